This is an optimization exercise on Yosys and OpenROAD, whose aim is small area, not a production implementation.
Only simulation tests tie the RTL to the original design; equivalence was not proved.
Runs are listed by start time; runs that overlapped did not see each other's results, and the first one shown may already differ from the original design.
Some runs may be left out. An edit can pass the tests and still lose a function that they never use.
Power figures rest on the tool's default switching activity, not on a simulated workload.

## flow/config.mk

```make
export PLATFORM = sky130hd
export DESIGN_NAME = fp16_approx_systolic_array
export DESIGN_NICKNAME = fp16_approx_systolic_array
export VERILOG_FILES = /design/flow/design.v
export SDC_FILE = /design/flow/constraint.sdc
export NUM_CORES = 8
export LEC_CHECK = 0
export CAP_MARGIN = 20
export CORE_MARGIN = 2
export CORE_UTILIZATION = 40
export SLEW_MARGIN = 20
```

## flow/constraint.sdc

```tcl
create_clock -name core_clock -period 12.0 [get_ports {clk}]
set_input_delay 2.4000 -clock core_clock [delete_from_list [all_inputs] [get_ports {clk}]]
set_output_delay 2.4000 -clock core_clock [all_outputs]
set_load 0.01 [all_outputs]
```

## flow/design.v

```verilog
module fp16_approximate_multiplier #(
    parameter APPROX_BITS = 6   
)(
    input wire [15:0] a,       
    input wire [15:0] b,       
    output wire [15:0] result  
);
    wire sign_a = a[15];
    wire sign_b = b[15];
    wire [4:0] exp_a = a[14:10];
    wire [4:0] exp_b = b[14:10];
    wire [9:0] mant_a = a[9:0];
    wire [9:0] mant_b = b[9:0];
    wire sign_result;
    reg [4:0] exp_result;
    reg [9:0] mant_result;
    assign sign_result = sign_a ^ sign_b;
    wire [5:0] exp_sum = exp_a + exp_b;
    wire [5:0] exp_unbiased = exp_sum - 6'd15;
    wire [10:0] mant_a_full = (exp_a == 0) ? {1'b0, mant_a} : {1'b1, mant_a};
    wire [10:0] mant_b_full = (exp_b == 0) ? {1'b0, mant_b} : {1'b1, mant_b};
    wire [APPROX_BITS-1:0] mant_a_approx = mant_a_full[10:10-APPROX_BITS+1];
    wire [APPROX_BITS-1:0] mant_b_approx = mant_b_full[10:10-APPROX_BITS+1];
    wire [2*APPROX_BITS-1:0] mant_mult_approx = mant_a_approx * mant_b_approx;
    wire normalize = mant_mult_approx[2*APPROX_BITS-1];
    always @(*) begin
        if (exp_a == 0 || exp_b == 0) begin
            exp_result = 5'b00000;
            mant_result = 10'b0;
        end else if (exp_a == 5'b11111 || exp_b == 5'b11111) begin
            exp_result = 5'b11111;
            mant_result = 10'b0;
        end else begin
            if (normalize) begin
                exp_result = exp_unbiased[4:0] + 1;
                mant_result = {mant_mult_approx[2*APPROX_BITS-2:2*APPROX_BITS-2-5], 4'b0};
            end else begin
                exp_result = exp_unbiased[4:0];
                mant_result = {mant_mult_approx[2*APPROX_BITS-3:2*APPROX_BITS-3-5], 4'b0};
            end
            if (exp_unbiased[5] == 1'b1) begin   
                exp_result = 5'b00000;
                mant_result = 10'b0;
            end else if (exp_result >= 5'b11111) begin   
                exp_result = 5'b11111;
                mant_result = 10'b0;
            end
        end
    end
    assign result = {sign_result, exp_result, mant_result};
endmodule
module fp16_approximate_adder #(
    parameter APPROX_ALIGN = 4   
)(
    input wire [15:0] a,
    input wire [15:0] b,
    output wire [15:0] result
);
    wire sign_a = a[15];
    wire sign_b = b[15];
    wire [4:0] exp_a = a[14:10];
    wire [4:0] exp_b = b[14:10];
    wire [9:0] mant_a = a[9:0];
    wire [9:0] mant_b = b[9:0];
    wire a_larger = (exp_a > exp_b) || ((exp_a == exp_b) && (mant_a >= mant_b));
    wire [4:0] exp_large = a_larger ? exp_a : exp_b;
    wire [4:0] exp_small = a_larger ? exp_b : exp_a;
    wire [9:0] mant_large = a_larger ? mant_a : mant_b;
    wire [9:0] mant_small = a_larger ? mant_b : mant_a;
    wire sign_large = a_larger ? sign_a : sign_b;
    wire sign_small = a_larger ? sign_b : sign_a;
    wire [10:0] mant_large_full = (exp_large == 0) ? {1'b0, mant_large} : {1'b1, mant_large};
    wire [10:0] mant_small_full = (exp_small == 0) ? {1'b0, mant_small} : {1'b1, mant_small};
    wire [4:0] exp_diff = exp_large - exp_small;
    wire [4:0] shift_amount = (exp_diff > APPROX_ALIGN) ? APPROX_ALIGN : exp_diff;
    wire [10:0] mant_small_aligned = mant_small_full >> shift_amount;
    reg [11:0] mant_sum;
    reg sign_result;
    always @(*) begin
        if (sign_large == sign_small) begin
            mant_sum = mant_large_full + mant_small_aligned;
            sign_result = sign_large;
        end else begin
            mant_sum = mant_large_full - mant_small_aligned;
            sign_result = sign_large;
        end
    end
    reg [4:0] exp_result;
    reg [9:0] mant_result;
    always @(*) begin
        if (mant_sum[11]) begin
            exp_result = exp_large + 1;
            mant_result = mant_sum[10:1];
        end else if (mant_sum[10]) begin
            exp_result = exp_large;
            mant_result = mant_sum[9:0];
        end else begin
            exp_result = exp_large - 1;
            mant_result = mant_sum[8:0] << 1;
        end
        if (exp_large == 0) begin
            exp_result = 5'b00000;
            mant_result = 10'b0;
        end else if (exp_result >= 5'b11111) begin
            exp_result = 5'b11111;
            mant_result = 10'b0;
        end
    end
    assign result = {sign_result, exp_result, mant_result};
endmodule
module fp16_approx_mac_unit #(
    parameter APPROX_MULT_BITS = 6,   
    parameter APPROX_ALIGN = 4         
)(
    input wire clk,
    input wire rst_n,
    input wire enable,
    input wire acc_clear,
    input wire [15:0] a_in,       
    input wire [15:0] w_in,       
    input wire [15:0] acc_in,     
    output reg [15:0] a_out,      
    output reg [15:0] w_out,      
    output reg [15:0] acc_out     
);
    wire [15:0] mult_result;
    reg [15:0] mult_result_reg;   
    wire [15:0] add_result;
    reg [15:0] accumulator;
    fp16_approximate_multiplier #(
        .APPROX_BITS(APPROX_MULT_BITS)
    ) mult (
        .a(a_in),
        .b(w_in),
        .result(mult_result)
    );
    fp16_approximate_adder #(
        .APPROX_ALIGN(APPROX_ALIGN)
    ) adder (
        .a(accumulator),
        .b(mult_result_reg),
        .result(add_result)
    );
    always @(posedge clk or negedge rst_n) begin
        if (!rst_n) begin
            mult_result_reg <= 16'h0000;   
            accumulator <= 16'h0000;   
            a_out <= 16'h0000;
            w_out <= 16'h0000;
            acc_out <= 16'h0000;
        end else if (enable) begin
            mult_result_reg <= mult_result;
            a_out <= a_in;
            w_out <= w_in;
            if (acc_clear) begin
                accumulator <= mult_result_reg;
            end else begin
                accumulator <= add_result;
            end
            acc_out <= accumulator;
        end
    end
endmodule
module fp16_approx_systolic_array #(
    parameter SIZE = 8,               
    parameter APPROX_MULT_BITS = 6,   
    parameter APPROX_ALIGN = 4        
)(
    input wire clk,
    input wire rst_n,
    input wire enable,
    input wire acc_clear,
    input wire [15:0] a_in_0, a_in_1, a_in_2, a_in_3,
    input wire [15:0] a_in_4, a_in_5, a_in_6, a_in_7,
    input wire [15:0] w_in_0, w_in_1, w_in_2, w_in_3,
    input wire [15:0] w_in_4, w_in_5, w_in_6, w_in_7,
    output wire [15:0] acc_out_00, acc_out_01, acc_out_02, acc_out_03, acc_out_04, acc_out_05, acc_out_06, acc_out_07,
    output wire [15:0] acc_out_10, acc_out_11, acc_out_12, acc_out_13, acc_out_14, acc_out_15, acc_out_16, acc_out_17,
    output wire [15:0] acc_out_20, acc_out_21, acc_out_22, acc_out_23, acc_out_24, acc_out_25, acc_out_26, acc_out_27,
    output wire [15:0] acc_out_30, acc_out_31, acc_out_32, acc_out_33, acc_out_34, acc_out_35, acc_out_36, acc_out_37,
    output wire [15:0] acc_out_40, acc_out_41, acc_out_42, acc_out_43, acc_out_44, acc_out_45, acc_out_46, acc_out_47,
    output wire [15:0] acc_out_50, acc_out_51, acc_out_52, acc_out_53, acc_out_54, acc_out_55, acc_out_56, acc_out_57,
    output wire [15:0] acc_out_60, acc_out_61, acc_out_62, acc_out_63, acc_out_64, acc_out_65, acc_out_66, acc_out_67,
    output wire [15:0] acc_out_70, acc_out_71, acc_out_72, acc_out_73, acc_out_74, acc_out_75, acc_out_76, acc_out_77
);
    wire [15:0] a_wire [0:SIZE-1][0:SIZE];
    wire [15:0] w_wire [0:SIZE][0:SIZE-1];
    wire [15:0] acc_wire [0:SIZE-1][0:SIZE-1];
    assign a_wire[0][0] = a_in_0;
    assign a_wire[1][0] = a_in_1;
    assign a_wire[2][0] = a_in_2;
    assign a_wire[3][0] = a_in_3;
    assign a_wire[4][0] = a_in_4;
    assign a_wire[5][0] = a_in_5;
    assign a_wire[6][0] = a_in_6;
    assign a_wire[7][0] = a_in_7;
    assign w_wire[0][0] = w_in_0;
    assign w_wire[0][1] = w_in_1;
    assign w_wire[0][2] = w_in_2;
    assign w_wire[0][3] = w_in_3;
    assign w_wire[0][4] = w_in_4;
    assign w_wire[0][5] = w_in_5;
    assign w_wire[0][6] = w_in_6;
    assign w_wire[0][7] = w_in_7;
    assign acc_out_00 = acc_wire[0][0];
    assign acc_out_01 = acc_wire[0][1];
    assign acc_out_02 = acc_wire[0][2];
    assign acc_out_03 = acc_wire[0][3];
    assign acc_out_04 = acc_wire[0][4];
    assign acc_out_05 = acc_wire[0][5];
    assign acc_out_06 = acc_wire[0][6];
    assign acc_out_07 = acc_wire[0][7];
    assign acc_out_10 = acc_wire[1][0];
    assign acc_out_11 = acc_wire[1][1];
    assign acc_out_12 = acc_wire[1][2];
    assign acc_out_13 = acc_wire[1][3];
    assign acc_out_14 = acc_wire[1][4];
    assign acc_out_15 = acc_wire[1][5];
    assign acc_out_16 = acc_wire[1][6];
    assign acc_out_17 = acc_wire[1][7];
    assign acc_out_20 = acc_wire[2][0];
    assign acc_out_21 = acc_wire[2][1];
    assign acc_out_22 = acc_wire[2][2];
    assign acc_out_23 = acc_wire[2][3];
    assign acc_out_24 = acc_wire[2][4];
    assign acc_out_25 = acc_wire[2][5];
    assign acc_out_26 = acc_wire[2][6];
    assign acc_out_27 = acc_wire[2][7];
    assign acc_out_30 = acc_wire[3][0];
    assign acc_out_31 = acc_wire[3][1];
    assign acc_out_32 = acc_wire[3][2];
    assign acc_out_33 = acc_wire[3][3];
    assign acc_out_34 = acc_wire[3][4];
    assign acc_out_35 = acc_wire[3][5];
    assign acc_out_36 = acc_wire[3][6];
    assign acc_out_37 = acc_wire[3][7];
    assign acc_out_40 = acc_wire[4][0];
    assign acc_out_41 = acc_wire[4][1];
    assign acc_out_42 = acc_wire[4][2];
    assign acc_out_43 = acc_wire[4][3];
    assign acc_out_44 = acc_wire[4][4];
    assign acc_out_45 = acc_wire[4][5];
    assign acc_out_46 = acc_wire[4][6];
    assign acc_out_47 = acc_wire[4][7];
    assign acc_out_50 = acc_wire[5][0];
    assign acc_out_51 = acc_wire[5][1];
    assign acc_out_52 = acc_wire[5][2];
    assign acc_out_53 = acc_wire[5][3];
    assign acc_out_54 = acc_wire[5][4];
    assign acc_out_55 = acc_wire[5][5];
    assign acc_out_56 = acc_wire[5][6];
    assign acc_out_57 = acc_wire[5][7];
    assign acc_out_60 = acc_wire[6][0];
    assign acc_out_61 = acc_wire[6][1];
    assign acc_out_62 = acc_wire[6][2];
    assign acc_out_63 = acc_wire[6][3];
    assign acc_out_64 = acc_wire[6][4];
    assign acc_out_65 = acc_wire[6][5];
    assign acc_out_66 = acc_wire[6][6];
    assign acc_out_67 = acc_wire[6][7];
    assign acc_out_70 = acc_wire[7][0];
    assign acc_out_71 = acc_wire[7][1];
    assign acc_out_72 = acc_wire[7][2];
    assign acc_out_73 = acc_wire[7][3];
    assign acc_out_74 = acc_wire[7][4];
    assign acc_out_75 = acc_wire[7][5];
    assign acc_out_76 = acc_wire[7][6];
    assign acc_out_77 = acc_wire[7][7];
    genvar row, col;
    generate
        for (row = 0; row < SIZE; row = row + 1) begin : gen_row
            for (col = 0; col < SIZE; col = col + 1) begin : gen_col
                fp16_approx_mac_unit #(
                    .APPROX_MULT_BITS(APPROX_MULT_BITS),
                    .APPROX_ALIGN(APPROX_ALIGN)
                ) pe (
                    .clk(clk),
                    .rst_n(rst_n),
                    .enable(enable),
                    .acc_clear(acc_clear),
                    .a_in(a_wire[row][col]),
                    .w_in(w_wire[row][col]),
                    .acc_in(16'h0000),
                    .a_out(a_wire[row][col+1]),
                    .w_out(w_wire[row+1][col]),
                    .acc_out(acc_wire[row][col])
                );
            end
        end
    endgenerate
endmodule
```

## flow/run.sh

```bash
#!/bin/bash
# synth_recipe.tcl (not shown) runs the flow's synth.tcl, then flattens the netlist and writes it again
# the make line also repeats each setting of config.mk as NAME=value (left out here)
make -C /OpenROAD-flow-scripts/flow DESIGN_CONFIG=/design/flow/config.mk WORK_HOME=/design/flow/orfs CLKGATE_MAP_FILE= SYNTH_SCRIPT=/design/flow/synth_recipe.tcl finish
```

==> results of run 1 <==
-- per-stage QoR --
stage               utilization [%]  cells  worst slack (ns)
floorplan                         -  44400              3.28
global placement               42.8  57300              1.25
CTS                            44.8  58300              1.29
detailed placement             42.8  57300              1.39
finish                         44.9  58500              1.04
global route                   44.9  58400             0.391
-- worst paths after layout --
check,start,end,slack (ns),cells after the start
max,gen_row[7].gen_col[2].pe.accumulator[10],gen_row[7].gen_col[2].pe.accumulator[4],1.04,35
min,gen_row[5].gen_col[0].pe.mult_result_reg[9],gen_row[5].gen_col[0].pe.accumulator[9],0.50,2
max reg2reg,gen_row[7].gen_col[2].pe.accumulator[10],gen_row[7].gen_col[2].pe.accumulator[4],1.04,35
min reg2reg,gen_row[5].gen_col[0].pe.mult_result_reg[9],gen_row[5].gen_col[0].pe.accumulator[9],0.50,2
max in group asynchronous,rst_n,gen_row[1].gen_col[4].pe.acc_out[12],7.85,4
min in group asynchronous,rst_n,gen_row[7].gen_col[2].pe.accumulator[8],1.28,1
-- Yosys cell counts, types with 955 or more instances --
library cell / count
a21oi_1: 3499
and2_1: 955
clkbuf_1: 1423
dfrtp_1: 4048
fa_1: 1216
ha_1: 3392
inv_1: 3882
mux2_2: 2508
mux2i_1: 1798
nand2_1: 3869
nor2_1: 3097
nor3_1: 999
o21ai_0: 2044
xnor2_1: 1517
-- cells by family (layout without fill, tap and decap cells) --
kind of cell | after synthesis | in the layout | synth area share [%]
xor gates and xnor gates | 2459 | 2459 | 5.61
muxes | 4527 | 4527 | 13.1
DFF | 4048 | 4048 | 25.9
buffers and inverters | 5679 | 6634 | 5.54
adders and majority gates | 4608 | 4608 | 17.1
and+or+nand+nor | 12500 | 12500 | 15.5
AOI/OAI and AO/OA | 10600 | 10600 | 17.2
other | 0 | 162 | 0
-- layer usage --
layer	wire [um]	vias up	track usage [%]
met3	108000	2382	5.80
met1	608000	169000	37.0
met5	615	-	0
li1	-	159000	-
met2	626000	11100	43.3
met4	95200	100	16.6
-- layout make-up --
type | instances | area (um^2)
Antenna cell | 162 | 405
Timing Repair Buffer | 1743 | 16600
Fill cell | 94000 | 535000
Sequential cell | 4048 | 101000
Clock buffer | 718 | 15700
Clock inverter | 258 | 3550
Multi-Input combinational cell | 34700 | 268000
Inverter | 3915 | 14700
Tap cell | 12900 | 16200
-- tightest hold or removal path, delay by kind of cell, from the launching register on --
kind             cells  cell delay, ns
AO/OA/AOI/OAI        1            0.06
AND/OR/NAND/NOR      1            0.07
flip-flops           1            0.34
==> run notes, run 1 <==
number of flip-flops under the largest register name 1024; Die W 992 um; Distinct cells, synth 151; Setup CP Type reg2reg; Avg Inst Size Synth 8.78 um^2; Avg Vias per Cell 5.84; Antenna Nets Post-Route 0; post-synth top area cell dfrtp_1; Pre-antenna DRT Iters 7; GRT Total Usage 28.3%; total grt overflow 0; CTS tree built; WHS 0.496 ns; fin area 437000 um^2; Max stage delay on crit path 0.87 ns; TNS Setup 0 ns; # DRC 0; element type at the critical path start flip-flop; cts hold-fix bufs 0; area growth from synthesis to layout 11.8%; flops & latches, synth 4048; clk_skew 0.0982 ns; post-synthesis sequential area ratio 25.9%; asr flop ratio synth 100%; initial drt markers 29500; most common cell after layout, fill and taps aside dfrtp_1; Detail Placement HPWL 1140000 um; Final min period 10.96 ns; Starting Density 40.2%; Syn Std Cell Area 390000 um^2; crit path capture type flip-flop; Worst-Margin Slew 1.28 ns; clock latency on the worst-skew pair 1.16 ns; Total Wirelength 1440000 um; die area 984000 um^2; CP required 12.88 ns; first-pass GRT wire length 2140000 um; WL/cell 24.6 um; PostCTS Resize Cnt 0; Synth Net Count 49300; DP Area 416000 um^2; # port buffers 1203; Setup Viol. Count Final 0; fin. max-slew vios 0; postcts setup bufs 0; initial antenna violation count 236; CP Max Fanout 38; RSZ-0062 raised after global routing no; clk buf depth 5; worst path bufs/invs 4; ranking of synthesized cells by area dfrtp_1, ha_1, mux2_2; final hold vios 0; TritonCTS Sinks 4048; CP delay by family, top compound AO/OA/AOI/OAI gates; Die H 992 um; vias in the first global route 331000; max_cap viols 0; CTS root buf clkbuf_16; instance count of the mapped netlist 44400; H-tree levels 6; I/O pins 1284; most frequent cells in the layout dfrtp_1, inv_1, nand2_1; Final #Nets 49800; synth warn 4; largest net degree at the start of global routing 164; CORE AREA 972000 um^2; outcome finished clean; share of the synthesized area in the top cell type 25.9%; WP data arrival 11.84 ns; Final period util 91.3%; GP Congestion 0.961; maximum clock frequency 0.0913 GHz; Hold WC Path Type reg2reg; Primary FF master, synth dfrtp_1; Clock transition at path regs 0.05 ns; # rows 362; layout cells sized above 1 10.2%; max_slew headroom 14.2%; Num CTS Buffers 556; Worst path slowest cell nand3_1; EDFF count, synth 0; routed via count 341000
Power of run 1 is left out: the tool's default activity adds up to more than one toggle a clock period on the data nets, which glitch-free logic cannot reach.
==> run 2, diff against run 1 <==
==> flow/design.v (replaced) <==
module fp16_approximate_multiplier (
    input  wire [10:0] a,
    input  wire        a_ok,    
    input  wire [10:0] b,
    input  wire        b_ok,
    output wire [11:0] p
);
    wire [4:0] ea = a[9:5], eb = b[9:5];
    wire [11:0] prod;
    mant_mul mm (.a(a[4:0]), .b(b[4:0]), .s(prod));
    wire norm = prod[11];
    wire [5:0] m = norm ? prod[10:5] : prod[9:4];
    wire [5:0] c;
    wire [4:0] u;
    assign c[0] = norm;
    genvar i;
    generate for (i = 0; i < 5; i = i + 1) begin : g_e
        assign u[i] = ea[i] ^ eb[i] ^ c[i];
        assign c[i+1] = (ea[i] & eb[i]) | (c[i] & (ea[i] ^ eb[i]));
    end endgenerate
    wire u5 = ea[4] ^ c[5];
    wire uf = u5 ^ (norm & (u == 5'd0));
    wire za = !a_ok | (ea == 5'b10000);
    wire zb = !b_ok | (eb == 5'b00001);
    wire ia = a_ok & (ea == 5'b01111);
    wire ib = b_ok & (eb == 5'b00000);
    wire zin = za | zb;
    wire iin = ia | ib;
    wire zero = zin | (!iin & uf);
    wire inf = !zin & (iin | (!uf & (u == 5'd31)));
    assign p[11] = (a[10] & a_ok) ^ (b[10] & b_ok);
    assign p[10:6] = zero ? 5'd0 : inf ? 5'd31 : u;
    assign p[5:0] = (zero | inf) ? 6'd0 : m;
endmodule
module mant_mul (
    input  wire [4:0] a,
    input  wire [4:0] b,
    output wire [11:0] s
);
    wire t1 = (a[0] & b[4]) ^ (a[1] & b[3]);
    wire t2 = (a[0] & b[4]) & (a[1] & b[3]);
    wire t3 = (a[1] & b[4]) ^ (a[2] & b[3]) ^ (a[3] & b[2]);
    wire t4 = ((a[1] & b[4]) & (a[2] & b[3])) | ((a[3] & b[2]) & ((a[1] & b[4]) ^ (a[2] & b[3])));
    wire t5 = (a[4] & b[1]) ^ a[0];
    wire t6 = (a[4] & b[1]) & a[0];
    wire t7 = (a[2] & b[4]) ^ (a[3] & b[3]) ^ (a[4] & b[2]);
    wire t8 = ((a[2] & b[4]) & (a[3] & b[3])) | ((a[4] & b[2]) & ((a[2] & b[4]) ^ (a[3] & b[3])));
    wire t9 = a[1] ^ b[1];
    wire t10 = a[1] & b[1];
    wire t11 = (a[3] & b[4]) ^ (a[4] & b[3]) ^ a[2];
    wire t12 = ((a[3] & b[4]) & (a[4] & b[3])) | (a[2] & ((a[3] & b[4]) ^ (a[4] & b[3])));
    wire t13 = (a[0] & b[3]) ^ (a[1] & b[2]);
    wire t14 = (a[0] & b[3]) & (a[1] & b[2]);
    wire t15 = t1 ^ (a[2] & b[2]) ^ (a[3] & b[1]);
    wire t16 = (t1 & (a[2] & b[2])) | ((a[3] & b[1]) & (t1 ^ (a[2] & b[2])));
    wire t17 = t2 ^ t3 ^ t5;
    wire t18 = (t2 & t3) | (t5 & (t2 ^ t3));
    wire t19 = t4 ^ t6 ^ t7;
    wire t20 = (t4 & t6) | (t7 & (t4 ^ t6));
    wire t21 = t8 ^ t10 ^ t11;
    wire t22 = (t8 & t10) | (t11 & (t8 ^ t10));
    wire t23 = t12 ^ (a[4] & b[4]) ^ a[3];
    wire t24 = (t12 & (a[4] & b[4])) | (a[3] & (t12 ^ (a[4] & b[4])));
    wire t25 = (a[0] & b[2]) ^ (a[1] & b[1]);
    wire t26 = (a[0] & b[2]) & (a[1] & b[1]);
    wire t27 = t13 ^ (a[2] & b[1]) ^ (a[3] & b[0]);
    wire t28 = (t13 & (a[2] & b[1])) | ((a[3] & b[0]) & (t13 ^ (a[2] & b[1])));
    wire t29 = t14 ^ t15 ^ (a[4] & b[0]);
    wire t30 = (t14 & t15) | ((a[4] & b[0]) & (t14 ^ t15));
    wire t31 = t16 ^ t17 ^ b[0];
    wire t32 = (t16 & t17) | (b[0] & (t16 ^ t17));
    wire t33 = t18 ^ t19 ^ t9;
    wire t34 = (t18 & t19) | (t9 & (t18 ^ t19));
    wire t35 = t20 ^ t21 ^ b[2];
    wire t36 = (t20 & t21) | (b[2] & (t20 ^ t21));
    wire t37 = t22 ^ t23 ^ b[3];
    wire t38 = (t22 & t23) | (b[3] & (t22 ^ t23));
    wire t39 = t24 ^ a[4] ^ b[4];
    wire t40 = (t24 & a[4]) | (b[4] & (t24 ^ a[4]));
    wire [12:0] c;
    assign c[0] = 1'b0;
    assign s[0] = (a[0] & b[0]) ^ 1'b0 ^ c[0];
    assign c[1] = ((a[0] & b[0]) & 1'b0) | (c[0] & ((a[0] & b[0]) ^ 1'b0));
    assign s[1] = (a[0] & b[1]) ^ (a[1] & b[0]) ^ c[1];
    assign c[2] = ((a[0] & b[1]) & (a[1] & b[0])) | (c[1] & ((a[0] & b[1]) ^ (a[1] & b[0])));
    assign s[2] = t25 ^ (a[2] & b[0]) ^ c[2];
    assign c[3] = (t25 & (a[2] & b[0])) | (c[2] & (t25 ^ (a[2] & b[0])));
    assign s[3] = t26 ^ t27 ^ c[3];
    assign c[4] = (t26 & t27) | (c[3] & (t26 ^ t27));
    assign s[4] = t28 ^ t29 ^ c[4];
    assign c[5] = (t28 & t29) | (c[4] & (t28 ^ t29));
    assign s[5] = t30 ^ t31 ^ c[5];
    assign c[6] = (t30 & t31) | (c[5] & (t30 ^ t31));
    assign s[6] = t32 ^ t33 ^ c[6];
    assign c[7] = (t32 & t33) | (c[6] & (t32 ^ t33));
    assign s[7] = t34 ^ t35 ^ c[7];
    assign c[8] = (t34 & t35) | (c[7] & (t34 ^ t35));
    assign s[8] = t36 ^ t37 ^ c[8];
    assign c[9] = (t36 & t37) | (c[8] & (t36 ^ t37));
    assign s[9] = t38 ^ t39 ^ c[9];
    assign c[10] = (t38 & t39) | (c[9] & (t38 ^ t39));
    assign s[10] = t40 ^ 1'b1 ^ c[10];
    assign c[11] = (t40 & 1'b1) | (c[10] & (t40 ^ 1'b1));
    assign s[11] = 1'b0 ^ 1'b0 ^ c[11];
    assign c[12] = (1'b0 & 1'b0) | (c[11] & (1'b0 ^ 1'b0));
endmodule
module fp16_approximate_adder (
    input  wire [15:0] x_in,
    input  wire [11:0] y,
    input  wire        clr,     
    input  wire        hold,    
    output wire [15:0] r
);
    wire sy = hold ? x_in[15] : y[11];
    wire [15:0] x = clr ? {sy, 15'd0} : x_in;
    wire sx = x[15];
    wire [4:0] ex = x[14:10], ey = y[10:6];
    wire [9:0] mx = x[9:0];
    wire [5:0] my = y[5:0];
    genvar i;
    wire [6:0] bc;
    assign bc[0] = 1'b0;
    generate for (i = 0; i < 6; i = i + 1) begin : g_bm
        assign bc[i+1] = (!mx[i+4] & my[i]) | (!(mx[i+4] ^ my[i]) & bc[i]);
    end endgenerate
    wire bm = bc[6];
    wire [5:0] tb;
    wire [5:0] t;
    assign tb[0] = 1'b0;
    generate for (i = 0; i < 5; i = i + 1) begin : g_t
        assign t[i] = ex[i] ^ ey[i] ^ tb[i];
        assign tb[i+1] = (!ex[i] & ey[i]) | (!(ex[i] ^ ey[i]) & tb[i]);
    end endgenerate
    assign t[5] = tb[5];
    wire tz = t[4:0] == 5'd0;
    wire x_ge = !t[5] & (!tz | !bm);
    wire sh4 = !((t[5:2] == 4'b0000) | ((t[5:2] == 4'b1111) & (t[1] | t[0])));
    wire sh1 = !sh4 & t[0];
    wire sh2 = !sh4 & (t[1] ^ (t[0] & t[5]));
    wire [4:0] el = x_ge ? ex : ey;
    wire hx = ex != 5'd0, hy = ey != 5'd0;
    wire [10:0] L = x_ge ? {1'b1, mx} : {1'b1, my, 4'd0};
    wire [10:0] S = x_ge ? {hy, my, 4'd0} : {hx, mx};
    wire o0 = !sh4 & !sh1 & !sh2, o1 = sh1 & !sh2, o2 = !sh1 & sh2, o3 = sh1 & sh2, o4 = sh4;
    wire [14:0] Sx = {4'b0, S};
    wire [10:0] S3;
    generate for (i = 0; i < 11; i = i + 1) begin : g_sh
        assign S3[i] = (o0 & Sx[i]) | (o1 & Sx[i+1]) | (o2 & Sx[i+2]) | (o3 & Sx[i+3]) | (o4 & Sx[i+4]);
    end endgenerate
    wire sub = sx ^ sy;
    wire [10:0] B = S3 ^ {11{sub}};
    wire [11:0] cc;
    wire [11:0] sum;
    assign cc[0] = sub;
    generate for (i = 0; i < 11; i = i + 1) begin : g_s
        assign sum[i] = L[i] ^ B[i] ^ cc[i];
        assign cc[i+1] = (L[i] & B[i]) | (cc[i] & (L[i] ^ B[i]));
    end endgenerate
    assign sum[11] = cc[11] & !sub;
    wire up = sum[11], dn = !sum[11] & !sum[10];
    wire kp = !sum[11] & sum[10];
    wire [11:0] sx0 = {sum[10:0], 1'b0};
    wire [9:0] mr;
    generate for (i = 0; i < 10; i = i + 1) begin : g_n
        assign mr[i] = (up & sum[i+1]) | (kp & sum[i]) | (dn & sx0[i]);
    end endgenerate
    wire [5:0] k;
    wire [4:0] er;
    assign k[0] = up | dn;
    generate for (i = 0; i < 5; i = i + 1) begin : g_e
        assign er[i] = el[i] ^ k[i];
        assign k[i+1] = k[i] & (el[i] ^ dn);
    end endgenerate
    wire zero = !clr & !hold & (x_ge ? !hx : !hy);
    wire inf = !zero & (er == 5'd31);
    assign r[15] = x_ge ? sx : sy;
    assign r[14:10] = zero ? 5'd0 : er;
    assign r[9:0] = (zero | inf) ? 10'd0 : mr;
endmodule
module fp16_approx_mac_unit (
    input  wire        clk,
    input  wire        rst_n,
    input  wire        enable,
    input  wire        clr_d,
    input  wire        p_ok,    
    input  wire [10:0] a,       
    input  wire        a_ok,    
    input  wire [10:0] w,
    input  wire        w_ok,
    output reg  [15:0] acc_out
);
    wire [11:0] p;
    reg  [11:0] p_reg;
    fp16_approximate_multiplier mult (.a(a), .a_ok(a_ok), .b(w), .b_ok(w_ok), .p(p));
    always @(posedge clk) begin
        if (enable)
            p_reg <= p;
    end
    wire live = enable & p_ok;
    wire [11:0] y = {p_reg[11], p_reg[10:0] & {11{live}}};
    wire [15:0] s;
    fp16_approximate_adder adder (.x_in(acc_out), .y(y), .clr(clr_d & enable), .hold(!enable), .r(s));
    always @(posedge clk or negedge rst_n) begin
        if (!rst_n)
            acc_out <= 16'h0000;
        else
            acc_out <= s;
    end
endmodule
module fp16_approx_systolic_array #(
    parameter SIZE = 8,
    parameter APPROX_MULT_BITS = 6,
    parameter APPROX_ALIGN = 4
)(
    input wire clk,
    input wire rst_n,
    input wire enable,
    input wire acc_clear,
    input wire [15:0] a_in_0,
    input wire [15:0] a_in_1,
    input wire [15:0] a_in_2,
    input wire [15:0] a_in_3,
    input wire [15:0] a_in_4,
    input wire [15:0] a_in_5,
    input wire [15:0] a_in_6,
    input wire [15:0] a_in_7,
    input wire [15:0] w_in_0,
    input wire [15:0] w_in_1,
    input wire [15:0] w_in_2,
    input wire [15:0] w_in_3,
    input wire [15:0] w_in_4,
    input wire [15:0] w_in_5,
    input wire [15:0] w_in_6,
    input wire [15:0] w_in_7,
    output wire [15:0] acc_out_00,
    output wire [15:0] acc_out_01,
    output wire [15:0] acc_out_02,
    output wire [15:0] acc_out_03,
    output wire [15:0] acc_out_04,
    output wire [15:0] acc_out_05,
    output wire [15:0] acc_out_06,
    output wire [15:0] acc_out_07,
    output wire [15:0] acc_out_10,
    output wire [15:0] acc_out_11,
    output wire [15:0] acc_out_12,
    output wire [15:0] acc_out_13,
    output wire [15:0] acc_out_14,
    output wire [15:0] acc_out_15,
    output wire [15:0] acc_out_16,
    output wire [15:0] acc_out_17,
    output wire [15:0] acc_out_20,
    output wire [15:0] acc_out_21,
    output wire [15:0] acc_out_22,
    output wire [15:0] acc_out_23,
    output wire [15:0] acc_out_24,
    output wire [15:0] acc_out_25,
    output wire [15:0] acc_out_26,
    output wire [15:0] acc_out_27,
    output wire [15:0] acc_out_30,
    output wire [15:0] acc_out_31,
    output wire [15:0] acc_out_32,
    output wire [15:0] acc_out_33,
    output wire [15:0] acc_out_34,
    output wire [15:0] acc_out_35,
    output wire [15:0] acc_out_36,
    output wire [15:0] acc_out_37,
    output wire [15:0] acc_out_40,
    output wire [15:0] acc_out_41,
    output wire [15:0] acc_out_42,
    output wire [15:0] acc_out_43,
    output wire [15:0] acc_out_44,
    output wire [15:0] acc_out_45,
    output wire [15:0] acc_out_46,
    output wire [15:0] acc_out_47,
    output wire [15:0] acc_out_50,
    output wire [15:0] acc_out_51,
    output wire [15:0] acc_out_52,
    output wire [15:0] acc_out_53,
    output wire [15:0] acc_out_54,
    output wire [15:0] acc_out_55,
    output wire [15:0] acc_out_56,
    output wire [15:0] acc_out_57,
    output wire [15:0] acc_out_60,
    output wire [15:0] acc_out_61,
    output wire [15:0] acc_out_62,
    output wire [15:0] acc_out_63,
    output wire [15:0] acc_out_64,
    output wire [15:0] acc_out_65,
    output wire [15:0] acc_out_66,
    output wire [15:0] acc_out_67,
    output wire [15:0] acc_out_70,
    output wire [15:0] acc_out_71,
    output wire [15:0] acc_out_72,
    output wire [15:0] acc_out_73,
    output wire [15:0] acc_out_74,
    output wire [15:0] acc_out_75,
    output wire [15:0] acc_out_76,
    output wire [15:0] acc_out_77
);
    wire [15:0] a_in [0:7];
    wire [15:0] w_in [0:7];
    wire [15:0] acc  [0:7][0:7];
    assign a_in[0] = a_in_0;
    assign w_in[0] = w_in_0;
    assign a_in[1] = a_in_1;
    assign w_in[1] = w_in_1;
    assign a_in[2] = a_in_2;
    assign w_in[2] = w_in_2;
    assign a_in[3] = a_in_3;
    assign w_in[3] = w_in_3;
    assign a_in[4] = a_in_4;
    assign w_in[4] = w_in_4;
    assign a_in[5] = a_in_5;
    assign w_in[5] = w_in_5;
    assign a_in[6] = a_in_6;
    assign w_in[6] = w_in_6;
    assign a_in[7] = a_in_7;
    assign w_in[7] = w_in_7;
    assign acc_out_00 = acc[0][0];
    assign acc_out_01 = acc[0][1];
    assign acc_out_02 = acc[0][2];
    assign acc_out_03 = acc[0][3];
    assign acc_out_04 = acc[0][4];
    assign acc_out_05 = acc[0][5];
    assign acc_out_06 = acc[0][6];
    assign acc_out_07 = acc[0][7];
    assign acc_out_10 = acc[1][0];
    assign acc_out_11 = acc[1][1];
    assign acc_out_12 = acc[1][2];
    assign acc_out_13 = acc[1][3];
    assign acc_out_14 = acc[1][4];
    assign acc_out_15 = acc[1][5];
    assign acc_out_16 = acc[1][6];
    assign acc_out_17 = acc[1][7];
    assign acc_out_20 = acc[2][0];
    assign acc_out_21 = acc[2][1];
    assign acc_out_22 = acc[2][2];
    assign acc_out_23 = acc[2][3];
    assign acc_out_24 = acc[2][4];
    assign acc_out_25 = acc[2][5];
    assign acc_out_26 = acc[2][6];
    assign acc_out_27 = acc[2][7];
    assign acc_out_30 = acc[3][0];
    assign acc_out_31 = acc[3][1];
    assign acc_out_32 = acc[3][2];
    assign acc_out_33 = acc[3][3];
    assign acc_out_34 = acc[3][4];
    assign acc_out_35 = acc[3][5];
    assign acc_out_36 = acc[3][6];
    assign acc_out_37 = acc[3][7];
    assign acc_out_40 = acc[4][0];
    assign acc_out_41 = acc[4][1];
    assign acc_out_42 = acc[4][2];
    assign acc_out_43 = acc[4][3];
    assign acc_out_44 = acc[4][4];
    assign acc_out_45 = acc[4][5];
    assign acc_out_46 = acc[4][6];
    assign acc_out_47 = acc[4][7];
    assign acc_out_50 = acc[5][0];
    assign acc_out_51 = acc[5][1];
    assign acc_out_52 = acc[5][2];
    assign acc_out_53 = acc[5][3];
    assign acc_out_54 = acc[5][4];
    assign acc_out_55 = acc[5][5];
    assign acc_out_56 = acc[5][6];
    assign acc_out_57 = acc[5][7];
    assign acc_out_60 = acc[6][0];
    assign acc_out_61 = acc[6][1];
    assign acc_out_62 = acc[6][2];
    assign acc_out_63 = acc[6][3];
    assign acc_out_64 = acc[6][4];
    assign acc_out_65 = acc[6][5];
    assign acc_out_66 = acc[6][6];
    assign acc_out_67 = acc[6][7];
    assign acc_out_70 = acc[7][0];
    assign acc_out_71 = acc[7][1];
    assign acc_out_72 = acc[7][2];
    assign acc_out_73 = acc[7][3];
    assign acc_out_74 = acc[7][4];
    assign acc_out_75 = acc[7][5];
    assign acc_out_76 = acc[7][6];
    assign acc_out_77 = acc[7][7];
    reg [10:0] a_dl [0:7][1:8];
    reg [10:0] w_dl [0:7][1:8];
    integer i, k;
    always @(posedge clk) begin
        if (enable) begin
            for (i = 0; i < 8; i = i + 1) begin
                a_dl[i][1] <= {a_in[i][15], a_in[i][14:10] ^ 5'b10000, a_in[i][9:5]};
                w_dl[i][1] <= {w_in[i][15], w_in[i][14:10] + 5'd1, w_in[i][9:5]};
                for (k = 2; k <= 8; k = k + 1) begin
                    a_dl[i][k] <= a_dl[i][k-1];
                    w_dl[i][k] <= w_dl[i][k-1];
                end
            end
        end
    end
    reg [8:1] fill;
    reg clr_d;
    always @(posedge clk or negedge rst_n) begin
        if (!rst_n) begin
            fill <= 8'd0;
            clr_d <= 1'b0;
        end else if (enable) begin
            fill <= {fill[7:1], 1'b1};
            clr_d <= acc_clear;
        end
    end
    genvar r, c;
    generate
        for (r = 0; r < 8; r = r + 1) begin : gen_row
            for (c = 0; c < 8; c = c + 1) begin : gen_col
                fp16_approx_mac_unit pe (
                    .clk(clk), .rst_n(rst_n), .enable(enable), .clr_d(clr_d), .p_ok(fill[1]),
                    .a(a_dl[r][c+1]), .a_ok(fill[c+1]),
                    .w(w_dl[c][r+1]), .w_ok(fill[r+1]),
                    .acc_out(acc[r][c])
                );
            end
        end
    endgenerate
endmodule
==> run notes, run 2 <==
outcome finished clean; most used cell, CP fa_1; total grt overflow 0 (unchanged); Detail Placement HPWL 787000 um (-31%); # DRC 0 (unchanged); H-tree levels 5 (-1); post-synthesis sequential area ratio 32.9% (+7.0 points); max_slew headroom 23.7% (+9.5 points); flops & latches, synth 3209 (-21%); Syn Std Cell Area 277000 um^2 (-29%); GRT Total Usage 27.2% (-1.0 points); Antenna Nets Post-Route 0 (unchanged); largest net degree at the start of global routing 140 (-15%); clk buf depth 4 (-1); WHS 0.428 ns (-0.0681 ns); reg2reg setup slack 1.23 ns (+0.19 ns); layout cells sized above 1 13.5% (+3.2 points); Worst path slowest cell or4b_2; share of the synthesized area in the top cell type 23.6% (-2.3 points); CP required 12.93 ns (+0.05 ns); first-pass GRT wire length 1460000 um (-32%); Final min period 11.65 ns (+0.694 ns); Pre-antenna DRT Iters 11 (+4); RSZ-0062 raised after global routing no; Final #Nets 35400 (-29%); Avg Inst Size Synth 9.62 um^2 (+9.6%); GP Congestion 0.955 (-0.60%); TNS Setup 0 ns (unchanged); Avg Vias per Cell 5.60 (-4.0%); Synth Net Count 32500 (-34%); die area 699000 um^2 (-29%); element type at the critical path start primary input; ranking of synthesized cells by area edfxtp_1, fa_1, dfrtp_1; I/O pins 1284 (unchanged); # rows 305 (-16%); number of flip-flops under the largest register name 1024 (unchanged); instance count of the mapped netlist 28800 (-35%); CTS tree built; cts hold-fix bufs 0 (unchanged); CP Max Fanout 12 (-68%); crit path capture type flip-flop; fin area 333000 um^2 (-24%); WL/cell 23.6 um (-4.0%); fin. max-slew vios 0 (unchanged); top cells by count, synth nand2_1, nor2_1, fa_1; max_cap viols 0 (unchanged); Die W 836 um (-16%); Die H 836 um (-16%); post-synth top area cell edfxtp_1; DP Area 319000 um^2 (-23%); WP data arrival 12.58 ns (+0.74 ns); Clock transition at path regs 0.06 ns (about the same); Worst-Margin Slew 1.14 ns (-0.137 ns); CTS root buf clkbuf_16; EDFF count, synth 2176 (+2176); clock latency on the worst-skew pair 1.12 ns (-0.04 ns); maximum clock frequency 0.0858 GHz (-6.0%); clk_skew 0.110 ns (+0.0118 ns); most common cell in the synthesized netlist nand2_1; Setup Viol. Count Final 0 (unchanged); asr flop ratio synth 32.2% (-68 points); Fillers 64400 (-31%); synth warn 6 (+2); Num CTS Buffers 398 (-28%); postcts setup bufs 0 (unchanged); Primary FF master, synth edfxtp_1; Setup CP Type in2reg; TritonCTS Sinks 3209 (-21%); Total Wirelength 975000 um (-32%); initial drt markers 21700 (-26%); vias in the first global route 227000 (-31%); Distinct cells, synth 125 (-17%); # port buffers 1203 (unchanged); initial antenna violation count 75 (-68%); most common cell after layout, fill and taps aside nand2_1; Starting Density 40.1% (about the same); area growth from synthesis to layout 20.1%; most frequent cells in the layout nand2_1, nor2_1, buf_4; final hold vios 0 (unchanged); Final period util 97.1% (+5.8 points); CORE AREA 690000 um^2 (-29%); Max stage delay on crit path 0.67 ns (-0.20 ns); routed via count 231000 (-32%); Hold WC Path Type reg2reg
[run 2: cell types whose count changed after synthesis, moves of 569 or more]
| cell | change |
|---|---|
| dfrtp_1 | -3015 |
| ha_1 | -2424 |
| a21oi_1 | -2409 |
| mux2_2 | -2352 |
| edfxtp_1 | +2176 |
| inv_1 | -1520 |
| fa_1 | +1280 |
| mux2i_1 | -867 |
| o21ai_0 | -824 |
| nor2b_1 | -657 |
| nand2_1 | -640 |
| xnor2_1 | -569 |
[run 2: kinds of logic after synthesis]
kind of cell | share of synthesized area [%]
AND/OR/NAND/NOR | 17.9
XOR/XNOR | 4.57
flip-flops | 32.9
multiplexers | 4.06
buffers and inverters | 5.18
AO/OA/AOI/OAI | 12.9
adder cells (fa/ha/maj) | 22.4
[run 2: metrics by stage]
| step | worst slack [ns] | cells | util [%] |
|---|---|---|---|
| floorplan | -0.0320 | 28800 | - |
| global placement | -0.497 | 40500 | 46.2 |
| detailed placement | -0.692 | 40500 | 46.2 |
| CTS | 0.411 | 41300 | 48.2 |
| global route | 0.0173 | 41300 | 48.2 |
| finish | 0.350 | 41300 | 48.2 |
[run 2: critical path, delay by kind of cell]
| kind | cells | cell delay (ns) |
|---|---|---|
| buffers and inverters | 8 | 1.20 |
| AOI/OAI and AO/OA | 9 | 1.57 |
| and+or+nand+nor | 7 | 1.63 |
| adders and majority gates | 15 | 5.21 |
| muxes | 2 | 0.43 |
[run 2: cell type report]
class	instances	area, um^2	share of cell area [%]
Multi-Input combinational cell	21900	174000	52.4
Sequential cell	3209	91200	27.4
Timing Repair Buffer	3834	32900	9.89
Tap cell	9210	11500	3.47
Clock buffer	466	10500	3.15
Inverter	2366	8880	2.67
Clock inverter	278	3290	0.990
Antenna cell	28	70.1	0.0211
[run 2: per-layer routing]
metal | vias up | wire [um] | global-route usage [%]
met5 | - | 37 | 0
met3 | 1382 | 69500 | 4.45
met2 | 8104 | 440000 | 43.2
li1 | 107000 | - | -
met4 | 6 | 43000 | 9.99
met1 | 115000 | 422000 | 37.7
[run 2: repair_timing]
action,in CTS,in global routing
hold endpoints to repair,0,0
setup endpoints to repair,0,23
resized for setup,0,8
[run 2: path summary, 6_finish.rpt]
kind,from,endpoint,depth (start not counted)
max,enable,gen_row[0].gen_col[5].pe.acc_out[4],41
min,a_dl[41][10],a_dl[42][10],0
max reg2reg,clr_d,gen_row[0].gen_col[5].pe.acc_out[4],39
min reg2reg,a_dl[41][10],a_dl[42][10],0
max in group asynchronous,rst_n,gen_row[3].gen_col[1].pe.acc_out[8],4
min in group asynchronous,rst_n,gen_row[7].gen_col[6].pe.acc_out[7],1
Power of run 2 is not shown: the default activity estimate is doubtful for this run.
==> run 3, diff against run 2 <==
==> flow/flow/run.sh (new file) <==
#!/bin/bash
# Own flow: the standard layout (standard.sh), with one change in synthesis: the final ABC
# technology mapping uses an area-oriented script (flow/area.abc) instead of ORFS's
# abc_speed/abc_area scripts. Everything else (the Yosys passes before it, the registers, and
# every layout step) is the standard flow's.
set -euo pipefail
here=$(pwd)
# synth_recipe.tcl with the abc command's -script argument replaced
{
  cat <<TCL
proc abc {args} {
  set i [lsearch -exact \$args -script]
  if {\$i >= 0} { lset args [expr {\$i + 1}] {$here/flow/area.abc} }
  puts "own flow: abc -script [lindex \$args [expr {\$i + 1}]]"
  yosys abc {*}\$args
}
TCL
  cat synth_recipe.tcl
} > own_synth.tcl
bash standard.sh SYNTH_SCRIPT="$here/own_synth.tcl" synth > synth.log 2>&1
bash standard.sh SYNTH_SCRIPT="$here/own_synth.tcl" finish > layout.log 2>&1
==> flow/flow/area.abc (new file) <==
strash
&get -n
&st
&dch
&nf -a -R 1000
&put
==> flow/standard.sh (new file) <==
#!/bin/bash
# synth_recipe.tcl (not shown) runs the flow's synth.tcl, then flattens the netlist and writes it again
# the make line also repeats each setting of config.mk as NAME=value (left out here)
make -C /OpenROAD-flow-scripts/flow DESIGN_CONFIG=/design/flow/config.mk WORK_HOME=/design/flow/orfs CLKGATE_MAP_FILE= SYNTH_SCRIPT=/design/flow/synth_recipe.tcl "${@:-finish}"
removed: flow/run.sh
==> run notes, run 3 <==
most used cell, CP fa_1; clk buf depth 4 (unchanged); instance count of the mapped netlist 25300 (-12%); CP delay by family, top adder cells; RSZ-0062 raised after global routing no; EDFF count, synth 2176 (unchanged); worst reg2reg path depth 37 (-5.1%); crit path from enable; GR met3 Demand/Resource 3.62% (-0.84 points); area growth from synthesis to layout 21.4%; Clock transition at path regs 0.06 ns (about the same); Setup Viol. Count Final 0 (unchanged); initial antenna violation count 45 (-40%); vias in the first global route 204000 (-10%); max_slew headroom 22.2% (-1.5 points); TNS Setup 0 ns (unchanged); WL/cell 22.2 um (-5.9%); PostCTS Resize Cnt 0 (unchanged); Worst-Margin Slew 1.15 ns (+0.0122 ns); maximum clock frequency 0.0879 GHz (+2.4%); GP Congestion 0.935 (-2.1%); # rows 293 (-3.9%); routed via count 205000 (-11%); critical path depth 41 (unchanged); Pre-antenna DRT Iters 13 (+2); Avg Inst Size Synth 10.1 um^2 (+5.1%); CORE AREA 637000 um^2 (-7.7%); H-tree levels 5 (unchanged); CP required 12.95 ns (+0.02 ns); Final min period 11.37 ns (-0.278 ns); crit path capture gen_row[2].gen_col[3].pe.acc_out[2]; max_cap viols 0 (unchanged); layout cells sized above 1 11.6% (-1.9 points); CTS root buf clkbuf_16; total grt overflow 0 (unchanged); Distinct cells, synth 52 (-58%); Setup CP Type in2reg; share of the synthesized area in the top cell type 25.5% (+1.9 points); final std cells w/o fill 37600 (-9.0%); Starting Density 40.2% (about the same); Num CTS Buffers 393 (-1.3%); Avg Vias per Cell 5.46 (-2.5%); clock latency on the worst-skew pair 1.07 ns (-0.05 ns); Detail Placement HPWL 681000 um (-13%); most frequent cells in the layout nand2_1, nor2_1, clkinv_1; CTS tree built; initial drt markers 16200 (-25%); post-synth top area cell edfxtp_1; Syn Std Cell Area 256000 um^2 (-7.6%); Total Wirelength 835000 um (-14%); ranking of synthesized cells by area edfxtp_1, fa_1, dfrtp_1; die area 646000 um^2 (-7.6%); # port buffers 1203 (unchanged); reg2reg setup slack 1.60 ns (+0.37 ns); outcome finished clean; Max stage delay on crit path 0.49 ns (-0.18 ns); synth warn 6 (unchanged); # DRC 0 (unchanged); Setup WS post-layout 0.628 ns (+0.278 ns); Worst R2R Start fill[1]; busiest grt layer met2; asr flop ratio synth 32.2% (unchanged); cts hold-fix bufs 0 (unchanged); first-pass GRT wire length 1260000 um (-14%); clk_skew 0.0682 ns (-0.0417 ns); fin. max-slew vios 0 (unchanged); crit path capture type flip-flop; Die H 804 um (-3.9%); Final period util 94.8% (-2.3 points); GRT Total Usage 25.4% (-1.8 points); top cells by count, synth nand2_1, fa_1, nor2_1; worst path bufs/invs 7 (-1); TritonCTS Sinks 3209 (unchanged); M1 GR Usage 32.8% (-4.8 points); Hold WC Path Type reg2reg; largest net degree at the start of global routing 133 (-5.0%); flops & latches, synth 3209 (unchanged); CP Max Fanout 33 (+21); Antenna Nets Post-Route 0 (unchanged); Primary FF master, synth edfxtp_1; postcts setup bufs 0 (unchanged); I/O pins 1284 (unchanged); r2r endpoint gen_row[7].gen_col[1].pe.acc_out[0]; most common cell in the synthesized netlist nand2_1; Place WS -0.340 ns (+0.353 ns); WP data arrival 12.33 ns (-0.25 ns); number of flip-flops under the largest register name 1024 (unchanged); most common cell after layout, fill and taps aside nand2_1; Final #Nets 32500 (-8.2%); Worst path slowest cell fa_1; post-synthesis sequential area ratio 35.7% (+2.7 points); Cells after DPL 36800 (-9.1%); Synth Net Count 29000 (-11%); met2 Usage GRT 41.9% (-1.3 points); Die W 804 um (-3.9%); final hold vios 0 (unchanged); element type at the critical path start primary input
-- run 3: per-layer routing --
metal	vias up	wire [um]
met3	1316	48900
met1	102000	345000
met5	-	110
met2	5931	392000
met4	16	49100
li1	96000	-
-- run 3: logic make-up (layout without fill, tap and decap cells) --
group	Yosys count	count (layout)	share of synthesized area, %
and+or+nand+nor	9557	9557	17.5
AOI/OAI and AO/OA	4699	4699	11.7
adders and majority gates	3464	3464	24.3
DFF	3209	3209	35.7
buffers and inverters	2225	6088	3.27
xor gates and xnor gates	1531	1531	5.24
muxes	589	589	2.31
other	0	21	0
-- run 3: worst reg2reg max path: cells and delay by family (launching register included) --
kind	cells	cell delay [ns]
multiplexers	1	0.14
adder cells (fa/ha/maj)	15	5.38
buffers and inverters	4	0.63
AND/OR/NAND/NOR	10	1.84
XOR/XNOR	1	0.09
flip-flops	1	0.73
AO/OA/AOI/OAI	6	1.43
-- run 3: worst min path at each step --
stage                     slack (ns)         start  cells past startpoint      endpoint
after floorplan                 0.43  a_dl[10][10]                      0  a_dl[11][10]
after global placement          0.43  a_dl[61][10]                      0  a_dl[62][10]
after detailed placement        0.43  a_dl[41][10]                      0  a_dl[42][10]
after CTS                       0.41  a_dl[57][10]                      0  a_dl[58][10]
after global routing            0.42  a_dl[57][10]                      0  a_dl[58][10]
final                           0.41  a_dl[57][10]                      0  a_dl[58][10]
-- run 3: layout make-up --
type	count	area, um^2
Clock buffer	493	10600
Multi-Input combinational cell	19800	159000
Clock inverter	244	2810
Tap cell	8407	10500
Antenna cell	21	52.6
Timing Repair Buffer	3126	27500
Inverter	2225	8380
Sequential cell	3209	91200
Fill cell	58500	326000
-- run 3: per-stage QoR --
stage / hold slack (ns) / utilization [%] / area (um^2)
global placement: 0.432 / 46.6 / 297000
global route: 0.421 / 48.7 / 310000
finish: 0.411 / 48.7 / 310000
floorplan: 0.427 / - / 259000
CTS: 0.409 / 48.7 / 310000
detailed placement: 0.434 / 46.6 / 297000
Power of run 3 is not shown: the default activity estimate is doubtful for this run.
==> run 4, diff against run 3 <==
--- a/flow/design.v
+++ b/flow/design.v
@@ -106,13 +106,12 @@
 endmodule
 module fp16_approximate_adder (
-    input  wire [15:0] x_in,
+    input  wire [15:0] x,
     input  wire [11:0] y,
-    input  wire        clr,     
-    input  wire        hold,    
+    input  wire        clr,
+    input  wire        kill,
     output wire [15:0] r
 );
-    wire sy = hold ? x_in[15] : y[11];
-    wire [15:0] x = clr ? {sy, 15'd0} : x_in;
     wire sx = x[15];
+    wire sy = y[11];
     wire [4:0] ex = x[14:10], ey = y[10:6];
     wire [9:0] mx = x[9:0];
@@ -134,5 +133,5 @@
     assign t[5] = tb[5];
     wire tz = t[4:0] == 5'd0;
-    wire x_ge = !t[5] & (!tz | !bm);
+    wire x_ge = kill | (!clr & !t[5] & (!tz | !bm));
     wire sh4 = !((t[5:2] == 4'b0000) | ((t[5:2] == 4'b1111) & (t[1] | t[0])));
     wire sh1 = !sh4 & t[0];
@@ -142,5 +141,7 @@
     wire [10:0] L = x_ge ? {1'b1, mx} : {1'b1, my, 4'd0};
     wire [10:0] S = x_ge ? {hy, my, 4'd0} : {hx, mx};
-    wire o0 = !sh4 & !sh1 & !sh2, o1 = sh1 & !sh2, o2 = !sh1 & sh2, o3 = sh1 & sh2, o4 = sh4;
+    wire nz = !(clr | kill);
+    wire o0 = nz & !sh4 & !sh1 & !sh2, o1 = nz & sh1 & !sh2, o2 = nz & !sh1 & sh2,
+         o3 = nz & sh1 & sh2, o4 = nz & sh4;
     wire [14:0] Sx = {4'b0, S};
     wire [10:0] S3;
@@ -172,5 +173,5 @@
         assign k[i+1] = k[i] & (el[i] ^ dn);
     end endgenerate
-    wire zero = !clr & !hold & (x_ge ? !hx : !hy);
+    wire zero = !clr & (x_ge ? !hx : !hy);
     wire inf = !zero & (er == 5'd31);
     assign r[15] = x_ge ? sx : sy;
@@ -197,12 +198,10 @@
             p_reg <= p;
     end
-    wire live = enable & p_ok;
-    wire [11:0] y = {p_reg[11], p_reg[10:0] & {11{live}}};
     wire [15:0] s;
-    fp16_approximate_adder adder (.x_in(acc_out), .y(y), .clr(clr_d & enable), .hold(!enable), .r(s));
+    fp16_approximate_adder adder (.x(acc_out), .y(p_reg), .clr(clr_d), .kill(!p_ok), .r(s));
     always @(posedge clk or negedge rst_n) begin
         if (!rst_n)
             acc_out <= 16'h0000;
-        else
+        else if (enable)
             acc_out <= s;
     end
==> flow/flow/run.sh (replaced) <==
#!/bin/bash
# Own flow: the standard layout (standard.sh), with two changes in synthesis: Yosys's synth
# runs without its generic ABC pass (-noabc), and the final ABC technology mapping uses an
# area-oriented script (flow/area.abc) instead of ORFS's abc_speed/abc_area scripts. Everything
# else (the Yosys passes, the registers, and every layout step) is the standard flow's.
set -euo pipefail
here=$(pwd)
# synth_recipe.tcl with the abc command's -script argument replaced
{
  cat <<TCL
proc abc {args} {
  set i [lsearch -exact \$args -script]
  if {\$i >= 0} { lset args [expr {\$i + 1}] {$here/flow/area.abc} }
  puts "own flow: abc -script [lindex \$args [expr {\$i + 1}]]"
  yosys abc {*}\$args
}
TCL
  head -n 1 synth_recipe.tcl
  # replaces synth_recipe.tcl's synth (its first line) with one that also skips the generic ABC
  # pass inside synth's fine stage, so that extract_fa sees the adders as written
  echo 'proc synth {args} { yosys synth -nofsm -noshare -noabc {*}$args }'
  tail -n +2 synth_recipe.tcl
} > own_synth.tcl
bash standard.sh SYNTH_SCRIPT="$here/own_synth.tcl" synth > synth.log 2>&1
bash standard.sh SYNTH_SCRIPT="$here/own_synth.tcl" finish > layout.log 2>&1
--- a/flow/config.mk
+++ b/flow/config.mk
@@ -8,4 +8,7 @@
 export CAP_MARGIN = 20
 export CORE_MARGIN = 2
-export CORE_UTILIZATION = 40
+export CORE_UTILIZATION = 60
+export CTS_BUF_LIST = sky130_fd_sc_hd__clkbuf_8
+export GPL_TIMING_DRIVEN = 0
+export PLACE_DENSITY = 0.72
 export SLEW_MARGIN = 20
==> run notes, run 4 <==
Detail Placement HPWL 605000 um (-11%); reg2reg setup slack 0.56 ns (-1.04 ns); fin. max-slew vios 0 (unchanged); GRT Total Usage 36.2% (+11 points); first-pass GRT wire length 1170000 um (-7.3%); asr flop ratio synth 32.2% (unchanged); area of the multi-input gates 156000 um^2 (-2.2%); WL/cell 24.8 um (+12%); flops & latches, synth 3209 (unchanged); maximum clock frequency 0.0874 GHz (-0.59%); Total Wirelength 773000 um (-7.4%); most frequent cells in the layout fa_1, nor2_1, edfxtp_1; Syn Std Cell Area 251000 um^2 (-1.8%); crit path capture type flip-flop; # rows 237 (-19%); M1 GR Usage 43.9% (+11 points); element type at the critical path start flip-flop; CTS root buf clkbuf_8; total grt overflow 0 (unchanged); clk_skew 0.0587 ns (-0.00958 ns); Antenna Nets Post-Route 0 (unchanged); Place WS -0.272 ns (+0.0677 ns); Pre-antenna DRT Iters 7 (-6); post-synthesis sequential area ratio 36.3% (+0.64 points); H-tree levels 6 (+1); Avg Inst Size Synth 10.8 um^2 (+6.8%); area growth from synthesis to layout 13.5%; Final min period 11.44 ns (+0.0679 ns); CP required 13.06 ns (+0.11 ns); Final period util 95.3% (+0.57 points); Hold WC Path Type reg2reg; routed via count 195000 (-4.9%); post-synth top area cell edfxtp_1; Synth Net Count 27000 (-6.8%); most used cell, CP fa_1; number of flip-flops under the largest register name 1024 (unchanged); r2r endpoint gen_row[5].gen_col[1].pe.acc_out[6]; Setup WS post-layout 0.560 ns (-0.0679 ns); Setup CP Type reg2reg; EDFF count, synth 2176 (unchanged); clock latency on the worst-skew pair 1.27 ns (+0.20 ns); Max stage delay on crit path 0.57 ns (+0.08 ns); max_slew headroom 17.4% (-4.8 points); layout cells sized above 1 4.39% (-7.2 points); GP Congestion 0.969 (+3.6%); TritonCTS Sinks 3209 (unchanged); Starting Density 60.3% (+20 points); Worst R2R Start gen_row[5].gen_col[1].pe.acc_out[10]; final hold vios 0 (unchanged); Fillers 31900 (-45%); clk buf depth 4 (unchanged); fin area 285000 um^2 (-8.1%); vias in the first global route 192000 (-5.9%); # DRC 0 (unchanged); synth warn 6 (unchanged); outcome finished clean; Worst-Margin Slew 1.23 ns (+0.0823 ns); GR met3 Demand/Resource 6.60% (+3.0 points); share of the synthesized area in the top cell type 26.0% (+0.46 points); Worst path slowest cell nor2b_2; Clock transition at path regs 0.07 ns (about the same); met2 Usage GRT 56.8% (+15 points); RSZ-0062 raised after global routing no; worst reg2reg path depth 34 (-8.1%); I/O pins 1284 (unchanged); die area 424000 um^2 (-34%); CP Max Fanout 24 (-27%); max_cap viols 0 (unchanged); Avg Vias per Cell 6.26 (+15%); Num CTS Buffers 583 (+48%); most common cell after layout, fill and taps aside fa_1; most common cell in the synthesized netlist fa_1; hold wc startpoint a_dl[29][10]; Die W 651 um (-19%); instance count of the mapped netlist 23200 (-8.0%); Distinct cells, synth 60 (+15%); ranking of synthesized cells by area edfxtp_1, fa_1, dfrtp_1; Hold Path Depth 0 (unchanged); initial drt markers 18200 (+12%); Hold EP a_dl[30][10]; WP data arrival 12.50 ns (+0.17 ns); Setup Viol. Count Final 0 (unchanged); Final #Nets 28900 (-11%); DP Area 273000 um^2 (-8.1%); busiest grt layer met2; initial antenna violation count 52 (+16%); Die H 651 um (-19%); top cells by count, synth fa_1, nor2_1, edfxtp_1; largest net degree at the start of global routing 172 (+29%); CORE AREA 417000 um^2 (-35%); CTS tree built; Reg area 91200 um^2 (about the same); # port buffers 1203 (unchanged); Primary FF master, synth edfxtp_1
run 4: how the worst max path moves through the flow:
stage,from,to,cells after the start
detailed placement,gen_row[6].gen_col[4].pe.acc_out[10],gen_row[6].gen_col[4].pe.acc_out[8],34
floorplan,gen_row[5].gen_col[6].pe.acc_out[10],gen_row[5].gen_col[6].pe.acc_out[1],35
global route,gen_row[5].gen_col[0].pe.acc_out[10],gen_row[5].gen_col[0].pe.acc_out[6],35
CTS,gen_row[2].gen_col[7].pe.acc_out[10],gen_row[2].gen_col[7].pe.acc_out[2],34
global placement,enable,gen_row[5].gen_col[0].pe.acc_out[2],3
finish,gen_row[5].gen_col[1].pe.acc_out[10],gen_row[5].gen_col[1].pe.acc_out[6],34
run 4: kinds of logic after synthesis:
kind of cell | Yosys count | synth area share, %
AO/OA/AOI/OAI | 5296 | 13.3
XOR/XNOR | 1536 | 5.36
adder cells (fa/ha/maj) | 3528 | 25.2
buffers and inverters | 1288 | 1.92
flip-flops | 3209 | 36.3
multiplexers | 795 | 3.22
AND/OR/NAND/NOR | 7591 | 14.6
run 4: cell type report:
type                            count  share of cell area (%)
Multi-Input combinational cell  18700                    54.6
Clock buffer                      641                    3.09
Inverter                         1288                    1.70
Tap cell                         5497                    2.41
Antenna cell                       38                  0.0333
Timing Repair Buffer             1321                    5.08
Clock inverter                    436                    1.06
Sequential cell                  3209                    32.0
run 4: worst max-delay path, delay by kind of cell, from the launching register on:
kind / cells / cell delay, ns
xor+xnor: 2 / 0.34
mux: 1 / 0.40
compound gates: 5 / 1.25
flops: 1 / 0.45
fa+ha+maj: 16 / 6.04
simple gates: 6 / 1.97
buf+inv: 4 / 0.74
run 4: timing repair:
action,in CTS,in global routing
gates resized for setup,5,37
pin swaps,0,3
buffers inserted,0,4
setup endpoints to repair,39,264
hold buffers,0,0
run 4: per-layer routing:
layer,vias to the layer above,part of all wire [%]
met5,-,0.028
met4,34,9.9
met3,2005,7.3
met2,7953,46
met1,96500,37
li1,88700,-
run 4: per-stage QoR:
stage	setup TNS (ns)	std cells	hold WS, ns	util, %
floorplan	0	23200	0.427	-
global placement	-	29900	0.430	64.8
detailed placement	-3.09	30100	0.433	65.5
CTS	0	31100	0.439	68.3
global route	0	31200	0.452	68.4
finish	0	31200	0.441	68.4
Power of run 4 is not shown: the default activity estimate is doubtful for this run.
==> run 5, diff against run 4 <==
--- a/flow/config.mk
+++ b/flow/config.mk
@@ -8,7 +8,4 @@
 export CAP_MARGIN = 20
 export CORE_MARGIN = 2
-export CORE_UTILIZATION = 60
-export CTS_BUF_LIST = sky130_fd_sc_hd__clkbuf_8
-export GPL_TIMING_DRIVEN = 0
-export PLACE_DENSITY = 0.72
+export CORE_UTILIZATION = 40
 export SLEW_MARGIN = 20
==> run notes, run 5 <==
post-synthesis sequential area ratio 36.3% (unchanged); final hold vios 0 (unchanged); first-pass GRT wire length 1260000 um (+7.3%); EDFF count, synth 2176 (unchanged); ranking of synthesized cells by area edfxtp_1, fa_1, dfrtp_1; number of flip-flops under the largest register name 1024 (unchanged); WP data arrival 12.10 ns (-0.40 ns); cts hold-fix bufs 0 (unchanged); Antenna Nets Post-Route 0 (unchanged); Syn Std Cell Area 251000 um^2 (unchanged); Worst path slowest cell o31a_1; vias in the first global route 192000 (+0.023%); clock latency on the worst-skew pair 1.07 ns (-0.20 ns); clk_skew 0.0650 ns (+0.00635 ns); area growth from synthesis to layout 15.6%; clk buf depth 4 (unchanged); Final min period 11.19 ns (-0.246 ns); instance count of the mapped netlist 23200 (unchanged); max_slew headroom 30.3% (+13 points); routed via count 193000 (-0.98%); crit path capture type flip-flop; Total Wirelength 847000 um (+9.6%); CTS root buf clkbuf_16; M1 GR Usage 31.0% (-13 points); # DRC 0 (unchanged); CORE AREA 627000 um^2 (+50%); top cells by count, synth fa_1, nor2_1, edfxtp_1; Detail Placement HPWL 671000 um (+11%); Setup Viol. Count Final 0 (unchanged); RSZ-0062 raised after global routing no; initial drt markers 15700 (-13%); GP Congestion 0.953 (-1.7%); WL/cell 25.0 um (+0.82%); Reg area 91200 um^2 (unchanged); Avg Vias per Cell 5.70 (-8.9%); GR met3 Demand/Resource 4.70% (-1.9 points); Starting Density 40.1% (-20 points); outcome finished clean; Final period util 93.3% (-2.1 points); final std cells w/o fill 33900 (+8.7%); H-tree levels 5 (-1); most common cell after layout, fill and taps aside fa_1; met2 Usage GRT 43.2% (-14 points); busiest grt layer met2; die area 634000 um^2 (+50%); CP required 12.90 ns (-0.16 ns); postcts setup bufs 0 (unchanged); Die H 796 um (+22%); element type at the critical path start flip-flop; Synth Net Count 27000 (unchanged); layout cells sized above 1 3.85% (-0.54 points); GRT Total Usage 26.2% (-10 points); Avg Inst Size Synth 10.8 um^2 (unchanged); share of the synthesized area in the top cell type 26.0% (unchanged); Num CTS Buffers 388 (-33%); Cells after DPL 33100 (+10%); Primary FF master, synth edfxtp_1; most used cell, CP fa_1; largest net degree at the start of global routing 159 (-7.6%); asr flop ratio synth 32.2% (unchanged); total grt overflow 0 (unchanged); Clock transition at path regs 0.06 ns (about the same); initial antenna violation count 82 (+58%); PostCTS Resize Cnt 0 (-5); TNS Setup 0 ns (unchanged); max_cap viols 0 (unchanged); most common cell in the synthesized netlist fa_1; CP Max Fanout 29 (+21%); # port buffers 1203 (unchanged); most frequent cells in the layout fa_1, nor2_1, edfxtp_1; flops & latches, synth 3209 (unchanged); CTS tree built; Worst-Margin Slew 1.05 ns (-0.189 ns); area of the multi-input gates 155000 um^2 (-0.37%); # rows 291 (+23%); Pre-antenna DRT Iters 8 (+1); synth warn 6 (unchanged); fin. max-slew vios 0 (unchanged); post-synth top area cell edfxtp_1; Distinct cells, synth 60 (unchanged); Hold WC Path Type reg2reg; Die W 796 um (+22%); Setup CP Type reg2reg; maximum clock frequency 0.0893 GHz (+2.2%); Fillers 58000 (+82%); I/O pins 1284 (unchanged); TritonCTS Sinks 3209 (unchanged); Max stage delay on crit path 0.84 ns (+0.27 ns); Final #Nets 28900 (+0.021%)
[run 5: cell counts after synthesis]
No cell type changed its count.
[run 5: final cells by class]
cell class | instances | share of cell area (%)
clock inverter | 251 | 1.11
clock buffer | 480 | 3.60
tap | 8350 | 3.60
antenna | 56 | 0.0483
inverter | 1288 | 1.67
sequential | 3209 | 31.4
timing repair buffer | 1522 | 5.07
multi-input combinational | 18700 | 53.5
[run 5: kinds of logic after synthesis]
family                     Yosys count  share of synthesized area [%]
muxes                              795                           3.22
xor gates and xnor gates          1536                           5.36
and+or+nand+nor                   7591                           14.6
buffers and inverters             1288                           1.92
AOI/OAI and AO/OA                 5296                           13.3
adders and majority gates         3528                           25.2
DFF                               3209                           36.3
[run 5: routing by layer]
metal,vias to the layer above,part of all wire [%]
met5,-,0.028
met4,36,8.7
met3,1645,6.3
met2,6591,47
met1,96300,38
li1,88600,-
[run 5: final timing paths]
path                                                 startpoint                             endpoint  slack (ns)  cells after the start
max in group asynchronous                                 rst_n  gen_row[3].gen_col[5].pe.acc_out[5]        8.35                      4
min                                                a_dl[20][10]                         a_dl[21][10]        0.45                      0
max reg2reg                gen_row[2].gen_col[1].pe.acc_out[10]  gen_row[2].gen_col[1].pe.acc_out[8]        0.81                     37
max                        gen_row[2].gen_col[1].pe.acc_out[10]  gen_row[2].gen_col[1].pe.acc_out[8]        0.81                     37
min in group asynchronous                                 rst_n  gen_row[4].gen_col[7].pe.acc_out[9]        1.31                      1
min reg2reg                                        a_dl[20][10]                         a_dl[21][10]        0.45                      0
[run 5: per-stage QoR]
stage / cell area, um^2 / hold WS (ns) / util (%) / setup slack (ns)
floorplan: 251000 / 0.427 / - / 0.00424
global placement: 277000 / 0.431 / 44.1 / 1.03
detailed placement: 277000 / 0.434 / 44.1 / 0.988
CTS: 290000 / 0.448 / 46.3 / 0.918
global route: 290000 / 0.457 / 46.3 / 0.0628
finish: 290000 / 0.449 / 46.3 / 0.806
[run 5: worst max-delay path, delay by kind of cell, from the launching register on]
kind	cells	cell delay (ns)
adders and majority gates	16	6.15
and+or+nand+nor	12	2.61
xor gates and xnor gates	2	0.24
AOI/OAI and AO/OA	5	1.47
buffers and inverters	2	0.22
DFF	1	0.36
Power of run 5 is not shown: the default activity estimate is doubtful for this run.
==> run 6, diff against run 5 <==
--- a/flow/design.v
+++ b/flow/design.v
@@ -161,8 +161,12 @@
     wire up = sum[11], dn = !sum[11] & !sum[10];
     wire kp = !sum[11] & sum[10];
+    wire zero = !clr & (x_ge ? !hx : !hy);
+    wire upm = up & !zero & (el != 5'd30);
+    wire kpm = kp & !zero & (el != 5'd31);
+    wire dnm = dn & !zero & (el != 5'd0);
     wire [11:0] sx0 = {sum[10:0], 1'b0};
     wire [9:0] mr;
     generate for (i = 0; i < 10; i = i + 1) begin : g_n
-        assign mr[i] = (up & sum[i+1]) | (kp & sum[i]) | (dn & sx0[i]);
+        assign mr[i] = (upm & sum[i+1]) | (kpm & sum[i]) | (dnm & sx0[i]);
     end endgenerate
     wire [5:0] k;
@@ -173,9 +177,7 @@
         assign k[i+1] = k[i] & (el[i] ^ dn);
     end endgenerate
-    wire zero = !clr & (x_ge ? !hx : !hy);
-    wire inf = !zero & (er == 5'd31);
     assign r[15] = x_ge ? sx : sy;
     assign r[14:10] = zero ? 5'd0 : er;
-    assign r[9:0] = (zero | inf) ? 10'd0 : mr;
+    assign r[9:0] = mr;
 endmodule
 module fp16_approx_mac_unit (
--- a/flow/flow/run.sh
+++ b/flow/flow/run.sh
@@ -3,5 +3,6 @@
 # runs without its generic ABC pass (-noabc), and the final ABC technology mapping uses an
 # area-oriented script (flow/area.abc) instead of ORFS's abc_speed/abc_area scripts. Everything
-# else (the Yosys passes, the registers, and every layout step) is the standard flow's.
+# else (the Yosys passes, the registers, and every layout step) is the standard flow's, except
+# for the clock tree synthesis options (cts_args below) and the port buffers' cell.
 set -euo pipefail
 here=$(pwd)
@@ -22,4 +23,8 @@
   tail -n +2 synth_recipe.tcl
 } > own_synth.tcl
+# clock tree: larger sink clusters and no dummy loads (fewer clock buffers)
+cts_args="-sink_clustering_enable -repair_clock_nets -dont_use_dummy_load -sink_clustering_size 20 -sink_clustering_max_diameter 100"
 bash standard.sh SYNTH_SCRIPT="$here/own_synth.tcl" synth > synth.log 2>&1
-bash standard.sh SYNTH_SCRIPT="$here/own_synth.tcl" finish > layout.log 2>&1
+# every input and output port still gets its buffer, the smallest one (buf_1)
+bash standard.sh SYNTH_SCRIPT="$here/own_synth.tcl" CTS_ARGS="$cts_args" \
+  BUFFER_PORTS_ARGS="-buffer_cell sky130_fd_sc_hd__buf_1" finish > layout.log 2>&1
--- a/flow/config.mk
+++ b/flow/config.mk
@@ -8,4 +8,6 @@
 export CAP_MARGIN = 20
 export CORE_MARGIN = 2
-export CORE_UTILIZATION = 40
+export CORE_UTILIZATION = 60
+export GPL_TIMING_DRIVEN = 0
+export PLACE_DENSITY = 0.72
 export SLEW_MARGIN = 20
==> run notes, run 6 <==
outcome finished clean; post-synth top area cell edfxtp_1; most common cell in the synthesized netlist fa_1; Starting Density 60.1% (+20 points); Post-Synth XOR/XNOR Area 5.34% (-0.020 points); synth warn 6 (unchanged); Final min period 10.48 ns (-0.716 ns); die area 425000 um^2 (-33%); maximum clock frequency 0.0954 GHz (+6.8%); CP required 12.86 ns (-0.04 ns); initial antenna violation count 38 (-54%); Total Wirelength 727000 um (-14%); PostCTS Resize Cnt 0 (unchanged); WP data arrival 11.34 ns (-0.76 ns); share of the synthesized area in the top cell type 25.9% (-0.097 points); Clock transition at path regs 0.08 ns (+0.02 ns); clock latency on the worst-skew pair 0.98 ns (-0.09 ns); CTS tree built; # port buffers 1203 (unchanged); GRT Total Usage 33.9% (+7.7 points); clk buf depth 4 (unchanged); # rows 238 (-18%); GP Congestion 0.968 (+1.6%); post-synthesis sequential area ratio 36.2% (-0.14 points); cts hold-fix bufs 0 (unchanged); simple logic cell fraction of the synthesized area 15.3% (+0.67 points); EDFF count, synth 2176 (unchanged); CTS root buf clkbuf_16; I/O pins 1284 (unchanged); H-tree levels 4 (-1); vias in the first global route 188000 (-2.5%); routed via count 192000 (-0.57%); most used cell, CP fa_1; final hold vios 0 (unchanged); CP Max Fanout 40 (+38%); reg2reg setup slack 1.52 ns (+0.72 ns); mux share of post-synthesis cell area 4.14% (+0.92 points); Avg Inst Size Synth 10.9 um^2 (+1.3%); asr flop ratio synth 32.2% (unchanged); initial drt markers 19500 (+24%); TritonCTS Sinks 3209 (unchanged); crit path capture type flip-flop; postcts setup bufs 0 (unchanged); ranking of synthesized cells by area edfxtp_1, fa_1, dfrtp_1; layout cells sized above 1 2.88% (-0.97 points); element type at the critical path start flip-flop; top cells by count, synth fa_1, nor2_1, edfxtp_1; Primary FF master, synth edfxtp_1; Max stage delay on crit path 0.90 ns (+0.06 ns); Final period util 87.3% (-6.0 points); hold wc startpoint a_dl[8][10]; worst path bufs/invs 2 (unchanged); CP delay by family, top adder cells; instance count of the mapped netlist 23000 (-0.87%); fin. max-slew vios 0 (unchanged); Setup CP Type reg2reg; max_slew headroom 20.2% (-10 points); largest net degree at the start of global routing 48 (-70%); Die H 652 um (-18%); Worst-Margin Slew 1.20 ns (+0.150 ns); Num CTS Buffers 195 (-50%); # DRC 0 (unchanged); worst reg2reg path depth 30 (-19%); number of flip-flops under the largest register name 1024 (unchanged); max_cap viols 0 (unchanged); Worst path slowest cell nor3_1; CORE AREA 419000 um^2 (-33%); Avg Vias per Cell 6.35 (+11%); Antenna Nets Post-Route 0 (unchanged); main combinational cell family by area after synthesis adder cells; RSZ-0062 raised after global routing no; Setup Viol. Count Final 0 (unchanged); Syn Std Cell Area 252000 um^2 (+0.37%); most frequent cells in the layout fa_1, nor2_1, edfxtp_1; Synth Area in Adders 25.1% (-0.094 points); Worst R2R Start gen_row[3].gen_col[6].pe.acc_out[10]; Die W 652 um (-18%); Compound-Gate Fraction of Synth Area 12.2% (-1.2 points); total grt overflow 0 (unchanged); area growth from synthesis to layout 8.93%; most common cell after layout, fill and taps aside fa_1; Hold Path Depth 0 (unchanged); Pre-antenna DRT Iters 14 (+6); clk_skew 0.0609 ns (-0.00407 ns); Hold EP a_dl[9][10]; Distinct cells, synth 60 (unchanged); TNS Setup 0 ns (unchanged); WL/cell 24.0 um (-3.9%); r2r endpoint gen_row[3].gen_col[6].pe.acc_out[2]; Detail Placement HPWL 580000 um (-14%); Synth Net Count 26800 (-0.75%); first-pass GRT wire length 1120000 um (-11%); flops & latches, synth 3209 (unchanged); Hold WC Path Type reg2reg; crit path from gen_row[3].gen_col[6].pe.acc_out[10]; Final #Nets 28500 (-1.5%)
==> run 6: cell type report <==
cell class / instances / area [um^2]
inverters: 1182 / 4440
repair buffers: 1487 / 9350
clock buffers: 195 / 4880
multi-input cells: 18700 / 158000
fillers: 32900 / 145000
diodes: 29 / 72.6
well taps: 5520 / 6910
flip-flops and latches: 3209 / 91200
==> run 6: logic make-up after synthesis <==
| family | count (synthesis) |
|---|---|
| xor gates and xnor gates | 1536 |
| muxes | 1030 |
| buffers and inverters | 1182 |
| and+or+nand+nor | 7873 |
| AOI/OAI and AO/OA | 4683 |
| adders and majority gates | 3528 |
| DFF | 3209 |
==> run 6: routing by layer <==
layer  track usage [%]  wire length [um]  up-vias
met1              44.1            283000    95800
met5                 0                81        -
met4              21.2             55100       12
met3              5.16             52500     1437
met2              53.8            336000     7436
li1                  -                 -    87400
==> run 6: through the flow <==
| step | setup WS (ns) | hold slack, ns | cell area [um^2] | util (%) | cells |
|---|---|---|---|---|---|
| finish | 1.52 | 0.452 | 275000 | 65.5 | 30300 |
| global route | 0.977 | 0.463 | 275000 | 65.5 | 30300 |
| CTS | 1.69 | 0.452 | 274000 | 65.4 | 30200 |
| detailed placement | 1.70 | 0.433 | 269000 | 64.3 | 30000 |
| global placement | -167.59 | 0.431 | 264000 | 62.9 | 29800 |
| floorplan | 1.23 | 0.427 | 252000 | - | 23000 |
==> run 6: worst max-delay path by stage <==
stage / endpoint / cells past startpoint
floorplan: gen_row[7].gen_col[6].pe.acc_out[1] / 23
global placement: gen_row[3].gen_col[6].pe.acc_out[10] / 3
detailed placement: gen_row[3].gen_col[6].pe.acc_out[8] / 30
CTS: gen_row[5].gen_col[6].pe.acc_out[8] / 29
global route: gen_row[2].gen_col[1].pe.acc_out[2] / 31
finish: gen_row[3].gen_col[6].pe.acc_out[2] / 30
Power of run 6 is not shown: the default activity estimate is doubtful for this run.
==> run 7, diff against run 6 <==
--- a/flow/design.v
+++ b/flow/design.v
@@ -110,4 +110,5 @@
     input  wire        clr,
     input  wire        kill,
+    input  wire        hold,
     output wire [15:0] r
 );
@@ -137,9 +138,10 @@
     wire sh1 = !sh4 & t[0];
     wire sh2 = !sh4 & (t[1] ^ (t[0] & t[5]));
-    wire [4:0] el = x_ge ? ex : ey;
+    wire xl = x_ge | hold;                 
+    wire [4:0] el = xl ? ex : ey;
     wire hx = ex != 5'd0, hy = ey != 5'd0;
-    wire [10:0] L = x_ge ? {1'b1, mx} : {1'b1, my, 4'd0};
+    wire [10:0] L = xl ? {1'b1, mx} : {1'b1, my, 4'd0};
     wire [10:0] S = x_ge ? {hy, my, 4'd0} : {hx, mx};
-    wire nz = !(clr | kill);
+    wire nz = !(clr | kill | hold);
     wire o0 = nz & !sh4 & !sh1 & !sh2, o1 = nz & sh1 & !sh2, o2 = nz & !sh1 & sh2,
          o3 = nz & sh1 & sh2, o4 = nz & sh4;
@@ -149,5 +151,5 @@
         assign S3[i] = (o0 & Sx[i]) | (o1 & Sx[i+1]) | (o2 & Sx[i+2]) | (o3 & Sx[i+3]) | (o4 & Sx[i+4]);
     end endgenerate
-    wire sub = sx ^ sy;
+    wire sub = !hold & (sx ^ sy);
     wire [10:0] B = S3 ^ {11{sub}};
     wire [11:0] cc;
@@ -161,5 +163,5 @@
     wire up = sum[11], dn = !sum[11] & !sum[10];
     wire kp = !sum[11] & sum[10];
-    wire zero = !clr & (x_ge ? !hx : !hy);
+    wire zero = !clr & !hold & (x_ge ? !hx : !hy);
     wire upm = up & !zero & (el != 5'd30);
     wire kpm = kp & !zero & (el != 5'd31);
@@ -177,5 +179,5 @@
         assign k[i+1] = k[i] & (el[i] ^ dn);
     end endgenerate
-    assign r[15] = x_ge ? sx : sy;
+    assign r[15] = xl ? sx : sy;
     assign r[14:10] = zero ? 5'd0 : er;
     assign r[9:0] = mr;
@@ -201,9 +203,10 @@
     end
     wire [15:0] s;
-    fp16_approximate_adder adder (.x(acc_out), .y(p_reg), .clr(clr_d), .kill(!p_ok), .r(s));
+    fp16_approximate_adder adder (.x(acc_out), .y(p_reg), .clr(clr_d & enable), .kill(!p_ok),
+                                  .hold(!enable), .r(s));
     always @(posedge clk or negedge rst_n) begin
         if (!rst_n)
             acc_out <= 16'h0000;
-        else if (enable)
+        else
             acc_out <= s;
     end
--- a/flow/config.mk
+++ b/flow/config.mk
@@ -6,8 +6,8 @@
 export NUM_CORES = 8
 export LEC_CHECK = 0
-export CAP_MARGIN = 20
+export CAP_MARGIN = 10
 export CORE_MARGIN = 2
-export CORE_UTILIZATION = 60
+export CORE_UTILIZATION = 70
 export GPL_TIMING_DRIVEN = 0
-export PLACE_DENSITY = 0.72
-export SLEW_MARGIN = 20
+export PLACE_DENSITY = 0.8
+export SLEW_MARGIN = 10
==> run notes, run 7 <==
outcome finished clean; crit path capture type flip-flop; vias in the first global route 187000 (-0.40%); most common cell in the synthesized netlist fa_1; Clock transition at path regs 0.09 ns (about the same); r2r endpoint gen_row[1].gen_col[0].pe.acc_out[5]; CP Max Fanout 36 (-10%); final std cells w/o fill 28800 (-4.8%); top cells by count, synth fa_1, nor2_1, edfxtp_1; CP required 12.79 ns (-0.07 ns); H-tree levels 4 (unchanged); Fillers 24100 (-27%); Synth Area in Adders 25.5% (+0.33 points); first-pass GRT wire length 1100000 um (-1.3%); Hold WC Path Type reg2reg; Worst path slowest cell nor4_2; initial antenna violation count 47 (+24%); simple logic cell fraction of the synthesized area 15.6% (+0.31 points); asr flop ratio synth 32.2% (unchanged); main combinational cell family by area after synthesis adder cells; # rows 218 (-8.4%); reg2reg setup slack 1.69 ns (+0.17 ns); clk buf depth 4 (unchanged); CTS tree built; flops & latches, synth 3209 (unchanged); Reg area 91200 um^2 (about the same); synth warn 6 (unchanged); Worst-Margin Slew 1.29 ns (+0.0928 ns); TNS Setup 0 ns (unchanged); initial drt markers 23000 (+18%); clock latency on the worst-skew pair 0.97 ns (about the same); fin. max-slew vios 0 (unchanged); Met1 Wirelength 267000 um (-5.7%); EDFF count, synth 2176 (unchanged); number of flip-flops under the largest register name 1024 (unchanged); met3 routed wirelength 70500 um (+34%); Final period util 97.1% (+9.8 points); Starting Density 70.5% (+10 points); cts hold-fix bufs 0 (unchanged); post-synthesis sequential area ratio 36.6% (+0.47 points); area of the multi-input gates 153000 um^2 (-3.2%); max_slew headroom 13.6% (-6.6 points); element type at the critical path start primary input; Post-Synth XOR/XNOR Area 5.09% (-0.24 points); Syn Std Cell Area 249000 um^2 (-1.3%); total grt overflow 0 (unchanged); maximum clock frequency 0.0858 GHz (-10%); most used cell, CP fa_1; WL/cell 25.0 um (+4.2%); Distinct cells, synth 61 (+1.7%); Avg Vias per Cell 6.59 (+3.9%); CORE AREA 353000 um^2 (-16%); share of the synthesized area in the top cell type 26.2% (+0.34 points); largest net degree at the start of global routing 43 (-10%); Final #Nets 27800 (-2.3%); Total Wirelength 721000 um (-0.75%); Antenna Nets Post-Route 0 (unchanged); # DRC 0 (unchanged); # port buffers 1203 (unchanged); Max stage delay on crit path 0.83 ns (-0.07 ns); die area 360000 um^2 (-15%); Setup CP Type in2reg; RSZ-0062 raised after global routing no; Num CTS Buffers 188 (-3.6%); most frequent cells in the layout fa_1, nor2_1, edfxtp_1; Pre-antenna DRT Iters 17 (+3); highest metal used met5; ranking of synthesized cells by area edfxtp_1, fa_1, dfrtp_1; met2 routed WL 324000 um (-3.8%); Die H 600 um (-8.0%); Worst R2R Start gen_row[1].gen_col[0].pe.acc_out[10]; max_cap viols 0 (unchanged); I/O pins 1284 (unchanged); Synth Net Count 26200 (-2.2%); instance count of the mapped netlist 22400 (-2.6%); most common cell after layout, fill and taps aside fa_1; worst reg2reg path depth 31 (+3.3%); Detail Placement HPWL 569000 um (-1.9%); routed via count 190000 (-1.1%); Compound-Gate Fraction of Synth Area 10.7% (-1.4 points); Cells after DPL 28600 (-5.0%); CTS root buf clkbuf_16; area growth from synthesis to layout 8.16%; Final min period 11.66 ns (+1.18 ns); GP Congestion 0.997 (+3.0%); WP data arrival 12.44 ns (+1.10 ns); Primary FF master, synth edfxtp_1; WHS 0.452 ns (+0.000137 ns); Setup Viol. Count Final 0 (unchanged); Avg Inst Size Synth 11.1 um^2 (+1.3%); TritonCTS Sinks 3209 (unchanged); layout cells sized above 1 2.69% (-0.19 points); Die W 600 um (-8.0%); Hold Path Depth 0 (unchanged); hold wc startpoint w_dl[1][10]; final hold vios 0 (unchanged); Layout Utilization 76.2% (+11 points); mux share of post-synthesis cell area 4.00% (-0.13 points); Hold EP w_dl[2][10]; clk_skew 0.0455 ns (-0.0155 ns); post-synth top area cell edfxtp_1; GRT Total Usage 39.8% (+5.9 points)
## run 7: layout make-up
cell class,count,area share [%]
Sequential cell,3209,33.9
Clock buffer,188,1.75
Antenna cell,46,0.0428
Inverter,1627,2.27
Timing Repair Buffer,1419,3.13
Tap cell,4730,2.20
Multi-Input combinational cell,17600,56.7
## run 7: what timing repair did
item,CTS,global route
gates cloned,9,4
pin swaps,2,3
setup buffers,14,13
endpoints found under the setup margin,959,856
resized for setup,189,24
## run 7: metal layers
layer	global-route usage [%]	up-vias
met5	0	-
met4	27.3	18
met3	8.55	1951
met2	60.6	9670
met1	51.6	94500
li1	-	84000
## run 7: worst max-delay path: cells and delay by family
kind | cells | cell delay, ns
AOI/OAI and AO/OA | 4 | 0.56
and+or+nand+nor | 8 | 2.12
buffers and inverters | 12 | 2.32
adders and majority gates | 11 | 4.34
xor gates and xnor gates | 3 | 0.48
## run 7: how the worst max path moves through the flow
stage,start,endpoint,slack [ns],cells past startpoint
3_3_place_gp,enable,gen_row[3].gen_col[5].pe.acc_out[1],-169.53,6
3_5_place_dp,enable,gen_row[1].gen_col[5].pe.acc_out[1],-3.85,37
5_1_grt,enable,gen_row[0].gen_col[5].pe.acc_out[14],0.03,41
2_1_floorplan,enable,gen_row[7].gen_col[6].pe.acc_out[1],0.03,24
6_report,enable,gen_row[3].gen_col[5].pe.acc_out[14],0.34,38
4_1_cts,enable,gen_row[0].gen_col[7].pe.acc_out[14],0.03,44
## run 7: cells by family (layout without fill, tap and decap cells)
kind of cell / after synthesis / count (layout)
flops: 3209 / 3209
xor+xnor: 1447 / 1447
fa+ha+maj: 3528 / 3528
compound gates: 3832 / 3832
buf+inv: 1627 / 3234
other cells: 0 / 46
simple gates: 7824 / 7826
mux: 979 / 979
## run 7: through the flow
step,setup WS (ns),area [um^2]
4_1_cts,0.0333,269000
6_report,0.344,269000
5_1_grt,0.0321,269000
2_1_floorplan,0.0311,249000
3_3_place_gp,-169.53,259000
3_5_place_dp,-3.85,263000
Power of run 7 is not shown: the default activity estimate is doubtful for this run.
==> run 8, diff against run 7 <==
--- a/flow/config.mk
+++ b/flow/config.mk
@@ -6,8 +6,8 @@
 export NUM_CORES = 8
 export LEC_CHECK = 0
-export CAP_MARGIN = 10
+export CAP_MARGIN = 20
 export CORE_MARGIN = 2
-export CORE_UTILIZATION = 70
+export CORE_UTILIZATION = 60
 export GPL_TIMING_DRIVEN = 0
-export PLACE_DENSITY = 0.8
-export SLEW_MARGIN = 10
+export PLACE_DENSITY = 0.72
+export SLEW_MARGIN = 20
==> run notes, run 8 <==
CP Max Fanout 50 (+39%); CTS root buf clkbuf_16; most common cell in the synthesized netlist fa_1; top cells by count, synth fa_1, nor2_1, edfxtp_1; WL/cell 24.5 um (-1.9%); Detail Placement HPWL 580000 um (+2.1%); CTS tree built; Final min period 11.58 ns (-0.0714 ns); Setup CP Type in2reg; vias in the first global route 183000 (-2.1%); element type at the critical path start primary input; Starting Density 60.3% (-10 points); Post-Synth XOR/XNOR Area 5.09% (unchanged); TritonCTS Sinks 3209 (unchanged); reg2reg setup slack 1.80 ns (+0.11 ns); RSZ-0062 raised after global routing no; maximum clock frequency 0.0863 GHz (+0.62%); GP Congestion 0.980 (-1.7%); total grt overflow 0 (unchanged); asr flop ratio synth 32.2% (unchanged); ranking of synthesized cells by area edfxtp_1, fa_1, dfrtp_1; max_slew headroom 24.2% (+11 points); first-pass GRT wire length 1100000 um (-0.19%); simple logic cell fraction of the synthesized area 15.6% (unchanged); CP required 12.83 ns (+0.04 ns); initial drt markers 20200 (-12%); die area 420000 um^2 (+17%); Synth Net Count 26200 (unchanged); main combinational cell family by area after synthesis adder cells; max_cap viols 0 (unchanged); routed via count 187000 (-1.7%); Pre-antenna DRT Iters 17 (unchanged); Met1 Wirelength 281000 um (+5.4%); Die H 648 um (+8.0%); Clock transition at path regs 0.08 ns (about the same); final hold vios 0 (unchanged); Worst-Margin Slew 1.13 ns (-0.158 ns); Place WS -2.96 ns (+0.884 ns); most frequent cells in the layout fa_1, nor2_1, edfxtp_1; largest net degree at the start of global routing 38 (-12%); Pwr Total 0.0754 W; cts hold-fix bufs 0 (unchanged); mux share of post-synthesis cell area 4.00% (unchanged); Pleak 103 nW; clk buf depth 4 (unchanged); GRT Total Usage 34.4% (-5.4 points); share of the synthesized area in the top cell type 26.2% (unchanged); Synth Area in Adders 25.5% (unchanged); met2 routed WL 327000 um (+0.93%); EDFF count, synth 2176 (unchanged); Die W 648 um (+8.0%); # DRC 0 (unchanged); flops & latches, synth 3209 (unchanged); number of flip-flops under the largest register name 1024 (unchanged); Num CTS Buffers 197 (+4.8%); highest metal used met5; outcome finished clean; crit path capture type flip-flop; pwr dens 278 nW/um^2; Avg Vias per Cell 6.31 (-4.3%); instance count of the mapped netlist 22400 (unchanged); met3 routed wirelength 62400 um (-12%); Total Wirelength 726000 um (+0.67%); CORE AREA 413000 um^2 (+17%); clock latency on the worst-skew pair 1.01 ns (+0.04 ns); Max stage delay on crit path 0.43 ns (-0.40 ns); Setup WS post-layout 0.415 ns (+0.0714 ns); # port buffers 1203 (unchanged); post-synth top area cell edfxtp_1; Avg Inst Size Synth 11.1 um^2 (unchanged); layout cells sized above 1 3.26% (+0.58 points); Antenna Nets Post-Route 0 (unchanged); post-synthesis sequential area ratio 36.6% (unchanged); # rows 236 (+8.3%); Syn Std Cell Area 249000 um^2 (unchanged); VDD IR max 0.248 mV; synth warn 6 (unchanged); WP data arrival 12.41 ns (-0.03 ns); Final period util 96.5% (-0.60 points); most common cell after layout, fill and taps aside fa_1; clk_skew 0.0827 ns (+0.0372 ns); fin. max-slew vios 0 (unchanged); Worst path slowest cell mux2_1; Distinct cells, synth 61 (unchanged); initial antenna violation count 50 (+6.4%); most used cell, CP fa_1; Compound-Gate Fraction of Synth Area 10.7% (unchanged); Final #Nets 27900 (+0.13%); Hold WC Path Type reg2reg; H-tree levels 4 (unchanged); area growth from synthesis to layout 9.00%; TNS Setup 0 ns (unchanged); Setup Viol. Count Final 0 (unchanged); Primary FF master, synth edfxtp_1; I/O pins 1284 (unchanged)
## run 8: changes by cell type in the layout (fill, tap and decap cells not counted), moves of 11 or more
cell       before  now
a211oi_1      157  123
a211oi_2       35   68
diode_2        46   24
and2_1         21    5
mux2i_1       843  828
clkbuf_16     192  205
o31a_1         16    3
buf_2          10   22
and2_4          6   17
mux2i_2         4   15
## run 8: worst paths after layout
kind                            depth (start not counted)                                    to                                  from
worst max-delay path                                   39  gen_row[1].gen_col[5].pe.acc_out[14]                                enable
worst min-delay path                                    0                          w_dl[50][10]                          w_dl[49][10]
worst max register to register                         34  gen_row[1].gen_col[0].pe.acc_out[14]  gen_row[1].gen_col[0].pe.acc_out[10]
worst min register to register                          0                          w_dl[50][10]                          w_dl[49][10]
max in group asynchronous                              10   gen_row[1].gen_col[6].pe.acc_out[4]                                 rst_n
min in group asynchronous                               1   gen_row[7].gen_col[3].pe.acc_out[8]                                 rst_n
## run 8: area by class of cell
type	instances	area (um^2)
well taps	5474	6850
clock buffers	197	4930
diodes	24	60.1
multi-input cells	17600	153000
repair buffers	1447	8820
flip-flops and latches	3209	91200
inverters	1627	6110
fillers	32300	142000
## run 8: logic make-up after synthesis
kind of cell	after synthesis
adders and majority gates	3528
AOI/OAI and AO/OA	3832
buffers and inverters	1627
and+or+nand+nor	7824
DFF	3209
xor gates and xnor gates	1447
muxes	979
## run 8: timing repair
item,CTS,global route
pin swaps,3,4
gates cloned,2,9
setup buffers,9,12
setup endpoints to repair,911,892
gates resized for setup,239,42
## run 8: stage by stage
stage          util (%)  instance area, um^2  hold WS, ns  cells
3_3_place_gp       63.0               260000        0.432  29100
4_1_cts            65.5               271000        0.443  29500
5_1_grt            65.7               271000        0.463  29600
6_report           65.7               271000        0.451  29600
3_5_place_dp       64.1               265000        0.436  29300
2_1_floorplan         -               249000        0.427  22400
## run 8: critical path: cells and delay by family
family	cells	cell delay [ns]
fa+ha+maj	11	4.24
buf+inv	15	3.03
simple gates	6	0.78
compound gates	3	0.61
xor+xnor	3	0.52
mux	1	0.43
## run 8: power breakdown
| group | total, W | internal, W | leakage, nW | switching (W) |
|---|---|---|---|---|
| clock | 0.00671 | 0.00291 | 2.43 | 0.00381 |
| sequential | 0.0184 | 0.0152 | 34.3 | 0.00316 |
| combinational | 0.0502 | 0.0204 | 66.7 | 0.0299 |
| total | 0.0754 | 0.0385 | 103 | 0.0368 |
## run 8: metal layers
metal / up-vias / global-route usage, %
met5: - / 0
li1: 84000 / -
met1: 93300 / 44.9
met3: 1488 / 6.82
met2: 8007 / 52.9
met4: 16 / 21.6
==> run 9, diff against run 8 <==
--- a/flow/design.v
+++ b/flow/design.v
@@ -8,5 +8,5 @@
     wire [4:0] ea = a[9:5], eb = b[9:5];
     wire [11:0] prod;
-    mant_mul mm (.a(a[4:0]), .b(b[4:0]), .s(prod));
+    mant_mul mm (.a(~a[4:0]), .b(~b[4:0]), .s(prod));    
     wire norm = prod[11];
     wire [5:0] m = norm ? prod[10:5] : prod[9:4];
@@ -203,6 +203,6 @@
     end
     wire [15:0] s;
-    fp16_approximate_adder adder (.x(acc_out), .y(p_reg), .clr(clr_d & enable), .kill(!p_ok),
-                                  .hold(!enable), .r(s));
+    fp16_approximate_adder adder (.x(acc_out), .y(p_reg), .clr(clr_d), .kill(!p_ok), .hold(!enable),
+                                  .r(s));
     always @(posedge clk or negedge rst_n) begin
         if (!rst_n)
@@ -391,6 +391,6 @@
         if (enable) begin
             for (i = 0; i < 8; i = i + 1) begin
-                a_dl[i][1] <= {a_in[i][15], a_in[i][14:10] ^ 5'b10000, a_in[i][9:5]};
-                w_dl[i][1] <= {w_in[i][15], w_in[i][14:10] + 5'd1, w_in[i][9:5]};
+                a_dl[i][1] <= {a_in[i][15], a_in[i][14:10] ^ 5'b10000, ~a_in[i][9:5]};
+                w_dl[i][1] <= {w_in[i][15], w_in[i][14:10] + 5'd1, ~w_in[i][9:5]};
                 for (k = 2; k <= 8; k = k + 1) begin
                     a_dl[i][k] <= a_dl[i][k-1];
--- a/flow/flow/run.sh
+++ b/flow/flow/run.sh
@@ -4,5 +4,6 @@
 # area-oriented script (flow/area.abc) instead of ORFS's abc_speed/abc_area scripts. Everything
 # else (the Yosys passes, the registers, and every layout step) is the standard flow's, except
-# for the clock tree synthesis options (cts_args below) and the port buffers' cell.
+# for the clock tree synthesis options (cts_args below), the port buffers' cell and no timing
+# repair in the floorplan step.
 set -euo pipefail
 here=$(pwd)
@@ -24,7 +25,9 @@
 } > own_synth.tcl
 # clock tree: larger sink clusters and no dummy loads (fewer clock buffers)
-cts_args="-sink_clustering_enable -repair_clock_nets -dont_use_dummy_load -sink_clustering_size 20 -sink_clustering_max_diameter 100"
+cts_args="-sink_clustering_enable -repair_clock_nets -dont_use_dummy_load -sink_clustering_size 25 -sink_clustering_max_diameter 120"
 bash standard.sh SYNTH_SCRIPT="$here/own_synth.tcl" synth > synth.log 2>&1
 # every input and output port still gets its buffer, the smallest one (buf_1)
-bash standard.sh SYNTH_SCRIPT="$here/own_synth.tcl" CTS_ARGS="$cts_args" \
+# floorplan: no timing repair before placement (REMOVE_ABC_BUFFERS, which only removes synthesis
+# buffers there); the enable net's unbuffered fanout makes that repair upsize cells for nothing
+bash standard.sh SYNTH_SCRIPT="$here/own_synth.tcl" CTS_ARGS="$cts_args" REMOVE_ABC_BUFFERS=1 \
   BUFFER_PORTS_ARGS="-buffer_cell sky130_fd_sc_hd__buf_1" finish > layout.log 2>&1
==> run notes, run 9 <==
Gate power share 64.6% (-2.1 points); clock latency on the worst-skew pair 0.97 ns (-0.04 ns); Fillers 32700 (+1.2%); max_cap viols 0 (unchanged); Num CTS Buffers 158 (-20%); final hold vios 0 (unchanged); CORE AREA 413000 um^2 (about the same); area growth from synthesis to layout 8.11%; instance count of the mapped netlist 23500 (+4.6%); VDD IR max 0.200 mV (-19%); H-tree levels 4 (unchanged); sequential fraction of design power 26.6% (+2.2 points); outcome finished clean; crit path capture type flip-flop; most common cell in the synthesized netlist nor2_1; highest metal used met5; post-synth top area cell edfxtp_1; most used cell, CP fa_1; switching share of power 48.5% (-0.36 points); Reg area 91200 um^2 (about the same); Die H 649 um (about the same); Pwr Total 0.0678 W (-10%); Die W 649 um (about the same); # port buffers 1203 (unchanged); Worst-Margin Slew 1.18 ns (+0.0524 ns); pwr dens 252 nW/um^2 (-9.4%); EDFF count, synth 2176 (unchanged); # DRC 0 (unchanged); WHS 0.450 ns (-0.000588 ns); post-synthesis sequential area ratio 36.6% (-0.073 points); Pre-antenna DRT Iters 15 (-2); routed via count 190000 (+1.5%); Final min period 11.60 ns (+0.0177 ns); flops & latches, synth 3209 (unchanged); Setup Viol. Count Final 0 (unchanged); element type at the critical path start primary input; Clock Power Share 8.8% (about the same); # rows 236 (unchanged); reg2reg setup slack 1.55 ns (-0.25 ns); Met1 Wirelength 279000 um (-0.78%); Hold WC Path Type reg2reg; Layout Utilization 65.2% (-0.45 points); postcts setup bufs 0 (-9); Clock transition at path regs 0.10 ns (+0.02 ns); fin. max-slew vios 0 (unchanged); vias in the first global route 185000 (+0.98%); I/O pins 1284 (unchanged); RSZ-0062 raised after global routing yes; maximum clock frequency 0.0862 GHz (-0.15%); synth warn 6 (unchanged); max_slew headroom 20.6% (-3.6 points); WL/cell 23.5 um (-4.2%); Total Wirelength 718000 um (-1.1%); most common cell after layout, fill and taps aside nor2_1; initial drt markers 19800 (-2.3%); WP data arrival 12.46 ns (+0.05 ns); met2 routed WL 327000 um (about the same); Final #Nets 28800 (+3.5%); Primary FF master, synth edfxtp_1; Setup CP Type in2reg; CP Max Fanout 34 (-32%); met3 routed wirelength 55800 um (-11%); Detail Placement HPWL 579000 um (-0.30%); number of flip-flops under the largest register name 1024 (unchanged); Avg Vias per Cell 6.20 (-1.7%); layout cells sized above 1 2.29% (-0.98 points); total grt overflow 0 (unchanged); Starting Density 60.3% (+0.077 points); Max stage delay on crit path 1.11 ns (+0.68 ns); top cells by count, synth nor2_1, clkinv_1, fa_1; CP required 12.86 ns (+0.03 ns); Distinct cells, synth 64 (+4.9%); most frequent cells in the layout nor2_1, clkinv_1, fa_1; Int Power 0.0349 W (-9.4%); CTS root buf clkbuf_16; GP Congestion 0.965 (-1.5%); PostCTS Resize Cnt 0 (-100%); share of the synthesized area in the top cell type 26.2% (-0.052 points); clk_skew 0.0848 ns (+0.00215 ns); Antenna Nets Post-Route 0 (unchanged); Worst path slowest cell nor2_2; Pleak 103 nW (-0.13%); ranking of synthesized cells by area edfxtp_1, fa_1, dfrtp_1; initial antenna violation count 37 (-26%); sw power 0.0329 W (-11%); cts hold-fix bufs 0 (unchanged); GRT Total Usage 33.9% (-0.44 points); largest net degree at the start of global routing 37 (-2.6%); TritonCTS Sinks 3209 (unchanged); Final period util 96.7% (+0.15 points); CTS tree built; asr flop ratio synth 32.2% (unchanged); Avg Inst Size Synth 10.6 um^2 (-4.2%); die area 421000 um^2 (+0.20%); first-pass GRT wire length 1100000 um (about the same); Syn Std Cell Area 249000 um^2 (+0.20%); clk buf depth 4 (unchanged); area of the multi-input gates 149000 um^2 (-2.7%)
## run 9: cell families (layout without fill, tap and decap cells)
family | count (synthesis) | count (layout) | share of synthesized area (%)
muxes | 1004 | 1004 | 4.09
AOI/OAI and AO/OA | 3851 | 3851 | 10.6
xor gates and xnor gates | 1424 | 1424 | 5.00
other | 0 | 26 | 0
buffers and inverters | 2640 | 4217 | 3.97
and+or+nand+nor | 7825 | 7825 | 14.3
adders and majority gates | 3528 | 3528 | 25.4
DFF | 3209 | 3209 | 36.6
## run 9: final cells by class
class,instances,area share (%)
Timing Repair Buffer,1419,3.12
Antenna cell,26,0.0241
Tap cell,5474,2.54
Clock buffer,158,1.47
Inverter,2640,3.68
Sequential cell,3209,33.8
Multi-Input combinational cell,17600,55.3
## run 9: worst max-delay path: cells and delay by family
family,cells,cell delay (ns)
adders and majority gates,11,4.15
buffers and inverters,12,3.14
and+or+nand+nor,5,2.37
AOI/OAI and AO/OA,1,0.22
## run 9: final timing paths
| check | startpoint | end | depth (start not counted) |
|---|---|---|---|
| setup / recovery | enable | gen_row[5].gen_col[5].pe.acc_out[1] | 29 |
| hold / removal | w_dl[46][10] | w_dl[47][10] | 0 |
| setup reg to reg | gen_row[1].gen_col[3].pe.acc_out[10] | gen_row[1].gen_col[3].pe.acc_out[1] | 30 |
| hold reg to reg | w_dl[46][10] | w_dl[47][10] | 0 |
| max in group asynchronous | rst_n | gen_row[0].gen_col[0].pe.acc_out[12] | 11 |
| min in group asynchronous | rst_n | gen_row[7].gen_col[5].pe.acc_out[4] | 1 |
## run 9: metrics by stage
| step | setup WS, ns | cell area [um^2] | cells | TNS (ns) |
|---|---|---|---|---|
| 2_1_floorplan | -4.70 | 249000 | 23500 | -3607.99 |
| 3_3_place_gp | -189.67 | 261000 | 30200 | - |
| 3_5_place_dp | -0.607 | 265000 | 30400 | -65.50 |
| 4_1_cts | 0.445 | 269000 | 30500 | 0 |
| 5_1_grt | -0.0717 | 270000 | 30500 | -0.411 |
| 6_report | 0.397 | 270000 | 30600 | 0 |
## run 9: metal layers
metal  vias to the layer above  track usage [%]
li1                      85900                -
met1                     94200             44.2
met2                      7930             53.1
met3                      1472             5.67
met4                        20             21.8
met5                         -                0
## run 9: power groups by stage
| stage | Clock, W | Combinational [W] | Sequential (W) |
|---|---|---|---|
| global route | 0.00647 | 0.0487 | 0.0183 |
| detailed placement | 0 | 0.0428 | 0.0182 |
| CTS | 0.00614 | 0.0432 | 0.0180 |
| global placement | 0 | 0.0415 | 0.0196 |
| floorplan | 0 | 0.0311 | 0.0177 |
| finish | 0.00598 | 0.0438 | 0.0180 |
==> run 10, diff against run 9 <==
--- a/flow/design.v
+++ b/flow/design.v
@@ -110,5 +110,4 @@
     input  wire        clr,
     input  wire        kill,
-    input  wire        hold,
     output wire [15:0] r
 );
@@ -138,10 +137,9 @@
     wire sh1 = !sh4 & t[0];
     wire sh2 = !sh4 & (t[1] ^ (t[0] & t[5]));
-    wire xl = x_ge | hold;                 
-    wire [4:0] el = xl ? ex : ey;
+    wire [4:0] el = x_ge ? ex : ey;
     wire hx = ex != 5'd0, hy = ey != 5'd0;
-    wire [10:0] L = xl ? {1'b1, mx} : {1'b1, my, 4'd0};
+    wire [10:0] L = x_ge ? {1'b1, mx} : {1'b1, my, 4'd0};
     wire [10:0] S = x_ge ? {hy, my, 4'd0} : {hx, mx};
-    wire nz = !(clr | kill | hold);
+    wire nz = !(clr | kill);
     wire o0 = nz & !sh4 & !sh1 & !sh2, o1 = nz & sh1 & !sh2, o2 = nz & !sh1 & sh2,
          o3 = nz & sh1 & sh2, o4 = nz & sh4;
@@ -151,5 +149,5 @@
         assign S3[i] = (o0 & Sx[i]) | (o1 & Sx[i+1]) | (o2 & Sx[i+2]) | (o3 & Sx[i+3]) | (o4 & Sx[i+4]);
     end endgenerate
-    wire sub = !hold & (sx ^ sy);
+    wire sub = sx ^ sy;
     wire [10:0] B = S3 ^ {11{sub}};
     wire [11:0] cc;
@@ -163,5 +161,5 @@
     wire up = sum[11], dn = !sum[11] & !sum[10];
     wire kp = !sum[11] & sum[10];
-    wire zero = !clr & !hold & (x_ge ? !hx : !hy);
+    wire zero = !clr & (x_ge ? !hx : !hy);
     wire upm = up & !zero & (el != 5'd30);
     wire kpm = kp & !zero & (el != 5'd31);
@@ -179,5 +177,5 @@
         assign k[i+1] = k[i] & (el[i] ^ dn);
     end endgenerate
-    assign r[15] = xl ? sx : sy;
+    assign r[15] = x_ge ? sx : sy;
     assign r[14:10] = zero ? 5'd0 : er;
     assign r[9:0] = mr;
@@ -203,10 +201,9 @@
     end
     wire [15:0] s;
-    fp16_approximate_adder adder (.x(acc_out), .y(p_reg), .clr(clr_d), .kill(!p_ok), .hold(!enable),
-                                  .r(s));
+    fp16_approximate_adder adder (.x(acc_out), .y(p_reg), .clr(clr_d), .kill(!p_ok), .r(s));
     always @(posedge clk or negedge rst_n) begin
         if (!rst_n)
             acc_out <= 16'h0000;
-        else
+        else if (enable)
             acc_out <= s;
     end
==> run notes, run 10 <==
Worst path slowest cell nor2_1; Final period util 88.7% (-7.9 points); ranking of synthesized cells by area edfxtp_1, fa_1, dfrtp_1; # DRC 0 (unchanged); total grt overflow 0 (unchanged); Clock transition at path regs 0.11 ns (about the same); Layout Utilization 65.3% (+0.12 points); Primary FF master, synth edfxtp_1; PostCTS Resize Cnt 0 (unchanged); GP Congestion 0.970 (+0.54%); Fillers 33200 (+1.6%); CTS tree built; Worst-Margin Slew 1.09 ns (-0.0917 ns); Num CTS Buffers 156 (-1.3%); Total Wirelength 752000 um (+4.7%); first-pass GRT wire length 1150000 um (+4.2%); crit path capture type flip-flop; initial drt markers 20300 (+2.5%); post-synth top area cell edfxtp_1; Setup WS post-layout 1.35 ns (+0.954 ns); # port buffers 1203 (unchanged); Final min period 10.65 ns (-0.954 ns); largest net degree at the start of global routing 50 (+35%); Die H 653 um (+0.68%); final hold vios 0 (unchanged); Antenna Nets Post-Route 0 (unchanged); crit path from gen_row[0].gen_col[2].pe.acc_out[10]; vias in the first global route 191000 (+3.4%); outcome finished clean; GRT Total Usage 35.2% (+1.2 points); TNS Setup 0 ns (unchanged); Setup CP Type reg2reg; flops & latches, synth 3209 (unchanged); clk buf depth 4 (unchanged); instance count of the mapped netlist 24000 (+2.3%); most common cell in the synthesized netlist nor2_1; CORE AREA 420000 um^2 (+1.6%); H-tree levels 4 (unchanged); die area 427000 um^2 (+1.4%); maximum clock frequency 0.0939 GHz (+9.0%); initial antenna violation count 47 (+27%); WHS 0.442 ns (-0.00831 ns); worst reg2reg path depth 29 (-3.3%); # rows 238 (+0.85%); most frequent cells in the layout nor2_1, fa_1, clkinv_1; synth warn 6 (unchanged); asr flop ratio synth 32.2% (unchanged); Detail Placement HPWL 607000 um (+4.8%); I/O pins 1284 (unchanged); WL/cell 24.1 um (+2.3%); Avg Inst Size Synth 10.5 um^2 (-0.95%); Hold WC Path Type reg2reg; Place WS 1.57 ns (+2.18 ns); Distinct cells, synth 59 (-7.8%); cts hold-fix bufs 0 (unchanged); CP required 12.87 ns (about the same); Setup Viol. Count Final 0 (unchanged); most used cell, CP fa_1; area growth from synthesis to layout 8.51%; Worst R2R Start gen_row[0].gen_col[2].pe.acc_out[10]; Max stage delay on crit path 0.73 ns (-0.38 ns); fin. max-slew vios 0 (unchanged); share of the synthesized area in the top cell type 25.8% (-0.35 points); Pre-antenna DRT Iters 14 (-1); Hold Path Depth 0 (unchanged); clock latency on the worst-skew pair 1.00 ns (+0.03 ns); layout cells sized above 1 2.69% (+0.40 points); max_cap viols 0 (unchanged); TritonCTS Sinks 3209 (unchanged); most common cell after layout, fill and taps aside nor2_1; Final #Nets 29500 (+2.3%); Starting Density 60.2% (-0.12 points); top cells by count, synth nor2_1, fa_1, clkinv_1; post-synthesis sequential area ratio 36.1% (-0.50 points); CTS root buf clkbuf_16; CP Max Fanout 38 (+12%); number of flip-flops under the largest register name 1024 (unchanged); Syn Std Cell Area 253000 um^2 (+1.4%); Die W 653 um (+0.68%); postcts setup bufs 0 (unchanged); hold wc startpoint a_dl[46][10]; max_slew headroom 26.9% (+6.3 points); EDFF count, synth 2176 (unchanged); element type at the critical path start flip-flop; clk_skew 0.0922 ns (+0.00732 ns); routed via count 195000 (+3.0%); RSZ-0062 raised after global routing no; WP data arrival 11.52 ns (-0.94 ns); Avg Vias per Cell 6.24 (+0.67%)
run 10: worst paths after layout:
kind	end	slack, ns
max in group asynchronous	gen_row[1].gen_col[1].pe.acc_out[5]	8.15
min	a_dl[47][10]	0.44
max reg2reg	gen_row[0].gen_col[2].pe.acc_out[9]	1.35
min in group asynchronous	gen_row[7].gen_col[5].pe.acc_out[12]	1.32
min reg2reg	a_dl[47][10]	0.44
max	gen_row[0].gen_col[2].pe.acc_out[9]	1.35
run 10: per-layer routing:
metal	GRT usage [%]	share of wire (%)	vias to the layer above
met4	27.9	9.9	22
met3	6.11	7.3	1745
met5	0	0.018	-
li1	-	-	89200
met2	55.0	46	7547
met1	43.3	37	96700
run 10: final cells by class:
type | instances | area (um^2) | area share, %
Inverter | 2195 | 8240 | 3.00
Clock buffer | 156 | 3900 | 1.42
Sequential cell | 3209 | 91200 | 33.2
Tap cell | 5520 | 6910 | 2.52
Multi-Input combinational cell | 18600 | 154000 | 56.3
Antenna cell | 29 | 72.6 | 0.0264
Timing Repair Buffer | 1520 | 9570 | 3.49
run 10: through the flow:
| step | cells | area [um^2] |
|---|---|---|
| detailed placement | 31100 | 270000 |
| global route | 31200 | 274000 |
| finish | 31300 | 274000 |
| CTS | 31200 | 274000 |
| global placement | 30800 | 264000 |
| floorplan | 24000 | 253000 |
run 10: critical path, delay by kind of cell, from the launching register on:
| family | cells | cell delay (ns) |
|---|---|---|
| fa+ha+maj | 16 | 6.15 |
| simple gates | 5 | 1.58 |
| compound gates | 3 | 1.18 |
| mux | 2 | 0.72 |
| flops | 1 | 0.48 |
| buf+inv | 2 | 0.22 |
| xor+xnor | 1 | 0.17 |
run 10: logic make-up after synthesis:
kind of cell	synth area share, %
AOI/OAI and AO/OA	12.0
xor gates and xnor gates	5.29
adders and majority gates	25.1
buffers and inverters	3.26
DFF	36.1
muxes	4.37
and+or+nand+nor	14.0
Power of run 10 is not shown: the default activity estimate is doubtful for this run.
==> run 11, diff against run 10 <==
--- a/flow/design.v
+++ b/flow/design.v
@@ -8,5 +8,5 @@
     wire [4:0] ea = a[9:5], eb = b[9:5];
     wire [11:0] prod;
-    mant_mul mm (.a(~a[4:0]), .b(~b[4:0]), .s(prod));    
+    mant_mul mm (.a(a[4:0]), .b(b[4:0]), .s(prod));
     wire norm = prod[11];
     wire [5:0] m = norm ? prod[10:5] : prod[9:4];
@@ -121,5 +121,5 @@
     assign bc[0] = 1'b0;
     generate for (i = 0; i < 6; i = i + 1) begin : g_bm
-        assign bc[i+1] = (!mx[i+4] & my[i]) | (!(mx[i+4] ^ my[i]) & bc[i]);
+        assign bc[i+1] = (!mx[i+4] & my[i]) | (!mx[i+4] & bc[i]) | (my[i] & bc[i]);
     end endgenerate
     wire bm = bc[6];
@@ -388,6 +388,6 @@
         if (enable) begin
             for (i = 0; i < 8; i = i + 1) begin
-                a_dl[i][1] <= {a_in[i][15], a_in[i][14:10] ^ 5'b10000, ~a_in[i][9:5]};
-                w_dl[i][1] <= {w_in[i][15], w_in[i][14:10] + 5'd1, ~w_in[i][9:5]};
+                a_dl[i][1] <= {a_in[i][15], a_in[i][14:10] ^ 5'b10000, a_in[i][9:5]};
+                w_dl[i][1] <= {w_in[i][15], w_in[i][14:10] + 5'd1, w_in[i][9:5]};
                 for (k = 2; k <= 8; k = k + 1) begin
                     a_dl[i][k] <= a_dl[i][k-1];
--- a/flow/flow/run.sh
+++ b/flow/flow/run.sh
@@ -4,6 +4,5 @@
 # area-oriented script (flow/area.abc) instead of ORFS's abc_speed/abc_area scripts. Everything
 # else (the Yosys passes, the registers, and every layout step) is the standard flow's, except
-# for the clock tree synthesis options (cts_args below), the port buffers' cell and no timing
-# repair in the floorplan step.
+# for the clock tree synthesis options (cts_args below) and the port buffers' cell.
 set -euo pipefail
 here=$(pwd)
@@ -25,9 +24,7 @@
 } > own_synth.tcl
 # clock tree: larger sink clusters and no dummy loads (fewer clock buffers)
-cts_args="-sink_clustering_enable -repair_clock_nets -dont_use_dummy_load -sink_clustering_size 25 -sink_clustering_max_diameter 120"
+cts_args="-sink_clustering_enable -repair_clock_nets -dont_use_dummy_load -sink_clustering_size 20 -sink_clustering_max_diameter 100"
 bash standard.sh SYNTH_SCRIPT="$here/own_synth.tcl" synth > synth.log 2>&1
 # every input and output port still gets its buffer, the smallest one (buf_1)
-# floorplan: no timing repair before placement (REMOVE_ABC_BUFFERS, which only removes synthesis
-# buffers there); the enable net's unbuffered fanout makes that repair upsize cells for nothing
-bash standard.sh SYNTH_SCRIPT="$here/own_synth.tcl" CTS_ARGS="$cts_args" REMOVE_ABC_BUFFERS=1 \
+bash standard.sh SYNTH_SCRIPT="$here/own_synth.tcl" CTS_ARGS="$cts_args" \
   BUFFER_PORTS_ARGS="-buffer_cell sky130_fd_sc_hd__buf_1" finish > layout.log 2>&1
--- a/flow/config.mk
+++ b/flow/config.mk
@@ -6,8 +6,8 @@
 export NUM_CORES = 8
 export LEC_CHECK = 0
-export CAP_MARGIN = 20
+export CAP_MARGIN = 10
 export CORE_MARGIN = 2
-export CORE_UTILIZATION = 60
+export CORE_UTILIZATION = 70
 export GPL_TIMING_DRIVEN = 0
-export PLACE_DENSITY = 0.72
-export SLEW_MARGIN = 20
+export PLACE_DENSITY = 0.8
+export SLEW_MARGIN = 10
==> run notes, run 11 <==
outcome finished clean; Total Wirelength 742000 um (-1.4%); synth warn 6 (unchanged); clk buf depth 4 (unchanged); Final period util 91.7% (+3.0 points); WP data arrival 11.87 ns (+0.35 ns); worst reg2reg path depth 32 (+10%); Final min period 11.00 ns (+0.355 ns); CORE AREA 353000 um^2 (-16%); final hold vios 0 (unchanged); first-pass GRT wire length 1130000 um (-1.5%); max_cap viols 0 (unchanged); CTS root buf clkbuf_16; clock latency on the worst-skew pair 0.96 ns (-0.04 ns); mux share of post-synthesis cell area 1.81% (-2.6 points); fin. max-slew vios 0 (unchanged); # DRC 0 (unchanged); Final #Nets 28500 (-3.5%); Layout Utilization 76.5% (+11 points); asr flop ratio synth 32.2% (unchanged); Num CTS Buffers 189 (+21%); initial antenna violation count 81 (+72%); element type at the critical path start flip-flop; GRT Total Usage 41.3% (+6.1 points); Detail Placement HPWL 585000 um (-3.6%); area growth from synthesis to layout 8.80%; Syn Std Cell Area 248000 um^2 (-1.8%); Hold Path Depth 0 (unchanged); CP Max Fanout 24 (-37%); I/O pins 1284 (unchanged); most common cell in the synthesized netlist fa_1; RSZ-0062 raised after global routing no; vias in the first global route 192000 (+0.47%); Max stage delay on crit path 1.08 ns (+0.35 ns); WL/cell 24.9 um (+3.5%); flops & latches, synth 3209 (unchanged); Die W 600 um (-8.2%); TNS Setup 0 ns (unchanged); die area 360000 um^2 (-16%); GP Congestion 0.989 (+1.9%); Avg Inst Size Synth 10.6 um^2 (+1.1%); layout cells sized above 1 2.53% (-0.16 points); max_slew headroom 10.6% (-16 points); H-tree levels 4 (unchanged); most frequent cells in the layout fa_1, nand2_1, nor2_1; reg2reg setup slack 1.0 ns (-0.35 ns); Hold EP a_dl[41][10]; Hold WC Path Type reg2reg; hold wc startpoint a_dl[40][10]; simple logic cell fraction of the synthesized area 16.4% (+2.4 points); total grt overflow 0 (unchanged); Compound-Gate Fraction of Synth Area 12.7% (+0.70 points); CP required 12.87 ns (about the same); r2r endpoint gen_row[1].gen_col[5].pe.acc_out[8]; Worst path slowest cell nor3b_1; share of the synthesized area in the top cell type 26.3% (+0.47 points); routed via count 196000 (+0.67%); Primary FF master, synth edfxtp_1; Worst-Margin Slew 1.34 ns (+0.245 ns); EDFF count, synth 2176 (unchanged); instance count of the mapped netlist 23300 (-2.9%); number of flip-flops under the largest register name 1024 (unchanged); crit path capture type flip-flop; # rows 218 (-8.4%); TritonCTS Sinks 3209 (unchanged); Pre-antenna DRT Iters 15 (+1); Synth Area in Adders 25.2% (+0.13 points); Clock transition at path regs 0.09 ns (-0.02 ns); Setup Viol. Count Final 0 (unchanged); PostCTS Resize Cnt 0 (unchanged); Starting Density 70.4% (+10 points); Distinct cells, synth 60 (+1.7%); main combinational cell family by area after synthesis adder cells; # port buffers 1203 (unchanged); Post-Synth XOR/XNOR Area 5.42% (+0.13 points); top cells by count, synth fa_1, nand2_1, nor2_1; most used cell, CP fa_1; Setup CP Type reg2reg; postcts setup bufs 0 (unchanged); initial drt markers 23500 (+16%); clk_skew 0.0754 ns (-0.0167 ns); Avg Vias per Cell 6.60 (+5.7%); post-synth top area cell edfxtp_1; post-synthesis sequential area ratio 36.7% (+0.66 points); Worst R2R Start gen_row[1].gen_col[5].pe.acc_out[10]; largest net degree at the start of global routing 201 (+300%); cts hold-fix bufs 0 (unchanged); ranking of synthesized cells by area edfxtp_1, fa_1, dfrtp_1; most common cell after layout, fill and taps aside fa_1; Synth Net Count 26800; Antenna Nets Post-Route 0 (unchanged); Die H 600 um (-8.2%); Fillers 24100 (-27%); maximum clock frequency 0.0909 GHz (-3.2%); CTS tree built
-- run 11: cell types whose count changed after synthesis, moves of 99 or more --
cell | before | now
o21ai_0 | 666 | 1663
clkinv_1 | 2195 | 1161
or2_0 | 214 | 53
nor2_1 | 3738 | 2368
nor2b_1 | 393 | 86
mux2_1 | 110 | 11
and2_0 | 33 | 1564
a22oi_1 | 256 | 101
a222oi_1 | 406 | 526
nand2_1 | 1536 | 2409
maj3_1 | 0 | 320
mux2i_1 | 979 | 437
a21oi_1 | 895 | 401
ha_1 | 968 | 648
-- run 11: kinds of logic (layout without fill, tap and decap cells) --
logic type / count (synthesis) / count (layout)
other: 0 / 46
buffers and inverters: 1161 / 2829
XOR/XNOR: 1537 / 1537
flip-flops: 3209 / 3209
multiplexers: 448 / 448
AND/OR/NAND/NOR: 8569 / 8569
AO/OA/AOI/OAI: 4885 / 4885
adder cells (fa/ha/maj): 3528 / 3528
-- run 11: how the worst max path moves through the flow --
| stage | from | end | slack [ns] | cells past startpoint |
|---|---|---|---|---|
| finish | gen_row[1].gen_col[5].pe.acc_out[10] | gen_row[1].gen_col[5].pe.acc_out[8] | 1.0 | 32 |
| global route | gen_row[2].gen_col[3].pe.acc_out[10] | gen_row[2].gen_col[3].pe.acc_out[1] | 0.47 | 32 |
| CTS | gen_row[2].gen_col[2].pe.acc_out[10] | gen_row[2].gen_col[2].pe.acc_out[5] | 1.05 | 31 |
| detailed placement | gen_row[2].gen_col[3].pe.acc_out[10] | gen_row[2].gen_col[3].pe.acc_out[1] | 1.08 | 32 |
| global placement | enable | gen_row[7].gen_col[6].pe.acc_out[0] | -229.46 | 4 |
| floorplan | gen_row[5].gen_col[6].pe.acc_out[10] | gen_row[5].gen_col[6].pe.acc_out[2] | 0.14 | 32 |
-- run 11: metal layers --
metal  GRT usage, %  vias up  routed length [um]  part of all wire [%]
li1               -    87600                   -                     -
met3           8.48     2427               67700                   9.1
met1           50.6    96200              261000                    35
met5              0        -                 372                 0.050
met2           63.7    10100              336000                    45
met4           34.0       56               76600                    10
-- run 11: per-stage QoR --
step	cells	cell area (um^2)	hold WS, ns	setup slack [ns]
after floorplan	23300	248000	0.427	0.137
after global placement	29300	259000	0.429	-229.46
after detailed placement	29500	265000	0.432	1.08
after CTS	29700	270000	0.449	1.05
after global routing	29800	270000	0.458	0.473
final	29800	270000	0.452	0.996
-- run 11: layout make-up --
| class | instances | area, um^2 | area share [%] |
|---|---|---|---|
| multi-input cells | 19000 | 154000 | 57.1 |
| flip-flops and latches | 3209 | 91200 | 33.8 |
| repair buffers | 1479 | 9520 | 3.53 |
| well taps | 4730 | 5920 | 2.19 |
| clock buffers | 189 | 4730 | 1.75 |
| inverters | 1161 | 4370 | 1.62 |
| diodes | 46 | 115 | 0.0426 |
-- run 11: worst max-delay path, delay by kind of cell, from the launching register on --
kind / cells / cell delay, ns
adder cells (fa/ha/maj): 16 / 6.06
flip-flops: 1 / 0.40
AND/OR/NAND/NOR: 5 / 1.67
buffers and inverters: 4 / 0.63
AO/OA/AOI/OAI: 6 / 2.00
XOR/XNOR: 1 / 0.11
Power of run 11 is not shown: the default activity estimate is doubtful for this run.
==> run 12, diff against run 11 <==
--- a/flow/design.v
+++ b/flow/design.v
@@ -110,4 +110,5 @@
     input  wire        clr,
     input  wire        kill,
+    input  wire        hold,
     output wire [15:0] r
 );
@@ -137,9 +138,10 @@
     wire sh1 = !sh4 & t[0];
     wire sh2 = !sh4 & (t[1] ^ (t[0] & t[5]));
-    wire [4:0] el = x_ge ? ex : ey;
+    wire xl = x_ge | hold;                 
+    wire [4:0] el = xl ? ex : ey;
     wire hx = ex != 5'd0, hy = ey != 5'd0;
-    wire [10:0] L = x_ge ? {1'b1, mx} : {1'b1, my, 4'd0};
+    wire [10:0] L = xl ? {1'b1, mx} : {1'b1, my, 4'd0};
     wire [10:0] S = x_ge ? {hy, my, 4'd0} : {hx, mx};
-    wire nz = !(clr | kill);
+    wire nz = !(clr | kill | hold);
     wire o0 = nz & !sh4 & !sh1 & !sh2, o1 = nz & sh1 & !sh2, o2 = nz & !sh1 & sh2,
          o3 = nz & sh1 & sh2, o4 = nz & sh4;
@@ -149,5 +151,5 @@
         assign S3[i] = (o0 & Sx[i]) | (o1 & Sx[i+1]) | (o2 & Sx[i+2]) | (o3 & Sx[i+3]) | (o4 & Sx[i+4]);
     end endgenerate
-    wire sub = sx ^ sy;
+    wire sub = !hold & (sx ^ sy);
     wire [10:0] B = S3 ^ {11{sub}};
     wire [11:0] cc;
@@ -161,5 +163,5 @@
     wire up = sum[11], dn = !sum[11] & !sum[10];
     wire kp = !sum[11] & sum[10];
-    wire zero = !clr & (x_ge ? !hx : !hy);
+    wire zero = !clr & !hold & (x_ge ? !hx : !hy);
     wire upm = up & !zero & (el != 5'd30);
     wire kpm = kp & !zero & (el != 5'd31);
@@ -177,5 +179,5 @@
         assign k[i+1] = k[i] & (el[i] ^ dn);
     end endgenerate
-    assign r[15] = x_ge ? sx : sy;
+    assign r[15] = xl ? sx : sy;
     assign r[14:10] = zero ? 5'd0 : er;
     assign r[9:0] = mr;
@@ -201,9 +203,10 @@
     end
     wire [15:0] s;
-    fp16_approximate_adder adder (.x(acc_out), .y(p_reg), .clr(clr_d), .kill(!p_ok), .r(s));
+    fp16_approximate_adder adder (.x(acc_out), .y(p_reg), .clr(clr_d & enable), .kill(!p_ok),
+                                  .hold(!enable), .r(s));
     always @(posedge clk or negedge rst_n) begin
         if (!rst_n)
             acc_out <= 16'h0000;
-        else if (enable)
+        else
             acc_out <= s;
     end
==> run notes, run 12 <==
share of the synthesized area in the top cell type 26.6% (+0.32 points); CTS tree built; I/O pins 1284 (unchanged); # DRC 0 (unchanged); Total Wirelength 725000 um (-2.3%); Clock transition at path regs 0.09 ns (about the same); max_cap viols 0 (unchanged); WP data arrival 12.56 ns (+0.69 ns); Setup Viol. Count Final 0 (unchanged); maximum clock frequency 0.0854 GHz (-6.1%); Pre-antenna DRT Iters 14 (-1); worst path bufs/invs 13 (+9); GP Congestion 0.979 (-0.97%); max_slew headroom 11.3% (+0.70 points); clock latency on the worst-skew pair 0.97 ns (about the same); Setup CP Type in2reg; Starting Density 70.3% (-0.086 points); EDFF count, synth 2176 (unchanged); CP Max Fanout 37 (+54%); routed via count 188000 (-4.4%); number of flip-flops under the largest register name 1024 (unchanged); die area 355000 um^2 (-1.2%); Die H 596 um (-0.60%); initial antenna violation count 76 (-6.2%); top cells by count, synth nor2_1, fa_1, edfxtp_1; Syn Std Cell Area 245000 um^2 (-1.2%); GRT Total Usage 40.3% (-0.98 points); Final #Nets 27500 (-3.6%); Final period util 97.6% (+5.9 points); Hold WC Path Type reg2reg; # rows 217 (-0.46%); Detail Placement HPWL 570000 um (-2.6%); H-tree levels 4 (unchanged); total grt overflow 0 (unchanged); crit path capture type flip-flop; WL/cell 25.3 um (+1.7%); Antenna Nets Post-Route 0 (unchanged); fin. max-slew vios 0 (unchanged); clk_skew 0.0684 ns (-0.00705 ns); element type at the critical path start primary input; most common cell in the synthesized netlist nor2_1; final hold vios 0 (unchanged); Max stage delay on crit path 0.86 ns (-0.22 ns); Place WS -2.46 ns (-3.53 ns); Setup WS post-layout 0.287 ns (-0.709 ns); Worst path slowest cell o31ai_1; most used cell, CP buf_16; largest net degree at the start of global routing 43 (-79%); Synth Net Count 25800 (-3.8%); Avg Inst Size Synth 11.0 um^2 (+3.3%); CTS root buf clkbuf_16; vias in the first global route 183000 (-4.7%); first-pass GRT wire length 1090000 um (-3.6%); layout cells sized above 1 3.14% (+0.61 points); # port buffers 1203 (unchanged); post-synthesis sequential area ratio 37.2% (+0.44 points); synth warn 6 (unchanged); area growth from synthesis to layout 8.43%; post-synth top area cell edfxtp_1; Primary FF master, synth edfxtp_1; cts hold-fix bufs 0 (unchanged); CORE AREA 349000 um^2 (-1.1%); ranking of synthesized cells by area edfxtp_1, fa_1, dfrtp_1; most frequent cells in the layout nor2_1, fa_1, edfxtp_1; outcome finished clean; flops & latches, synth 3209 (unchanged); Num CTS Buffers 188 (-0.53%); clk buf depth 4 (unchanged); Die W 596 um (-0.60%); initial drt markers 22400 (-4.6%); most common cell after layout, fill and taps aside nor2_1; Distinct cells, synth 61 (+1.7%); instance count of the mapped netlist 22300 (-4.3%); Avg Vias per Cell 6.56 (-0.56%); asr flop ratio synth 32.2% (unchanged); CP delay by family, top adder cells; CP required 12.85 ns (-0.02 ns); TritonCTS Sinks 3209 (unchanged); Worst-Margin Slew 1.32 ns (-0.0139 ns); Final min period 11.71 ns (+0.709 ns)
## run 12: through the flow
step	cells	instance area, um^2	hold WS, ns	util, %	setup TNS [ns]
2_1_floorplan	22300	245000	0.427	-	-0.0440
3_3_place_gp	28100	256000	0.430	73.2	-
3_5_place_dp	28300	259000	0.433	74.1	-1369.76
4_1_cts	28500	264000	0.441	75.6	-0.0107
5_1_grt	28600	266000	0.460	76.2	-0.0651
6_report	28600	266000	0.454	76.2	0
## run 12: metal layers
| layer | track usage [%] | part of all wire (%) |
|---|---|---|
| met5 | 0 | 0.055 |
| met4 | 29.1 | 9.0 |
| met3 | 9.48 | 10 |
| met2 | 61.6 | 45 |
| met1 | 50.7 | 36 |
## run 12: logic make-up (layout without fill, tap and decap cells)
kind of cell,Yosys count,in the layout,share of synthesized area [%]
AND/OR/NAND/NOR,7866,7867,15.6
AO/OA/AOI/OAI,3755,3756,10.5
adder cells (fa/ha/maj),3528,3528,25.5
flip-flops,3209,3209,37.2
buffers and inverters,1680,3339,2.57
XOR/XNOR,1445,1445,5.16
multiplexers,839,839,3.49
other,0,37,0
## run 12: worst register-to-register path, delay by kind of cell (launching register included)
kind	cells	cell delay, ns
adders and majority gates	16	6.09
and+or+nand+nor	7	1.62
buffers and inverters	4	0.82
DFF	1	0.42
xor gates and xnor gates	1	0.11
AOI/OAI and AO/OA	4	0.98
## run 12: path summary, 6_finish.rpt
| kind | startpoint | end | slack [ns] | cells after the start |
|---|---|---|---|---|
| min in group asynchronous | rst_n | gen_row[6].gen_col[5].pe.acc_out[4] | 1.26 | 1 |
| min reg2reg | a_dl[62][10] | a_dl[63][10] | 0.45 | 0 |
| min | a_dl[62][10] | a_dl[63][10] | 0.45 | 0 |
| max in group asynchronous | rst_n | gen_row[0].gen_col[0].pe.acc_out[0] | 8.09 | 10 |
| max | enable | gen_row[5].gen_col[5].pe.acc_out[14] | 0.29 | 37 |
| max reg2reg | gen_row[1].gen_col[3].pe.acc_out[10] | gen_row[1].gen_col[3].pe.acc_out[1] | 1.89 | 32 |
## run 12: layout make-up
| type | instances | area [um^2] |
|---|---|---|
| multi-input cells | 17400 | 149000 |
| flip-flops and latches | 3209 | 91200 |
| fillers | 23700 | 83100 |
| repair buffers | 1470 | 8580 |
| inverters | 1680 | 6370 |
| well taps | 4599 | 5750 |
| clock buffers | 188 | 4700 |
| diodes | 37 | 92.6 |
| repair inverters | 1 | 5.00 |
## run 12: repair_timing
| action | 4_1_cts | 5_1_grt |
|---|---|---|
| pin swaps | 7 | 20 |
| resized for setup | 119 | 208 |
| hold endpoints to repair | 0 | 0 |
| setup buffers | 17 | 100 |
| endpoints found under the setup margin | 821 | 862 |
| gates cloned | 0 | 11 |
Power of run 12 is not shown: the default activity estimate is doubtful for this run.
==> run 13, diff against run 12 <==
--- a/flow/design.v
+++ b/flow/design.v
@@ -110,5 +110,4 @@
     input  wire        clr,
     input  wire        kill,
-    input  wire        hold,
     output wire [15:0] r
 );
@@ -138,10 +137,9 @@
     wire sh1 = !sh4 & t[0];
     wire sh2 = !sh4 & (t[1] ^ (t[0] & t[5]));
-    wire xl = x_ge | hold;                 
-    wire [4:0] el = xl ? ex : ey;
+    wire [4:0] el = x_ge ? ex : ey;
     wire hx = ex != 5'd0, hy = ey != 5'd0;
-    wire [10:0] L = xl ? {1'b1, mx} : {1'b1, my, 4'd0};
+    wire [10:0] L = x_ge ? {1'b1, mx} : {1'b1, my, 4'd0};
     wire [10:0] S = x_ge ? {hy, my, 4'd0} : {hx, mx};
-    wire nz = !(clr | kill | hold);
+    wire nz = !(clr | kill);
     wire o0 = nz & !sh4 & !sh1 & !sh2, o1 = nz & sh1 & !sh2, o2 = nz & !sh1 & sh2,
          o3 = nz & sh1 & sh2, o4 = nz & sh4;
@@ -151,5 +149,5 @@
         assign S3[i] = (o0 & Sx[i]) | (o1 & Sx[i+1]) | (o2 & Sx[i+2]) | (o3 & Sx[i+3]) | (o4 & Sx[i+4]);
     end endgenerate
-    wire sub = !hold & (sx ^ sy);
+    wire sub = sx ^ sy;
     wire [10:0] B = S3 ^ {11{sub}};
     wire [11:0] cc;
@@ -163,5 +161,5 @@
     wire up = sum[11], dn = !sum[11] & !sum[10];
     wire kp = !sum[11] & sum[10];
-    wire zero = !clr & !hold & (x_ge ? !hx : !hy);
+    wire zero = !clr & (x_ge ? !hx : !hy);
     wire upm = up & !zero & (el != 5'd30);
     wire kpm = kp & !zero & (el != 5'd31);
@@ -179,5 +177,5 @@
         assign k[i+1] = k[i] & (el[i] ^ dn);
     end endgenerate
-    assign r[15] = xl ? sx : sy;
+    assign r[15] = x_ge ? sx : sy;
     assign r[14:10] = zero ? 5'd0 : er;
     assign r[9:0] = mr;
@@ -203,10 +201,9 @@
     end
     wire [15:0] s;
-    fp16_approximate_adder adder (.x(acc_out), .y(p_reg), .clr(clr_d & enable), .kill(!p_ok),
-                                  .hold(!enable), .r(s));
+    fp16_approximate_adder adder (.x(acc_out), .y(p_reg), .clr(clr_d), .kill(!p_ok), .r(s));
     always @(posedge clk or negedge rst_n) begin
         if (!rst_n)
             acc_out <= 16'h0000;
-        else
+        else if (enable)
             acc_out <= s;
     end
--- a/flow/flow/run.sh
+++ b/flow/flow/run.sh
@@ -24,5 +24,5 @@
 } > own_synth.tcl
 # clock tree: larger sink clusters and no dummy loads (fewer clock buffers)
-cts_args="-sink_clustering_enable -repair_clock_nets -dont_use_dummy_load -sink_clustering_size 20 -sink_clustering_max_diameter 100"
+cts_args="-sink_clustering_enable -repair_clock_nets -dont_use_dummy_load -sink_clustering_size 25 -sink_clustering_max_diameter 120"
 bash standard.sh SYNTH_SCRIPT="$here/own_synth.tcl" synth > synth.log 2>&1
 # every input and output port still gets its buffer, the smallest one (buf_1)
==> run notes, run 13 <==
clk buf depth 4 (unchanged); element type at the critical path start flip-flop; GRT Total Usage 41.1% (+0.87 points); Max stage delay on crit path 1.01 ns (+0.15 ns); Avg Vias per Cell 6.58 (+0.34%); post-synth top area cell edfxtp_1; RSZ-0062 raised after global routing no; final hold vios 0 (unchanged); reg2reg setup slack 0.99 ns (-0.90 ns); Primary FF master, synth edfxtp_1; total grt overflow 0 (unchanged); Worst-Margin Slew 1.33 ns (+0.0103 ns); most frequent cells in the layout fa_1, nand2_1, nor2_1; area growth from synthesis to layout 8.46% (about the same); Worst R2R Start gen_row[2].gen_col[3].pe.acc_out[10]; initial antenna violation count 73 (-3.9%); CP delay by family, top adder cells; most used cell, CP fa_1; ranking of synthesized cells by area edfxtp_1, fa_1, dfrtp_1; post-synthesis sequential area ratio 36.7% (-0.44 points); # rows 218 (+0.46%); TritonCTS Sinks 3209 (unchanged); # DRC 0 (unchanged); Final #Nets 28400 (+3.6%); EDFF count, synth 2176 (unchanged); number of flip-flops under the largest register name 1024 (unchanged); most common cell in the synthesized netlist fa_1; Setup CP Type reg2reg; PostCTS Resize Cnt 0 (-100%); instance count of the mapped netlist 23300 (+4.5%); worst reg2reg path depth 32 (unchanged); CTS tree built; clk_skew 0.0574 ns (-0.0110 ns); Clock transition at path regs 0.11 ns (+0.02 ns); asr flop ratio synth 32.2% (unchanged); CTS root buf clkbuf_16; max_cap viols 0 (unchanged); worst path bufs/invs 3 (-10); postcts setup bufs 0 (-17); H-tree levels 4 (unchanged); Setup Viol. Count Final 0 (unchanged); Avg Inst Size Synth 10.6 um^2 (-3.2%); CORE AREA 353000 um^2 (+1.1%); Detail Placement HPWL 585000 um (+2.6%); fin. max-slew vios 0 (unchanged); Starting Density 70.4% (+0.086 points); initial drt markers 23100 (+3.1%); Final min period 11.01 ns (-0.701 ns); crit path capture type flip-flop; maximum clock frequency 0.0908 GHz (+6.4%); TNS Setup 0 ns (unchanged); hold wc startpoint w_dl[43][10]; Syn Std Cell Area 248000 um^2 (+1.2%); max_slew headroom 10.7% (-0.69 points); Hold WC Path Type reg2reg; Synth Net Count 26800 (+3.9%); Pre-antenna DRT Iters 15 (+1); share of the synthesized area in the top cell type 26.3% (-0.32 points); routed via count 196000 (+4.3%); largest net degree at the start of global routing 201 (+370%); die area 360000 um^2 (+1.2%); most common cell after layout, fill and taps aside fa_1; Total Wirelength 740000 um (+2.1%); Distinct cells, synth 60 (-1.6%); CP required 12.88 ns (+0.03 ns); top cells by count, synth fa_1, nand2_1, nor2_1; Die W 600 um (+0.60%); I/O pins 1284 (unchanged); vias in the first global route 192000 (+4.7%); first-pass GRT wire length 1130000 um (+3.5%); Hold Path Depth 0 (unchanged); clock latency on the worst-skew pair 1.00 ns (+0.03 ns); flops & latches, synth 3209 (unchanged); # port buffers 1203 (unchanged); layout cells sized above 1 2.40% (-0.75 points); Num CTS Buffers 155 (-18%); Hold EP w_dl[44][10]; Final period util 91.8% (-5.8 points); Antenna Nets Post-Route 0 (unchanged); outcome finished clean; GP Congestion 0.989 (+0.98%); synth warn 6 (unchanged); CP Max Fanout 19 (-49%); WP data arrival 11.89 ns (-0.67 ns); Die H 600 um (+0.60%); cts hold-fix bufs 0 (unchanged); WL/cell 24.9 um (-1.8%); r2r endpoint gen_row[2].gen_col[3].pe.acc_out[1]; Worst path slowest cell nor3_1
run 13: changes by cell type after synthesis, sizes merged, moves of 65 or more:
cell    delta
o21ai   +1127
nand2   +1008
clkinv   -519
o22ai    +303
mux2i    -262
a21oi    -251
nor2     -243
mux2     -129
xor2     +125
a211oi   -103
nor2b     -86
a31oi     +72
a221o     -65
run 13: metrics by stage:
step           setup WS (ns)  hold WS, ns  util, %  instances  cell area (um^2)
6_report               0.989        0.452     76.3      29700            269000
5_1_grt                0.488        0.465     76.3      29700            269000
4_1_cts                 1.05        0.455     76.3      29700            269000
3_5_place_dp            1.08        0.432     75.2      29500            265000
3_3_place_gp         -229.46        0.429     73.3      29300            259000
2_1_floorplan          0.137        0.427        -      23300            248000
run 13: how the worst max path moves through the flow:
stage                                                     from                             endpoint  slack, ns  cells after the start
after floorplan           gen_row[5].gen_col[6].pe.acc_out[10]  gen_row[5].gen_col[6].pe.acc_out[2]       0.14                     32
after global placement                                  enable  gen_row[7].gen_col[6].pe.acc_out[0]    -229.46                      4
after detailed placement  gen_row[2].gen_col[3].pe.acc_out[10]  gen_row[2].gen_col[3].pe.acc_out[1]       1.08                     32
after CTS                 gen_row[2].gen_col[2].pe.acc_out[10]  gen_row[2].gen_col[2].pe.acc_out[5]       1.05                     31
after global routing      gen_row[3].gen_col[4].pe.acc_out[10]  gen_row[3].gen_col[4].pe.acc_out[7]       0.49                     31
final                     gen_row[2].gen_col[3].pe.acc_out[10]  gen_row[2].gen_col[3].pe.acc_out[1]       0.99                     32
run 13: logic make-up (layout without fill, tap and decap cells):
kind of cell	count (synthesis)	in the layout	share of synthesized area [%]
DFF	3209	3209	36.7
muxes	448	448	1.81
AOI/OAI and AO/OA	4885	4885	12.7
other	0	47	0
buffers and inverters	1161	2795	1.75
and+or+nand+nor	8569	8569	16.4
xor gates and xnor gates	1537	1537	5.42
adders and majority gates	3528	3528	25.2
run 13: layout make-up:
| cell class | count | area, um^2 |
|---|---|---|
| multi-input cells | 19000 | 154000 |
| flip-flops and latches | 3209 | 91200 |
| fillers | 24200 | 83600 |
| repair buffers | 1479 | 9520 |
| well taps | 4730 | 5920 |
| inverters | 1161 | 4370 |
| clock buffers | 155 | 3880 |
| diodes | 47 | 118 |
run 13: per-layer routing:
| layer | GRT usage [%] | wire, um | up-vias |
|---|---|---|---|
| li1 | - | - | 87600 |
| met1 | 50.4 | 261000 | 96200 |
| met2 | 63.7 | 337000 | 9667 |
| met3 | 8.51 | 66900 | 2299 |
| met4 | 33.3 | 75200 | 52 |
| met5 | 0 | 328 | - |
run 13: worst reg2reg max path: cells and delay by family, from the launching register on:
family | cells | cell delay [ns]
XOR/XNOR | 1 | 0.18
AO/OA/AOI/OAI | 6 | 2.06
AND/OR/NAND/NOR | 5 | 1.47
adder cells (fa/ha/maj) | 16 | 6.11
flip-flops | 1 | 0.38
multiplexers | 1 | 0.23
buffers and inverters | 3 | 0.55
Power of run 13 is not shown: the default activity estimate is doubtful for this run.
==> run 14, diff against run 13 <==
--- a/flow/design.v
+++ b/flow/design.v
@@ -110,4 +110,5 @@
     input  wire        clr,
     input  wire        kill,
+    input  wire        hold,
     output wire [15:0] r
 );
@@ -137,9 +138,10 @@
     wire sh1 = !sh4 & t[0];
     wire sh2 = !sh4 & (t[1] ^ (t[0] & t[5]));
-    wire [4:0] el = x_ge ? ex : ey;
+    wire xl = x_ge | hold;                 
+    wire [4:0] el = xl ? ex : ey;
     wire hx = ex != 5'd0, hy = ey != 5'd0;
-    wire [10:0] L = x_ge ? {1'b1, mx} : {1'b1, my, 4'd0};
+    wire [10:0] L = xl ? {1'b1, mx} : {1'b1, my, 4'd0};
     wire [10:0] S = x_ge ? {hy, my, 4'd0} : {hx, mx};
-    wire nz = !(clr | kill);
+    wire nz = !(clr | kill | hold);
     wire o0 = nz & !sh4 & !sh1 & !sh2, o1 = nz & sh1 & !sh2, o2 = nz & !sh1 & sh2,
          o3 = nz & sh1 & sh2, o4 = nz & sh4;
@@ -149,5 +151,5 @@
         assign S3[i] = (o0 & Sx[i]) | (o1 & Sx[i+1]) | (o2 & Sx[i+2]) | (o3 & Sx[i+3]) | (o4 & Sx[i+4]);
     end endgenerate
-    wire sub = sx ^ sy;
+    wire sub = !hold & (sx ^ sy);
     wire [10:0] B = S3 ^ {11{sub}};
     wire [11:0] cc;
@@ -161,5 +163,5 @@
     wire up = sum[11], dn = !sum[11] & !sum[10];
     wire kp = !sum[11] & sum[10];
-    wire zero = !clr & (x_ge ? !hx : !hy);
+    wire zero = !clr & !hold & (x_ge ? !hx : !hy);
     wire upm = up & !zero & (el != 5'd30);
     wire kpm = kp & !zero & (el != 5'd31);
@@ -177,5 +179,5 @@
         assign k[i+1] = k[i] & (el[i] ^ dn);
     end endgenerate
-    assign r[15] = x_ge ? sx : sy;
+    assign r[15] = xl ? sx : sy;
     assign r[14:10] = zero ? 5'd0 : er;
     assign r[9:0] = mr;
@@ -201,9 +203,10 @@
     end
     wire [15:0] s;
-    fp16_approximate_adder adder (.x(acc_out), .y(p_reg), .clr(clr_d), .kill(!p_ok), .r(s));
+    fp16_approximate_adder adder (.x(acc_out), .y(p_reg), .clr(clr_d & enable), .kill(!p_ok),
+                                  .hold(!enable), .r(s));
     always @(posedge clk or negedge rst_n) begin
         if (!rst_n)
             acc_out <= 16'h0000;
-        else if (enable)
+        else
             acc_out <= s;
     end
--- a/flow/flow/run.sh
+++ b/flow/flow/run.sh
@@ -4,5 +4,6 @@
 # area-oriented script (flow/area.abc) instead of ORFS's abc_speed/abc_area scripts. Everything
 # else (the Yosys passes, the registers, and every layout step) is the standard flow's, except
-# for the clock tree synthesis options (cts_args below) and the port buffers' cell.
+# for the clock tree synthesis options (cts_args below), the port buffers' cell and buffer trees
+# for the high-fanout signal nets, built before repair_design (flow/pre_resize.tcl).
 set -euo pipefail
 here=$(pwd)
@@ -24,7 +25,9 @@
 } > own_synth.tcl
 # clock tree: larger sink clusters and no dummy loads (fewer clock buffers)
-cts_args="-sink_clustering_enable -repair_clock_nets -dont_use_dummy_load -sink_clustering_size 25 -sink_clustering_max_diameter 120"
+cts_args="-sink_clustering_enable -repair_clock_nets -dont_use_dummy_load -sink_clustering_size 20 -sink_clustering_max_diameter 100"
 bash standard.sh SYNTH_SCRIPT="$here/own_synth.tcl" synth > synth.log 2>&1
 # every input and output port still gets its buffer, the smallest one (buf_1)
+# before repair_design: buffer trees for the high-fanout nets (flow/pre_resize.tcl)
 bash standard.sh SYNTH_SCRIPT="$here/own_synth.tcl" CTS_ARGS="$cts_args" \
-  BUFFER_PORTS_ARGS="-buffer_cell sky130_fd_sc_hd__buf_1" finish > layout.log 2>&1
+  BUFFER_PORTS_ARGS="-buffer_cell sky130_fd_sc_hd__buf_1" PRE_RESIZE_TCL="$here/flow/pre_resize.tcl" \
+  finish > layout.log 2>&1
==> flow/flow/hf_tree.tcl (new file) <==
# Buffer trees for the high-fanout signal nets of the placed design, built before repair_design:
# each net's loads are grouped by a grid over the core (about 16 loads per occupied cell), each
# occupied cell gets a leaf buffer at its loads' centre, and when there are many leaves they are
# grouped again (3 x 3 cells per region) under region buffers. repair_design then only has to
# fix what is left, instead of chaining buffers along the nets.
proc my_fanout {net} {
  set n 0
  foreach it [$net getITerms] { if {[$it isInputSignal]} { incr n } }
  return $n
}

proc my_is_global_gate {inst min_loads} {
  global my_global_gates
  return [info exists my_global_gates([$inst getName])]
}

proc my_tree_net {net leaf_cell mid_cell tag min_loads} {
  set db [ord::get_db]
  set block [ord::get_db_block]
  set loads {}
  set kept 0
  foreach it [$net getITerms] {
    if {![$it isInputSignal]} continue
    if {[my_is_global_gate [$it getInst] $min_loads]} { incr kept; continue }
    lappend loads $it
  }
  set nl [llength $loads]
  set G [expr {max(1, int(round(sqrt($nl / 16.0))))}]
  set G2 3
  set G1 [expr {max(1, int(ceil(double($G) / $G2)))}]
  set G [expr {$G1 * $G2}]
  set core [$block getCoreArea]
  set x0 [$core xMin]; set y0 [$core yMin]; set x1 [$core xMax]; set y1 [$core yMax]
  set dx [expr {double($x1 - $x0) / $G}]; set dy [expr {double($y1 - $y0) / $G}]
  array set cell {}
  foreach it $loads {
    set loc [[$it getInst] getLocation]
    set x [lindex $loc 0]; set y [lindex $loc 1]
    set i [expr {min($G - 1, max(0, int(($x - $x0) / $dx)))}]
    set j [expr {min($G - 1, max(0, int(($y - $y0) / $dy)))}]
    lappend cell($i,$j) [list $it $x $y]
  }
  array set region {}
  set n 0
  foreach key [array names cell] {
    lassign [split $key ,] i j
    set sx 0; set sy 0; set k 0
    foreach e $cell($key) { set sx [expr {$sx + [lindex $e 1]}]; set sy [expr {$sy + [lindex $e 2]}]; incr k }
    set cx [expr {int($sx / $k)}]; set cy [expr {int($sy / $k)}]
    set inst [odb::dbInst_create $block [$db findMaster $leaf_cell] "my_tree_${tag}_l${i}_${j}"]
    set ln [odb::dbNet_create $block "my_tree_${tag}_n${i}_${j}"]
    $ln setSigType SIGNAL
    foreach e $cell($key) {
      set it [lindex $e 0]
      $it disconnect
      $it connect $ln
    }
    [$inst findITerm X] connect $ln
    [$inst findITerm A] connect $net
    $inst setLocation $cx $cy
    $inst setPlacementStatus PLACED
    lappend region([expr {$i / $G2}],[expr {$j / $G2}]) [list $inst $cx $cy]
    incr n
  }
  set m 0
  if {$n > 9} {
    foreach key [array names region] {
      if {[llength $region($key)] < 2} continue
      set sx 0; set sy 0; set k 0
      foreach e $region($key) { set sx [expr {$sx + [lindex $e 1]}]; set sy [expr {$sy + [lindex $e 2]}]; incr k }
      set cx [expr {int($sx / $k)}]; set cy [expr {int($sy / $k)}]
      lassign [split $key ,] i j
      set inst [odb::dbInst_create $block [$db findMaster $mid_cell] "my_tree_${tag}_m${i}_${j}"]
      set mn [odb::dbNet_create $block "my_tree_${tag}_mn${i}_${j}"]
      $mn setSigType SIGNAL
      foreach e $region($key) {
        set li [lindex $e 0]
        [$li findITerm A] disconnect
        [$li findITerm A] connect $mn
      }
      [$inst findITerm X] connect $mn
      [$inst findITerm A] connect $net
      $inst setLocation $cx $cy
      $inst setPlacementStatus PLACED
      incr m
    }
  }
  puts "my_tree: [$net getName]: $nl loads, $n leaf and $m region buffers, $kept global gates kept on the root"
}

proc my_trees {min_loads leaf_cell mid_cell} {
  set block [ord::get_db_block]
  set todo {}
  foreach net [$block getNets] {
    if {[$net getSigType] ne "SIGNAL"} continue
    set n 0
    foreach it [$net getITerms] { if {[$it isInputSignal]} { incr n } }
    if {$n >= $min_loads} { lappend todo $net }
  }
  # cells driving such nets, found before any net is split: kept on the root of their input
  # trees, so that a signal derived from another high-fanout one is not delayed twice
  global my_global_gates
  array unset my_global_gates
  foreach net $todo {
    foreach it [$net getITerms] {
      if {[$it isOutputSignal]} { set my_global_gates([[$it getInst] getName]) 1 }
    }
  }
  set t 0
  foreach net $todo { my_tree_net $net $leaf_cell $mid_cell $t $min_loads; incr t }
}
==> flow/flow/pre_resize.tcl (new file) <==
# PRE_RESIZE hook: buffer trees for the high-fanout signal nets (see hf_tree.tcl), built from the
# global placement before repair_design.
source [file join [file dirname [info script]] hf_tree.tcl]
my_trees 40 sky130_fd_sc_hd__buf_4 sky130_fd_sc_hd__buf_8
==> run notes, run 14 <==
outcome finished clean; number of flip-flops under the largest register name 1024 (unchanged); most common cell in the synthesized netlist nor2_1; Synth Net Count 25800 (-3.8%); Die W 596 um (-0.60%); r2r endpoint gen_row[5].gen_col[6].pe.acc_out[1]; most used cell, CP fa_1; Worst path slowest cell nor3_1; instance count of the mapped netlist 22300 (-4.3%); post-synth top area cell edfxtp_1; initial drt markers 23100 (+0.082%); clock latency on the worst-skew pair 0.97 ns (-0.03 ns); # rows 217 (-0.46%); CP Max Fanout 16 (-3); DP Area 259000 um^2 (-2.4%); VDD IR max 0.311 mV; Max stage delay on crit path 0.80 ns (-0.21 ns); layout cells sized above 1 2.56% (+0.16 points); Starting Density 70.3% (-0.086 points); vias in the first global route 184000 (-4.0%); # DRC 0 (unchanged); reg2reg setup slack 1.12 ns (+0.13 ns); I/O pins 1284 (unchanged); crit path capture type flip-flop; Primary FF master, synth edfxtp_1; Avg Vias per Cell 6.57 (-0.22%); largest net degree at the start of global routing 42 (-79%); Setup CP Type in2reg; post-synthesis sequential area ratio 37.2% (+0.44 points); element type at the critical path start primary input; Fillers 24000 (-0.79%); Detail Placement HPWL 584000 um (about the same); maximum clock frequency 0.0861 GHz (-5.2%); flops & latches, synth 3209 (unchanged); Clock transition at path regs 0.08 ns (-0.03 ns); crit path from enable; area growth from synthesis to layout 7.60%; Reg area 91200 um^2 (about the same); cts hold-fix bufs 0 (unchanged); Total Wirelength 739000 um (-0.19%); Final #Nets 27600 (-3.1%); CTS root buf clkbuf_16; initial antenna violation count 79 (+8.2%); clk_skew 0.0656 ns (+0.00821 ns); fin area 264000 um^2 (-2.0%); top cells by count, synth nor2_1, fa_1, edfxtp_1; Distinct cells, synth 61 (+1.7%); CP required 12.86 ns (-0.02 ns); Syn Std Cell Area 245000 um^2 (-1.2%); pwr dens 283 nW/um^2; CTS tree built; max_cap viols 0 (unchanged); EDFF count, synth 2176 (unchanged); Avg Inst Size Synth 11.0 um^2 (+3.3%); Pleak 100 nW; GRT Total Usage 41.3% (+0.20 points); total grt overflow 0 (unchanged); WP data arrival 12.48 ns (+0.59 ns); Setup WS post-layout 0.385 ns (-0.604 ns); Place WS -1.04 ns (-2.12 ns); TritonCTS Sinks 3209 (unchanged); first-pass GRT wire length 1110000 um (-1.6%); CP delay by family, top adder cells; Final period util 96.8% (+5.0 points); # port buffers 1203 (unchanged); Final min period 11.62 ns (+0.604 ns); CORE AREA 349000 um^2 (-1.1%); share of the synthesized area in the top cell type 26.6% (+0.32 points); fin. max-slew vios 0 (unchanged); die area 355000 um^2 (-1.2%); Antenna Nets Post-Route 0 (unchanged); most common cell after layout, fill and taps aside nor2_1; Setup Viol. Count Final 0 (unchanged); crit path capture gen_row[6].gen_col[6].pe.acc_out[1]; RSZ-0062 raised after global routing no; H-tree levels 4 (unchanged); WL/cell 25.7 um (+3.3%); Num CTS Buffers 189 (+22%); area of the multi-input gates 148000 um^2 (-4.0%); Hold WC Path Type reg2reg; GP Congestion 0.979 (-0.97%); routed via count 189000 (-3.6%); asr flop ratio synth 32.2% (unchanged); worst path bufs/invs 9 (+6); final hold vios 0 (unchanged); Pre-antenna DRT Iters 15 (unchanged); most frequent cells in the layout nor2_1, fa_1, edfxtp_1; clk buf depth 4 (unchanged); Worst R2R Start gen_row[5].gen_col[6].pe.acc_out[10]; synth warn 6 (unchanged); Die H 596 um (-0.60%); critical path depth 34 (+6.3%); ranking of synthesized cells by area edfxtp_1, fa_1, dfrtp_1; max_slew headroom 9.46% (-1.2 points); Worst-Margin Slew 1.35 ns (+0.0168 ns); worst reg2reg path depth 31 (-3.1%)
-- run 14: power by group --
group	internal (W)	total [W]	switching, W
clock network	0.00280	0.00657	0.00377
logic	0.0197	0.0495	0.0298
registers	0.0153	0.0186	0.00330
total	0.0378	0.0746	0.0369
-- run 14: cells by family after synthesis --
| kind of cell | after synthesis | share of synthesized area, % |
|---|---|---|
| simple gates | 7866 | 15.6 |
| xor+xnor | 1445 | 5.16 |
| mux | 839 | 3.49 |
| flops | 3209 | 37.2 |
| buf+inv | 1680 | 2.57 |
| compound gates | 3755 | 10.5 |
| fa+ha+maj | 3528 | 25.5 |
-- run 14: worst register-to-register path: cells and delay by family, from the launching register on --
family	cells	cell delay, ns
buffers and inverters	4	0.94
AND/OR/NAND/NOR	6	1.85
flip-flops	1	0.44
AO/OA/AOI/OAI	4	1.41
XOR/XNOR	1	0.13
adder cells (fa/ha/maj)	16	6.06
-- run 14: final cells by class --
class / count / area share, %
Buffer: 340 / 1.05
Clock buffer: 189 / 1.79
Tap cell: 4599 / 2.18
Timing Repair Buffer: 1229 / 1.87
Inverter: 1680 / 2.39
Sequential cell: 3209 / 34.5
Antenna cell: 57 / 0.0540
Multi-Input combinational cell: 17400 / 56.1
-- run 14: stage by stage --
step                      hold WS [ns]  total power, W  utilization (%)  setup TNS [ns]  cells
after floorplan                  0.427          0.0535                -         -0.0440  22300
after global routing             0.429          0.0802             75.6               0  28700
final                            0.440          0.0746             75.6               0  28700
after global placement           0.430          0.0681             73.2               -  28100
after detailed placement         0.434          0.0666             74.2         -449.15  28500
after CTS                        0.422          0.0735             75.5               0  28700
-- run 14: worst min-delay path by stage --
| stage | startpoint | endpoint | slack [ns] | cells after the start |
|---|---|---|---|---|
| 2_1_floorplan | a_dl[10][10] | a_dl[11][10] | 0.43 | 0 |
| 3_3_place_gp | a_dl[51][10] | a_dl[52][10] | 0.43 | 0 |
| 3_5_place_dp | a_dl[46][10] | a_dl[47][10] | 0.43 | 0 |
| 4_1_cts | w_dl[8][10] | w_dl[9][10] | 0.42 | 0 |
| 5_1_grt | w_dl[8][10] | w_dl[9][10] | 0.43 | 0 |
| 6_report | w_dl[8][10] | w_dl[9][10] | 0.44 | 0 |
-- run 14: metal layers --
metal,global-route usage (%),share of wire [%],up-vias
met4,30.5,8.9,60
met1,51.6,36,93400
met5,0,0.056,-
li1,-,-,83300
met2,62.6,45,9854
met3,10.8,10,2082
-- run 14: timing repair --
action	4_1_cts	5_1_grt
setup buffers	1	0
gates resized for setup	0	5
pin swaps	1	0
setup endpoints to repair	3	63
cloned	0	0
==> run 15, diff against run 14 <==
--- a/flow/design.v
+++ b/flow/design.v
@@ -4,5 +4,5 @@
     input  wire [10:0] b,
     input  wire        b_ok,
-    output wire [11:0] p
+    output wire [10:0] p
 );
     wire [4:0] ea = a[9:5], eb = b[9:5];
@@ -29,5 +29,4 @@
     wire zero = zin | (!iin & uf);
     wire inf = !zin & (iin | (!uf & (u == 5'd31)));
-    assign p[11] = (a[10] & a_ok) ^ (b[10] & b_ok);
     assign p[10:6] = zero ? 5'd0 : inf ? 5'd31 : u;
     assign p[5:0] = (zero | inf) ? 6'd0 : m;
@@ -107,5 +106,6 @@
 module fp16_approximate_adder (
     input  wire [15:0] x,
-    input  wire [11:0] y,
+    input  wire        sy,
+    input  wire [10:0] y,     
     input  wire        clr,
     input  wire        kill,
@@ -114,5 +114,4 @@
 );
     wire sx = x[15];
-    wire sy = y[11];
     wire [4:0] ex = x[14:10], ey = y[10:6];
     wire [9:0] mx = x[9:0];
@@ -193,8 +192,12 @@
     input  wire [10:0] w,
     input  wire        w_ok,
+    input  wire        a_s,     
+    input  wire        a_s_ok,  
+    input  wire        w_s,
+    input  wire        w_s_ok,
     output reg  [15:0] acc_out
 );
-    wire [11:0] p;
-    reg  [11:0] p_reg;
+    wire [10:0] p;
+    reg  [10:0] p_reg;
     fp16_approximate_multiplier mult (.a(a), .a_ok(a_ok), .b(w), .b_ok(w_ok), .p(p));
     always @(posedge clk) begin
@@ -202,6 +205,7 @@
             p_reg <= p;
     end
+    wire p_sign = (a_s & a_s_ok) ^ (w_s & w_s_ok);
     wire [15:0] s;
-    fp16_approximate_adder adder (.x(acc_out), .y(p_reg), .clr(clr_d & enable), .kill(!p_ok),
+    fp16_approximate_adder adder (.x(acc_out), .sy(p_sign), .y(p_reg), .clr(clr_d & enable), .kill(!p_ok),
                                   .hold(!enable), .r(s));
     always @(posedge clk or negedge rst_n) begin
@@ -387,8 +391,12 @@
     reg [10:0] a_dl [0:7][1:8];
     reg [10:0] w_dl [0:7][1:8];
+    reg a_s9 [0:7];
+    reg w_s9 [0:7];
     integer i, k;
     always @(posedge clk) begin
         if (enable) begin
             for (i = 0; i < 8; i = i + 1) begin
+                a_s9[i] <= a_dl[i][8][10];
+                w_s9[i] <= w_dl[i][8][10];
                 a_dl[i][1] <= {a_in[i][15], a_in[i][14:10] ^ 5'b10000, a_in[i][9:5]};
                 w_dl[i][1] <= {w_in[i][15], w_in[i][14:10] + 5'd1, w_in[i][9:5]};
@@ -400,17 +408,29 @@
         end
     end
-    reg [8:1] fill;
+    reg [9:1] fill;
     reg clr_d;
     always @(posedge clk or negedge rst_n) begin
         if (!rst_n) begin
-            fill <= 8'd0;
+            fill <= 9'd0;
             clr_d <= 1'b0;
         end else if (enable) begin
-            fill <= {fill[7:1], 1'b1};
+            fill <= {fill[8:1], 1'b1};
             clr_d <= acc_clear;
         end
     end
+    wire [9:2] a_s [0:7];
+    wire [9:2] w_s [0:7];
     genvar r, c;
     generate
+        for (r = 0; r < 8; r = r + 1) begin : gen_sign
+            for (c = 2; c <= 8; c = c + 1) begin : gen_stage
+                assign a_s[r][c] = a_dl[r][c][10];
+                assign w_s[r][c] = w_dl[r][c][10];
+            end
+            assign a_s[r][9] = a_s9[r];
+            assign w_s[r][9] = w_s9[r];
+        end
+    endgenerate
+    generate
         for (r = 0; r < 8; r = r + 1) begin : gen_row
             for (c = 0; c < 8; c = c + 1) begin : gen_col
@@ -419,4 +439,6 @@
                     .a(a_dl[r][c+1]), .a_ok(fill[c+1]),
                     .w(w_dl[c][r+1]), .w_ok(fill[r+1]),
+                    .a_s(a_s[r][c+2]), .a_s_ok(fill[c+2]),
+                    .w_s(w_s[c][r+2]), .w_s_ok(fill[r+2]),
                     .acc_out(acc[r][c])
                 );
--- a/flow/flow/run.sh
+++ b/flow/flow/run.sh
@@ -25,5 +25,5 @@
 } > own_synth.tcl
 # clock tree: larger sink clusters and no dummy loads (fewer clock buffers)
-cts_args="-sink_clustering_enable -repair_clock_nets -dont_use_dummy_load -sink_clustering_size 20 -sink_clustering_max_diameter 100"
+cts_args="-sink_clustering_enable -repair_clock_nets -dont_use_dummy_load -sink_clustering_size 25 -sink_clustering_max_diameter 120"
 bash standard.sh SYNTH_SCRIPT="$here/own_synth.tcl" synth > synth.log 2>&1
 # every input and output port still gets its buffer, the smallest one (buf_1)
==> run notes, run 15 <==
outcome finished clean; vias in the first global route 182000 (-0.83%); GP Congestion 0.982 (+0.23%); Hold Path Depth 0 (unchanged); crit path capture type flip-flop; largest net degree at the start of global routing 43 (+2.4%); first-pass GRT wire length 1070000 um (-3.7%); VDD IR max 0.241 mV (-23%); Hold WC Path Type reg2reg; Hold EP a_dl[9][10]; cts hold-fix bufs 0 (unchanged); Max stage delay on crit path 0.92 ns (+0.12 ns); Total Wirelength 698000 um (-5.4%); post-synth top area cell edfxtp_1; # port buffers 1203 (unchanged); most frequent cells in the layout nor2_1, fa_1, edfxtp_1; fin. max-slew vios 0 (unchanged); Antenna Nets Post-Route 0 (unchanged); Pre-antenna DRT Iters 15 (unchanged); flops & latches, synth 3162 (-1.5%); Cells after DPL 28500 (+0.11%); r2r endpoint gen_row[1].gen_col[3].pe.acc_out[1]; asr flop ratio synth 32.7% (+0.51 points); layout cells sized above 1 2.86% (+0.30 points); EDFF count, synth 2128 (-2.2%); Setup WS post-layout 0.411 ns (+0.0264 ns); top cells by count, synth nor2_1, fa_1, edfxtp_1; Setup Viol. Count Final 0 (unchanged); Distinct cells, synth 63 (+3.3%); Final #Nets 27600 (+0.058%); reg2reg setup slack 1.18 ns (+0.06 ns); Avg Vias per Cell 6.54 (-0.44%); initial drt markers 22500 (-2.9%); CTS root buf clkbuf_16; number of flip-flops under the largest register name 1024 (unchanged); RSZ-0062 raised after global routing no; TritonCTS Sinks 3162 (-1.5%); Num CTS Buffers 153 (-19%); Primary FF master, synth edfxtp_1; Fillers 24000 (+0.088%); CP required 12.86 ns (about the same); synth warn 10 (+4); instance count of the mapped netlist 22300 (+0.11%); Detail Placement HPWL 552000 um (-5.6%); WP data arrival 12.45 ns (-0.03 ns); ranking of synthesized cells by area edfxtp_1, fa_1, dfrtp_1; clk_skew 0.0541 ns (-0.0115 ns); # DRC 0 (unchanged); CTS tree built; pwr dens 272 nW/um^2 (-3.8%); maximum clock frequency 0.0863 GHz (+0.23%); share of the synthesized area in the top cell type 26.2% (-0.43 points); worst reg2reg path depth 31 (unchanged); Pleak 100 nW (about the same); WL/cell 24.3 um (-5.3%); Setup CP Type in2reg; Clock transition at path regs 0.11 ns (+0.03 ns); clock latency on the worst-skew pair 0.95 ns (-0.02 ns); Syn Std Cell Area 244000 um^2 (-0.62%); area growth from synthesis to layout 7.48%; Largest Register gen_row.gen_col.pe.acc_out; Worst R2R Start gen_row[1].gen_col[3].pe.acc_out[10]; GRT Total Usage 39.3% (-2.0 points); die area 353000 um^2 (-0.61%); initial antenna violation count 46 (-42%); most used cell, CP fa_1; max_cap viols 0 (unchanged); most common cell after layout, fill and taps aside nor2_1; CP Max Fanout 13 (-3); Avg Inst Size Synth 10.9 um^2 (-0.72%); final hold vios 0 (unchanged); most common cell in the synthesized netlist nor2_1; Final period util 96.6% (-0.22 points); Worst path slowest cell o31ai_1; Die H 594 um (-0.31%); final std cells w/o fill 28700 (-0.10%); Starting Density 70.4% (+0.11 points); post-synthesis sequential area ratio 36.8% (-0.35 points); # rows 216 (-0.46%); I/O pins 1284 (unchanged); Die W 594 um (-0.31%); Final min period 11.59 ns (-0.0264 ns); total grt overflow 0 (unchanged); element type at the critical path start primary input; H-tree levels 4 (unchanged); clk buf depth 4 (unchanged); routed via count 188000 (-0.55%); CORE AREA 346000 um^2 (-0.77%); Synth Net Count 25800 (+0.093%); Worst-Margin Slew 1.28 ns (-0.0671 ns); max_slew headroom 14.0% (+4.6 points); hold wc startpoint a_dl[8][10]; Place WS -1.23 ns (-0.190 ns)
==> run 15: cell type report <==
class / instances / area, um^2 / share of cell area [%]
diodes: 32 / 80.1 / 0.0306
plain buffers: 356 / 2890 / 1.10
flip-flops and latches: 3162 / 89800 / 34.3
multi-input cells: 17600 / 149000 / 56.7
repair buffers: 1241 / 5120 / 1.95
inverters: 1613 / 6060 / 2.31
well taps: 4578 / 5730 / 2.19
clock buffers: 153 / 3830 / 1.46
==> run 15: per-layer routing <==
metal / wire length [um] / up-vias / GRT usage (%)
met5: 279 / - / 0
met4: 52000 / 42 / 24.3
met3: 74800 / 1734 / 9.62
met2: 309000 / 9570 / 59.1
met1: 262000 / 92900 / 52.0
li1: - / 83500 / -
==> run 15: how the worst max path moves through the flow <==
stage | start | end | slack, ns | cells after the start
6_report | enable | gen_row[2].gen_col[4].pe.acc_out[1] | 0.41 | 29
3_5_place_dp | enable | gen_row[2].gen_col[1].pe.acc_out[1] | -1.23 | 33
4_1_cts | enable | gen_row[1].gen_col[6].pe.acc_out[1] | 0.08 | 28
3_3_place_gp | enable | gen_row[6].gen_col[6].pe.acc_out[1] | -155.03 | 24
2_1_floorplan | enable | gen_row[3].gen_col[0].pe.acc_out[1] | -0.04 | 24
5_1_grt | enable | gen_row[0].gen_col[4].pe.acc_out[14] | 0.02 | 33
==> run 15: logic make-up after synthesis <==
family	after synthesis	share of synthesized area, %
buf+inv	1613	2.48
simple gates	8054	16.0
fa+ha+maj	3528	25.7
mux	840	3.52
compound gates	3780	10.6
xor+xnor	1369	4.92
flops	3162	36.8
==> run 15: critical path, delay by kind of cell <==
kind | cells | cell delay [ns]
fa+ha+maj | 11 | 4.16
buf+inv | 8 | 2.29
simple gates | 5 | 1.78
compound gates | 4 | 1.60
xor+xnor | 1 | 0.13
==> run 15: repair_timing <==
item	in CTS	in global routing
resized for setup	1	14
buffers inserted	1	0
pin swaps	1	0
endpoints found under the setup margin	65	161
==> run 15: where the power goes <==
group	switching [W]	internal (W)	total, W	leakage [nW]
clock network	0.00358	0.00230	0.00588	1.89
logic	0.0284	0.0189	0.0473	64.4
registers	0.00315	0.0149	0.0181	33.8
==> run 15: stage by stage <==
| stage | instance area [um^2] | hold slack (ns) | setup TNS (ns) | power, W | util, % |
|---|---|---|---|---|---|
| 4_1_cts | 262000 | 0.435 | 0 | 0.0702 | 75.5 |
| 6_report | 262000 | 0.434 | 0 | 0.0713 | 75.6 |
| 2_1_floorplan | 244000 | 0.400 | -0.0570 | 0.0516 | - |
| 3_5_place_dp | 258000 | 0.406 | -549.00 | 0.0641 | 74.4 |
| 5_1_grt | 262000 | 0.444 | 0 | 0.0768 | 75.6 |
| 3_3_place_gp | 254000 | 0.402 | - | 0.0652 | 73.4 |
==> run 16, diff against run 15 <==
--- a/flow/flow/run.sh
+++ b/flow/flow/run.sh
@@ -25,5 +25,5 @@
 } > own_synth.tcl
 # clock tree: larger sink clusters and no dummy loads (fewer clock buffers)
-cts_args="-sink_clustering_enable -repair_clock_nets -dont_use_dummy_load -sink_clustering_size 25 -sink_clustering_max_diameter 120"
+cts_args="-sink_clustering_enable -repair_clock_nets -dont_use_dummy_load -sink_clustering_size 20 -sink_clustering_max_diameter 100"
 bash standard.sh SYNTH_SCRIPT="$here/own_synth.tcl" synth > synth.log 2>&1
 # every input and output port still gets its buffer, the smallest one (buf_1)
--- a/flow/flow/hf_tree.tcl
+++ b/flow/flow/hf_tree.tcl
@@ -110,2 +110,16 @@
   foreach net $todo { my_tree_net $net $leaf_cell $mid_cell $t $min_loads; incr t }
 }
+
+# Gives the buffer that buffer_ports put on a port another (buffer) master.
+proc my_port_buffer {port cell} {
+  set db [ord::get_db]
+  set block [ord::get_db_block]
+  set net [[$block findBTerm $port] getNet]
+  foreach it [$net getITerms] {
+    if {[$it isInputSignal]} {
+      set inst [$it getInst]
+      puts "my_port_buffer: [$inst getName] [[$inst getMaster] getName] -> $cell"
+      $inst swapMaster [$db findMaster $cell]
+    }
+  }
+}
--- a/flow/flow/pre_resize.tcl
+++ b/flow/flow/pre_resize.tcl
@@ -2,3 +2,5 @@
 # global placement before repair_design.
 source [file join [file dirname [info script]] hf_tree.tcl]
+# the enable port's buffer drives the root of the largest tree: a stronger one (still a buffer)
+my_port_buffer enable sky130_fd_sc_hd__buf_8
 my_trees 40 sky130_fd_sc_hd__buf_4 sky130_fd_sc_hd__buf_8
--- a/flow/config.mk
+++ b/flow/config.mk
@@ -11,3 +11,4 @@
 export GPL_TIMING_DRIVEN = 0
 export PLACE_DENSITY = 0.8
+export SETUP_SLACK_MARGIN = 0.2
 export SLEW_MARGIN = 10
==> run notes, run 16 <==
met2 Usage GRT 59.7% (+0.61 points); CTS root buf clkbuf_16; CTS tree built; Reg area 89800 um^2 (unchanged); # rows 216 (unchanged); number of flip-flops under the largest register name 1024 (unchanged); fin. max-slew vios 0 (unchanged); element type at the critical path start primary input; asr flop ratio synth 32.7% (unchanged); synth warn 10 (unchanged); Synth Net Count 25800 (unchanged); CORE AREA 346000 um^2 (unchanged); layout cells sized above 1 3.39% (+0.54 points); Detail Placement HPWL 550000 um (-0.39%); max_cap viols 0 (unchanged); WP data arrival 12.21 ns (-0.24 ns); share of the synthesized area in the top cell type 26.2% (unchanged); most common cell in the synthesized netlist nor2_1; clk buf depth 4 (unchanged); worst path bufs/invs 6 (-2); crit path from enable; vias in the first global route 183000 (+0.53%); Final #Nets 27600 (+0.054%); ranking of synthesized cells by area edfxtp_1, fa_1, dfrtp_1; instance count of the mapped netlist 22300 (unchanged); post-synth top area cell edfxtp_1; # DRC 0 (unchanged); cts hold-fix bufs 0 (unchanged); Final min period 11.35 ns (-0.237 ns); flops & latches, synth 3162 (unchanged); initial antenna violation count 49 (+6.5%); Total Wirelength 698000 um (about the same); Largest Register gen_row.gen_col.pe.acc_out; busiest grt layer met2; Worst R2R Start gen_row[2].gen_col[4].pe.acc_out[10]; Fillers 23800 (-0.89%); area growth from synthesis to layout 7.95%; H-tree levels 4 (unchanged); VDD IR max 0.272 mV (+13%); first-pass GRT wire length 1070000 um (+0.28%); Worst path slowest cell o31ai_1; Avg Inst Size Synth 10.9 um^2 (unchanged); Hold WC Path Type reg2reg; post-synthesis sequential area ratio 36.8% (unchanged); Max stage delay on crit path 0.99 ns (+0.07 ns); Avg Vias per Cell 6.53 (about the same); most frequent cells in the layout nor2_1, fa_1, edfxtp_1; Die H 594 um (unchanged); Final period util 94.6% (-2.0 points); Starting Density 70.4% (unchanged); TritonCTS Sinks 3162 (unchanged); Pre-antenna DRT Iters 22 (+7); initial drt markers 23300 (+3.7%); max_slew headroom 14.1% (+0.085 points); RSZ-0062 raised after global routing no; Die W 594 um (unchanged); most used cell, CP fa_1; pwr dens 274 nW/um^2 (+0.75%); Worst-Margin Slew 1.30 ns (+0.0154 ns); crit path capture type flip-flop; EDFF count, synth 2128 (unchanged); Setup CP Type in2reg; top cells by count, synth nor2_1, fa_1, edfxtp_1; Syn Std Cell Area 244000 um^2 (unchanged); Pleak 100 nW (+0.30%); CP delay by family, top adder cells; Num CTS Buffers 185 (+21%); outcome finished clean; Pwr Total 0.0721 W (+1.2%); largest net degree at the start of global routing 42 (-2.3%); # port buffers 1203 (unchanged); hold wc startpoint a_dl[40][10]; most common cell after layout, fill and taps aside nor2_1; maximum clock frequency 0.0881 GHz (+2.1%); Distinct cells, synth 63 (unchanged); GR met3 Demand/Resource 9.56% (-0.060 points); M1 GR Usage 51.7% (-0.36 points); clk_skew 0.0695 ns (+0.0154 ns); WL/cell 24.3 um (-0.20%); clock latency on the worst-skew pair 0.99 ns (+0.04 ns); CP required 12.86 ns (about the same); CP Max Fanout 19 (+6); Layout Utilization 76.0% (+0.33 points); final hold vios 0 (unchanged); die area 353000 um^2 (unchanged); area of the multi-input gates 149000 um^2 (+0.31%); Clock transition at path regs 0.09 ns (-0.02 ns); total grt overflow 0 (unchanged); I/O pins 1284 (unchanged); GRT Total Usage 39.4% (+0.084 points); GP Congestion 0.971 (-1.1%); Antenna Nets Post-Route 0 (unchanged); Setup Viol. Count Final 0 (unchanged); Primary FF master, synth edfxtp_1; routed via count 188000 (+0.013%)
run 16: kinds of logic (layout without fill, tap and decap cells):
family                   after synthesis  after routing  share of synthesized area [%]
flip-flops                          3162           3162                           36.8
adder cells (fa/ha/maj)             3528           3528                           25.7
AND/OR/NAND/NOR                     8054           8054                           16.0
multiplexers                         840            840                           3.52
other                                  0             49                              0
AO/OA/AOI/OAI                       3780           3780                           10.6
buffers and inverters               1613           3378                           2.48
XOR/XNOR                            1369           1369                           4.92
run 16: report_power, final:
part	switching (W)	total (W)	internal (W)	leakage, nW
Combinational	0.0286	0.0477	0.0191	64.3
Clock	0.00370	0.00644	0.00274	2.28
Sequential	0.00309	0.0180	0.0149	33.8
run 16: worst paths after layout:
kind | end | slack [ns] | cells after the start
worst min-delay path | a_dl[41][10] | 0.42 | 0
worst max-delay path | gen_row[2].gen_col[4].pe.acc_out[5] | 0.65 | 27
max in group asynchronous | gen_row[5].gen_col[1].pe.acc_out[7] | 8.71 | 4
worst min register to register | a_dl[41][10] | 0.42 | 0
min in group asynchronous | fill[6] | 2.37 | 2
worst max register to register | gen_row[2].gen_col[4].pe.acc_out[5] | 0.98 | 31
run 16: routing by layer:
metal  vias to the layer above  part of all wire [%]
met5                         -                 0.032
met4                        28                   7.5
met3                      1874                    11
met2                      9543                    45
met1                     92800                    37
li1                      83500                     -
run 16: area by class of cell:
| class | count | area share, % |
|---|---|---|
| Antenna cell | 49 | 0.0466 |
| Buffer | 347 | 1.07 |
| Clock buffer | 185 | 1.76 |
| Inverter | 1613 | 2.30 |
| Multi-Input combinational cell | 17600 | 56.6 |
| Sequential cell | 3162 | 34.1 |
| Tap cell | 4578 | 2.18 |
| Timing Repair Buffer | 1233 | 1.91 |
run 16: metrics by stage:
stage	TNS (ns)	hold slack [ns]	cell area [um^2]	setup WS, ns	instances
floorplan	0	0.400	244000	0.178	22300
global placement	-	0.404	255000	-153.65	28100
detailed placement	-20.77	0.405	258000	-0.410	28500
CTS	0	0.418	263000	0.564	28700
global route	0	0.425	263000	0.341	28700
finish	0	0.419	263000	0.648	28700
run 16: repair_timing:
action / in CTS / in global routing
endpoints found under the setup margin: 0 / 9
buffers inserted: 0 / 2
gates resized for setup: 0 / 1
==> run 17, diff against run 16 <==
--- a/flow/config.mk
+++ b/flow/config.mk
@@ -8,7 +8,7 @@
 export CAP_MARGIN = 10
 export CORE_MARGIN = 2
-export CORE_UTILIZATION = 70
+export CORE_UTILIZATION = 75
 export GPL_TIMING_DRIVEN = 0
-export PLACE_DENSITY = 0.8
+export PLACE_DENSITY = 0.85
 export SETUP_SLACK_MARGIN = 0.2
 export SLEW_MARGIN = 10
==> run notes, run 17 <==
GP Congestion 0.993 (+2.2%); vias in the first global route 187000 (+2.2%); first-pass GRT wire length 1090000 um (+1.9%); Detail Placement HPWL 555000 um (+1.1%); fin area 263000 um^2 (-0.15%); Setup CP Type in2reg; Starting Density 75.3% (+4.9 points); Largest Register gen_row.gen_col.pe.acc_out; Distinct cells, synth 63 (unchanged); Die H 574 um (-3.4%); most common cell after layout, fill and taps aside nor2_1; Worst-Margin Slew 1.32 ns (+0.0242 ns); layout cells sized above 1 3.36% (-0.037 points); initial drt markers 24300 (+4.4%); element type at the critical path start primary input; outcome finished clean; TritonCTS Sinks 3162 (unchanged); # port buffers 1203 (unchanged); sw power 0.0361 W (+2.0%); routed via count 193000 (+2.6%); Hold WC Path Type reg2reg; GRT Total Usage 43.1% (+3.7 points); DP Area 258000 um^2 (-0.13%); clock latency on the worst-skew pair 0.98 ns (about the same); fin. max-slew vios 0 (unchanged); Syn Std Cell Area 244000 um^2 (unchanged); clk_skew 0.0583 ns (-0.0112 ns); Clock transition at path regs 0.10 ns (about the same); Max stage delay on crit path 0.99 ns (about the same); H-tree levels 4 (unchanged); Final period util 95.9% (+1.3 points); Pwr Total 0.0729 W (+1.0%); number of flip-flops under the largest register name 1024 (unchanged); Place WS -0.380 ns (+0.0299 ns); I/O pins 1284 (unchanged); final hold vios 0 (unchanged); ranking of synthesized cells by area edfxtp_1, fa_1, dfrtp_1; total grt overflow 0 (unchanged); TNS Setup 0 ns (unchanged); Clock Power Share 8.8% (about the same); WP data arrival 12.40 ns (+0.19 ns); largest net degree at the start of global routing 39 (-7.1%); max_cap viols 0 (unchanged); Num CTS Buffers 183 (-1.1%); EDFF count, synth 2128 (unchanged); WL/cell 25.1 um (+3.3%); CP Max Fanout 19 (unchanged); max_slew headroom 11.4% (-2.7 points); die area 330000 um^2 (-6.6%); pwr dens 277 nW/um^2 (+1.2%); synth warn 10 (unchanged); initial antenna violation count 51 (+4.1%); sequential fraction of design power 24.8% (-0.2 points); Final min period 11.51 ns (+0.161 ns); Gate power share 66.4% (+0.3 points); switching share of power 49.6% (+0.45 points); Synth Net Count 25800 (unchanged); Int Power 0.0368 W (+0.15%); # rows 209 (-3.2%); postcts setup bufs 0 (unchanged); asr flop ratio synth 32.7% (unchanged); Total Wirelength 715000 um (+2.4%); Worst path slowest cell nor3_1; VDD IR max 0.288 mV (+5.9%); Pleak 100 nW (about the same); post-synth top area cell edfxtp_1; most common cell in the synthesized netlist nor2_1; clk buf depth 4 (unchanged); most frequent cells in the layout nor2_1, fa_1, edfxtp_1; CTS root buf clkbuf_16; share of the synthesized area in the top cell type 26.2% (unchanged); Avg Inst Size Synth 10.9 um^2 (unchanged); Antenna Nets Post-Route 0 (unchanged); post-synthesis sequential area ratio 36.8% (unchanged); crit path capture type flip-flop; area growth from synthesis to layout 7.79%; Primary FF master, synth edfxtp_1; CORE AREA 324000 um^2 (-6.6%); # DRC 0 (unchanged); Avg Vias per Cell 6.76 (+3.5%); flops & latches, synth 3162 (unchanged); maximum clock frequency 0.0869 GHz (-1.4%); most used cell, CP fa_1; top cells by count, synth nor2_1, fa_1, edfxtp_1; Die W 574 um (-3.4%); Setup Viol. Count Final 0 (unchanged); CP required 12.88 ns (+0.02 ns); Setup WS post-layout 0.488 ns (-0.161 ns); Pre-antenna DRT Iters 15 (-32%); instance count of the mapped netlist 22300 (unchanged); CTS tree built; Final #Nets 27600 (unchanged); RSZ-0062 raised after global routing no
run 17: cell counts after synthesis:
No cell type changed its count.
run 17: area by class of cell:
type,count,area [um^2]
Sequential cell,3162,89800
Multi-Input combinational cell,17600,149000
Timing Repair Buffer,1234,5010
Clock buffer,183,4580
Tap cell,4325,5410
Fill cell,19900,60900
Inverter,1613,6060
Buffer,348,2830
Antenna cell,60,150
run 17: worst paths after layout:
path                                                         to                            startpoint  depth (start not counted)  slack [ns]
min                                                a_dl[25][10]                          a_dl[24][10]                          0        0.40
max in group asynchronous  gen_row[5].gen_col[0].pe.acc_out[14]                                 rst_n                          4        8.71
min reg2reg                                        a_dl[25][10]                          a_dl[24][10]                          0        0.40
max                         gen_row[4].gen_col[5].pe.acc_out[1]                                enable                         29        0.49
max reg2reg                 gen_row[4].gen_col[6].pe.acc_out[1]  gen_row[4].gen_col[6].pe.acc_out[10]                         30        0.84
min in group asynchronous                               fill[8]                                 rst_n                          2        2.35
run 17: power groups by stage:
stage	clock [W]	sequential, W	combinational, W
6_report	0.00642	0.0181	0.0484
4_1_cts	0.00642	0.0179	0.0471
2_1_floorplan	0	0.0178	0.0342
5_1_grt	0.00674	0.0183	0.0529
3_5_place_dp	0	0.0181	0.0465
3_3_place_gp	0	0.0194	0.0457
run 17: worst max-delay path: cells and delay by family:
| family | cells | cell delay (ns) |
|---|---|---|
| AOI/OAI and AO/OA | 5 | 0.93 |
| xor gates and xnor gates | 1 | 0.16 |
| adders and majority gates | 11 | 4.28 |
| buffers and inverters | 7 | 1.87 |
| and+or+nand+nor | 5 | 2.54 |
run 17: kinds of logic (layout without fill, tap and decap cells):
logic type	count (synthesis)	in the layout	share of synthesized area [%]
fa+ha+maj	3528	3528	25.7
other cells	0	60	0
xor+xnor	1369	1369	4.92
flops	3162	3162	36.8
buf+inv	1613	3378	2.48
mux	840	840	3.52
simple gates	8054	8054	16.0
compound gates	3780	3780	10.6
run 17: stage by stage:
stage / util [%] / cells / hold slack, ns
after floorplan: - / 22300 / 0.400
after global placement: 78.6 / 27900 / 0.403
after detailed placement: 79.7 / 28300 / 0.405
after CTS: 81.1 / 28400 / 0.406
after global routing: 81.2 / 28500 / 0.431
final: 81.2 / 28500 / 0.405
run 17: layer usage:
metal  vias to the layer above  share of wire (%)  track usage [%]
li1                      83600                  -                -
met2                     12200                 45             64.7
met5                         -              0.030                0
met3                      2440                 12             11.9
met4                        32                8.3             29.4
met1                     94300                 35             55.1
run 17: what timing repair did:
item | 4_1_cts | 5_1_grt
hold buffers | 0 | 0
setup endpoints to repair | 0 | 10
resized for setup | 0 | 1
==> run 18, diff against run 17 <==
--- a/flow/flow/run.sh
+++ b/flow/flow/run.sh
@@ -25,5 +25,5 @@
 } > own_synth.tcl
 # clock tree: larger sink clusters and no dummy loads (fewer clock buffers)
-cts_args="-sink_clustering_enable -repair_clock_nets -dont_use_dummy_load -sink_clustering_size 20 -sink_clustering_max_diameter 100"
+cts_args="-sink_clustering_enable -repair_clock_nets -dont_use_dummy_load -sink_clustering_size 25 -sink_clustering_max_diameter 120"
 bash standard.sh SYNTH_SCRIPT="$here/own_synth.tcl" synth > synth.log 2>&1
 # every input and output port still gets its buffer, the smallest one (buf_1)
--- a/flow/flow/hf_tree.tcl
+++ b/flow/flow/hf_tree.tcl
@@ -110,16 +110,2 @@
   foreach net $todo { my_tree_net $net $leaf_cell $mid_cell $t $min_loads; incr t }
 }
-
-# Gives the buffer that buffer_ports put on a port another (buffer) master.
-proc my_port_buffer {port cell} {
-  set db [ord::get_db]
-  set block [ord::get_db_block]
-  set net [[$block findBTerm $port] getNet]
-  foreach it [$net getITerms] {
-    if {[$it isInputSignal]} {
-      set inst [$it getInst]
-      puts "my_port_buffer: [$inst getName] [[$inst getMaster] getName] -> $cell"
-      $inst swapMaster [$db findMaster $cell]
-    }
-  }
-}
==> flow/flow/pre_resize.tcl (replaced) <==
# PRE_RESIZE hook: buffer trees for the high-fanout signal nets (see hf_tree.tcl), built from the
# global placement before repair_design.
source [file join [file dirname [info script]] hf_tree.tcl]
my_trees 40 sky130_fd_sc_hd__buf_4 sky130_fd_sc_hd__buf_8
--- a/flow/config.mk
+++ b/flow/config.mk
@@ -11,4 +11,3 @@
 export GPL_TIMING_DRIVEN = 0
 export PLACE_DENSITY = 0.85
-export SETUP_SLACK_MARGIN = 0.2
 export SLEW_MARGIN = 10
==> run notes, run 18 <==
most common cell in the synthesized netlist nor2_1; H-tree levels 4 (unchanged); most used cell, CP fa_1; initial drt markers 24300 (-0.25%); TritonCTS Sinks 3162 (unchanged); Worst R2R Start gen_row[5].gen_col[6].pe.acc_out[10]; PostCTS Resize Cnt 0 (unchanged); post-synthesis sequential area ratio 36.8% (unchanged); RSZ-0062 raised after global routing no; DP Area 257000 um^2 (-0.18%); # rows 209 (unchanged); GP Congestion 1.01 (+1.8%); most frequent cells in the layout nor2_1, fa_1, edfxtp_1; postcts setup bufs 0 (unchanged); total grt overflow 0 (unchanged); VDD IR max 0.282 mV (-2.2%); Largest Register gen_row.gen_col.pe.acc_out; CP Max Fanout 19 (unchanged); crit path capture type flip-flop; # DRC 0 (unchanged); switching share of power 49.8% (+0.20 points); most common cell after layout, fill and taps aside nor2_1; instance count of the mapped netlist 22300 (unchanged); Num CTS Buffers 150 (-18%); number of flip-flops under the largest register name 1024 (unchanged); die area 330000 um^2 (unchanged); final hold vios 0 (unchanged); synth warn 10 (unchanged); routed via count 192000 (-0.088%); fin. max-slew vios 0 (unchanged); Int Power 0.0362 W (-1.6%); Synth Net Count 25800 (unchanged); outcome finished clean; clock latency on the worst-skew pair 0.94 ns (-0.04 ns); flops & latches, synth 3162 (unchanged); fin area 262000 um^2 (-0.47%); hold wc startpoint a_dl[32][10]; Avg Inst Size Synth 10.9 um^2 (unchanged); sequential fraction of design power 25.1% (+0.3 points); Setup CP Type in2reg; cts hold-fix bufs 0 (unchanged); Antenna Nets Post-Route 0 (unchanged); Setup Viol. Count Final 0 (unchanged); Distinct cells, synth 63 (unchanged); Pwr Total 0.0720 W (-1.3%); Clock Power Share 8.1% (-0.7 points); Final min period 11.63 ns (+0.116 ns); Total Wirelength 716000 um (+0.18%); Die W 574 um (unchanged); Syn Std Cell Area 244000 um^2 (unchanged); first-pass GRT wire length 1100000 um (+0.39%); initial antenna violation count 43 (-16%); Final #Nets 27600 (-0.094%); post-synth top area cell edfxtp_1; Pre-antenna DRT Iters 17 (+2); TNS Setup 0 ns (unchanged); Gate power share 66.8% (+0.4 points); element type at the critical path start primary input; CTS tree built; max_cap viols 0 (unchanged); share of the synthesized area in the top cell type 26.2% (unchanged); clk_skew 0.0781 ns (+0.0198 ns); CTS root buf clkbuf_16; GRT Total Usage 43.2% (+0.13 points); WL/cell 25.2 um (+0.29%); layout cells sized above 1 2.77% (-0.59 points); Hold WC Path Type reg2reg; CORE AREA 324000 um^2 (unchanged); Worst-Margin Slew 1.33 ns (+0.00997 ns); asr flop ratio synth 32.7% (unchanged); max_slew headroom 10.6% (-0.73 points); WP data arrival 12.47 ns (+0.07 ns); Clock transition at path regs 0.11 ns (about the same); clk buf depth 4 (unchanged); Pleak 100 nW (-0.38%); ranking of synthesized cells by area edfxtp_1, fa_1, dfrtp_1; largest net degree at the start of global routing 44 (+13%); maximum clock frequency 0.0860 GHz (-0.99%); EDFF count, synth 2128 (unchanged); area growth from synthesis to layout 7.28%; Detail Placement HPWL 560000 um (+0.90%); Die H 574 um (unchanged); Hold Path Depth 0 (unchanged); sw power 0.0358 W (-0.86%); CP required 12.84 ns (-0.04 ns); Primary FF master, synth edfxtp_1; Max stage delay on crit path 0.97 ns (-0.02 ns); worst reg2reg path depth 31 (+3.3%); Starting Density 75.3% (unchanged); vias in the first global route 189000 (+1.1%); Final period util 96.9% (+0.96 points); crit path from enable; Avg Vias per Cell 6.76 (about the same); top cells by count, synth nor2_1, fa_1, edfxtp_1; I/O pins 1284 (unchanged); pwr dens 275 nW/um^2 (-0.79%); # port buffers 1203 (unchanged); Worst path slowest cell nor3_1
## run 18: cell counts after synthesis
No cell type changed its count.
## run 18: path summary, 6_finish.rpt
check                                                       end  slack, ns
max in group asynchronous  gen_row[3].gen_col[1].pe.acc_out[12]       8.78
min                                                a_dl[33][10]       0.41
max                         gen_row[5].gen_col[6].pe.acc_out[1]       0.37
max reg2reg                 gen_row[5].gen_col[6].pe.acc_out[1]       0.87
min in group asynchronous                               fill[6]       2.28
min reg2reg                                        a_dl[33][10]       0.41
## run 18: kinds of logic after synthesis
logic type                 after synthesis  share of synthesized area [%]
buffers and inverters                 1613                           2.48
and+or+nand+nor                       8054                           16.0
AOI/OAI and AO/OA                     3780                           10.6
xor gates and xnor gates              1369                           4.92
adders and majority gates             3528                           25.7
muxes                                  840                           3.52
DFF                                   3162                           36.8
## run 18: stage by stage
| step | hold slack, ns | utilization, % | std cells | setup slack (ns) |
|---|---|---|---|---|
| floorplan | 0.400 | - | 22300 | -0.0401 |
| finish | 0.412 | 80.8 | 28500 | 0.372 |
| global placement | 0.402 | 78.4 | 27900 | -151.21 |
| CTS | 0.418 | 80.7 | 28400 | 0.531 |
| global route | 0.425 | 80.8 | 28400 | 0.0119 |
| detailed placement | 0.405 | 79.5 | 28300 | -0.340 |
## run 18: critical path, delay by kind of cell
kind                     cells  cell delay [ns]
AO/OA/AOI/OAI                3             0.43
XOR/XNOR                     1             0.14
adder cells (fa/ha/maj)     11             4.28
buffers and inverters        8             1.70
AND/OR/NAND/NOR              9             3.45
## run 18: cell type report
type,instances,area [um^2]
Multi-Input combinational cell,17600,149000
Sequential cell,3162,89800
Fill cell,19800,62100
Inverter,1613,6060
Tap cell,4325,5410
Timing Repair Buffer,1239,5070
Clock buffer,150,3750
Buffer,350,2850
Antenna cell,55,138
## run 18: power groups by stage
stage               Sequential, W  Clock [W]  Combinational [W]
CTS                        0.0179    0.00580             0.0468
global route               0.0183    0.00611             0.0527
global placement           0.0194          0             0.0454
detailed placement         0.0181          0             0.0463
finish                     0.0181    0.00581             0.0481
floorplan                  0.0178          0             0.0339
## run 18: per-layer routing
metal	up-vias	track usage, %	part of all wire, %
met5	-	0.201	0.047
met4	42	31.2	8.6
met3	2499	11.3	12
met2	12000	64.9	45
met1	94400	54.9	35
li1	83400	-	-
==> run 19, diff against run 18 <==
--- a/flow/design.v
+++ b/flow/design.v
@@ -37,69 +37,69 @@
     output wire [11:0] s
 );
-    wire t1 = (a[0] & b[4]) ^ (a[1] & b[3]);
-    wire t2 = (a[0] & b[4]) & (a[1] & b[3]);
-    wire t3 = (a[1] & b[4]) ^ (a[2] & b[3]) ^ (a[3] & b[2]);
-    wire t4 = ((a[1] & b[4]) & (a[2] & b[3])) | ((a[3] & b[2]) & ((a[1] & b[4]) ^ (a[2] & b[3])));
-    wire t5 = (a[4] & b[1]) ^ a[0];
-    wire t6 = (a[4] & b[1]) & a[0];
-    wire t7 = (a[2] & b[4]) ^ (a[3] & b[3]) ^ (a[4] & b[2]);
-    wire t8 = ((a[2] & b[4]) & (a[3] & b[3])) | ((a[4] & b[2]) & ((a[2] & b[4]) ^ (a[3] & b[3])));
-    wire t9 = a[1] ^ b[1];
-    wire t10 = a[1] & b[1];
-    wire t11 = (a[3] & b[4]) ^ (a[4] & b[3]) ^ a[2];
-    wire t12 = ((a[3] & b[4]) & (a[4] & b[3])) | (a[2] & ((a[3] & b[4]) ^ (a[4] & b[3])));
-    wire t13 = (a[0] & b[3]) ^ (a[1] & b[2]);
-    wire t14 = (a[0] & b[3]) & (a[1] & b[2]);
-    wire t15 = t1 ^ (a[2] & b[2]) ^ (a[3] & b[1]);
-    wire t16 = (t1 & (a[2] & b[2])) | ((a[3] & b[1]) & (t1 ^ (a[2] & b[2])));
-    wire t17 = t2 ^ t3 ^ t5;
-    wire t18 = (t2 & t3) | (t5 & (t2 ^ t3));
-    wire t19 = t4 ^ t6 ^ t7;
-    wire t20 = (t4 & t6) | (t7 & (t4 ^ t6));
-    wire t21 = t8 ^ t10 ^ t11;
-    wire t22 = (t8 & t10) | (t11 & (t8 ^ t10));
-    wire t23 = t12 ^ (a[4] & b[4]) ^ a[3];
-    wire t24 = (t12 & (a[4] & b[4])) | (a[3] & (t12 ^ (a[4] & b[4])));
-    wire t25 = (a[0] & b[2]) ^ (a[1] & b[1]);
-    wire t26 = (a[0] & b[2]) & (a[1] & b[1]);
-    wire t27 = t13 ^ (a[2] & b[1]) ^ (a[3] & b[0]);
-    wire t28 = (t13 & (a[2] & b[1])) | ((a[3] & b[0]) & (t13 ^ (a[2] & b[1])));
-    wire t29 = t14 ^ t15 ^ (a[4] & b[0]);
-    wire t30 = (t14 & t15) | ((a[4] & b[0]) & (t14 ^ t15));
-    wire t31 = t16 ^ t17 ^ b[0];
-    wire t32 = (t16 & t17) | (b[0] & (t16 ^ t17));
-    wire t33 = t18 ^ t19 ^ t9;
-    wire t34 = (t18 & t19) | (t9 & (t18 ^ t19));
-    wire t35 = t20 ^ t21 ^ b[2];
-    wire t36 = (t20 & t21) | (b[2] & (t20 ^ t21));
-    wire t37 = t22 ^ t23 ^ b[3];
-    wire t38 = (t22 & t23) | (b[3] & (t22 ^ t23));
-    wire t39 = t24 ^ a[4] ^ b[4];
-    wire t40 = (t24 & a[4]) | (b[4] & (t24 ^ a[4]));
-    wire [12:0] c;
+    wire t1 = (a[0] & b[2]) ^ (a[1] & b[1]) ^ (a[2] & b[0]);
+    wire t2 = ((a[0] & b[2]) & (a[1] & b[1])) | ((a[2] & b[0]) & ((a[0] & b[2]) ^ (a[1] & b[1])));
+    wire t3 = (a[0] & b[3]) ^ (a[1] & b[2]) ^ (a[2] & b[1]);
+    wire t4 = ((a[0] & b[3]) & (a[1] & b[2])) | ((a[2] & b[1]) & ((a[0] & b[3]) ^ (a[1] & b[2])));
+    wire t5 = (a[0] & b[4]) ^ (a[1] & b[3]) ^ (a[2] & b[2]);
+    wire t6 = ((a[0] & b[4]) & (a[1] & b[3])) | ((a[2] & b[2]) & ((a[0] & b[4]) ^ (a[1] & b[3])));
+    wire t7 = (a[1] & b[4]) ^ (a[2] & b[3]) ^ (a[3] & b[2]);
+    wire t8 = ((a[1] & b[4]) & (a[2] & b[3])) | ((a[3] & b[2]) & ((a[1] & b[4]) ^ (a[2] & b[3])));
+    wire t9 = (a[4] & b[1]) ^ a[0] ^ b[0];
+    wire t10 = ((a[4] & b[1]) & a[0]) | (b[0] & ((a[4] & b[1]) ^ a[0]));
+    wire t11 = (a[2] & b[4]) ^ (a[3] & b[3]) ^ (a[4] & b[2]);
+    wire t12 = ((a[2] & b[4]) & (a[3] & b[3])) | ((a[4] & b[2]) & ((a[2] & b[4]) ^ (a[3] & b[3])));
+    wire t13 = (a[3] & b[4]) ^ (a[4] & b[3]) ^ a[2];
+    wire t14 = ((a[3] & b[4]) & (a[4] & b[3])) | (a[2] & ((a[3] & b[4]) ^ (a[4] & b[3])));
+    wire t15 = (a[4] & b[4]) ^ a[3] ^ b[3];
+    wire t16 = ((a[4] & b[4]) & a[3]) | (b[3] & ((a[4] & b[4]) ^ a[3]));
+    wire t17 = t2 ^ t3 ^ (a[3] & b[0]);
+    wire t18 = (t2 & t3) | ((a[3] & b[0]) & (t2 ^ t3));
+    wire t19 = t4 ^ t5 ^ (a[3] & b[1]);
+    wire t20 = (t4 & t5) | ((a[3] & b[1]) & (t4 ^ t5));
+    wire t21 = t6 ^ t7 ^ t9;
+    wire t22 = (t6 & t7) | (t9 & (t6 ^ t7));
+    wire t23 = t8 ^ t10 ^ t11;
+    wire t24 = (t8 & t10) | (t11 & (t8 ^ t10));
+    wire t25 = t12 ^ t13 ^ b[2];
+    wire t26 = (t12 & t13) | (b[2] & (t12 ^ t13));
+    wire t27 = t16 ^ a[4] ^ b[4];
+    wire t28 = (t16 & a[4]) | (b[4] & (t16 ^ a[4]));
+    wire t29 = t18 ^ t19 ^ (a[4] & b[0]);
+    wire t30 = (t18 & t19) | ((a[4] & b[0]) & (t18 ^ t19));
+    wire t31 = t22 ^ t23 ^ a[1];
+    wire t32 = (t22 & t23) | (a[1] & (t22 ^ t23));
+    wire t33 = t26 ^ t14 ^ t15;
+    wire t34 = (t26 & t14) | (t15 & (t26 ^ t14));
+    wire t35 = t30 ^ t20 ^ t21;
+    wire t36 = (t30 & t20) | (t21 & (t30 ^ t20));
+    wire t37 = t32 ^ t24 ^ t25;
+    wire t38 = (t32 & t24) | (t25 & (t32 ^ t24));
+    wire t39 = t36 ^ t31 ^ b[1];
+    wire t40 = (t36 & t31) | (b[1] & (t36 ^ t31));
+    wire [13:0] c;
     assign c[0] = 1'b0;
-    assign s[0] = (a[0] & b[0]) ^ 1'b0 ^ c[0];
+    assign s[0] = ((a[0] & b[0]) ^ 1'b0 ^ c[0]);
     assign c[1] = ((a[0] & b[0]) & 1'b0) | (c[0] & ((a[0] & b[0]) ^ 1'b0));
-    assign s[1] = (a[0] & b[1]) ^ (a[1] & b[0]) ^ c[1];
+    assign s[1] = ((a[0] & b[1]) ^ (a[1] & b[0]) ^ c[1]);
     assign c[2] = ((a[0] & b[1]) & (a[1] & b[0])) | (c[1] & ((a[0] & b[1]) ^ (a[1] & b[0])));
-    assign s[2] = t25 ^ (a[2] & b[0]) ^ c[2];
-    assign c[3] = (t25 & (a[2] & b[0])) | (c[2] & (t25 ^ (a[2] & b[0])));
-    assign s[3] = t26 ^ t27 ^ c[3];
-    assign c[4] = (t26 & t27) | (c[3] & (t26 ^ t27));
-    assign s[4] = t28 ^ t29 ^ c[4];
-    assign c[5] = (t28 & t29) | (c[4] & (t28 ^ t29));
-    assign s[5] = t30 ^ t31 ^ c[5];
-    assign c[6] = (t30 & t31) | (c[5] & (t30 ^ t31));
-    assign s[6] = t32 ^ t33 ^ c[6];
-    assign c[7] = (t32 & t33) | (c[6] & (t32 ^ t33));
-    assign s[7] = t34 ^ t35 ^ c[7];
-    assign c[8] = (t34 & t35) | (c[7] & (t34 ^ t35));
-    assign s[8] = t36 ^ t37 ^ c[8];
-    assign c[9] = (t36 & t37) | (c[8] & (t36 ^ t37));
-    assign s[9] = t38 ^ t39 ^ c[9];
-    assign c[10] = (t38 & t39) | (c[9] & (t38 ^ t39));
-    assign s[10] = t40 ^ 1'b1 ^ c[10];
-    assign c[11] = (t40 & 1'b1) | (c[10] & (t40 ^ 1'b1));
-    assign s[11] = 1'b0 ^ 1'b0 ^ c[11];
+    assign s[2] = (t1 ^ 1'b0 ^ c[2]);
+    assign c[3] = (t1 & 1'b0) | (c[2] & (t1 ^ 1'b0));
+    assign s[3] = (t17 ^ 1'b0 ^ c[3]);
+    assign c[4] = (t17 & 1'b0) | (c[3] & (t17 ^ 1'b0));
+    assign s[4] = (t29 ^ 1'b0 ^ c[4]);
+    assign c[5] = (t29 & 1'b0) | (c[4] & (t29 ^ 1'b0));
+    assign s[5] = (t35 ^ 1'b0 ^ c[5]);
+    assign c[6] = (t35 & 1'b0) | (c[5] & (t35 ^ 1'b0));
+    assign s[6] = (t39 ^ 1'b0 ^ c[6]);
+    assign c[7] = (t39 & 1'b0) | (c[6] & (t39 ^ 1'b0));
+    assign s[7] = (t40 ^ t37 ^ c[7]);
+    assign c[8] = (t40 & t37) | (c[7] & (t40 ^ t37));
+    assign s[8] = (t38 ^ t33 ^ c[8]);
+    assign c[9] = (t38 & t33) | (c[8] & (t38 ^ t33));
+    assign s[9] = (t34 ^ t27 ^ c[9]);
+    assign c[10] = (t34 & t27) | (c[9] & (t34 ^ t27));
+    assign s[10] = (t28 ^ 1'b1 ^ c[10]);
+    assign c[11] = (t28 & 1'b1) | (c[10] & (t28 ^ 1'b1));
+    assign s[11] = (1'b0 ^ 1'b0 ^ c[11]);
     assign c[12] = (1'b0 & 1'b0) | (c[11] & (1'b0 ^ 1'b0));
 endmodule
--- a/flow/config.mk
+++ b/flow/config.mk
@@ -8,6 +8,6 @@
 export CAP_MARGIN = 10
 export CORE_MARGIN = 2
-export CORE_UTILIZATION = 75
+export CORE_UTILIZATION = 70
 export GPL_TIMING_DRIVEN = 0
-export PLACE_DENSITY = 0.85
+export PLACE_DENSITY = 0.8
 export SLEW_MARGIN = 10
==> run notes, run 19 <==
outcome finished clean; total grt overflow 0 (unchanged); Syn Std Cell Area 243000 um^2 (-0.31%); Synth Net Count 25500 (-1.2%); number of flip-flops under the largest register name 1024 (unchanged); maximum clock frequency 0.0881 GHz (+2.4%); Die H 593 um (+3.3%); die area 352000 um^2 (+6.8%); # DRC 0 (unchanged); Pre-antenna DRT Iters 14 (-3); WP data arrival 12.26 ns (-0.21 ns); first-pass GRT wire length 1110000 um (+1.4%); initial drt markers 24600 (+1.4%); area growth from synthesis to layout 7.49%; largest net degree at the start of global routing 39 (-11%); Die W 593 um (+3.3%); Pleak 98.0 nW (-2.0%); TNS Setup 0 ns (unchanged); WHS 0.428 ns (+0.0159 ns); RSZ-0062 raised after global routing no; routed via count 189000 (-1.6%); Antenna Nets Post-Route 0 (unchanged); GP Congestion 0.978 (-3.2%); layout cells sized above 1 2.81% (+0.039 points); max_cap viols 0 (unchanged); I/O pins 1284 (unchanged); post-synthesis sequential area ratio 36.9% (+0.11 points); WL/cell 26.0 um (+3.2%); clk buf depth 4 (unchanged); Primary FF master, synth edfxtp_1; CP Max Fanout 21 (+2); CP required 12.90 ns (+0.06 ns); Avg Vias per Cell 6.63 (-1.9%); PostCTS Resize Cnt 0 (unchanged); CTS root buf clkbuf_16; Hold WC Path Type reg2reg; Avg Inst Size Synth 11.0 um^2 (+0.56%); most frequent cells in the layout fa_1, nor2_1, edfxtp_1; clk_skew 0.0650 ns (-0.0130 ns); max_slew headroom 13.1% (+2.4 points); initial antenna violation count 92 (+110%); # port buffers 1203 (unchanged); TritonCTS Sinks 3162 (unchanged); most common cell in the synthesized netlist nor2_1; Num CTS Buffers 152 (+1.3%); crit path from enable; H-tree levels 4 (unchanged); most common cell after layout, fill and taps aside fa_1; Largest Register gen_row.gen_col.pe.acc_out; final hold vios 0 (unchanged); # rows 216 (+3.3%); Setup CP Type in2reg; Worst-Margin Slew 1.29 ns (-0.0456 ns); Total Wirelength 741000 um (+3.5%); cts hold-fix bufs 0 (unchanged); hold wc startpoint w_dl[8][10]; synth warn 10 (unchanged); Final period util 94.6% (-2.3 points); GRT Total Usage 42.1% (-1.2 points); instance count of the mapped netlist 22200 (-0.86%); Detail Placement HPWL 587000 um (+4.8%); Place WS -0.466 ns (-0.126 ns); CORE AREA 346000 um^2 (+6.9%); VDD IR max 0.277 mV (-1.8%); asr flop ratio synth 32.7% (unchanged); top cells by count, synth nor2_1, fa_1, edfxtp_1; Layout Utilization 75.5% (-5.3 points); Final #Nets 27200 (-1.2%); Clock transition at path regs 0.10 ns (about the same); Worst R2R Start gen_row[5].gen_col[1].pe.acc_out[10]; pwr dens 282 nW/um^2 (+2.6%); Setup WS post-layout 0.644 ns (+0.272 ns); element type at the critical path start primary input; Fillers 24000 (+21%); EDFF count, synth 2128 (unchanged); share of the synthesized area in the top cell type 26.3% (+0.082 points); Setup Viol. Count Final 0 (unchanged); clock latency on the worst-skew pair 0.96 ns (+0.02 ns); DP Area 257000 um^2 (-0.19%); post-synth top area cell edfxtp_1; flops & latches, synth 3162 (unchanged); vias in the first global route 184000 (-3.0%); fin. max-slew vios 0 (unchanged); Final min period 11.36 ns (-0.272 ns); ranking of synthesized cells by area edfxtp_1, fa_1, dfrtp_1; Starting Density 70.3% (-5.1 points); Distinct cells, synth 66 (+4.8%); CTS tree built; crit path capture type flip-flop; fin area 261000 um^2 (-0.11%)
run 19: cell count changes after synthesis, sizes merged, moves of 61 or more:
cell,previous run,this run
clkinv,1613,1707
o22ai,930,844
ha,648,392
nor2,2803,2717
fa,2560,2688
nand4,282,349
a21o,76,15
a31o,69,5
run 19: final timing paths:
check	end	slack, ns	cells past startpoint
max	gen_row[1].gen_col[3].pe.acc_out[1]	0.64	27
min	w_dl[9][10]	0.43	0
max reg2reg	gen_row[5].gen_col[1].pe.acc_out[1]	1.04	30
min reg2reg	w_dl[9][10]	0.43	0
max in group asynchronous	gen_row[3].gen_col[3].pe.acc_out[14]	8.65	4
min in group asynchronous	fill[5]	2.37	2
run 19: per-layer routing:
metal | global-route usage (%) | part of all wire [%] | up-vias
met2 | 63.4 | 45 | 10900
met3 | 10.8 | 11 | 2277
met1 | 52.4 | 35 | 93500
li1 | - | - | 82500
met4 | 32.6 | 9.3 | 50
met5 | 0 | 0.043 | -
run 19: cell type report:
class	instances	area, um^2	share of cell area (%)
Antenna cell	79	198	0.0757
Inverter	1707	6410	2.45
Clock buffer	152	3800	1.46
Sequential cell	3162	89800	34.4
Multi-Input combinational cell	17300	147000	56.4
Buffer	341	2780	1.06
Timing Repair Buffer	1249	5140	1.97
Tap cell	4578	5730	2.19
run 19: critical path, cell delays in order:
cell	delay [ns]
buf_2	0.24
buf_12	0.25
and2_4	0.51
buf_12	0.25
buf_4	0.32
nor2_1	0.07
o31ai_1	0.09
and2_0	0.82
nand2_1	0.74
and2_0	0.42
fa_1	0.44
fa_1	0.39
fa_1	0.41
fa_1	0.40
fa_1	0.41
fa_1	0.42
fa_1	0.41
fa_1	0.41
fa_1	0.39
fa_1	0.40
clkinv_1	0.06
ha_1	0.23
nand2_1	0.22
nand2_1	0.14
nor3_1	0.93
a222oi_1	0.30
clkinv_1	0.09
run 19: cells by family (layout without fill, tap and decap cells):
family / Yosys count / count (layout) / share of synthesized area (%)
simple gates: 7924 / 7924 / 15.8
compound gates: 3679 / 3679 / 10.4
xor+xnor: 1433 / 1433 / 5.16
fa+ha+maj: 3400 / 3400 / 25.5
other cells: 0 / 79 / 0
buf+inv: 1707 / 3449 / 2.64
flops: 3162 / 3162 / 36.9
mux: 848 / 848 / 3.57
run 19: through the flow:
stage               power, W  std cells
floorplan             0.0531      22200
finish                0.0738      28600
global route          0.0794      28500
CTS                   0.0724      28500
detailed placement    0.0663      28300
global placement      0.0669      27900
run 19: what timing repair did:
action                                 CTS  global route
endpoints found under the hold margin    0             0
setup buffers                            0             2
setup endpoints to repair                0             9
run 19: power by group:
group          internal, W  total (W)  leakage [nW]  switching, W
registers           0.0150     0.0183          33.8       0.00331
clock network      0.00228    0.00589          1.87       0.00361
logic               0.0198     0.0496          62.3        0.0298
==> run 20, diff against run 19 <==
--- a/flow/flow/hf_tree.tcl
+++ b/flow/flow/hf_tree.tcl
@@ -1,4 +1,5 @@
 # Buffer trees for the high-fanout signal nets of the placed design, built before repair_design:
-# each net's loads are grouped by a grid over the core (about 16 loads per occupied cell), each
+# each net's loads are grouped by a grid over the core (about 16 loads per occupied cell, 40 for
+# flip-flop enable and reset pins, which get a tree of their own), each
 # occupied cell gets a leaf buffer at its loads' centre, and when there are many leaves they are
 # grouped again (3 x 3 cells per region) under region buffers. repair_design then only has to
@@ -15,16 +16,32 @@
 }
 
+# Flip-flop enable and asynchronous reset pins: loads with a whole cycle to spare, which share
+# larger, slower leaves.
+proc my_is_slow_load {it} {
+  set m [[$it getInst] getMaster]
+  if {![$m isSequential]} { return 0 }
+  set pin [[$it getMTerm] getName]
+  return [expr {$pin eq "DE" || $pin eq "RESET_B" || $pin eq "SET_B"}]
+}
+
 proc my_tree_net {net leaf_cell mid_cell tag min_loads} {
-  set db [ord::get_db]
-  set block [ord::get_db_block]
-  set loads {}
+  set loads_fast {}
+  set loads_slow {}
   set kept 0
   foreach it [$net getITerms] {
     if {![$it isInputSignal]} continue
     if {[my_is_global_gate [$it getInst] $min_loads]} { incr kept; continue }
-    lappend loads $it
+    if {[my_is_slow_load $it]} { lappend loads_slow $it } else { lappend loads_fast $it }
   }
+  if {[llength $loads_fast] > 0} { my_tree_loads $net $loads_fast 16.0 $leaf_cell $mid_cell "${tag}f" }
+  if {[llength $loads_slow] > 0} { my_tree_loads $net $loads_slow 40.0 $leaf_cell $mid_cell "${tag}s" }
+  puts "my_tree: [$net getName]: [llength $loads_fast] fast and [llength $loads_slow] slow loads, $kept global gates kept on the root"
+}
+
+proc my_tree_loads {net loads per_leaf leaf_cell mid_cell tag} {
+  set db [ord::get_db]
+  set block [ord::get_db_block]
   set nl [llength $loads]
-  set G [expr {max(1, int(round(sqrt($nl / 16.0))))}]
+  set G [expr {max(1, int(round(sqrt($nl / $per_leaf))))}]
   set G2 3
   set G1 [expr {max(1, int(ceil(double($G) / $G2)))}]
@@ -86,5 +103,5 @@
     }
   }
-  puts "my_tree: [$net getName]: $nl loads, $n leaf and $m region buffers, $kept global gates kept on the root"
+  puts "my_tree:   $tag: $nl loads, $n leaf and $m region buffers"
 }
 
==> run notes, run 20 <==
outcome finished clean; largest net degree at the start of global routing 65 (+67%); top cells by count, synth nor2_1, fa_1, edfxtp_1; flops & latches, synth 3162 (unchanged); post-synth top area cell edfxtp_1; # rows 216 (unchanged); CORE AREA 346000 um^2 (unchanged); Pre-antenna DRT Iters 17 (+3); Total Wirelength 739000 um (-0.25%); Setup CP Type in2reg; WP data arrival 12.60 ns (+0.34 ns); final hold vios 0 (unchanged); Detail Placement HPWL 583000 um (-0.72%); PostCTS Resize Cnt 0 (unchanged); Num CTS Buffers 152 (unchanged); crit path capture type flip-flop; max_slew headroom 9.35% (-3.7 points); routed via count 189000 (-0.38%); maximum clock frequency 0.0856 GHz (-2.8%); Final period util 97.4% (+2.8 points); TNS Setup 0 ns (unchanged); clk buf depth 4 (unchanged); share of the synthesized area in the top cell type 26.3% (unchanged); # DRC 0 (unchanged); fin. max-slew vios 0 (unchanged); ranking of synthesized cells by area edfxtp_1, fa_1, dfrtp_1; Clock transition at path regs 0.10 ns (about the same); most common cell in the synthesized netlist nor2_1; Synth Net Count 25500 (unchanged); number of flip-flops under the largest register name 1024 (unchanged); element type at the critical path start primary input; first-pass GRT wire length 1110000 um (-0.47%); H-tree levels 4 (unchanged); TritonCTS Sinks 3162 (unchanged); Largest Register gen_row.gen_col.pe.acc_out; worst path bufs/invs 8 (+2); clock latency on the worst-skew pair 0.97 ns (about the same); initial drt markers 25800 (+4.8%); Die H 593 um (unchanged); layout cells sized above 1 2.40% (-0.41 points); CP Max Fanout 22 (+4.8%); Avg Inst Size Synth 11.0 um^2 (unchanged); initial antenna violation count 85 (-7.6%); # port buffers 1203 (unchanged); Worst-Margin Slew 1.35 ns (+0.0658 ns); CP delay by family, top adder cells; Final #Nets 27100 (-0.38%); WL/cell 26.0 um (about the same); Die W 593 um (unchanged); vias in the first global route 183000 (-0.32%); most common cell after layout, fill and taps aside fa_1; most frequent cells in the layout fa_1, nor2_1, edfxtp_1; Hold WC Path Type reg2reg; CTS tree built; area growth from synthesis to layout 7.14%; fin area 260000 um^2 (-0.32%); Syn Std Cell Area 243000 um^2 (unchanged); most used cell, CP fa_1; clk_skew 0.0759 ns (+0.0108 ns); GRT Total Usage 41.9% (-0.18 points); I/O pins 1284 (unchanged); cts hold-fix bufs 0 (unchanged); die area 352000 um^2 (unchanged); asr flop ratio synth 32.7% (unchanged); DP Area 256000 um^2 (-0.34%); CP required 12.91 ns (about the same); Worst path slowest cell nor2_4; Final min period 11.69 ns (+0.333 ns); instance count of the mapped netlist 22200 (unchanged); Max stage delay on crit path 1.06 ns (+0.13 ns); Distinct cells, synth 66 (unchanged); GP Congestion 0.978 (unchanged); Setup Viol. Count Final 0 (unchanged); max_cap viols 0 (unchanged); Avg Vias per Cell 6.62 (about the same); Antenna Nets Post-Route 0 (unchanged); RSZ-0062 raised after global routing no; Starting Density 70.3% (unchanged); post-synthesis sequential area ratio 36.9% (unchanged); total grt overflow 0 (unchanged); synth warn 10 (unchanged); CTS root buf clkbuf_16; Primary FF master, synth edfxtp_1; EDFF count, synth 2128 (unchanged); postcts setup bufs 0 (unchanged)
==> run 20: layer usage <==
| layer | track usage, % | vias up | share of wire (%) |
|---|---|---|---|
| li1 | - | 82300 | - |
| met1 | 52.6 | 92900 | 35 |
| met2 | 62.9 | 10900 | 45 |
| met3 | 10.5 | 2277 | 11 |
| met4 | 32.4 | 38 | 9.3 |
| met5 | 0.0676 | - | 0.039 |
==> run 20: cell families after synthesis <==
| family | after synthesis | synth area share [%] |
|---|---|---|
| compound gates | 3679 | 10.4 |
| xor+xnor | 1433 | 5.16 |
| fa+ha+maj | 3400 | 25.5 |
| buf+inv | 1707 | 2.64 |
| flops | 3162 | 36.9 |
| mux | 848 | 3.57 |
| simple gates | 7924 | 15.8 |
==> run 20: final timing paths <==
path / from / endpoint / slack (ns) / cells after the start
max: enable / gen_row[5].gen_col[1].pe.acc_out[1] / 0.31 / 31
min: a_dl[24][10] / a_dl[25][10] / 0.43 / 0
max reg2reg: gen_row[5].gen_col[1].pe.acc_out[10] / gen_row[5].gen_col[1].pe.acc_out[1] / 0.86 / 30
min reg2reg: a_dl[24][10] / a_dl[25][10] / 0.43 / 0
max in group asynchronous: rst_n / gen_row[3].gen_col[3].pe.acc_out[1] / 8.63 / 4
min in group asynchronous: rst_n / fill[5] / 1.89 / 2
==> run 20: cell type report <==
type,count,area [um^2]
Antenna cell,90,225
Buffer,238,1910
Clock buffer,152,3800
Fill cell,24000,85500
Inverter,1707,6410
Multi-Input combinational cell,17300,147000
Sequential cell,3162,89800
Tap cell,4578,5730
Timing Repair Buffer,1249,5130
==> run 20: through the flow <==
stage          cells  util, %  setup WS, ns  hold WS [ns]
3_3_place_gp   27900     73.2       -149.89         0.401
3_5_place_dp   28200     74.0        -0.445         0.405
5_1_grt        28400     75.2        0.0325         0.438
6_report       28500     75.3         0.311         0.428
2_1_floorplan  22200        -        0.0721         0.400
4_1_cts        28400     75.1         0.547         0.429
Power of run 20 is not shown: the default activity estimate is doubtful for this run.
==> run 21, diff against run 20 <==
--- a/flow/design.v
+++ b/flow/design.v
@@ -162,8 +162,8 @@
     wire up = sum[11], dn = !sum[11] & !sum[10];
     wire kp = !sum[11] & sum[10];
-    wire zero = !clr & !hold & (x_ge ? !hx : !hy);
+    wire zero = !clr & !hold & (el == 5'd0);
     wire upm = up & !zero & (el != 5'd30);
     wire kpm = kp & !zero & (el != 5'd31);
-    wire dnm = dn & !zero & (el != 5'd0);
+    wire dnm = dn & !zero;    
     wire [11:0] sx0 = {sum[10:0], 1'b0};
     wire [9:0] mr;
==> run notes, run 21 <==
outcome finished clean; crit path capture type flip-flop; H-tree levels 4 (unchanged); Avg Vias per Cell 6.58 (-0.63%); Die W 593 um (about the same); CTS root buf clkbuf_16; initial antenna violation count 72 (-15%); Largest Register gen_row.gen_col.pe.acc_out; # rows 216 (unchanged); RSZ-0062 raised after global routing no; post-synth top area cell edfxtp_1; Distinct cells, synth 64 (-3.0%); number of flip-flops under the largest register name 1024 (unchanged); maximum clock frequency 0.0878 GHz (+2.6%); Syn Std Cell Area 243000 um^2 (-0.20%); Starting Density 70.2% (-0.082 points); Detail Placement HPWL 586000 um (+0.52%); GRT Total Usage 42.3% (+0.36 points); Hold WC Path Type reg2reg; Worst-Margin Slew 1.44 ns (+0.0845 ns); # DRC 0 (unchanged); vias in the first global route 184000 (+0.40%); Pre-antenna DRT Iters 14 (-3); routed via count 188000 (-0.40%); # port buffers 1203 (unchanged); Num CTS Buffers 153 (+0.66%); CP required 12.84 ns (-0.07 ns); Cells after DPL 28300 (+0.34%); CP Max Fanout 26 (+18%); Final min period 11.39 ns (-0.297 ns); Final period util 94.9% (-2.5 points); Setup CP Type in2reg; most used cell, CP fa_1; Worst path slowest cell buf_2; layout cells sized above 1 2.32% (-0.076 points); I/O pins 1284 (unchanged); share of the synthesized area in the top cell type 26.3% (+0.051 points); most common cell after layout, fill and taps aside fa_1; top cells by count, synth nor2_1, fa_1, edfxtp_1; Max stage delay on crit path 0.58 ns (-0.48 ns); Total Wirelength 741000 um (+0.18%); most common cell in the synthesized netlist nor2_1; Clock transition at path regs 0.11 ns (about the same); first-pass GRT wire length 1120000 um (+0.72%); synth warn 10 (unchanged); most frequent cells in the layout fa_1, nor2_1, edfxtp_1; max_cap viols 0 (unchanged); Die H 593 um (about the same); Primary FF master, synth edfxtp_1; post-synthesis sequential area ratio 37.0% (+0.072 points); CORE AREA 346000 um^2 (about the same); Antenna Nets Post-Route 0 (unchanged); Setup Viol. Count Final 0 (unchanged); total grt overflow 0 (unchanged); clock latency on the worst-skew pair 0.95 ns (-0.02 ns); Avg Inst Size Synth 10.9 um^2 (-0.61%); area of the multi-input gates 147000 um^2 (about the same); PostCTS Resize Cnt 0 (unchanged); fin. max-slew vios 0 (unchanged); clk buf depth 4 (unchanged); area growth from synthesis to layout 7.11% (about the same); largest net degree at the start of global routing 60 (-7.7%); die area 351000 um^2 (-0.19%); Final #Nets 27200 (+0.34%); max_slew headroom 4.26% (-5.1 points); instance count of the mapped netlist 22200 (+0.42%); EDFF count, synth 2128 (unchanged); initial drt markers 23400 (-9.3%); ranking of synthesized cells by area edfxtp_1, fa_1, dfrtp_1; Reg area 89800 um^2 (about the same); GP Congestion 0.992 (+1.5%); asr flop ratio synth 32.7% (unchanged); Fillers 23800 (-0.64%); flops & latches, synth 3162 (unchanged); Synth Net Count 25600 (+0.36%); CTS tree built; WL/cell 26.0 um (about the same); final hold vios 0 (unchanged); WP data arrival 12.23 ns (-0.37 ns); clk_skew 0.0688 ns (-0.00704 ns); element type at the critical path start primary input; TritonCTS Sinks 3162 (unchanged); final std cells w/o fill 28500 (+0.22%)
## run 21: final timing paths
check | slack, ns | startpoint | cells past startpoint | to
worst max-delay path | 0.61 | enable | 34 | gen_row[4].gen_col[3].pe.acc_out[14]
worst min-delay path | 0.44 | a_dl[0][10] | 0 | a_dl[1][10]
worst max register to register | 1.06 | gen_row[0].gen_col[4].pe.acc_out[10] | 32 | gen_row[0].gen_col[4].pe.acc_out[3]
worst min register to register | 0.44 | a_dl[0][10] | 0 | a_dl[1][10]
max in group asynchronous | 8.75 | rst_n | 4 | gen_row[5].gen_col[1].pe.acc_out[7]
min in group asynchronous | 1.84 | rst_n | 2 | fill[5]
## run 21: worst max-delay path: cells and delay by family
family                     cells  cell delay (ns)
and+or+nand+nor               10             2.07
xor gates and xnor gates       1             0.14
adders and majority gates     11             4.27
AOI/OAI and AO/OA              4             0.68
buffers and inverters          8             2.52
## run 21: final cells by class
cell class	count	area share (%)
multi-input cells	17500	56.7
flip-flops and latches	3162	34.6
inverters	1603	2.32
well taps	4578	2.20
repair buffers	1246	1.96
clock buffers	153	1.47
plain buffers	238	0.737
diodes	63	0.0607
## run 21: timing repair
item | CTS | global route
buffers inserted | 0 | 2
hold buffers | 0 | 0
setup endpoints to repair | 0 | 56
## run 21: cell families after synthesis
family	share of synthesized area (%)
buffers and inverters	2.48
muxes	3.42
DFF	37.0
AOI/OAI and AO/OA	9.95
xor gates and xnor gates	5.15
adders and majority gates	25.5
and+or+nand+nor	16.5
## run 21: per-stage QoR
| step | setup slack [ns] | utilization, % | instance area, um^2 | TNS, ns | hold WS [ns] |
|---|---|---|---|---|---|
| finish | 0.609 | 75.2 | 260000 | 0 | 0.436 |
| global placement | -161.90 | 73.2 | 253000 | - | 0.402 |
| global route | 0.219 | 75.1 | 260000 | 0 | 0.447 |
| detailed placement | -0.818 | 74.0 | 256000 | -115.85 | 0.406 |
| CTS | 0.130 | 75.1 | 260000 | 0 | 0.431 |
| floorplan | 0.169 | - | 243000 | 0 | 0.400 |
## run 21: layer usage
metal | global-route usage (%) | vias up | routed length [um]
li1 | - | 82300 | -
met1 | 51.7 | 92900 | 258000
met4 | 37.5 | 48 | 79900
met3 | 11.3 | 2299 | 78600
met5 | 0.122 | - | 392
met2 | 62.2 | 10200 | 323000
Power of run 21 is not shown: the default activity estimate is doubtful for this run.
==> run 22, diff against run 21 <==
--- a/flow/config.mk
+++ b/flow/config.mk
@@ -8,6 +8,6 @@
 export CAP_MARGIN = 10
 export CORE_MARGIN = 2
-export CORE_UTILIZATION = 70
+export CORE_UTILIZATION = 75
 export GPL_TIMING_DRIVEN = 0
-export PLACE_DENSITY = 0.8
+export PLACE_DENSITY = 0.85
 export SLEW_MARGIN = 10
==> run notes, run 22 <==
outcome failed layout checks; layout check failures antenna rules; CP delay by family, top adder cells; area growth from synthesis to layout 6.97%; cts hold-fix bufs 0 (unchanged); Worst-Margin Slew 1.32 ns (-0.120 ns); Antenna Nets Post-Route 1 (+1); routed via count 193000 (+2.7%); TritonCTS Sinks 3162 (unchanged); max_slew headroom 11.4% (+7.2 points); element type at the critical path start primary input; clock latency on the worst-skew pair 0.93 ns (-0.02 ns); total grt overflow 0 (unchanged); WP data arrival 12.17 ns (-0.06 ns); Starting Density 75.5% (+5.3 points); H-tree levels 4 (unchanged); post-synth top area cell edfxtp_1; Final min period 11.32 ns (-0.0673 ns); number of flip-flops under the largest register name 1024 (unchanged); Worst path slowest cell o31ai_1; Primary FF master, synth edfxtp_1; die area 328000 um^2 (-6.6%); Clock transition at path regs 0.10 ns (about the same); Setup Viol. Count Final 0 (unchanged); synth warn 10 (unchanged); # port buffers 1203 (unchanged); Detail Placement HPWL 592000 um (+0.90%); clk_skew 0.0457 ns (-0.0231 ns); Syn Std Cell Area 243000 um^2 (unchanged); Total Wirelength 752000 um (+1.5%); GP Congestion 1.00 (+1.1%); most used cell, CP fa_1; initial antenna violation count 94 (+31%); # rows 208 (-3.7%); Final period util 94.4% (-0.56 points); ranking of synthesized cells by area edfxtp_1, fa_1, dfrtp_1; CP Max Fanout 16 (-38%); EDFF count, synth 2128 (unchanged); layout cells sized above 1 2.33% (+0.012 points); RSZ-0062 raised after global routing no; Hold WC Path Type reg2reg; Max stage delay on crit path 0.81 ns (+0.23 ns); maximum clock frequency 0.0883 GHz (+0.59%); Distinct cells, synth 64 (unchanged); first-pass GRT wire length 1140000 um (+2.0%); asr flop ratio synth 32.7% (unchanged); flops & latches, synth 3162 (unchanged); most common cell in the synthesized netlist nor2_1; Final #Nets 27200 (+0.026%); Synth Net Count 25600 (unchanged); CTS tree built; most frequent cells in the layout fa_1, nor2_1, edfxtp_1; crit path capture type flip-flop; Die W 573 um (-3.4%); I/O pins 1284 (unchanged); # DRC 0 (unchanged); top cells by count, synth nor2_1, fa_1, edfxtp_1; final hold vios 0 (unchanged); worst path bufs/invs 6 (-2); clk buf depth 4 (unchanged); CP required 12.84 ns (about the same); CTS root buf clkbuf_16; GRT Total Usage 45.7% (+3.5 points); Avg Vias per Cell 6.82 (+3.7%); share of the synthesized area in the top cell type 26.3% (unchanged); WL/cell 26.6 um (+2.5%); Num CTS Buffers 151 (-1.3%); Largest Register gen_row.gen_col.pe.acc_out; WHS 0.420 ns (-0.0159 ns); Die H 573 um (-3.4%); Pre-antenna DRT Iters 15 (+1); vias in the first global route 190000 (+3.5%); largest net degree at the start of global routing 59 (-1.7%); fin. max-slew vios 0 (unchanged); Fillers 19700 (-17%); initial drt markers 25500 (+9.1%); Avg Inst Size Synth 10.9 um^2 (unchanged); max_cap viols 0 (unchanged); CORE AREA 321000 um^2 (-7.0%); Setup CP Type in2reg; post-synthesis sequential area ratio 37.0% (unchanged); most common cell after layout, fill and taps aside fa_1; instance count of the mapped netlist 22200 (unchanged)
==> run 22: cell counts after synthesis <==
No cell type changed its count.
==> run 22: final timing paths <==
| check | start | end | slack (ns) | cells past startpoint |
|---|---|---|---|---|
| min in group asynchronous | rst_n | fill[6] | 1.92 | 2 |
| setup / recovery | enable | gen_row[2].gen_col[3].pe.acc_out[14] | 0.68 | 31 |
| setup reg to reg | gen_row[2].gen_col[3].pe.acc_out[10] | gen_row[2].gen_col[3].pe.acc_out[14] | 1.06 | 34 |
| max in group asynchronous | rst_n | gen_row[3].gen_col[3].pe.acc_out[0] | 8.72 | 4 |
| hold / removal | w_dl[24][10] | w_dl[25][10] | 0.42 | 0 |
| hold reg to reg | w_dl[24][10] | w_dl[25][10] | 0.42 | 0 |
==> run 22: metrics by stage <==
stage | TNS (ns) | worst slack, ns | area, um^2 | utilization [%] | instances
floorplan | 0 | 0.169 | 243000 | - | 22200
global placement | - | -158.27 | 253000 | 78.6 | 27800
detailed placement | -71.25 | -0.843 | 255000 | 79.5 | 28000
CTS | 0 | 0.155 | 259000 | 80.6 | 28200
global route | 0 | 0.395 | 259000 | 80.7 | 28200
finish | 0 | 0.676 | 260000 | 80.7 | 28300
==> run 22: worst register-to-register path: cells and delay by family (launching register included) <==
kind / cells / cell delay [ns]
AO/OA/AOI/OAI: 7 / 1.82
XOR/XNOR: 1 / 0.18
adder cells (fa/ha/maj): 16 / 6.07
buffers and inverters: 3 / 0.84
flip-flops: 1 / 0.41
AND/OR/NAND/NOR: 7 / 1.56
==> run 22: cell families after synthesis <==
kind of cell    count (synthesis)  synth area share (%)
compound gates               3553                  9.95
xor+xnor                     1426                  5.15
fa+ha+maj                    3400                  25.5
buf+inv                      1603                  2.48
flops                        3162                  37.0
mux                           812                  3.42
simple gates                 8290                  16.5
==> run 22: what timing repair did <==
action,4_1_cts,5_1_grt
buffers inserted,0,3
endpoints found under the setup margin,0,22
gates resized for setup,0,2
==> run 22: layout make-up <==
type / count / area [um^2] / area share [%]
Buffer: 243 / 1950 / 0.752
Timing Repair Buffer: 1250 / 5130 / 1.98
Tap cell: 4305 / 5390 / 2.08
Inverter: 1603 / 6020 / 2.32
Antenna cell: 64 / 160 / 0.0617
Clock buffer: 151 / 3780 / 1.46
Sequential cell: 3162 / 89800 / 34.6
Multi-Input combinational cell: 17500 / 147000 / 56.8
==> run 22: per-layer routing <==
layer  up-vias  track usage [%]  wire, um
met5         -                0       414
met4        62             40.1     82800
met3      3076             12.1     89400
met2     12800             68.0    331000
met1     94500             55.5    248000
li1      82300                -         -
Power of run 22 is not shown: the default activity estimate is doubtful for this run.

re-timing with driven ports:
How much do the figures lean on ideal ports? The routed layouts below were timed once more, with nothing changed but the port constraints. Step 1, drivers: a clkbuf_16 drives clk and a buf_2 each remaining input, both assumed. Step 2 adds t to the input delays and takes it off the output delays; t is the mean of the earliest and latest rising clock arrival at the registers after step 1. Input paths then give back, and output paths get back, about the clock's delay inside the block. Slacks: no drivers / after step 1 / after step 2; pairs: no drivers / after step 1.
run | t (ns) | setup slack, ns | worst hold slack (ns) | cell pins on the clock port's net
run 1 | 1.220 | 1.044 / 1.044 / 1.044 | 0.496 / 0.496 / 0.496 | 1
run 2 | 1.204 | 0.350 / 0.277 / -0.927 | 0.428 / 0.428 / 0.428 | 1
run 3 | 1.160 | 0.628 / 0.709 / -0.451 | 0.411 / 0.411 / 0.411 | 1
run 4 | 1.368 | 0.560 / 0.560 / 0.560 | 0.441 / 0.441 / 0.441 | 1
run 5 | 1.179 | 0.806 / 0.806 / 0.806 | 0.449 / 0.449 / 0.449 | 1
run 6 | 1.072 | 1.522 / 1.522 / 1.522 | 0.452 / 0.452 / 0.452 | 1
run 7 | 1.067 | 0.344 / 0.420 / -0.646 | 0.452 / 0.452 / 0.452 | 1
run 8 | 1.087 | 0.415 / 0.511 / -0.576 | 0.451 / 0.451 / 0.451 | 1
run 9 | 1.047 | 0.397 / 0.498 / -0.549 | 0.450 / 0.450 / 0.450 | 1
run 10 | 1.075 | 1.351 / 1.351 / 1.351 | 0.442 / 0.442 / 0.442 | 1
run 11 | 1.063 | 0.996 / 0.996 / 0.996 | 0.452 / 0.452 / 0.452 | 1
run 12 | 1.062 | 0.287 / 0.377 / -0.684 | 0.454 / 0.454 / 0.454 | 1
run 13 | 1.059 | 0.989 / 0.989 / 0.989 | 0.452 / 0.452 / 0.452 | 1
run 14 | 1.071 | 0.385 / 0.496 / -0.575 | 0.440 / 0.440 / 0.440 | 1
run 15 | 1.051 | 0.411 / 0.515 / -0.537 | 0.434 / 0.434 / 0.434 | 1
run 16 | 1.077 | 0.648 / 0.741 / -0.336 | 0.419 / 0.419 / 0.419 | 1
run 17 | 1.075 | 0.488 / 0.568 / -0.506 | 0.405 / 0.405 / 0.405 | 1
run 18 | 1.031 | 0.372 / 0.478 / -0.553 | 0.412 / 0.412 / 0.412 | 1
run 19 | 1.058 | 0.644 / 0.747 / -0.311 | 0.428 / 0.428 / 0.428 | 1
run 20 | 1.059 | 0.311 / 0.405 / -0.654 | 0.428 / 0.428 / 0.428 | 1
run 21 | 1.049 | 0.609 / 0.712 / -0.337 | 0.436 / 0.436 / 0.436 | 1
run 22 | 1.032 | 0.676 / 0.772 / -0.261 | 0.420 / 0.420 / 0.420 | 1
For run 2, which loses most, drivers alone change the setup slack by -0.073 ns; drivers and shift together by -1.277 ns.
